What follows belongs to an exercise in optimizing a design on an open flow for small area, a short achievable clock period and few clock cycles; a production flow would make more cautious choices. Where RTL was checked, it was by simulation tests only, not by an equivalence proof against the original. Order is by start time. A run may have started before the one above it ended, and the first run may already hold edits. The series may have gaps, and a smaller design here may also do less where the tests do not look. Function not checked in runs 2 to 4: the RTL went through the layout flow alone.

===== flow/run.sh =====
#!/bin/bash
# synth_recipe.tcl (not shown) runs the flow's synth.tcl, then flattens the netlist and writes it again
# the make line also repeats each setting of config.mk as NAME=value (left out here)
make -C /OpenROAD-flow-scripts/flow DESIGN_CONFIG=/design/flow/config.mk WORK_HOME=/design/flow/orfs CLKGATE_MAP_FILE= SYNTH_SCRIPT=/design/flow/synth_recipe.tcl finish

===== flow/config.mk =====
export PLATFORM = sky130hd
export DESIGN_NAME = conv_mac
export DESIGN_NICKNAME = conv_mac
export VERILOG_FILES = /design/flow/design.v
export SDC_FILE = /design/flow/constraint.sdc
export NUM_CORES = 4
export LEC_CHECK = 0
export CAP_MARGIN = 20
export CORE_MARGIN = 2
export CORE_UTILIZATION = 40
export SLEW_MARGIN = 20

===== flow/constraint.sdc =====
create_clock -name core_clock -period 44.0 [get_ports {clk}]
set_input_delay 8.8000 -clock core_clock [delete_from_list [all_inputs] [get_ports {clk}]]
set_output_delay 8.8000 -clock core_clock [all_outputs]
set_load 0.01 [all_outputs]

===== flow/design.v =====
module floating_Mult(
    input               clk, 
    input               rst,
    input       [31:0]  OperandA,
    input       [31:0]  OperandB,
    input               in_valid,
    output              zero_exponent,  
    output              Exception,  
    output              NaN,  
    output reg          out_valid,
    output reg  [31:0]  out
);
    reg sign_out;
    reg normalize;  
    reg [7:0] Exponent_out;
    reg [22:0] Mantissa_out;
    reg [23:0] OperandA_reg, OperandB_reg;  
    reg [47:0] Mantissa_product;
    localparam BIAS = 127;
    always @(*) begin
        out = 32'b0;
        out_valid = 1'b0;
        sign_out = 1'b0;
        normalize = 1'b0;
        Exponent_out = 8'b0;
        Mantissa_out = 23'b0;
        OperandA_reg = 24'b0;
        OperandB_reg = 24'b0;
        Mantissa_product = 48'b0;
        if(~rst) begin
            out = 32'b0;
            out_valid = 1'b0;
        end
        else if(in_valid) begin 
            sign_out = OperandA[31] ^ OperandB[31];
       		OperandA_reg = (|OperandA[30:23]) ? {1'b1, OperandA[22:0]} : {1'b0, OperandA[22:0]};
            OperandB_reg = (|OperandB[30:23]) ? {1'b1, OperandB[22:0]} : {1'b0, OperandB[22:0]};
            Mantissa_product = OperandA_reg * OperandB_reg;
            normalize = Mantissa_product[47];  
            if(~normalize && ~zero_exponent) begin
      			Mantissa_product = Mantissa_product << 1 ;
      			Mantissa_out = Mantissa_product[46:24] + Mantissa_product[23] ;  
      			normalize = Mantissa_product[47];
      			Exponent_out = (OperandA[30:23] + OperandB[30:23] - BIAS);
    		end
  			else begin
  				Mantissa_out = Mantissa_product [46:24];  
  				Exponent_out = (OperandA[30:23] + OperandB[30:23] - BIAS) + normalize;
  			end
            if (zero_exponent) begin
                out = 32'b0;
                out_valid = 1'b1;
            end
            else if(NaN) begin
                out = {sign_out,8'b1111_1111, 23'b111_1111_1111_1111_1111_1111};
                out_valid = 1'b1;
            end
            else if(Exception) begin
                out = {sign_out,8'b1111_1111,23'b0};
                out_valid = 1'b1;
            end
            else if (normalize) begin
                out = {sign_out, Exponent_out, Mantissa_out};
                out_valid = 1'b1;
            end
        end
        else begin  
            out = 32'b0;
            out_valid = 1'b0;
        end
    end
    assign Exception = ( ( (&OperandA[30:23]) && (OperandA[22:0] == 0) )   || ( (&OperandB[30:23]) && (OperandB[22:0] == 0) ) ) ? 1'b1 : 1'b0;
    assign zero_exponent = ((OperandA[30:23] == 0) | (OperandB[30:23] == 0)) ? 1'b1 : 1'b0;
    assign NaN =( ( (OperandA[30:23] == 8'b1111_1111) && (OperandA [22:0] != 23'b0) ) || ( (OperandB[30:23] == 8'b1111_1111) && (OperandB [22:0] != 23'b0) ) ) ? 1 : 0; 
endmodule
module Adder(
    input               clk,
    input               rst,
    input       [31:0]  OperandA,
    input       [31:0]  OperandB,
    input               in_valid,
    output              Exception,  
    output              zero_exponent,
    output              NaN,
    output reg out_valid,
output reg [31:0] out
    );
reg signA;
reg [23:0] mantissaA;
reg [7:0] expA;
reg signB;
reg [23:0] mantissaB;
reg [7:0] expB, expB_new;
reg [24:0] mantissa_sum;
reg [23:0] mantissaB_shift;
reg sign_out;
reg [7:0] exp_out;
reg [22:0] mantissa_out;
reg [8:0] Diff_exponent;  
integer norm_i;
always @(*) begin
    out = 32'b0;
    out_valid = 1'b0;
    expB_new = 8'b0;
    mantissa_sum = 25'b0;
    mantissaB_shift = 24'b0;
    sign_out = 1'b0;
    exp_out = 8'b0;
    mantissa_out = 23'b0;
    Diff_exponent = 9'b0;
    signA = OperandA [31];
    expA = OperandA [30:23];
    mantissaA = (|OperandA[30:23]) ? {1'b1, OperandA[22:0]} : {1'b0, OperandA[22:0]};
    signB = OperandB [31];
    expB = OperandB [30:23];
    mantissaB = (|OperandB[30:23]) ? {1'b1, OperandB[22:0]} : {1'b0, OperandB[22:0]};
    if (~rst) begin
        out = 32'b0;
        out_valid = 1'b0;
    end
    else if(in_valid) begin
       if (expA < expB) begin
            {signA, expA, mantissaA, signB, expB, mantissaB} = {signB, expB, mantissaB, signA, expA, mantissaA};
        end
        Diff_exponent = expA - expB ;
        expB_new = expB + Diff_exponent ;
        mantissaB_shift = (Diff_exponent > 0) ? mantissaB >> Diff_exponent : mantissaB ;
        exp_out = expA;
        if(signA == signB) begin
            mantissa_sum = mantissaA + mantissaB_shift;
            sign_out = signA;
        end
        else begin
        if(mantissaA >= mantissaB_shift) begin
            mantissa_sum = mantissaA - mantissaB_shift;
            sign_out = signA;
        end
        else begin
            mantissa_sum = mantissaB_shift - mantissaA;
            sign_out = signB ;
        end
        end
        if(mantissa_sum[24]) begin
            mantissa_sum = mantissa_sum >> 1;  
            exp_out = exp_out + 1 ;
        end 
        for (norm_i = 0; norm_i < 24; norm_i = norm_i + 1)
            if (~ mantissa_sum[23] & (|mantissa_sum) )
            begin
            mantissa_sum = mantissa_sum << 1;
            exp_out = exp_out - 1;
            end
        mantissa_out = mantissa_sum[22:0];
         if(NaN) begin
            out = {sign_out,8'b1111_1111, 23'b111_1111_1111_1111_1111_1111};
            out_valid = 1'b1;
        end
        else if(Exception) begin
            out = {sign_out,8'b1111_1111,23'b0};
            out_valid = 1'b1;
        end
        else begin
            out = {sign_out, exp_out, mantissa_out};
            out_valid = 1'b1;
        end
    end
    else begin
        out_valid = 1'b0;
    end
end
assign NaN =( ( (OperandA[30:23] == 8'b1111_1111) && (OperandA [22:0] != 23'b0) ) || ( (OperandB[30:23] == 8'b1111_1111) && (OperandB [22:0] != 23'b0) ) ) ? 1 : 0;
assign Exception = ( ( (&OperandA[30:23]) && (OperandA[22:0] == 0) )   || ( (&OperandB[30:23]) && (OperandB[22:0] == 0) ) ) ? 1'b1 : 1'b0;
endmodule 
module Accumulator(
    input               clk, 
    input               rst,
    input    [31:0]     IN1,
    input               in_valid,
    input [7:0]         kernel_size,
    output reg [31:0]   Accumulator,
    output reg              output_valid
    );
wire [31:0] out;
wire [15:0] counter_tmp;
reg  [15:0] counter ;
assign counter_tmp = kernel_size*kernel_size;
always @(posedge clk or negedge rst) begin
    if(~rst) begin
        Accumulator <= 0;
        output_valid <= 0;
        counter <= 0;
    end
    else if (in_valid) begin
      counter <= counter + 1 ;
        if (counter == counter_tmp-1)
          begin
            counter <= 0;
            output_valid <= 1;
            Accumulator <= (counter == 0) ? IN1 : out;  
          end
        else if (counter == 0)begin
          Accumulator <= IN1;  
          output_valid <= 0;
        end
       else
         begin
        Accumulator <= out;
        output_valid <= 0;
         end
    end
    else begin
      Accumulator <= Accumulator;  
      output_valid <= 0;
      end
end
        Adder add_inst(
            .clk(clk),
            .rst(rst),
            .OperandA(IN1),
            .OperandB(Accumulator),
            .in_valid(in_valid),
            .Exception(),
            .zero_exponent(),
            .NaN(),
            .out_valid(),
            .out(out)
        );
endmodule 
module conv_mac (
    input         clk,
    input         rst,           
    input         in_valid,
    input  [31:0] OperandA,      
    input  [31:0] OperandB,      
    input  [7:0]  kernel_size,
    output        out_valid,
    output [31:0] result
);
wire        acc_en;
wire [31:0] mult_result;
floating_Mult multiplier(
    .clk(clk),
    .rst(rst),
    .OperandA(OperandA),
    .OperandB(OperandB),
    .in_valid(in_valid),
    .zero_exponent(),
    .Exception(),
    .NaN(),
    .out_valid(acc_en),
    .out(mult_result)
);
Accumulator accumulator(
    .clk(clk),
    .rst(rst),
    .IN1(mult_result),
    .in_valid(acc_en),
    .Accumulator(result),
    .output_valid(out_valid),
    .kernel_size(kernel_size)
);
endmodule

==> impl_metrics.csv, run 1 <==
group,metric,value,unit
synth,synth_edf_count,0,
clocking,post_cts_clock_slew_at_the_launch_and_capture_registers_of_the_worst_setup_and_hold_paths,0.09,ns
global_routing,number_of_antenna_violations_at_the_first_check_in_global_routing,1,
final_layout,instances_no_fill,7131,
clocking,tritoncts.num_buffers,5,
worst_hold_path,worstHoldPathCells,1,
final_layout,filler_cell_count,10900,
final_layout,layout-drive-gt1-share,0.0557,
placed_design,placed_cells_incl_taps,7123,
worst_hold_path,hp-class,"reg2reg",
clocking,h-tree-depth,2,
placed_design,io_buffer_count,107,
clocking,clock_path_buffers,2,
synth,synth_cells,5809,
timing,fin_crit_sh,0.958,
clocking,insertion_delay,0.33,ns
routing,drt-initial-drc-count,4191,
global_routing,grt_start_max_net_pins,46,
timing,fin_worst_skew,0.0121,ns
synth,synthesis.area,0.0426,mm²
synth,synth.most_common_cell,"nand2_1",
critical_path,cp.arrival,42.36,ns
global_routing,grtUsageTotal,0.284,
synth,synth_commonest_cells,"nand2_1, inv_1, fa_1",
die,die_x,331,µm
global_routing,grt_overflow_total,0,
synth,ys_top_cells_by_area,"fa_1, ha_1, nand2_1",
final_layout,sequential_cell_area,0.00123,mm²
die,dieHeight,331,µm
die,top_level_port_count,108,
critical_path,reg2regPathDepth,95,
synth,synth-seq-cells,49,
timing,final.hold.worst_slack,0.566,ns
timing,max_slew.worst_pin.slew,1.24,ns
synth,yosysSeqAreaShare,0.0287,
clocking,cts-root-buf,"clkbuf_16",
placed_design,place.gp.congestion,1.03,
clocking,cts_setup_buffers,0,
critical_path,path_class,"in2reg",
synth,syn-mean-instance-area,7.34,µm²
critical_path,worstPathRequired,44.22,ns
clocking,ctsHoldBuffers,0,
final_layout,post-route-util,0.430,
timing,timing.setup.tns,0,ns
routing,viasPerCell,5.98,
timing,setup_viol_count_final,0,
die,core_box_area,0.106,mm²
global_routing,grt_first_pass_wirelength,244,mm
timing,final_hold_viol_count,0,
synth,async_flop_share,1.00,
routing,residual_drc,0,
global_routing,grt_pass1_vias,42100,
synth,ys_dominant_reg_cell,"dfrtp_1",
critical_path,critPathMostFrequentCell,"ha_1",
placed_design,dp_hpwl,127,mm
critical_path,critPathCaptureType,"flop",
synth,netlist.top_cell.by_area,"fa_1",
run,max_cap_viol_count,0,
clocking,tritoncts_num_sinks,49,
timing,max-slew-margin-rel,0.172,
final_layout,area_occupied_by_multi_input_gates,0.0374,mm²
die,floorplan.initialDensity,0.404,
timing,setup_repair_after_global_routing_missed_its_margin,"false",
die,row_count,119,
synth,portion_of_synthesized_cell_area_occupied_by_the_leading_cell_type,0.242,
final_layout,syn_to_final_growth,6.46,%
timing,finalCriticalPeriod,42.14,ns
final_layout,nets,6659,
die,floorplan.die_area,0.109,mm²
critical_path,worstPathMaxFanout,22,
critical_path,max_stage_delay,0.85,ns
timing,timing_max_transition_violations_final,0,
routing,total_wirelength_of_the_detailed_routed_design,156,mm
timing,max_freq,0.0237,GHz
synth,synth_fp_nets,6729,
routing,vias,42600,
final_layout,count_of_antenna_diodes_in_the_layout,0,
critical_path,worstSetupStartpointType,"primary input",
routing,drt_pass1_iterations,8,
critical_path,crit_slowest_cell,"clkdlybuf4s50_1",
routing,detail_route.wl_per_cell,21.9,µm
routing,drtAntennaViolNets,0,
synth,synth-warning-count,3,
outcome,outcome,"no timing/DRC/antenna violations",
clocking,tritoncts,"done",
synth,synth_cell_types,119,
-- layer usage --
| metal | share of wire | global-route usage |
|---|---|---|
| met1 | 0.41 | 0.370 |
| met2 | 0.47 | 0.479 |
| met3 | 0.076 | 0.0367 |
| met4 | 0.045 | 0.107 |
| met5 | 0 | 0 |
-- worst max-delay path, delay by kind of cell --
family	cells	cell delay (ns)
buffers and inverters	11	1.87
xor gates and xnor gates	3	0.84
muxes	15	4.02
and+or+nand+nor	38	8.64
AOI/OAI and AO/OA	38	10.25
adders and majority gates	21	7.86
-- what timing repair did --
item	in CTS	in global routing
endpoints found under the setup margin	0	7
endpoints found under the hold margin	0	0
resized for setup	0	15
-- stage by stage --
step	cell area, µm²	setup slack, ns
2_1_floorplan	42600	7.56
3_3_place_gp	45200	1.85
3_5_place_dp	45200	1.48
4_1_cts	45400	1.72
5_1_grt	45400	0.00261
6_report	45400	1.86
-- layout make-up --
class,instances,area share
clock inverters,3,0.000744
inverters,737,0.0609
repair buffers,241,0.0455
well taps,1391,0.0383
clock buffers,5,0.00276
flip-flops and latches,49,0.0270
multi-input cells,4705,0.825
-- cells by family after synthesis --
| family | share of synthesized area |
|---|---|
| adders and majority gates | 0.339 |
| and+or+nand+nor | 0.248 |
| buffers and inverters | 0.0954 |
| DFF | 0.0288 |
| muxes | 0.0430 |
| xor gates and xnor gates | 0.0562 |
| AOI/OAI and AO/OA | 0.190 |
-- layout by cell type (no fill, tap or decap), types with 118 or more instances in the layout --
cell type  count
ha_1         330
nand3_1      127
a21oi_1      318
nor2_1       410
xnor2_1      174
mux2i_1      118
inv_1        731
nor3_1       120
and2_1       264
o21ai_0      244
nand2_1      824
fa_1         515
buf_4        134
-- path summary, 6_finish.rpt --
path / slack (ns) / start / endpoint
min reg2reg: 0.57 / accumulator.counter[0]$_DFFE_PN0P_ / accumulator.counter[0]$_DFFE_PN0P_
max in group asynchronous: 34.67 / rst / accumulator.output_valid$_DFF_PN0_
max reg2reg: 18.57 / accumulator.Accumulator[24]$_DFFE_PN0P_ / accumulator.Accumulator[29]$_DFFE_PN0P_
min: 0.57 / accumulator.counter[0]$_DFFE_PN0P_ / accumulator.counter[0]$_DFFE_PN0P_
min in group asynchronous: 8.56 / rst / accumulator.Accumulator[12]$_DFFE_PN0P_
max: 1.86 / OperandA[12] / accumulator.Accumulator[29]$_DFFE_PN0P_
-- state kept, by name, indices dropped and copies added, names as in the netlist --
register,count
accumulator.Accumulator,32
accumulator.counter,16
accumulator.output_valid,1
Testbench counts, summed over its fixed seeds: cycles 56,404.
Power of run 1 is not shown: default switching activity piles up to over one toggle a cycle in this logic, so the estimate is an artifact.
==> inputs of run 2 (changes only) <==
==> flow/design.v (replaced) <==
module floating_Mult(
    input  [31:0] OperandA,
    input  [31:0] OperandB,
    input         sign_in,       
    output [31:0] out
);
    wire [7:0]  eA = OperandA[30:23];
    wire [7:0]  eB = OperandB[30:23];
    wire        zero_exponent = ~|eA | ~|eB;
    wire        NaN = (&eA & |OperandA[22:0]) | (&eB & |OperandB[22:0]);
    wire        Exception = (&eA & ~|OperandA[22:0]) | (&eB & ~|OperandB[22:0]);
    wire [47:0] P = {1'b1, OperandA[22:0]} * {1'b1, OperandB[22:0]};
    wire [7:0]  e_base = eA + eB + 8'd129;           
    wire [22:0] frac_rnd = P[45:23] + {22'b0, P[22]};
    wire [7:0]  e_out = P[47] ? e_base + 8'd1 : e_base;
    wire [22:0] f_out = P[47] ? P[46:24] : frac_rnd;
    assign out = zero_exponent ? 32'b0 :
                 NaN           ? {sign_in, 8'hFF, 23'h7FFFFF} :
                 Exception     ? {sign_in, 8'hFF, 23'h0} :
                                 {sign_in, e_out, f_out};
endmodule
module Adder(
    input  [31:0] OperandA,
    input  [31:0] OperandB,
    output [31:0] out
);
    wire [7:0]  eX = OperandA[30:23];
    wire [7:0]  eY = OperandB[30:23];
    wire [23:0] mX = {|eX, OperandA[22:0]};
    wire [23:0] mY = {|eY, OperandB[22:0]};
    wire        swap = eX < eY;
    wire        sA = swap ? OperandB[31] : OperandA[31];
    wire        sB = swap ? OperandA[31] : OperandB[31];
    wire [7:0]  eA = swap ? eY : eX;
    wire [7:0]  eB = swap ? eX : eY;
    wire [23:0] mA = swap ? mY : mX;
    wire [23:0] mB = swap ? mX : mY;
    wire [7:0]  diff = eA - eB;
    wire [23:0] mBs = mB >> diff;
    wire        same = sA == sB;
    wire        ge = mA >= mBs;
    wire [24:0] sum = same ? {1'b0, mA} + {1'b0, mBs} :
                      ge   ? {1'b0, mA} - {1'b0, mBs} :
                             {1'b0, mBs} - {1'b0, mA};
    wire        sign_out = (same | ge) ? sA : sB;
    wire [23:0] n0 = sum[23:0];
    wire        z16 = ~|n0[23:8];
    wire [23:0] n1 = z16 ? {n0[7:0], 16'b0} : n0;
    wire        z8 = ~|n1[23:16];
    wire [23:0] n2 = z8 ? {n1[15:0], 8'b0} : n1;
    wire        z4 = ~|n2[23:20];
    wire [23:0] n3 = z4 ? {n2[19:0], 4'b0} : n2;
    wire        z2 = ~|n3[23:22];
    wire [23:0] n4 = z2 ? {n3[21:0], 2'b0} : n3;
    wire        z1 = ~n4[23];
    wire [23:0] n5 = z1 ? {n4[22:0], 1'b0} : n4;
    wire [4:0]  lz = {z16, z8, z4, z2, z1};
    wire        is_zero = ~|sum;
    wire [7:0]  exp_out = sum[24] ? eA + 8'd1 :
                          is_zero ? eA : eA - {3'b0, lz};
    wire [22:0] mant_out = sum[24] ? sum[23:1] : n5[22:0];
    wire NaN = (&eX & |OperandA[22:0]) | (&eY & |OperandB[22:0]);
    wire Exception = (&eX & ~|OperandA[22:0]) | (&eY & ~|OperandB[22:0]);
    assign out = NaN       ? {sign_out, 8'hFF, 23'h7FFFFF} :
                 Exception ? {sign_out, 8'hFF, 23'h0} :
                             {sign_out, exp_out, mant_out};
endmodule
module Accumulator(
    input             clk,
    input             rst,
    input      [31:0] IN1,
    input             in_valid,
    input      [7:0]  kernel_size,
    output reg [31:0] Accumulator,
    output reg        output_valid
);
    reg  [7:0] cnt_j, cnt_i;
    wire [7:0] j1 = cnt_j + 8'd1;
    wire [7:0] i1 = cnt_i + 8'd1;
    wire       j_wrap = j1 == kernel_size;
    wire       i_wrap = i1 == kernel_size;
    wire       first = ~|cnt_j & ~|cnt_i;
    wire       last = j_wrap & i_wrap & |kernel_size;
    wire [31:0] out;
    always @(posedge clk or negedge rst) begin
        if (~rst) begin
            cnt_j <= 8'd0;
            cnt_i <= 8'd0;
            output_valid <= 1'b0;
        end else begin
            output_valid <= in_valid & last;
            if (in_valid) begin
                cnt_j <= j_wrap ? 8'd0 : j1;
                if (j_wrap) cnt_i <= i_wrap ? 8'd0 : i1;
            end
        end
    end
    always @(posedge clk)
        if (in_valid) Accumulator <= first ? IN1 : out;
    Adder add_inst(
        .OperandA(IN1),
        .OperandB(Accumulator),
        .out(out)
    );
endmodule
module conv_mac (
    input         clk,
    input         rst,           
    input         in_valid,
    input  [31:0] OperandA,      
    input  [31:0] OperandB,      
    input  [7:0]  kernel_size,
    output        out_valid,
    output [31:0] result
);
reg         v_in;
reg  [30:0] a_in, b_in;
reg         s_in;
reg         v_prod;
reg  [31:0] prod;
wire [31:0] mult_result;
always @(posedge clk or negedge rst) begin
    if (~rst) begin
        v_in <= 1'b0;
        v_prod <= 1'b0;
    end else begin
        v_in <= in_valid;
        v_prod <= v_in;
    end
end
always @(posedge clk) begin
    a_in <= OperandA[30:0];
    b_in <= OperandB[30:0];
    s_in <= OperandA[31] ^ OperandB[31];
    prod <= mult_result;
end
floating_Mult multiplier(
    .OperandA({1'b0, a_in}),
    .OperandB({1'b0, b_in}),
    .sign_in(s_in),
    .out(mult_result)
);
Accumulator accumulator(
    .clk(clk),
    .rst(rst),
    .IN1(prod),
    .in_valid(v_prod),
    .kernel_size(kernel_size),
    .Accumulator(result),
    .output_valid(out_valid)
);
endmodule
==> run 2 against run 1 <==
  * Still clean
  * Critical path depth fell by 81
  * Utilization rose by 0.58 points
  * First-iteration DRC count fell by 45%
  * Worst setup slack improved by 28 ns
  * Via count fell by 33%
  * Cell area fell by 21%
  * Clock-buffer cell count rose by 12
==> impl_metrics.csv, run 2 <==
group,metric,value,unit
placed_design,placed_cells_incl_taps,4967,
placed_design,dp_hpwl,84.4,mm
clocking,post_cts_resized,0,
routing,vias,28400,
routing,total_wirelength_of_the_detailed_routed_design,112,mm
synth,yosysSeqAreaShare,0.101,
synth,synth-seq-cells,146,
die,floorplan.die_area,0.0847,mm²
synth,synth_cell_types,103,
synth,synth_commonest_cells,"inv_1, nand2_1, fa_1",
clocking,ctsHoldBuffers,0,
die,core_box_area,0.0818,mm²
synth,synthesis.area,0.0329,mm²
routing,detail_route.wl_per_cell,22.4,µm
critical_path,critPathCaptureType,"flop",
timing,setup_repair_after_global_routing_missed_its_margin,"false",
die,die_x,291,µm
synth,ys_dominant_reg_cell,"dfxtp_1",
synth,syn-mean-instance-area,8.39,µm²
clocking,tritoncts_num_sinks,146,
clocking,h-tree-depth,4,
final_layout,registers.top_by_ff_count,"prod",
synth,ys_top_cells_by_area,"fa_1, ha_1, inv_1",
timing,fin_worst_skew,0.0202,ns
synth,portion_of_synthesized_cell_area_occupied_by_the_leading_cell_type,0.295,
global_routing,grt_first_pass_wirelength,173,mm
synth,synth-warning-count,2,
clocking,cts_setup_buffers,0,
timing,timing.setup.tns,0,ns
clocking,tritoncts,"done",
routing,drt-initial-drc-count,2300,
critical_path,worstSetupStartpointType,"flop",
synth,async_flop_share,0.130,
timing,max_freq,0.0700,GHz
final_layout,count_of_antenna_diodes_in_the_layout,0,
placed_design,io_buffer_count,107,
die,row_count,105,
routing,drt_pass1_iterations,6,
timing,timing_max_transition_violations_final,0,
critical_path,crit_slowest_cell,"nor2_1",
die,dieHeight,291,µm
synth,synth_cells,3927,
placed_design,place.gp.congestion,0.962,
global_routing,number_of_antenna_violations_at_the_first_check_in_global_routing,0,
synth,synth.most_common_cell,"inv_1",
timing,final_hold_viol_count,0,
timing,fin_crit_sh,0.325,
final_layout,instances_no_fill,4999,
worst_hold_path,hp-class,"reg2reg",
clocking,tritoncts.num_buffers,17,
final_layout,layout-drive-gt1-share,0.0532,
die,top_level_port_count,108,
global_routing,grt_start_max_net_pins,53,
final_layout,filler_cell_count,8152,
global_routing,grt_pass1_vias,28900,
synth,netlist.top_cell.by_area,"fa_1",
critical_path,critical_path.n_buffers_inverters,4,
final_layout,sequential_cell_area,0.00334,mm²
clocking,post_cts_clock_slew_at_the_launch_and_capture_registers_of_the_worst_setup_and_hold_paths,0.07,ns
critical_path,critical-path-top-delay-family,"simple AND/OR/NAND/NOR gates",
routing,residual_drc,0,
synth,synth_fp_nets,4764,
global_routing,grt_overflow_total,0,
critical_path,cp.arrival,14.47,ns
timing,max-slew-margin-rel,0.261,
final_layout,mostFrequentLayoutCells,"inv_1, nand2_1, fa_1, ha_1, and2_1",
global_routing,grtUsageTotal,0.266,
die,floorplan.initialDensity,0.403,
critical_path,worstPathRequired,44.19,ns
clocking,insertion_delay,0.50,ns
final_layout,nets,4753,
timing,finalCriticalPeriod,14.28,ns
timing,setup_viol_count_final,0,
critical_path,max_stage_delay,0.87,ns
final_layout,number_of_flip_flops_in_the_largest_register,32,
outcome,outcome,"no timing/DRC/antenna violations",
final_layout,area_occupied_by_multi_input_gates,0.0265,mm²
critical_path,worstPathMaxFanout,26,
final_layout,mostFrequentLayoutCell,"inv_1",
run,max_cap_viol_count,0,
critical_path,critPathMostFrequentCell,"o21a_1",
routing,viasPerCell,5.68,
clocking,cts-root-buf,"clkbuf_16",
timing,max_slew.worst_pin.slew,1.10,ns
critical_path,path_class,"reg2reg",
final_layout,syn_to_final_growth,8.29,%
routing,drtAntennaViolNets,0,
synth,synth_edf_count,32,
clocking,clock_path_buffers,2,
-- run 2: changes by cell type after synthesis, moves of 67 or more --
cell / change
nand2_1: -289
nor3_1: -67
clkbuf_1: -93
o21ai_0: -110
xnor2_1: -86
nand3_1: -71
nor2_1: -255
inv_1: -101
a21oi_1: -127
dfxtp_1: +95
-- run 2: final timing paths --
| path | start | endpoint | slack, ns | depth (start not counted) |
|---|---|---|---|---|
| max in group asynchronous | rst | accumulator.output_valid$_DFF_PN0_ | 34.57 | 1 |
| worst max register to register | accumulator.Accumulator[24]$_DFFE_PP_ | accumulator.Accumulator[29]$_DFFE_PP_ | 29.72 | 45 |
| min in group asynchronous | rst | accumulator.cnt_i[7]$_DFFE_PN0P_ | 8.84 | 1 |
| worst min register to register | v_in$_DFF_PN0_ | v_prod$_DFF_PN0_ | 0.35 | 0 |
| worst min-delay path | v_in$_DFF_PN0_ | v_prod$_DFF_PN0_ | 0.35 | 0 |
| worst max-delay path | accumulator.Accumulator[24]$_DFFE_PP_ | accumulator.Accumulator[29]$_DFFE_PP_ | 29.72 | 45 |
-- run 2: logic make-up after synthesis --
| kind of cell | after synthesis | share of synthesized area |
|---|---|---|
| compound gates | 684 | 0.139 |
| xor+xnor | 121 | 0.0324 |
| fa+ha+maj | 762 | 0.400 |
| buf+inv | 837 | 0.0971 |
| flops | 146 | 0.101 |
| mux | 100 | 0.0403 |
| simple gates | 1277 | 0.190 |
-- run 2: metrics by stage --
step	hold slack, ns	area [µm²]	util	setup slack [ns]
5_1_grt	0.358	35700	0.436	28.77
6_report	0.349	35700	0.436	29.72
2_1_floorplan	0.331	32900	-	33.53
4_1_cts	0.349	35700	0.436	29.93
3_5_place_dp	0.336	35100	0.429	30.00
3_3_place_gp	0.332	35100	0.429	30.03
-- run 2: cell type report --
type	count	share of cell area
repair buffers	172	0.0437
well taps	1070	0.0375
clock inverters	15	0.00473
clock buffers	17	0.0119
flip-flops and latches	146	0.0937
multi-input cells	2944	0.741
inverters	635	0.0670
-- run 2: routing by layer --
layer | up-vias | global-route usage | share of wire
met5 | - | 0 | 0
met3 | 204 | 0.0446 | 0.071
met2 | 1139 | 0.434 | 0.46
li1 | 12900 | - | -
met1 | 14200 | 0.357 | 0.43
met4 | 0 | 0.0904 | 0.033
Power of run 2 is left out for the same reason.
==> inputs of run 3 (changes only) <==
--- a/flow/config.mk
+++ b/flow/config.mk
@@ -5,7 +5,7 @@
 export SDC_FILE = /design/flow/constraint.sdc
 export NUM_CORES = 4
 export LEC_CHECK = 0
-export CAP_MARGIN = 20
+export CAP_MARGIN = 70
 export CORE_MARGIN = 2
 export CORE_UTILIZATION = 40
-export SLEW_MARGIN = 20
+export SLEW_MARGIN = 70
==> run 3 against run 2 <==
  * Sequential share of layout area shrank 0.29 points
  * Clock skew down 0.0074 ns
  * Clock-buffer cell count is the same
  * Via count grew 1.6%
  * Hold slack is essentially flat
  * Critical endpoint is now accumulator.Accumulator[30]$_DFFE_PP_
  * Largest cell class unchanged
==> impl_metrics.csv, run 3 <==
group,metric,value,unit
outcome,outcome,"no timing/DRC/antenna violations",
timing,max_freq,0.0823,GHz
critical_path,critPathMostFrequentCell,"ha_1",
die,die_x,291,µm
synth,syn-mean-instance-area,8.39,µm²
routing,drt-initial-drc-count,2512,
placed_design,place_ws,31.86,ns
clocking,ctsHoldBuffers,0,
critical_path,max_stage_delay,0.64,ns
clocking,cts_setup_buffers,0,
synth,synth-seq-cells,146,
clocking,tritoncts_num_sinks,146,
synth,synthesis.area,0.0329,mm²
final_layout,registers.top_by_ff_count,"prod",
timing,finalCriticalPeriod,12.16,ns
timing,timing_max_transition_violations_final,0,
clocking,clock_path_buffers,2,
placed_design,io_buffer_count,107,
timing,final_hold_viol_count,0,
critical_path,worstPathRequired,44.23,ns
critical_path,worstPathMaxFanout,26,
critical_path,cp.arrival,12.39,ns
synth,ys_dominant_reg_cell,"dfxtp_1",
critical_path,reg2reg_setup_slack,31.84,ns
global_routing,grtUsageTotal,0.268,
global_routing,grt_pass1_vias,29400,
timing,max-slew-margin-rel,0.681,
synth,async_flop_share,0.130,
routing,vias,28900,
timing,fin_crit_sh,0.276,
routing,detail_route.wl_per_cell,22.3,µm
final_layout,filler_cell_count,8024,
die,dieHeight,291,µm
synth,portion_of_synthesized_cell_area_occupied_by_the_leading_cell_type,0.295,
placed_design,dp_hpwl,85.7,mm
synth,synth_fp_nets,4764,
synth,synth_edf_count,32,
global_routing,grt_overflow_total,0,
die,floorplan.die_area,0.0847,mm²
clocking,tritoncts,"done",
synth,synth_cell_types,103,
synth,synth_cells,3927,
critical_path,crit_slowest_cell,"or4_1",
critical_path,critPathCaptureType,"flop",
die,floorplan.initialDensity,0.403,
final_layout,nets,4792,
timing,final.hold.worst_slack,0.349,ns
timing,fin_worst_skew,0.0129,ns
clocking,post_cts_clock_slew_at_the_launch_and_capture_registers_of_the_worst_setup_and_hold_paths,0.07,ns
final_layout,count_of_antenna_diodes_in_the_layout,0,
global_routing,number_of_antenna_violations_at_the_first_check_in_global_routing,2,
timing,setup_ws,31.84,ns
placed_design,place.gp.congestion,0.962,
final_layout,mostFrequentLayoutCell,"inv_1",
synth,synth_commonest_cells,"inv_1, nand2_1, fa_1",
die,core_box_area,0.0818,mm²
critical_path,path_class,"reg2reg",
synth,yosysSeqAreaShare,0.101,
timing,setup_repair_after_global_routing_missed_its_margin,"false",
final_layout,layout-drive-gt1-share,0.0935,
final_layout,syn_to_final_growth,12.2,%
clocking,h-tree-depth,4,
synth,ys_top_cells_by_area,"fa_1, ha_1, inv_1",
global_routing,grt_start_max_net_pins,50,
worst_hold_path,hp-class,"reg2reg",
routing,total_wirelength_of_the_detailed_routed_design,112,mm
clocking,tritoncts.num_buffers,17,
synth,netlist.top_cell.by_area,"fa_1",
final_layout,mostFrequentLayoutCells,"inv_1, nand2_1, fa_1, ha_1, and2_1",
clocking,post_cts_resized,0,
timing,timing.setup.tns,0,ns
synth,synth.most_common_cell,"inv_1",
die,row_count,105,
final_layout,number_of_flip_flops_in_the_largest_register,32,
critical_path,worstSetupStartpointType,"flop",
global_routing,grt_first_pass_wirelength,175,mm
die,top_level_port_count,108,
timing,setup_viol_count_final,0,
routing,residual_drc,0,
routing,drtAntennaViolNets,0,
synth,synth-warning-count,2,
clocking,insertion_delay,0.50,ns
clocking,cts-root-buf,"clkbuf_16",
run,max_cap_viol_count,0,
routing,viasPerCell,5.73,
timing,max_slew.worst_pin.slew,0.479,ns
routing,drt_pass1_iterations,6,
## run 3: cell counts after synthesis
No cell type changed its count.
## run 3: layer usage
layer	wire, µm	GRT usage
met1	48100	0.364
met2	51700	0.434
met3	8350	0.0386
met4	4110	0.0990
met5	25	0
## run 3: worst paths after layout
kind                                                       startpoint                                     to  cells past startpoint
worst max register to register  accumulator.Accumulator[24]$_DFFE_PP_  accumulator.Accumulator[30]$_DFFE_PP_                     48
worst min-delay path                                   v_in$_DFF_PN0_                       v_prod$_DFF_PN0_                      0
worst min register to register                         v_in$_DFF_PN0_                       v_prod$_DFF_PN0_                      0
max in group asynchronous                                         rst     accumulator.output_valid$_DFF_PN0_                      1
worst max-delay path            accumulator.Accumulator[24]$_DFFE_PP_  accumulator.Accumulator[30]$_DFFE_PP_                     48
min in group asynchronous                                         rst       accumulator.cnt_i[7]$_DFFE_PN0P_                      1
## run 3: stage by stage
stage                     instance area (µm²)   util  std cells
after floorplan                         32900      -       3927
after detailed placement                36000  0.440       4998
after CTS                               36600  0.447       5030
after global placement                  35100  0.429       4967
final                                   37000  0.452       5038
after global routing                    37000  0.452       5038
## run 3: critical path, delay by kind of cell, from the launching register on
kind,cells,cell delay (ns)
AO/OA/AOI/OAI,22,5.05
XOR/XNOR,2,0.29
adder cells (fa/ha/maj),4,1.25
buffers and inverters,7,1.28
flip-flops,1,0.44
multiplexers,1,0.18
AND/OR/NAND/NOR,12,3.37
## run 3: area by class of cell
| type | count | area [µm²] | area share |
|---|---|---|---|
| tap | 1070 | 1340 | 0.0362 |
| clock buffer | 17 | 425 | 0.0115 |
| inverter | 635 | 2390 | 0.0647 |
| clock inverter | 15 | 186 | 0.00504 |
| sequential | 146 | 3350 | 0.0907 |
| multi-input combinational | 2944 | 27200 | 0.737 |
| timing repair buffer | 211 | 2040 | 0.0552 |
## run 3: cells by family after synthesis
family	after synthesis	synth area share
fa+ha+maj	762	0.400
mux	100	0.0403
flops	146	0.101
simple gates	1277	0.190
buf+inv	837	0.0971
compound gates	684	0.139
xor+xnor	121	0.0324
Power of run 3 is left out for the same reason.
==> inputs of run 4 (changes only) <==
--- a/flow/config.mk
+++ b/flow/config.mk
@@ -5,7 +5,7 @@
 export SDC_FILE = /design/flow/constraint.sdc
 export NUM_CORES = 4
 export LEC_CHECK = 0
-export CAP_MARGIN = 70
+export CAP_MARGIN = 90
 export CORE_MARGIN = 2
 export CORE_UTILIZATION = 40
-export SLEW_MARGIN = 70
+export SLEW_MARGIN = 90
==> run 4 against run 3 <==
  * The run now fails in 5_1_grt
  * Synthesized area stayed put
  * Synthesized cell count stayed put
==> impl_metrics.csv, run 4 <==
group,metric,value,unit
outcome,outcome,"stopped before the end",
outcome,failing_step,"5_1_grt",
outcome,error_line,"[ERROR GRT-0116] Global routing finished with congestion. Check the congestion regions in the DRC Viewer.",
synth,synth_edf_count,32,
global_routing,grtUsageTotal,0.793,
die,row_count,105,
global_routing,grt_pass1_vias,58000,
synth,netlist.top_cell.by_area,"fa_1",
placed_design,dp_hpwl,174,mm
global_routing,grt_start_max_net_pins,18,
synth,synth-seq-cells,146,
placed_design,placed_cells_incl_taps,6767,
synth,synth-warning-count,2,
die,top_level_port_count,108,
placed_design,io_buffer_count,107,
synth,ys_dominant_reg_cell,"dfxtp_1",
synth,synth_cell_types,103,
synth,yosys.area_share.adder,0.400,
synth,synth.area.mux_share,0.0403,
synth,synth_cells,3927,
synth,syn-mean-instance-area,8.39,µm²
synth,synth_fp_nets,4764,
synth,synthesis.area,0.0329,mm²
clocking,clock_path_buffers,2,
global_routing,grt_first_pass_wirelength,485,mm
global_routing,grt_overflow_total,1202,
synth,async_flop_share,0.130,
clocking,tritoncts.num_buffers,17,
synth,synth_top_family_by_area,"adder cells",
clocking,ctsHoldBuffers,0,
die,floorplan.initialDensity,0.403,
die,die_x,291,µm
synth,synth.most_common_cell,"inv_1",
clocking,tritoncts_num_sinks,146,
synth,synth_simple_gate_area_share,0.190,
synth,ys_top_cells_by_area,"fa_1, ha_1, inv_1",
clocking,cts-root-buf,"clkbuf_16",
placed_design,place.gp.congestion,0.962,
clocking,h-tree-depth,4,
synth,post_synth_xor_area_fraction,0.0324,
synth,synth_commonest_cells,"inv_1, nand2_1, fa_1",
synth,yosysSeqAreaShare,0.101,
die,dieHeight,291,µm
synth,portion_of_synthesized_cell_area_occupied_by_the_leading_cell_type,0.295,
synth,synth-compound-area-share,0.139,
## run 4: how the worst min path moves through the flow
stage | from | to | slack (ns)
after detailed placement | v_in$_DFF_PN0_ | v_prod$_DFF_PN0_ | 0.35
after global placement | v_in$_DFF_PN0_ | v_prod$_DFF_PN0_ | 0.33
after CTS | v_in$_DFF_PN0_ | v_prod$_DFF_PN0_ | 0.37
after floorplan | v_in$_DFF_PN0_ | v_prod$_DFF_PN0_ | 0.33
## run 4: cell families after synthesis
logic type | after synthesis
mux | 100
xor+xnor | 121
buf+inv | 837
simple gates | 1277
compound gates | 684
fa+ha+maj | 762
flops | 146
## run 4: repair_timing
action                                  in CTS
pin swaps                                    3
buffers inserted                             1
endpoints found under the setup margin       4
resized for setup                            8
## run 4: metrics by stage
stage,setup TNS [ns],cell area (µm²),setup WS (ns)
2_1_floorplan,0,32900,33.53
3_3_place_gp,0,35100,30.03
3_5_place_dp,-4.92,60300,-4.92
4_1_cts,0,60700,0.0324
## run 4: layer usage
layer | track usage | GRT overflow
met1 | 0.792 | 126
met2 | 0.924 | 711
met3 | 0.695 | 72
met4 | 0.736 | 288
met5 | 0.530 | 5
==> inputs of run 5 (changes only) <==
==> flow/design.v (replaced) <==
module floating_Mult(
    input  [31:0] OperandA,
    input  [31:0] OperandB,
    input         sign_in,       
    output [31:0] out
);
    wire [7:0]  eA = OperandA[30:23];
    wire [7:0]  eB = OperandB[30:23];
    wire        zero_exponent = ~|eA | ~|eB;
    wire        NaN = (&eA & |OperandA[22:0]) | (&eB & |OperandB[22:0]);
    wire        Exception = (&eA & ~|OperandA[22:0]) | (&eB & ~|OperandB[22:0]);
    wire [25:0] P;               
    mant_mul mm(.a({1'b1, OperandA[22:0]}), .b({1'b1, OperandB[22:0]}), .p(P));
    wire [7:0]  e_base = eA + eB + 8'd129;           
    wire [22:0] x = P[23:1];
    wire [22:0] c [0:5];         
    genvar k, l;
    generate
        for (k = 0; k < 23; k = k + 1) begin : pre
            assign c[0][k] = (k == 0) ? P[0] : x[k-1];
        end
        for (l = 0; l < 5; l = l + 1) begin : lvl
            for (k = 0; k < 23; k = k + 1) begin : node
                if (k >= (1 << l))
                    assign c[l+1][k] = c[l][k] & c[l][k - (1 << l)];
                else
                    assign c[l+1][k] = c[l][k];
            end
        end
    endgenerate
    wire [22:0] frac_rnd = x ^ c[5];
    wire [7:0]  e_out = P[25] ? e_base + 8'd1 : e_base;
    wire [22:0] f_out = P[25] ? P[24:2] : frac_rnd;
    assign out = zero_exponent ? 32'b0 :
                 NaN           ? {sign_in, 8'hFF, 23'h7FFFFF} :
                 Exception     ? {sign_in, 8'hFF, 23'h0} :
                                 {sign_in, e_out, f_out};
endmodule
module mant_mul(
    input  [23:0] a,
    input  [23:0] b,
    output [25:0] p
);
wire one0;
wire two0;
wire neg0;
wire pp1;
wire pp2;
wire pp3;
wire pp4;
wire pp5;
wire pp6;
wire pp7;
wire pp8;
wire pp9;
wire pp10;
wire pp11;
wire pp12;
wire pp13;
wire pp14;
wire pp15;
wire pp16;
wire pp17;
wire pp18;
wire pp19;
wire pp20;
wire pp21;
wire pp22;
wire pp23;
wire pp24;
wire pp25;
wire nn26;
wire one1;
wire two1;
wire neg1;
wire pp27;
wire pp28;
wire pp29;
wire pp30;
wire pp31;
wire pp32;
wire pp33;
wire pp34;
wire pp35;
wire pp36;
wire pp37;
wire pp38;
wire pp39;
wire pp40;
wire pp41;
wire pp42;
wire pp43;
wire pp44;
wire pp45;
wire pp46;
wire pp47;
wire pp48;
wire pp49;
wire pp50;
wire pp51;
wire nn52;
wire one2;
wire two2;
wire neg2;
wire pp53;
wire pp54;
wire pp55;
wire pp56;
wire pp57;
wire pp58;
wire pp59;
wire pp60;
wire pp61;
wire pp62;
wire pp63;
wire pp64;
wire pp65;
wire pp66;
wire pp67;
wire pp68;
wire pp69;
wire pp70;
wire pp71;
wire pp72;
wire pp73;
wire pp74;
wire pp75;
wire pp76;
wire pp77;
wire nn78;
wire one3;
wire two3;
wire neg3;
wire pp79;
wire pp80;
wire pp81;
wire pp82;
wire pp83;
wire pp84;
wire pp85;
wire pp86;
wire pp87;
wire pp88;
wire pp89;
wire pp90;
wire pp91;
wire pp92;
wire pp93;
wire pp94;
wire pp95;
wire pp96;
wire pp97;
wire pp98;
wire pp99;
wire pp100;
wire pp101;
wire pp102;
wire pp103;
wire nn104;
wire one4;
wire two4;
wire neg4;
wire pp105;
wire pp106;
wire pp107;
wire pp108;
wire pp109;
wire pp110;
wire pp111;
wire pp112;
wire pp113;
wire pp114;
wire pp115;
wire pp116;
wire pp117;
wire pp118;
wire pp119;
wire pp120;
wire pp121;
wire pp122;
wire pp123;
wire pp124;
wire pp125;
wire pp126;
wire pp127;
wire pp128;
wire pp129;
wire nn130;
wire one5;
wire two5;
wire neg5;
wire pp131;
wire pp132;
wire pp133;
wire pp134;
wire pp135;
wire pp136;
wire pp137;
wire pp138;
wire pp139;
wire pp140;
wire pp141;
wire pp142;
wire pp143;
wire pp144;
wire pp145;
wire pp146;
wire pp147;
wire pp148;
wire pp149;
wire pp150;
wire pp151;
wire pp152;
wire pp153;
wire pp154;
wire pp155;
wire nn156;
wire one6;
wire two6;
wire neg6;
wire pp157;
wire pp158;
wire pp159;
wire pp160;
wire pp161;
wire pp162;
wire pp163;
wire pp164;
wire pp165;
wire pp166;
wire pp167;
wire pp168;
wire pp169;
wire pp170;
wire pp171;
wire pp172;
wire pp173;
wire pp174;
wire pp175;
wire pp176;
wire pp177;
wire pp178;
wire pp179;
wire pp180;
wire pp181;
wire nn182;
wire one7;
wire two7;
wire neg7;
wire pp183;
wire pp184;
wire pp185;
wire pp186;
wire pp187;
wire pp188;
wire pp189;
wire pp190;
wire pp191;
wire pp192;
wire pp193;
wire pp194;
wire pp195;
wire pp196;
wire pp197;
wire pp198;
wire pp199;
wire pp200;
wire pp201;
wire pp202;
wire pp203;
wire pp204;
wire pp205;
wire pp206;
wire pp207;
wire nn208;
wire one8;
wire two8;
wire neg8;
wire pp209;
wire pp210;
wire pp211;
wire pp212;
wire pp213;
wire pp214;
wire pp215;
wire pp216;
wire pp217;
wire pp218;
wire pp219;
wire pp220;
wire pp221;
wire pp222;
wire pp223;
wire pp224;
wire pp225;
wire pp226;
wire pp227;
wire pp228;
wire pp229;
wire pp230;
wire pp231;
wire pp232;
wire pp233;
wire nn234;
wire one9;
wire two9;
wire neg9;
wire pp235;
wire pp236;
wire pp237;
wire pp238;
wire pp239;
wire pp240;
wire pp241;
wire pp242;
wire pp243;
wire pp244;
wire pp245;
wire pp246;
wire pp247;
wire pp248;
wire pp249;
wire pp250;
wire pp251;
wire pp252;
wire pp253;
wire pp254;
wire pp255;
wire pp256;
wire pp257;
wire pp258;
wire pp259;
wire nn260;
wire one10;
wire two10;
wire neg10;
wire pp261;
wire pp262;
wire pp263;
wire pp264;
wire pp265;
wire pp266;
wire pp267;
wire pp268;
wire pp269;
wire pp270;
wire pp271;
wire pp272;
wire pp273;
wire pp274;
wire pp275;
wire pp276;
wire pp277;
wire pp278;
wire pp279;
wire pp280;
wire pp281;
wire pp282;
wire pp283;
wire pp284;
wire pp285;
wire nn286;
wire one11;
wire two11;
wire neg11;
wire pp287;
wire pp288;
wire pp289;
wire pp290;
wire pp291;
wire pp292;
wire pp293;
wire pp294;
wire pp295;
wire pp296;
wire pp297;
wire pp298;
wire pp299;
wire pp300;
wire pp301;
wire pp302;
wire pp303;
wire pp304;
wire pp305;
wire pp306;
wire pp307;
wire pp308;
wire pp309;
wire pp310;
wire pp311;
wire s312;
wire c313;
wire s314;
wire c315;
wire s316;
wire c317;
wire s318;
wire c319;
wire s320;
wire c321;
wire s322;
wire c323;
wire s324;
wire c325;
wire s326;
wire c327;
wire s328;
wire c329;
wire s330;
wire c331;
wire s332;
wire c333;
wire s334;
wire c335;
wire s336;
wire c337;
wire s338;
wire c339;
wire s340;
wire c341;
wire s342;
wire c343;
wire s344;
wire c345;
wire s346;
wire c347;
wire s348;
wire c349;
wire s350;
wire c351;
wire s352;
wire c353;
wire s354;
wire c355;
wire s356;
wire c357;
wire s358;
wire c359;
wire s360;
wire c361;
wire s362;
wire c363;
wire s364;
wire c365;
wire s366;
wire c367;
wire s368;
wire c369;
wire s370;
wire c371;
wire s372;
wire c373;
wire s374;
wire c375;
wire s376;
wire c377;
wire s378;
wire c379;
wire s380;
wire c381;
wire s382;
wire c383;
wire s384;
wire c385;
wire s386;
wire c387;
wire s388;
wire c389;
wire s390;
wire c391;
wire s392;
wire c393;
wire s394;
wire c395;
wire s396;
wire c397;
wire s398;
wire c399;
wire s400;
wire c401;
wire s402;
wire c403;
wire s404;
wire c405;
wire s406;
wire c407;
wire s408;
wire c409;
wire s410;
wire c411;
wire s412;
wire c413;
wire s414;
wire c415;
wire s416;
wire c417;
wire s418;
wire c419;
wire s420;
wire c421;
wire s422;
wire c423;
wire s424;
wire c425;
wire s426;
wire c427;
wire s428;
wire c429;
wire s430;
wire c431;
wire s432;
wire c433;
wire s434;
wire c435;
wire s436;
wire c437;
wire s438;
wire c439;
wire s440;
wire c441;
wire s442;
wire c443;
wire s444;
wire c445;
wire s446;
wire c447;
wire s448;
wire c449;
wire s450;
wire c451;
wire s452;
wire c453;
wire s454;
wire c455;
wire s456;
wire c457;
wire s458;
wire c459;
wire s460;
wire c461;
wire s462;
wire c463;
wire s464;
wire c465;
wire s466;
wire c467;
wire s468;
wire c469;
wire s470;
wire c471;
wire s472;
wire c473;
wire s474;
wire c475;
wire s476;
wire c477;
wire s478;
wire c479;
wire s480;
wire c481;
wire s482;
wire c483;
wire s484;
wire c485;
wire s486;
wire c487;
wire s488;
wire c489;
wire s490;
wire c491;
wire s492;
wire c493;
wire s494;
wire c495;
wire s496;
wire c497;
wire s498;
wire c499;
wire s500;
wire c501;
wire s502;
wire c503;
wire s504;
wire c505;
wire s506;
wire c507;
wire s508;
wire c509;
wire s510;
wire c511;
wire s512;
wire c513;
wire s514;
wire c515;
wire s516;
wire c517;
wire s518;
wire c519;
wire s520;
wire c521;
wire s522;
wire c523;
wire s524;
wire c525;
wire s526;
wire c527;
wire s528;
wire c529;
wire s530;
wire c531;
wire s532;
wire c533;
wire s534;
wire c535;
wire s536;
wire c537;
wire s538;
wire c539;
wire s540;
wire c541;
wire s542;
wire c543;
wire s544;
wire c545;
wire s546;
wire c547;
wire s548;
wire c549;
wire s550;
wire c551;
wire s552;
wire c553;
wire s554;
wire c555;
wire s556;
wire c557;
wire s558;
wire c559;
wire s560;
wire c561;
wire s562;
wire c563;
wire s564;
wire c565;
wire s566;
wire c567;
wire s568;
wire c569;
wire s570;
wire c571;
wire s572;
wire c573;
wire s574;
wire c575;
wire s576;
wire c577;
wire s578;
wire c579;
wire s580;
wire c581;
wire s582;
wire c583;
wire s584;
wire c585;
wire s586;
wire c587;
wire s588;
wire c589;
wire s590;
wire c591;
wire s592;
wire c593;
wire s594;
wire c595;
wire s596;
wire c597;
wire s598;
wire c599;
wire s600;
wire c601;
wire s602;
wire c603;
wire s604;
wire c605;
wire s606;
wire c607;
wire s608;
wire c609;
wire s610;
wire c611;
wire s612;
wire c613;
wire s614;
wire c615;
wire s616;
wire c617;
wire s618;
wire c619;
wire s620;
wire c621;
wire s622;
wire c623;
wire s624;
wire c625;
wire s626;
wire c627;
wire s628;
wire c629;
wire s630;
wire c631;
wire s632;
wire c633;
wire s634;
wire c635;
wire s636;
wire c637;
wire s638;
wire c639;
wire s640;
wire c641;
wire s642;
wire c643;
wire s644;
wire c645;
wire s646;
wire c647;
wire s648;
wire c649;
wire s650;
wire c651;
wire s652;
wire c653;
wire s654;
wire c655;
wire s656;
wire c657;
wire s658;
wire c659;
wire s660;
wire c661;
wire s662;
wire c663;
wire s664;
wire c665;
wire s666;
wire c667;
wire s668;
wire c669;
wire s670;
wire c671;
wire s672;
wire c673;
wire s674;
wire c675;
wire s676;
wire c677;
wire s678;
wire c679;
wire s680;
wire c681;
wire s682;
wire c683;
wire s684;
wire c685;
wire s686;
wire c687;
wire s688;
wire c689;
wire s690;
wire c691;
wire s692;
wire c693;
wire s694;
wire c695;
wire s696;
wire c697;
wire s698;
wire c699;
wire s700;
wire c701;
wire s702;
wire c703;
wire s704;
wire c705;
wire s706;
wire c707;
wire s708;
wire c709;
wire s710;
wire c711;
wire s712;
wire c713;
wire s714;
wire c715;
wire s716;
wire c717;
wire s718;
wire c719;
wire s720;
wire c721;
wire s722;
wire c723;
wire s724;
wire c725;
wire s726;
wire c727;
wire s728;
wire c729;
wire s730;
wire c731;
wire s732;
wire c733;
wire s734;
wire c735;
wire s736;
wire c737;
wire s738;
wire c739;
wire s740;
wire c741;
wire s742;
wire c743;
wire s744;
wire c745;
wire s746;
wire c747;
wire s748;
wire c749;
wire s750;
wire c751;
wire s752;
wire c753;
wire s754;
wire c755;
wire s756;
wire c757;
wire s758;
wire c759;
wire s760;
wire c761;
wire s762;
wire c763;
wire s764;
wire c765;
wire s766;
wire c767;
wire s768;
wire c769;
wire s770;
wire c771;
wire s772;
wire c773;
wire s774;
wire c775;
wire s776;
wire c777;
wire s778;
wire c779;
wire s780;
wire c781;
wire s782;
wire c783;
wire s784;
wire c785;
wire s786;
wire c787;
wire s788;
wire c789;
wire s790;
wire c791;
wire s792;
wire c793;
wire s794;
wire c795;
wire s796;
wire c797;
wire s798;
wire c799;
wire s800;
wire c801;
wire s802;
wire c803;
wire s804;
wire c805;
wire s806;
wire c807;
wire s808;
wire c809;
wire s810;
wire c811;
wire s812;
wire c813;
wire s814;
wire c815;
wire s816;
wire c817;
wire s818;
wire c819;
wire s820;
wire c821;
wire s822;
wire c823;
wire s824;
wire c825;
wire s826;
wire c827;
wire s828;
wire c829;
wire s830;
wire c831;
wire s832;
wire c833;
wire s834;
wire c835;
wire s836;
wire c837;
wire s838;
wire c839;
wire s840;
wire c841;
wire s842;
wire c843;
wire s844;
wire c845;
wire s846;
wire c847;
wire s848;
wire c849;
wire s850;
wire c851;
wire s852;
wire c853;
wire s854;
wire c855;
wire s856;
wire c857;
wire s858;
wire c859;
wire s860;
wire c861;
wire s862;
wire c863;
wire s864;
wire c865;
wire s866;
wire c867;
wire s868;
wire c869;
wire s870;
wire c871;
wire s872;
wire c873;
wire s874;
wire c875;
wire s876;
wire c877;
wire s878;
wire c879;
wire s880;
wire c881;
wire s882;
wire c883;
wire s884;
wire c885;
wire s886;
wire c887;
wire s888;
wire c889;
wire s890;
wire c891;
wire s892;
wire c893;
wire s894;
wire c895;
wire s896;
wire c897;
wire s898;
wire c899;
wire s900;
wire c901;
wire s902;
wire c903;
wire s904;
wire c905;
wire s906;
wire c907;
wire g908;
wire p909;
wire g910;
wire p911;
wire g912;
wire p913;
wire g914;
wire p915;
wire g916;
wire p917;
wire g918;
wire p919;
wire g920;
wire p921;
wire g922;
wire p923;
wire g924;
wire p925;
wire g926;
wire p927;
wire g928;
wire p929;
wire g930;
wire p931;
wire g932;
wire p933;
wire g934;
wire p935;
wire g936;
wire p937;
wire g938;
wire p939;
wire g940;
wire p941;
wire g942;
wire p943;
wire g944;
wire p945;
wire g946;
wire p947;
wire g948;
wire p949;
wire g950;
wire p951;
wire g952;
wire p953;
wire g954;
wire p955;
wire g956;
wire p957;
wire g958;
wire p959;
wire g960;
wire p961;
wire g962;
wire p963;
wire g964;
wire p965;
wire g966;
wire p967;
wire g968;
wire p969;
wire g970;
wire p971;
wire g972;
wire p973;
wire g974;
wire p975;
wire g976;
wire p977;
wire g978;
wire p979;
wire g980;
wire p981;
wire g982;
wire p983;
wire g984;
wire p985;
wire g986;
wire p987;
wire g988;
wire p989;
wire g990;
wire p991;
wire g992;
wire p993;
wire g994;
wire p995;
wire g996;
wire p997;
wire g998;
wire p999;
wire g1000;
wire p1001;
wire g1002;
wire p1003;
wire G1004;
wire P1005;
wire G1006;
wire P1007;
wire G1008;
wire P1009;
wire G1010;
wire P1011;
wire G1012;
wire P1013;
wire G1014;
wire P1015;
wire G1016;
wire P1017;
wire G1018;
wire P1019;
wire G1020;
wire P1021;
wire G1022;
wire P1023;
wire G1024;
wire P1025;
wire G1026;
wire P1027;
wire G1028;
wire P1029;
wire G1030;
wire P1031;
wire G1032;
wire P1033;
wire G1034;
wire P1035;
wire G1036;
wire P1037;
wire G1038;
wire P1039;
wire G1040;
wire P1041;
wire G1042;
wire P1043;
wire G1044;
wire P1045;
wire G1046;
wire P1047;
wire G1048;
wire P1049;
wire G1050;
wire P1051;
wire G1052;
wire P1053;
wire G1054;
wire P1055;
wire G1056;
wire P1057;
wire G1058;
wire P1059;
wire G1060;
wire P1061;
wire G1062;
wire P1063;
wire G1064;
wire P1065;
wire G1066;
wire P1067;
wire G1068;
wire P1069;
wire G1070;
wire P1071;
wire G1072;
wire P1073;
wire G1074;
wire P1075;
wire G1076;
wire P1077;
wire G1078;
wire P1079;
wire G1080;
wire P1081;
wire G1082;
wire P1083;
wire G1084;
wire P1085;
wire G1086;
wire P1087;
wire G1088;
wire P1089;
wire G1090;
wire P1091;
wire G1092;
wire P1093;
wire G1094;
wire P1095;
wire G1096;
wire P1097;
wire G1098;
wire P1099;
wire G1100;
wire P1101;
wire G1102;
wire P1103;
wire G1104;
wire P1105;
wire G1106;
wire P1107;
wire G1108;
wire P1109;
wire G1110;
wire P1111;
wire G1112;
wire P1113;
wire G1114;
wire P1115;
wire G1116;
wire P1117;
wire G1118;
wire P1119;
wire G1120;
wire P1121;
wire G1122;
wire P1123;
wire G1124;
wire P1125;
wire G1126;
wire P1127;
wire G1128;
wire P1129;
wire G1130;
wire P1131;
wire G1132;
wire P1133;
wire G1134;
wire P1135;
wire G1136;
wire P1137;
wire G1138;
wire P1139;
wire G1140;
wire P1141;
wire G1142;
wire P1143;
wire G1144;
wire P1145;
wire G1146;
wire P1147;
wire G1148;
wire P1149;
wire G1150;
wire P1151;
wire G1152;
wire P1153;
wire G1154;
wire P1155;
wire G1156;
wire P1157;
wire G1158;
wire P1159;
wire G1160;
wire P1161;
wire G1162;
wire P1163;
wire G1164;
wire P1165;
wire G1166;
wire P1167;
wire G1168;
wire P1169;
wire G1170;
wire P1171;
wire G1172;
wire P1173;
wire G1174;
wire P1175;
wire G1176;
wire P1177;
wire G1178;
wire P1179;
wire o1180;
wire o1181;
wire o1182;
wire o1183;
wire o1184;
wire o1185;
wire o1186;
wire o1187;
wire o1188;
wire o1189;
wire o1190;
wire o1191;
wire o1192;
wire o1193;
wire o1194;
wire o1195;
wire o1196;
wire o1197;
wire o1198;
wire o1199;
wire o1200;
wire o1201;
wire o1202;
wire o1203;
wire o1204;
wire o1205;
assign one0 = b[0] ^ 1'b0;
assign two0 = (b[1] & ~b[0] & ~1'b0) | (~b[1] & b[0] & 1'b0);
assign neg0 = b[1];
assign pp1 = (((one0 & a[0]) | (two0 & 1'b0))) ^ neg0;
assign pp2 = (((one0 & a[1]) | (two0 & a[0]))) ^ neg0;
assign pp3 = (((one0 & a[2]) | (two0 & a[1]))) ^ neg0;
assign pp4 = (((one0 & a[3]) | (two0 & a[2]))) ^ neg0;
assign pp5 = (((one0 & a[4]) | (two0 & a[3]))) ^ neg0;
assign pp6 = (((one0 & a[5]) | (two0 & a[4]))) ^ neg0;
assign pp7 = (((one0 & a[6]) | (two0 & a[5]))) ^ neg0;
assign pp8 = (((one0 & a[7]) | (two0 & a[6]))) ^ neg0;
assign pp9 = (((one0 & a[8]) | (two0 & a[7]))) ^ neg0;
assign pp10 = (((one0 & a[9]) | (two0 & a[8]))) ^ neg0;
assign pp11 = (((one0 & a[10]) | (two0 & a[9]))) ^ neg0;
assign pp12 = (((one0 & a[11]) | (two0 & a[10]))) ^ neg0;
assign pp13 = (((one0 & a[12]) | (two0 & a[11]))) ^ neg0;
assign pp14 = (((one0 & a[13]) | (two0 & a[12]))) ^ neg0;
assign pp15 = (((one0 & a[14]) | (two0 & a[13]))) ^ neg0;
assign pp16 = (((one0 & a[15]) | (two0 & a[14]))) ^ neg0;
assign pp17 = (((one0 & a[16]) | (two0 & a[15]))) ^ neg0;
assign pp18 = (((one0 & a[17]) | (two0 & a[16]))) ^ neg0;
assign pp19 = (((one0 & a[18]) | (two0 & a[17]))) ^ neg0;
assign pp20 = (((one0 & a[19]) | (two0 & a[18]))) ^ neg0;
assign pp21 = (((one0 & a[20]) | (two0 & a[19]))) ^ neg0;
assign pp22 = (((one0 & a[21]) | (two0 & a[20]))) ^ neg0;
assign pp23 = (((one0 & a[22]) | (two0 & a[21]))) ^ neg0;
assign pp24 = (((one0 & 1'b1) | (two0 & a[22]))) ^ neg0;
assign pp25 = (((one0 & 1'b0) | (two0 & 1'b1))) ^ neg0;
assign nn26 = ~neg0;
assign one1 = b[2] ^ b[1];
assign two1 = (b[3] & ~b[2] & ~b[1]) | (~b[3] & b[2] & b[1]);
assign neg1 = b[3];
assign pp27 = (((one1 & a[0]) | (two1 & 1'b0))) ^ neg1;
assign pp28 = (((one1 & a[1]) | (two1 & a[0]))) ^ neg1;
assign pp29 = (((one1 & a[2]) | (two1 & a[1]))) ^ neg1;
assign pp30 = (((one1 & a[3]) | (two1 & a[2]))) ^ neg1;
assign pp31 = (((one1 & a[4]) | (two1 & a[3]))) ^ neg1;
assign pp32 = (((one1 & a[5]) | (two1 & a[4]))) ^ neg1;
assign pp33 = (((one1 & a[6]) | (two1 & a[5]))) ^ neg1;
assign pp34 = (((one1 & a[7]) | (two1 & a[6]))) ^ neg1;
assign pp35 = (((one1 & a[8]) | (two1 & a[7]))) ^ neg1;
assign pp36 = (((one1 & a[9]) | (two1 & a[8]))) ^ neg1;
assign pp37 = (((one1 & a[10]) | (two1 & a[9]))) ^ neg1;
assign pp38 = (((one1 & a[11]) | (two1 & a[10]))) ^ neg1;
assign pp39 = (((one1 & a[12]) | (two1 & a[11]))) ^ neg1;
assign pp40 = (((one1 & a[13]) | (two1 & a[12]))) ^ neg1;
assign pp41 = (((one1 & a[14]) | (two1 & a[13]))) ^ neg1;
assign pp42 = (((one1 & a[15]) | (two1 & a[14]))) ^ neg1;
assign pp43 = (((one1 & a[16]) | (two1 & a[15]))) ^ neg1;
assign pp44 = (((one1 & a[17]) | (two1 & a[16]))) ^ neg1;
assign pp45 = (((one1 & a[18]) | (two1 & a[17]))) ^ neg1;
assign pp46 = (((one1 & a[19]) | (two1 & a[18]))) ^ neg1;
assign pp47 = (((one1 & a[20]) | (two1 & a[19]))) ^ neg1;
assign pp48 = (((one1 & a[21]) | (two1 & a[20]))) ^ neg1;
assign pp49 = (((one1 & a[22]) | (two1 & a[21]))) ^ neg1;
assign pp50 = (((one1 & 1'b1) | (two1 & a[22]))) ^ neg1;
assign pp51 = (((one1 & 1'b0) | (two1 & 1'b1))) ^ neg1;
assign nn52 = ~neg1;
assign one2 = b[4] ^ b[3];
assign two2 = (b[5] & ~b[4] & ~b[3]) | (~b[5] & b[4] & b[3]);
assign neg2 = b[5];
assign pp53 = (((one2 & a[0]) | (two2 & 1'b0))) ^ neg2;
assign pp54 = (((one2 & a[1]) | (two2 & a[0]))) ^ neg2;
assign pp55 = (((one2 & a[2]) | (two2 & a[1]))) ^ neg2;
assign pp56 = (((one2 & a[3]) | (two2 & a[2]))) ^ neg2;
assign pp57 = (((one2 & a[4]) | (two2 & a[3]))) ^ neg2;
assign pp58 = (((one2 & a[5]) | (two2 & a[4]))) ^ neg2;
assign pp59 = (((one2 & a[6]) | (two2 & a[5]))) ^ neg2;
assign pp60 = (((one2 & a[7]) | (two2 & a[6]))) ^ neg2;
assign pp61 = (((one2 & a[8]) | (two2 & a[7]))) ^ neg2;
assign pp62 = (((one2 & a[9]) | (two2 & a[8]))) ^ neg2;
assign pp63 = (((one2 & a[10]) | (two2 & a[9]))) ^ neg2;
assign pp64 = (((one2 & a[11]) | (two2 & a[10]))) ^ neg2;
assign pp65 = (((one2 & a[12]) | (two2 & a[11]))) ^ neg2;
assign pp66 = (((one2 & a[13]) | (two2 & a[12]))) ^ neg2;
assign pp67 = (((one2 & a[14]) | (two2 & a[13]))) ^ neg2;
assign pp68 = (((one2 & a[15]) | (two2 & a[14]))) ^ neg2;
assign pp69 = (((one2 & a[16]) | (two2 & a[15]))) ^ neg2;
assign pp70 = (((one2 & a[17]) | (two2 & a[16]))) ^ neg2;
assign pp71 = (((one2 & a[18]) | (two2 & a[17]))) ^ neg2;
assign pp72 = (((one2 & a[19]) | (two2 & a[18]))) ^ neg2;
assign pp73 = (((one2 & a[20]) | (two2 & a[19]))) ^ neg2;
assign pp74 = (((one2 & a[21]) | (two2 & a[20]))) ^ neg2;
assign pp75 = (((one2 & a[22]) | (two2 & a[21]))) ^ neg2;
assign pp76 = (((one2 & 1'b1) | (two2 & a[22]))) ^ neg2;
assign pp77 = (((one2 & 1'b0) | (two2 & 1'b1))) ^ neg2;
assign nn78 = ~neg2;
assign one3 = b[6] ^ b[5];
assign two3 = (b[7] & ~b[6] & ~b[5]) | (~b[7] & b[6] & b[5]);
assign neg3 = b[7];
assign pp79 = (((one3 & a[0]) | (two3 & 1'b0))) ^ neg3;
assign pp80 = (((one3 & a[1]) | (two3 & a[0]))) ^ neg3;
assign pp81 = (((one3 & a[2]) | (two3 & a[1]))) ^ neg3;
assign pp82 = (((one3 & a[3]) | (two3 & a[2]))) ^ neg3;
assign pp83 = (((one3 & a[4]) | (two3 & a[3]))) ^ neg3;
assign pp84 = (((one3 & a[5]) | (two3 & a[4]))) ^ neg3;
assign pp85 = (((one3 & a[6]) | (two3 & a[5]))) ^ neg3;
assign pp86 = (((one3 & a[7]) | (two3 & a[6]))) ^ neg3;
assign pp87 = (((one3 & a[8]) | (two3 & a[7]))) ^ neg3;
assign pp88 = (((one3 & a[9]) | (two3 & a[8]))) ^ neg3;
assign pp89 = (((one3 & a[10]) | (two3 & a[9]))) ^ neg3;
assign pp90 = (((one3 & a[11]) | (two3 & a[10]))) ^ neg3;
assign pp91 = (((one3 & a[12]) | (two3 & a[11]))) ^ neg3;
assign pp92 = (((one3 & a[13]) | (two3 & a[12]))) ^ neg3;
assign pp93 = (((one3 & a[14]) | (two3 & a[13]))) ^ neg3;
assign pp94 = (((one3 & a[15]) | (two3 & a[14]))) ^ neg3;
assign pp95 = (((one3 & a[16]) | (two3 & a[15]))) ^ neg3;
assign pp96 = (((one3 & a[17]) | (two3 & a[16]))) ^ neg3;
assign pp97 = (((one3 & a[18]) | (two3 & a[17]))) ^ neg3;
assign pp98 = (((one3 & a[19]) | (two3 & a[18]))) ^ neg3;
assign pp99 = (((one3 & a[20]) | (two3 & a[19]))) ^ neg3;
assign pp100 = (((one3 & a[21]) | (two3 & a[20]))) ^ neg3;
assign pp101 = (((one3 & a[22]) | (two3 & a[21]))) ^ neg3;
assign pp102 = (((one3 & 1'b1) | (two3 & a[22]))) ^ neg3;
assign pp103 = (((one3 & 1'b0) | (two3 & 1'b1))) ^ neg3;
assign nn104 = ~neg3;
assign one4 = b[8] ^ b[7];
assign two4 = (b[9] & ~b[8] & ~b[7]) | (~b[9] & b[8] & b[7]);
assign neg4 = b[9];
assign pp105 = (((one4 & a[0]) | (two4 & 1'b0))) ^ neg4;
assign pp106 = (((one4 & a[1]) | (two4 & a[0]))) ^ neg4;
assign pp107 = (((one4 & a[2]) | (two4 & a[1]))) ^ neg4;
assign pp108 = (((one4 & a[3]) | (two4 & a[2]))) ^ neg4;
assign pp109 = (((one4 & a[4]) | (two4 & a[3]))) ^ neg4;
assign pp110 = (((one4 & a[5]) | (two4 & a[4]))) ^ neg4;
assign pp111 = (((one4 & a[6]) | (two4 & a[5]))) ^ neg4;
assign pp112 = (((one4 & a[7]) | (two4 & a[6]))) ^ neg4;
assign pp113 = (((one4 & a[8]) | (two4 & a[7]))) ^ neg4;
assign pp114 = (((one4 & a[9]) | (two4 & a[8]))) ^ neg4;
assign pp115 = (((one4 & a[10]) | (two4 & a[9]))) ^ neg4;
assign pp116 = (((one4 & a[11]) | (two4 & a[10]))) ^ neg4;
assign pp117 = (((one4 & a[12]) | (two4 & a[11]))) ^ neg4;
assign pp118 = (((one4 & a[13]) | (two4 & a[12]))) ^ neg4;
assign pp119 = (((one4 & a[14]) | (two4 & a[13]))) ^ neg4;
assign pp120 = (((one4 & a[15]) | (two4 & a[14]))) ^ neg4;
assign pp121 = (((one4 & a[16]) | (two4 & a[15]))) ^ neg4;
assign pp122 = (((one4 & a[17]) | (two4 & a[16]))) ^ neg4;
assign pp123 = (((one4 & a[18]) | (two4 & a[17]))) ^ neg4;
assign pp124 = (((one4 & a[19]) | (two4 & a[18]))) ^ neg4;
assign pp125 = (((one4 & a[20]) | (two4 & a[19]))) ^ neg4;
assign pp126 = (((one4 & a[21]) | (two4 & a[20]))) ^ neg4;
assign pp127 = (((one4 & a[22]) | (two4 & a[21]))) ^ neg4;
assign pp128 = (((one4 & 1'b1) | (two4 & a[22]))) ^ neg4;
assign pp129 = (((one4 & 1'b0) | (two4 & 1'b1))) ^ neg4;
assign nn130 = ~neg4;
assign one5 = b[10] ^ b[9];
assign two5 = (b[11] & ~b[10] & ~b[9]) | (~b[11] & b[10] & b[9]);
assign neg5 = b[11];
assign pp131 = (((one5 & a[0]) | (two5 & 1'b0))) ^ neg5;
assign pp132 = (((one5 & a[1]) | (two5 & a[0]))) ^ neg5;
assign pp133 = (((one5 & a[2]) | (two5 & a[1]))) ^ neg5;
assign pp134 = (((one5 & a[3]) | (two5 & a[2]))) ^ neg5;
assign pp135 = (((one5 & a[4]) | (two5 & a[3]))) ^ neg5;
assign pp136 = (((one5 & a[5]) | (two5 & a[4]))) ^ neg5;
assign pp137 = (((one5 & a[6]) | (two5 & a[5]))) ^ neg5;
assign pp138 = (((one5 & a[7]) | (two5 & a[6]))) ^ neg5;
assign pp139 = (((one5 & a[8]) | (two5 & a[7]))) ^ neg5;
assign pp140 = (((one5 & a[9]) | (two5 & a[8]))) ^ neg5;
assign pp141 = (((one5 & a[10]) | (two5 & a[9]))) ^ neg5;
assign pp142 = (((one5 & a[11]) | (two5 & a[10]))) ^ neg5;
assign pp143 = (((one5 & a[12]) | (two5 & a[11]))) ^ neg5;
assign pp144 = (((one5 & a[13]) | (two5 & a[12]))) ^ neg5;
assign pp145 = (((one5 & a[14]) | (two5 & a[13]))) ^ neg5;
assign pp146 = (((one5 & a[15]) | (two5 & a[14]))) ^ neg5;
assign pp147 = (((one5 & a[16]) | (two5 & a[15]))) ^ neg5;
assign pp148 = (((one5 & a[17]) | (two5 & a[16]))) ^ neg5;
assign pp149 = (((one5 & a[18]) | (two5 & a[17]))) ^ neg5;
assign pp150 = (((one5 & a[19]) | (two5 & a[18]))) ^ neg5;
assign pp151 = (((one5 & a[20]) | (two5 & a[19]))) ^ neg5;
assign pp152 = (((one5 & a[21]) | (two5 & a[20]))) ^ neg5;
assign pp153 = (((one5 & a[22]) | (two5 & a[21]))) ^ neg5;
assign pp154 = (((one5 & 1'b1) | (two5 & a[22]))) ^ neg5;
assign pp155 = (((one5 & 1'b0) | (two5 & 1'b1))) ^ neg5;
assign nn156 = ~neg5;
assign one6 = b[12] ^ b[11];
assign two6 = (b[13] & ~b[12] & ~b[11]) | (~b[13] & b[12] & b[11]);
assign neg6 = b[13];
assign pp157 = (((one6 & a[0]) | (two6 & 1'b0))) ^ neg6;
assign pp158 = (((one6 & a[1]) | (two6 & a[0]))) ^ neg6;
assign pp159 = (((one6 & a[2]) | (two6 & a[1]))) ^ neg6;
assign pp160 = (((one6 & a[3]) | (two6 & a[2]))) ^ neg6;
assign pp161 = (((one6 & a[4]) | (two6 & a[3]))) ^ neg6;
assign pp162 = (((one6 & a[5]) | (two6 & a[4]))) ^ neg6;
assign pp163 = (((one6 & a[6]) | (two6 & a[5]))) ^ neg6;
assign pp164 = (((one6 & a[7]) | (two6 & a[6]))) ^ neg6;
assign pp165 = (((one6 & a[8]) | (two6 & a[7]))) ^ neg6;
assign pp166 = (((one6 & a[9]) | (two6 & a[8]))) ^ neg6;
assign pp167 = (((one6 & a[10]) | (two6 & a[9]))) ^ neg6;
assign pp168 = (((one6 & a[11]) | (two6 & a[10]))) ^ neg6;
assign pp169 = (((one6 & a[12]) | (two6 & a[11]))) ^ neg6;
assign pp170 = (((one6 & a[13]) | (two6 & a[12]))) ^ neg6;
assign pp171 = (((one6 & a[14]) | (two6 & a[13]))) ^ neg6;
assign pp172 = (((one6 & a[15]) | (two6 & a[14]))) ^ neg6;
assign pp173 = (((one6 & a[16]) | (two6 & a[15]))) ^ neg6;
assign pp174 = (((one6 & a[17]) | (two6 & a[16]))) ^ neg6;
assign pp175 = (((one6 & a[18]) | (two6 & a[17]))) ^ neg6;
assign pp176 = (((one6 & a[19]) | (two6 & a[18]))) ^ neg6;
assign pp177 = (((one6 & a[20]) | (two6 & a[19]))) ^ neg6;
assign pp178 = (((one6 & a[21]) | (two6 & a[20]))) ^ neg6;
assign pp179 = (((one6 & a[22]) | (two6 & a[21]))) ^ neg6;
assign pp180 = (((one6 & 1'b1) | (two6 & a[22]))) ^ neg6;
assign pp181 = (((one6 & 1'b0) | (two6 & 1'b1))) ^ neg6;
assign nn182 = ~neg6;
assign one7 = b[14] ^ b[13];
assign two7 = (b[15] & ~b[14] & ~b[13]) | (~b[15] & b[14] & b[13]);
assign neg7 = b[15];
assign pp183 = (((one7 & a[0]) | (two7 & 1'b0))) ^ neg7;
assign pp184 = (((one7 & a[1]) | (two7 & a[0]))) ^ neg7;
assign pp185 = (((one7 & a[2]) | (two7 & a[1]))) ^ neg7;
assign pp186 = (((one7 & a[3]) | (two7 & a[2]))) ^ neg7;
assign pp187 = (((one7 & a[4]) | (two7 & a[3]))) ^ neg7;
assign pp188 = (((one7 & a[5]) | (two7 & a[4]))) ^ neg7;
assign pp189 = (((one7 & a[6]) | (two7 & a[5]))) ^ neg7;
assign pp190 = (((one7 & a[7]) | (two7 & a[6]))) ^ neg7;
assign pp191 = (((one7 & a[8]) | (two7 & a[7]))) ^ neg7;
assign pp192 = (((one7 & a[9]) | (two7 & a[8]))) ^ neg7;
assign pp193 = (((one7 & a[10]) | (two7 & a[9]))) ^ neg7;
assign pp194 = (((one7 & a[11]) | (two7 & a[10]))) ^ neg7;
assign pp195 = (((one7 & a[12]) | (two7 & a[11]))) ^ neg7;
assign pp196 = (((one7 & a[13]) | (two7 & a[12]))) ^ neg7;
assign pp197 = (((one7 & a[14]) | (two7 & a[13]))) ^ neg7;
assign pp198 = (((one7 & a[15]) | (two7 & a[14]))) ^ neg7;
assign pp199 = (((one7 & a[16]) | (two7 & a[15]))) ^ neg7;
assign pp200 = (((one7 & a[17]) | (two7 & a[16]))) ^ neg7;
assign pp201 = (((one7 & a[18]) | (two7 & a[17]))) ^ neg7;
assign pp202 = (((one7 & a[19]) | (two7 & a[18]))) ^ neg7;
assign pp203 = (((one7 & a[20]) | (two7 & a[19]))) ^ neg7;
assign pp204 = (((one7 & a[21]) | (two7 & a[20]))) ^ neg7;
assign pp205 = (((one7 & a[22]) | (two7 & a[21]))) ^ neg7;
assign pp206 = (((one7 & 1'b1) | (two7 & a[22]))) ^ neg7;
assign pp207 = (((one7 & 1'b0) | (two7 & 1'b1))) ^ neg7;
assign nn208 = ~neg7;
assign one8 = b[16] ^ b[15];
assign two8 = (b[17] & ~b[16] & ~b[15]) | (~b[17] & b[16] & b[15]);
assign neg8 = b[17];
assign pp209 = (((one8 & a[0]) | (two8 & 1'b0))) ^ neg8;
assign pp210 = (((one8 & a[1]) | (two8 & a[0]))) ^ neg8;
assign pp211 = (((one8 & a[2]) | (two8 & a[1]))) ^ neg8;
assign pp212 = (((one8 & a[3]) | (two8 & a[2]))) ^ neg8;
assign pp213 = (((one8 & a[4]) | (two8 & a[3]))) ^ neg8;
assign pp214 = (((one8 & a[5]) | (two8 & a[4]))) ^ neg8;
assign pp215 = (((one8 & a[6]) | (two8 & a[5]))) ^ neg8;
assign pp216 = (((one8 & a[7]) | (two8 & a[6]))) ^ neg8;
assign pp217 = (((one8 & a[8]) | (two8 & a[7]))) ^ neg8;
assign pp218 = (((one8 & a[9]) | (two8 & a[8]))) ^ neg8;
assign pp219 = (((one8 & a[10]) | (two8 & a[9]))) ^ neg8;
assign pp220 = (((one8 & a[11]) | (two8 & a[10]))) ^ neg8;
assign pp221 = (((one8 & a[12]) | (two8 & a[11]))) ^ neg8;
assign pp222 = (((one8 & a[13]) | (two8 & a[12]))) ^ neg8;
assign pp223 = (((one8 & a[14]) | (two8 & a[13]))) ^ neg8;
assign pp224 = (((one8 & a[15]) | (two8 & a[14]))) ^ neg8;
assign pp225 = (((one8 & a[16]) | (two8 & a[15]))) ^ neg8;
assign pp226 = (((one8 & a[17]) | (two8 & a[16]))) ^ neg8;
assign pp227 = (((one8 & a[18]) | (two8 & a[17]))) ^ neg8;
assign pp228 = (((one8 & a[19]) | (two8 & a[18]))) ^ neg8;
assign pp229 = (((one8 & a[20]) | (two8 & a[19]))) ^ neg8;
assign pp230 = (((one8 & a[21]) | (two8 & a[20]))) ^ neg8;
assign pp231 = (((one8 & a[22]) | (two8 & a[21]))) ^ neg8;
assign pp232 = (((one8 & 1'b1) | (two8 & a[22]))) ^ neg8;
assign pp233 = (((one8 & 1'b0) | (two8 & 1'b1))) ^ neg8;
assign nn234 = ~neg8;
assign one9 = b[18] ^ b[17];
assign two9 = (b[19] & ~b[18] & ~b[17]) | (~b[19] & b[18] & b[17]);
assign neg9 = b[19];
assign pp235 = (((one9 & a[0]) | (two9 & 1'b0))) ^ neg9;
assign pp236 = (((one9 & a[1]) | (two9 & a[0]))) ^ neg9;
assign pp237 = (((one9 & a[2]) | (two9 & a[1]))) ^ neg9;
assign pp238 = (((one9 & a[3]) | (two9 & a[2]))) ^ neg9;
assign pp239 = (((one9 & a[4]) | (two9 & a[3]))) ^ neg9;
assign pp240 = (((one9 & a[5]) | (two9 & a[4]))) ^ neg9;
assign pp241 = (((one9 & a[6]) | (two9 & a[5]))) ^ neg9;
assign pp242 = (((one9 & a[7]) | (two9 & a[6]))) ^ neg9;
assign pp243 = (((one9 & a[8]) | (two9 & a[7]))) ^ neg9;
assign pp244 = (((one9 & a[9]) | (two9 & a[8]))) ^ neg9;
assign pp245 = (((one9 & a[10]) | (two9 & a[9]))) ^ neg9;
assign pp246 = (((one9 & a[11]) | (two9 & a[10]))) ^ neg9;
assign pp247 = (((one9 & a[12]) | (two9 & a[11]))) ^ neg9;
assign pp248 = (((one9 & a[13]) | (two9 & a[12]))) ^ neg9;
assign pp249 = (((one9 & a[14]) | (two9 & a[13]))) ^ neg9;
assign pp250 = (((one9 & a[15]) | (two9 & a[14]))) ^ neg9;
assign pp251 = (((one9 & a[16]) | (two9 & a[15]))) ^ neg9;
assign pp252 = (((one9 & a[17]) | (two9 & a[16]))) ^ neg9;
assign pp253 = (((one9 & a[18]) | (two9 & a[17]))) ^ neg9;
assign pp254 = (((one9 & a[19]) | (two9 & a[18]))) ^ neg9;
assign pp255 = (((one9 & a[20]) | (two9 & a[19]))) ^ neg9;
assign pp256 = (((one9 & a[21]) | (two9 & a[20]))) ^ neg9;
assign pp257 = (((one9 & a[22]) | (two9 & a[21]))) ^ neg9;
assign pp258 = (((one9 & 1'b1) | (two9 & a[22]))) ^ neg9;
assign pp259 = (((one9 & 1'b0) | (two9 & 1'b1))) ^ neg9;
assign nn260 = ~neg9;
assign one10 = b[20] ^ b[19];
assign two10 = (b[21] & ~b[20] & ~b[19]) | (~b[21] & b[20] & b[19]);
assign neg10 = b[21];
assign pp261 = (((one10 & a[0]) | (two10 & 1'b0))) ^ neg10;
assign pp262 = (((one10 & a[1]) | (two10 & a[0]))) ^ neg10;
assign pp263 = (((one10 & a[2]) | (two10 & a[1]))) ^ neg10;
assign pp264 = (((one10 & a[3]) | (two10 & a[2]))) ^ neg10;
assign pp265 = (((one10 & a[4]) | (two10 & a[3]))) ^ neg10;
assign pp266 = (((one10 & a[5]) | (two10 & a[4]))) ^ neg10;
assign pp267 = (((one10 & a[6]) | (two10 & a[5]))) ^ neg10;
assign pp268 = (((one10 & a[7]) | (two10 & a[6]))) ^ neg10;
assign pp269 = (((one10 & a[8]) | (two10 & a[7]))) ^ neg10;
assign pp270 = (((one10 & a[9]) | (two10 & a[8]))) ^ neg10;
assign pp271 = (((one10 & a[10]) | (two10 & a[9]))) ^ neg10;
assign pp272 = (((one10 & a[11]) | (two10 & a[10]))) ^ neg10;
assign pp273 = (((one10 & a[12]) | (two10 & a[11]))) ^ neg10;
assign pp274 = (((one10 & a[13]) | (two10 & a[12]))) ^ neg10;
assign pp275 = (((one10 & a[14]) | (two10 & a[13]))) ^ neg10;
assign pp276 = (((one10 & a[15]) | (two10 & a[14]))) ^ neg10;
assign pp277 = (((one10 & a[16]) | (two10 & a[15]))) ^ neg10;
assign pp278 = (((one10 & a[17]) | (two10 & a[16]))) ^ neg10;
assign pp279 = (((one10 & a[18]) | (two10 & a[17]))) ^ neg10;
assign pp280 = (((one10 & a[19]) | (two10 & a[18]))) ^ neg10;
assign pp281 = (((one10 & a[20]) | (two10 & a[19]))) ^ neg10;
assign pp282 = (((one10 & a[21]) | (two10 & a[20]))) ^ neg10;
assign pp283 = (((one10 & a[22]) | (two10 & a[21]))) ^ neg10;
assign pp284 = (((one10 & 1'b1) | (two10 & a[22]))) ^ neg10;
assign pp285 = (((one10 & 1'b0) | (two10 & 1'b1))) ^ neg10;
assign nn286 = ~neg10;
assign one11 = b[22] ^ b[21];
assign two11 = (1'b1 & ~b[22] & ~b[21]) | (~1'b1 & b[22] & b[21]);
assign neg11 = 1'b1;
assign pp287 = (((one11 & a[0]) | (two11 & 1'b0))) ^ neg11;
assign pp288 = (((one11 & a[1]) | (two11 & a[0]))) ^ neg11;
assign pp289 = (((one11 & a[2]) | (two11 & a[1]))) ^ neg11;
assign pp290 = (((one11 & a[3]) | (two11 & a[2]))) ^ neg11;
assign pp291 = (((one11 & a[4]) | (two11 & a[3]))) ^ neg11;
assign pp292 = (((one11 & a[5]) | (two11 & a[4]))) ^ neg11;
assign pp293 = (((one11 & a[6]) | (two11 & a[5]))) ^ neg11;
assign pp294 = (((one11 & a[7]) | (two11 & a[6]))) ^ neg11;
assign pp295 = (((one11 & a[8]) | (two11 & a[7]))) ^ neg11;
assign pp296 = (((one11 & a[9]) | (two11 & a[8]))) ^ neg11;
assign pp297 = (((one11 & a[10]) | (two11 & a[9]))) ^ neg11;
assign pp298 = (((one11 & a[11]) | (two11 & a[10]))) ^ neg11;
assign pp299 = (((one11 & a[12]) | (two11 & a[11]))) ^ neg11;
assign pp300 = (((one11 & a[13]) | (two11 & a[12]))) ^ neg11;
assign pp301 = (((one11 & a[14]) | (two11 & a[13]))) ^ neg11;
assign pp302 = (((one11 & a[15]) | (two11 & a[14]))) ^ neg11;
assign pp303 = (((one11 & a[16]) | (two11 & a[15]))) ^ neg11;
assign pp304 = (((one11 & a[17]) | (two11 & a[16]))) ^ neg11;
assign pp305 = (((one11 & a[18]) | (two11 & a[17]))) ^ neg11;
assign pp306 = (((one11 & a[19]) | (two11 & a[18]))) ^ neg11;
assign pp307 = (((one11 & a[20]) | (two11 & a[19]))) ^ neg11;
assign pp308 = (((one11 & a[21]) | (two11 & a[20]))) ^ neg11;
assign pp309 = (((one11 & a[22]) | (two11 & a[21]))) ^ neg11;
assign pp310 = (((one11 & 1'b1) | (two11 & a[22]))) ^ neg11;
assign pp311 = (((one11 & 1'b0) | (two11 & 1'b1))) ^ neg11;
assign s312 = nn26 ^ pp50;
assign c313 = nn26 & pp50;
assign s314 = pp51 ^ pp75;
assign c315 = pp51 & pp75;
assign s316 = pp17 ^ pp41;
assign c317 = pp17 & pp41;
assign s318 = pp18 ^ pp42;
assign c319 = pp18 & pp42;
assign s320 = pp19 ^ pp43 ^ pp67;
assign c321 = (pp19 & pp43) | (pp19 & pp67) | (pp43 & pp67);
assign s322 = pp91 ^ pp115;
assign c323 = pp91 & pp115;
assign s324 = pp20 ^ pp44 ^ pp68;
assign c325 = (pp20 & pp44) | (pp20 & pp68) | (pp44 & pp68);
assign s326 = pp92 ^ pp116;
assign c327 = pp92 & pp116;
assign s328 = pp21 ^ pp45 ^ pp69;
assign c329 = (pp21 & pp45) | (pp21 & pp69) | (pp45 & pp69);
assign s330 = pp93 ^ pp117 ^ pp141;
assign c331 = (pp93 & pp117) | (pp93 & pp141) | (pp117 & pp141);
assign s332 = pp165 ^ pp189;
assign c333 = pp165 & pp189;
assign s334 = pp22 ^ pp46 ^ pp70;
assign c335 = (pp22 & pp46) | (pp22 & pp70) | (pp46 & pp70);
assign s336 = pp94 ^ pp118 ^ pp142;
assign c337 = (pp94 & pp118) | (pp94 & pp142) | (pp118 & pp142);
assign s338 = pp166 ^ pp190;
assign c339 = pp166 & pp190;
assign s340 = pp23 ^ pp47 ^ pp71;
assign c341 = (pp23 & pp47) | (pp23 & pp71) | (pp47 & pp71);
assign s342 = pp95 ^ pp119 ^ pp143;
assign c343 = (pp95 & pp119) | (pp95 & pp143) | (pp119 & pp143);
assign s344 = pp167 ^ pp191 ^ pp215;
assign c345 = (pp167 & pp191) | (pp167 & pp215) | (pp191 & pp215);
assign s346 = pp239 ^ pp263;
assign c347 = pp239 & pp263;
assign s348 = pp24 ^ pp48 ^ pp72;
assign c349 = (pp24 & pp48) | (pp24 & pp72) | (pp48 & pp72);
assign s350 = pp96 ^ pp120 ^ pp144;
assign c351 = (pp96 & pp120) | (pp96 & pp144) | (pp120 & pp144);
assign s352 = pp168 ^ pp192 ^ pp216;
assign c353 = (pp168 & pp192) | (pp168 & pp216) | (pp192 & pp216);
assign s354 = pp240 ^ pp264;
assign c355 = pp240 & pp264;
assign s356 = pp25 ^ pp49 ^ pp73;
assign c357 = (pp25 & pp49) | (pp25 & pp73) | (pp49 & pp73);
assign s358 = pp97 ^ pp121 ^ pp145;
assign c359 = (pp97 & pp121) | (pp97 & pp145) | (pp121 & pp145);
assign s360 = pp169 ^ pp193 ^ pp217;
assign c361 = (pp169 & pp193) | (pp169 & pp217) | (pp193 & pp217);
assign s362 = pp241 ^ pp265 ^ pp289;
assign c363 = (pp241 & pp265) | (pp241 & pp289) | (pp265 & pp289);
assign s364 = s312 ^ pp74 ^ pp98;
assign c365 = (s312 & pp74) | (s312 & pp98) | (pp74 & pp98);
assign s366 = pp122 ^ pp146 ^ pp170;
assign c367 = (pp122 & pp146) | (pp122 & pp170) | (pp146 & pp170);
assign s368 = pp194 ^ pp218 ^ pp242;
assign c369 = (pp194 & pp218) | (pp194 & pp242) | (pp218 & pp242);
assign s370 = pp266 ^ pp290 ^ a[1];
assign c371 = (pp266 & pp290) | (pp266 & a[1]) | (pp290 & a[1]);
assign s372 = c313 ^ s314 ^ pp99;
assign c373 = (c313 & s314) | (c313 & pp99) | (s314 & pp99);
assign s374 = pp123 ^ pp147 ^ pp171;
assign c375 = (pp123 & pp147) | (pp123 & pp171) | (pp147 & pp171);
assign s376 = pp195 ^ pp219 ^ pp243;
assign c377 = (pp195 & pp219) | (pp195 & pp243) | (pp219 & pp243);
assign s378 = pp267 ^ pp291 ^ a[2];
assign c379 = (pp267 & pp291) | (pp267 & a[2]) | (pp291 & a[2]);
assign s380 = c315 ^ nn52 ^ pp76;
assign c381 = (c315 & nn52) | (c315 & pp76) | (nn52 & pp76);
assign s382 = pp100 ^ pp124 ^ pp148;
assign c383 = (pp100 & pp124) | (pp100 & pp148) | (pp124 & pp148);
assign s384 = pp172 ^ pp196 ^ pp220;
assign c385 = (pp172 & pp196) | (pp172 & pp220) | (pp196 & pp220);
assign s386 = pp244 ^ pp268 ^ pp292;
assign c387 = (pp244 & pp268) | (pp244 & pp292) | (pp268 & pp292);
assign s388 = pp77 ^ pp101 ^ pp125;
assign c389 = (pp77 & pp101) | (pp77 & pp125) | (pp101 & pp125);
assign s390 = pp149 ^ pp173 ^ pp197;
assign c391 = (pp149 & pp173) | (pp149 & pp197) | (pp173 & pp197);
assign s392 = pp221 ^ pp245 ^ pp269;
assign c393 = (pp221 & pp245) | (pp221 & pp269) | (pp245 & pp269);
assign s394 = pp293 ^ a[4];
assign c395 = pp293 & a[4];
assign s396 = nn78 ^ pp102 ^ pp126;
assign c397 = (nn78 & pp102) | (nn78 & pp126) | (pp102 & pp126);
assign s398 = pp150 ^ pp174 ^ pp198;
assign c399 = (pp150 & pp174) | (pp150 & pp198) | (pp174 & pp198);
assign s400 = pp222 ^ pp246 ^ pp270;
assign c401 = (pp222 & pp246) | (pp222 & pp270) | (pp246 & pp270);
assign s402 = pp103 ^ pp127 ^ pp151;
assign c403 = (pp103 & pp127) | (pp103 & pp151) | (pp127 & pp151);
assign s404 = pp175 ^ pp199 ^ pp223;
assign c405 = (pp175 & pp199) | (pp175 & pp223) | (pp199 & pp223);
assign s406 = pp247 ^ pp271;
assign c407 = pp247 & pp271;
assign s408 = nn104 ^ pp128 ^ pp152;
assign c409 = (nn104 & pp128) | (nn104 & pp152) | (pp128 & pp152);
assign s410 = pp176 ^ pp200 ^ pp224;
assign c411 = (pp176 & pp200) | (pp176 & pp224) | (pp200 & pp224);
assign s412 = pp129 ^ pp153 ^ pp177;
assign c413 = (pp129 & pp153) | (pp129 & pp177) | (pp153 & pp177);
assign s414 = pp201 ^ pp225;
assign c415 = pp201 & pp225;
assign s416 = nn130 ^ pp154 ^ pp178;
assign c417 = (nn130 & pp154) | (nn130 & pp178) | (pp154 & pp178);
assign s418 = pp155 ^ pp179;
assign c419 = pp155 & pp179;
assign s420 = pp11 ^ pp35;
assign c421 = pp11 & pp35;
assign s422 = pp12 ^ pp36;
assign c423 = pp12 & pp36;
assign s424 = pp13 ^ pp37 ^ pp61;
assign c425 = (pp13 & pp37) | (pp13 & pp61) | (pp37 & pp61);
assign s426 = pp85 ^ pp109;
assign c427 = pp85 & pp109;
assign s428 = pp14 ^ pp38 ^ pp62;
assign c429 = (pp14 & pp38) | (pp14 & pp62) | (pp38 & pp62);
assign s430 = pp86 ^ pp110;
assign c431 = pp86 & pp110;
assign s432 = pp15 ^ pp39 ^ pp63;
assign c433 = (pp15 & pp39) | (pp15 & pp63) | (pp39 & pp63);
assign s434 = pp87 ^ pp111 ^ pp135;
assign c435 = (pp87 & pp111) | (pp87 & pp135) | (pp111 & pp135);
assign s436 = pp159 ^ pp183;
assign c437 = pp159 & pp183;
assign s438 = pp16 ^ pp40 ^ pp64;
assign c439 = (pp16 & pp40) | (pp16 & pp64) | (pp40 & pp64);
assign s440 = pp88 ^ pp112 ^ pp136;
assign c441 = (pp88 & pp112) | (pp88 & pp136) | (pp112 & pp136);
assign s442 = pp160 ^ pp184;
assign c443 = pp160 & pp184;
assign s444 = s316 ^ pp65 ^ pp89;
assign c445 = (s316 & pp65) | (s316 & pp89) | (pp65 & pp89);
assign s446 = pp113 ^ pp137 ^ pp161;
assign c447 = (pp113 & pp137) | (pp113 & pp161) | (pp137 & pp161);
assign s448 = pp185 ^ pp209 ^ neg8;
assign c449 = (pp185 & pp209) | (pp185 & neg8) | (pp209 & neg8);
assign s450 = c317 ^ s318 ^ pp66;
assign c451 = (c317 & s318) | (c317 & pp66) | (s318 & pp66);
assign s452 = pp90 ^ pp114 ^ pp138;
assign c453 = (pp90 & pp114) | (pp90 & pp138) | (pp114 & pp138);
assign s454 = pp162 ^ pp186 ^ pp210;
assign c455 = (pp162 & pp186) | (pp162 & pp210) | (pp186 & pp210);
assign s456 = c319 ^ s320 ^ s322;
assign c457 = (c319 & s320) | (c319 & s322) | (s320 & s322);
assign s458 = pp139 ^ pp163 ^ pp187;
assign c459 = (pp139 & pp163) | (pp139 & pp187) | (pp163 & pp187);
assign s460 = pp211 ^ pp235 ^ neg9;
assign c461 = (pp211 & pp235) | (pp211 & neg9) | (pp235 & neg9);
assign s462 = c321 ^ c323 ^ s324;
assign c463 = (c321 & c323) | (c321 & s324) | (c323 & s324);
assign s464 = s326 ^ pp140 ^ pp164;
assign c465 = (s326 & pp140) | (s326 & pp164) | (pp140 & pp164);
assign s466 = pp188 ^ pp212 ^ pp236;
assign c467 = (pp188 & pp212) | (pp188 & pp236) | (pp212 & pp236);
assign s468 = c325 ^ c327 ^ s328;
assign c469 = (c325 & c327) | (c325 & s328) | (c327 & s328);
assign s470 = s330 ^ s332 ^ pp213;
assign c471 = (s330 & s332) | (s330 & pp213) | (s332 & pp213);
assign s472 = pp237 ^ pp261 ^ neg10;
assign c473 = (pp237 & pp261) | (pp237 & neg10) | (pp261 & neg10);
assign s474 = c329 ^ c331 ^ c333;
assign c475 = (c329 & c331) | (c329 & c333) | (c331 & c333);
assign s476 = s334 ^ s336 ^ s338;
assign c477 = (s334 & s336) | (s334 & s338) | (s336 & s338);
assign s478 = pp214 ^ pp238 ^ pp262;
assign c479 = (pp214 & pp238) | (pp214 & pp262) | (pp238 & pp262);
assign s480 = c335 ^ c337 ^ c339;
assign c481 = (c335 & c337) | (c335 & c339) | (c337 & c339);
assign s482 = s340 ^ s342 ^ s344;
assign c483 = (s340 & s342) | (s340 & s344) | (s342 & s344);
assign s484 = s346 ^ pp287 ^ 1'b1;
assign c485 = (s346 & pp287) | (s346 & 1'b1) | (pp287 & 1'b1);
assign s486 = c341 ^ c343 ^ c345;
assign c487 = (c341 & c343) | (c341 & c345) | (c343 & c345);
assign s488 = c347 ^ s348 ^ s350;
assign c489 = (c347 & s348) | (c347 & s350) | (s348 & s350);
assign s490 = s352 ^ s354 ^ pp288;
assign c491 = (s352 & s354) | (s352 & pp288) | (s354 & pp288);
assign s492 = c349 ^ c351 ^ c353;
assign c493 = (c349 & c351) | (c349 & c353) | (c351 & c353);
assign s494 = c355 ^ s356 ^ s358;
assign c495 = (c355 & s356) | (c355 & s358) | (s356 & s358);
assign s496 = s360 ^ s362 ^ a[0];
assign c497 = (s360 & s362) | (s360 & a[0]) | (s362 & a[0]);
assign s498 = c357 ^ c359 ^ c361;
assign c499 = (c357 & c359) | (c357 & c361) | (c359 & c361);
assign s500 = c363 ^ s364 ^ s366;
assign c501 = (c363 & s364) | (c363 & s366) | (s364 & s366);
assign s502 = s368 ^ s370 ^ 1'b1;
assign c503 = (s368 & s370) | (s368 & 1'b1) | (s370 & 1'b1);
assign s504 = c365 ^ c367 ^ c369;
assign c505 = (c365 & c367) | (c365 & c369) | (c367 & c369);
assign s506 = c371 ^ s372 ^ s374;
assign c507 = (c371 & s372) | (c371 & s374) | (s372 & s374);
assign s508 = s376 ^ s378 ^ 1'b1;
assign c509 = (s376 & s378) | (s376 & 1'b1) | (s378 & 1'b1);
assign s510 = c373 ^ c375 ^ c377;
assign c511 = (c373 & c375) | (c373 & c377) | (c375 & c377);
assign s512 = c379 ^ s380 ^ s382;
assign c513 = (c379 & s380) | (c379 & s382) | (s380 & s382);
assign s514 = s384 ^ s386 ^ a[3];
assign c515 = (s384 & s386) | (s384 & a[3]) | (s386 & a[3]);
assign s516 = c381 ^ c383 ^ c385;
assign c517 = (c381 & c383) | (c381 & c385) | (c383 & c385);
assign s518 = c387 ^ s388 ^ s390;
assign c519 = (c387 & s388) | (c387 & s390) | (s388 & s390);
assign s520 = s392 ^ s394 ^ 1'b1;
assign c521 = (s392 & s394) | (s392 & 1'b1) | (s394 & 1'b1);
assign s522 = c389 ^ c391 ^ c393;
assign c523 = (c389 & c391) | (c389 & c393) | (c391 & c393);
assign s524 = c395 ^ s396 ^ s398;
assign c525 = (c395 & s396) | (c395 & s398) | (s396 & s398);
assign s526 = s400 ^ pp294 ^ a[5];
assign c527 = (s400 & pp294) | (s400 & a[5]) | (pp294 & a[5]);
assign s528 = c397 ^ c399 ^ c401;
assign c529 = (c397 & c399) | (c397 & c401) | (c399 & c401);
assign s530 = s402 ^ s404 ^ s406;
assign c531 = (s402 & s404) | (s402 & s406) | (s404 & s406);
assign s532 = pp295 ^ a[6] ^ 1'b1;
assign c533 = (pp295 & a[6]) | (pp295 & 1'b1) | (a[6] & 1'b1);
assign s534 = c403 ^ c405 ^ c407;
assign c535 = (c403 & c405) | (c403 & c407) | (c405 & c407);
assign s536 = s408 ^ s410 ^ pp248;
assign c537 = (s408 & s410) | (s408 & pp248) | (s410 & pp248);
assign s538 = pp272 ^ pp296 ^ a[7];
assign c539 = (pp272 & pp296) | (pp272 & a[7]) | (pp296 & a[7]);
assign s540 = c409 ^ c411 ^ s412;
assign c541 = (c409 & c411) | (c409 & s412) | (c411 & s412);
assign s542 = s414 ^ pp249 ^ pp273;
assign c543 = (s414 & pp249) | (s414 & pp273) | (pp249 & pp273);
assign s544 = pp297 ^ a[8] ^ 1'b1;
assign c545 = (pp297 & a[8]) | (pp297 & 1'b1) | (a[8] & 1'b1);
assign s546 = c413 ^ c415 ^ s416;
assign c547 = (c413 & c415) | (c413 & s416) | (c415 & s416);
assign s548 = pp202 ^ pp226 ^ pp250;
assign c549 = (pp202 & pp226) | (pp202 & pp250) | (pp226 & pp250);
assign s550 = pp274 ^ pp298 ^ a[9];
assign c551 = (pp274 & pp298) | (pp274 & a[9]) | (pp298 & a[9]);
assign s552 = c417 ^ s418 ^ pp203;
assign c553 = (c417 & s418) | (c417 & pp203) | (s418 & pp203);
assign s554 = pp227 ^ pp251 ^ pp275;
assign c555 = (pp227 & pp251) | (pp227 & pp275) | (pp251 & pp275);
assign s556 = pp299 ^ a[10] ^ 1'b1;
assign c557 = (pp299 & a[10]) | (pp299 & 1'b1) | (a[10] & 1'b1);
assign s558 = c419 ^ nn156 ^ pp180;
assign c559 = (c419 & nn156) | (c419 & pp180) | (nn156 & pp180);
assign s560 = pp204 ^ pp228 ^ pp252;
assign c561 = (pp204 & pp228) | (pp204 & pp252) | (pp228 & pp252);
assign s562 = pp276 ^ pp300 ^ a[11];
assign c563 = (pp276 & pp300) | (pp276 & a[11]) | (pp300 & a[11]);
assign s564 = pp181 ^ pp205 ^ pp229;
assign c565 = (pp181 & pp205) | (pp181 & pp229) | (pp205 & pp229);
assign s566 = pp253 ^ pp277 ^ pp301;
assign c567 = (pp253 & pp277) | (pp253 & pp301) | (pp277 & pp301);
assign s568 = a[12] ^ 1'b1;
assign c569 = a[12] & 1'b1;
assign s570 = nn182 ^ pp206 ^ pp230;
assign c571 = (nn182 & pp206) | (nn182 & pp230) | (pp206 & pp230);
assign s572 = pp254 ^ pp278 ^ pp302;
assign c573 = (pp254 & pp278) | (pp254 & pp302) | (pp278 & pp302);
assign s574 = pp207 ^ pp231 ^ pp255;
assign c575 = (pp207 & pp231) | (pp207 & pp255) | (pp231 & pp255);
assign s576 = pp279 ^ pp303;
assign c577 = pp279 & pp303;
assign s578 = nn208 ^ pp232 ^ pp256;
assign c579 = (nn208 & pp232) | (nn208 & pp256) | (pp232 & pp256);
assign s580 = pp233 ^ pp257;
assign c581 = pp233 & pp257;
assign s582 = pp7 ^ pp31;
assign c583 = pp7 & pp31;
assign s584 = pp8 ^ pp32;
assign c585 = pp8 & pp32;
assign s586 = pp9 ^ pp33 ^ pp57;
assign c587 = (pp9 & pp33) | (pp9 & pp57) | (pp33 & pp57);
assign s588 = pp81 ^ pp105;
assign c589 = pp81 & pp105;
assign s590 = pp10 ^ pp34 ^ pp58;
assign c591 = (pp10 & pp34) | (pp10 & pp58) | (pp34 & pp58);
assign s592 = pp82 ^ pp106;
assign c593 = pp82 & pp106;
assign s594 = s420 ^ pp59 ^ pp83;
assign c595 = (s420 & pp59) | (s420 & pp83) | (pp59 & pp83);
assign s596 = pp107 ^ pp131 ^ neg5;
assign c597 = (pp107 & pp131) | (pp107 & neg5) | (pp131 & neg5);
assign s598 = c421 ^ s422 ^ pp60;
assign c599 = (c421 & s422) | (c421 & pp60) | (s422 & pp60);
assign s600 = pp84 ^ pp108 ^ pp132;
assign c601 = (pp84 & pp108) | (pp84 & pp132) | (pp108 & pp132);
assign s602 = c423 ^ s424 ^ s426;
assign c603 = (c423 & s424) | (c423 & s426) | (s424 & s426);
assign s604 = pp133 ^ pp157 ^ neg6;
assign c605 = (pp133 & pp157) | (pp133 & neg6) | (pp157 & neg6);
assign s606 = c425 ^ c427 ^ s428;
assign c607 = (c425 & c427) | (c425 & s428) | (c427 & s428);
assign s608 = s430 ^ pp134 ^ pp158;
assign c609 = (s430 & pp134) | (s430 & pp158) | (pp134 & pp158);
assign s610 = c429 ^ c431 ^ s432;
assign c611 = (c429 & c431) | (c429 & s432) | (c431 & s432);
assign s612 = s434 ^ s436 ^ neg7;
assign c613 = (s434 & s436) | (s434 & neg7) | (s436 & neg7);
assign s614 = c433 ^ c435 ^ c437;
assign c615 = (c433 & c435) | (c433 & c437) | (c435 & c437);
assign s616 = s438 ^ s440 ^ s442;
assign c617 = (s438 & s440) | (s438 & s442) | (s440 & s442);
assign s618 = c439 ^ c441 ^ c443;
assign c619 = (c439 & c441) | (c439 & c443) | (c441 & c443);
assign s620 = s444 ^ s446 ^ s448;
assign c621 = (s444 & s446) | (s444 & s448) | (s446 & s448);
assign s622 = c445 ^ c447 ^ c449;
assign c623 = (c445 & c447) | (c445 & c449) | (c447 & c449);
assign s624 = s450 ^ s452 ^ s454;
assign c625 = (s450 & s452) | (s450 & s454) | (s452 & s454);
assign s626 = c451 ^ c453 ^ c455;
assign c627 = (c451 & c453) | (c451 & c455) | (c453 & c455);
assign s628 = s456 ^ s458 ^ s460;
assign c629 = (s456 & s458) | (s456 & s460) | (s458 & s460);
assign s630 = c457 ^ c459 ^ c461;
assign c631 = (c457 & c459) | (c457 & c461) | (c459 & c461);
assign s632 = s462 ^ s464 ^ s466;
assign c633 = (s462 & s464) | (s462 & s466) | (s464 & s466);
assign s634 = c463 ^ c465 ^ c467;
assign c635 = (c463 & c465) | (c463 & c467) | (c465 & c467);
assign s636 = s468 ^ s470 ^ s472;
assign c637 = (s468 & s470) | (s468 & s472) | (s470 & s472);
assign s638 = c469 ^ c471 ^ c473;
assign c639 = (c469 & c471) | (c469 & c473) | (c471 & c473);
assign s640 = s474 ^ s476 ^ s478;
assign c641 = (s474 & s476) | (s474 & s478) | (s476 & s478);
assign s642 = c475 ^ c477 ^ c479;
assign c643 = (c475 & c477) | (c475 & c479) | (c477 & c479);
assign s644 = s480 ^ s482 ^ s484;
assign c645 = (s480 & s482) | (s480 & s484) | (s482 & s484);
assign s646 = c481 ^ c483 ^ c485;
assign c647 = (c481 & c483) | (c481 & c485) | (c483 & c485);
assign s648 = s486 ^ s488 ^ s490;
assign c649 = (s486 & s488) | (s486 & s490) | (s488 & s490);
assign s650 = c487 ^ c489 ^ c491;
assign c651 = (c487 & c489) | (c487 & c491) | (c489 & c491);
assign s652 = s492 ^ s494 ^ s496;
assign c653 = (s492 & s494) | (s492 & s496) | (s494 & s496);
assign s654 = c493 ^ c495 ^ c497;
assign c655 = (c493 & c495) | (c493 & c497) | (c495 & c497);
assign s656 = s498 ^ s500 ^ s502;
assign c657 = (s498 & s500) | (s498 & s502) | (s500 & s502);
assign s658 = c499 ^ c501 ^ c503;
assign c659 = (c499 & c501) | (c499 & c503) | (c501 & c503);
assign s660 = s504 ^ s506 ^ s508;
assign c661 = (s504 & s506) | (s504 & s508) | (s506 & s508);
assign s662 = c505 ^ c507 ^ c509;
assign c663 = (c505 & c507) | (c505 & c509) | (c507 & c509);
assign s664 = s510 ^ s512 ^ s514;
assign c665 = (s510 & s512) | (s510 & s514) | (s512 & s514);
assign s666 = c511 ^ c513 ^ c515;
assign c667 = (c511 & c513) | (c511 & c515) | (c513 & c515);
assign s668 = s516 ^ s518 ^ s520;
assign c669 = (s516 & s518) | (s516 & s520) | (s518 & s520);
assign s670 = c517 ^ c519 ^ c521;
assign c671 = (c517 & c519) | (c517 & c521) | (c519 & c521);
assign s672 = s522 ^ s524 ^ s526;
assign c673 = (s522 & s524) | (s522 & s526) | (s524 & s526);
assign s674 = c523 ^ c525 ^ c527;
assign c675 = (c523 & c525) | (c523 & c527) | (c525 & c527);
assign s676 = s528 ^ s530 ^ s532;
assign c677 = (s528 & s530) | (s528 & s532) | (s530 & s532);
assign s678 = c529 ^ c531 ^ c533;
assign c679 = (c529 & c531) | (c529 & c533) | (c531 & c533);
assign s680 = s534 ^ s536 ^ s538;
assign c681 = (s534 & s536) | (s534 & s538) | (s536 & s538);
assign s682 = c535 ^ c537 ^ c539;
assign c683 = (c535 & c537) | (c535 & c539) | (c537 & c539);
assign s684 = s540 ^ s542 ^ s544;
assign c685 = (s540 & s542) | (s540 & s544) | (s542 & s544);
assign s686 = c541 ^ c543 ^ c545;
assign c687 = (c541 & c543) | (c541 & c545) | (c543 & c545);
assign s688 = s546 ^ s548 ^ s550;
assign c689 = (s546 & s548) | (s546 & s550) | (s548 & s550);
assign s690 = c547 ^ c549 ^ c551;
assign c691 = (c547 & c549) | (c547 & c551) | (c549 & c551);
assign s692 = s552 ^ s554 ^ s556;
assign c693 = (s552 & s554) | (s552 & s556) | (s554 & s556);
assign s694 = c553 ^ c555 ^ c557;
assign c695 = (c553 & c555) | (c553 & c557) | (c555 & c557);
assign s696 = s558 ^ s560 ^ s562;
assign c697 = (s558 & s560) | (s558 & s562) | (s560 & s562);
assign s698 = c559 ^ c561 ^ c563;
assign c699 = (c559 & c561) | (c559 & c563) | (c561 & c563);
assign s700 = s564 ^ s566 ^ s568;
assign c701 = (s564 & s566) | (s564 & s568) | (s566 & s568);
assign s702 = c565 ^ c567 ^ c569;
assign c703 = (c565 & c567) | (c565 & c569) | (c567 & c569);
assign s704 = s570 ^ s572 ^ a[13];
assign c705 = (s570 & s572) | (s570 & a[13]) | (s572 & a[13]);
assign s706 = c571 ^ c573 ^ s574;
assign c707 = (c571 & c573) | (c571 & s574) | (c573 & s574);
assign s708 = s576 ^ a[14] ^ 1'b1;
assign c709 = (s576 & a[14]) | (s576 & 1'b1) | (a[14] & 1'b1);
assign s710 = c575 ^ c577 ^ s578;
assign c711 = (c575 & c577) | (c575 & s578) | (c577 & s578);
assign s712 = pp280 ^ pp304 ^ a[15];
assign c713 = (pp280 & pp304) | (pp280 & a[15]) | (pp304 & a[15]);
assign s714 = c579 ^ s580 ^ pp281;
assign c715 = (c579 & s580) | (c579 & pp281) | (s580 & pp281);
assign s716 = pp305 ^ a[16] ^ 1'b1;
assign c717 = (pp305 & a[16]) | (pp305 & 1'b1) | (a[16] & 1'b1);
assign s718 = c581 ^ nn234 ^ pp258;
assign c719 = (c581 & nn234) | (c581 & pp258) | (nn234 & pp258);
assign s720 = pp282 ^ pp306 ^ a[17];
assign c721 = (pp282 & pp306) | (pp282 & a[17]) | (pp306 & a[17]);
assign s722 = pp259 ^ pp283 ^ pp307;
assign c723 = (pp259 & pp283) | (pp259 & pp307) | (pp283 & pp307);
assign s724 = a[18] ^ 1'b1;
assign c725 = a[18] & 1'b1;
assign s726 = nn260 ^ pp284 ^ pp308;
assign c727 = (nn260 & pp284) | (nn260 & pp308) | (pp284 & pp308);
assign s728 = pp285 ^ pp309;
assign c729 = pp285 & pp309;
assign s730 = pp5 ^ pp29;
assign c731 = pp5 & pp29;
assign s732 = pp6 ^ pp30;
assign c733 = pp6 & pp30;
assign s734 = s582 ^ pp55 ^ pp79;
assign c735 = (s582 & pp55) | (s582 & pp79) | (pp55 & pp79);
assign s736 = c583 ^ s584 ^ pp56;
assign c737 = (c583 & s584) | (c583 & pp56) | (s584 & pp56);
assign s738 = c585 ^ s586 ^ s588;
assign c739 = (c585 & s586) | (c585 & s588) | (s586 & s588);
assign s740 = c587 ^ c589 ^ s590;
assign c741 = (c587 & c589) | (c587 & s590) | (c589 & s590);
assign s742 = c591 ^ c593 ^ s594;
assign c743 = (c591 & c593) | (c591 & s594) | (c593 & s594);
assign s744 = c595 ^ c597 ^ s598;
assign c745 = (c595 & c597) | (c595 & s598) | (c597 & s598);
assign s746 = c599 ^ c601 ^ s602;
assign c747 = (c599 & c601) | (c599 & s602) | (c601 & s602);
assign s748 = c603 ^ c605 ^ s606;
assign c749 = (c603 & c605) | (c603 & s606) | (c605 & s606);
assign s750 = c607 ^ c609 ^ s610;
assign c751 = (c607 & c609) | (c607 & s610) | (c609 & s610);
assign s752 = c611 ^ c613 ^ s614;
assign c753 = (c611 & c613) | (c611 & s614) | (c613 & s614);
assign s754 = c615 ^ c617 ^ s618;
assign c755 = (c615 & c617) | (c615 & s618) | (c617 & s618);
assign s756 = c619 ^ c621 ^ s622;
assign c757 = (c619 & c621) | (c619 & s622) | (c621 & s622);
assign s758 = c623 ^ c625 ^ s626;
assign c759 = (c623 & c625) | (c623 & s626) | (c625 & s626);
assign s760 = c627 ^ c629 ^ s630;
assign c761 = (c627 & c629) | (c627 & s630) | (c629 & s630);
assign s762 = c631 ^ c633 ^ s634;
assign c763 = (c631 & c633) | (c631 & s634) | (c633 & s634);
assign s764 = c635 ^ c637 ^ s638;
assign c765 = (c635 & c637) | (c635 & s638) | (c637 & s638);
assign s766 = c639 ^ c641 ^ s642;
assign c767 = (c639 & c641) | (c639 & s642) | (c641 & s642);
assign s768 = c643 ^ c645 ^ s646;
assign c769 = (c643 & c645) | (c643 & s646) | (c645 & s646);
assign s770 = c647 ^ c649 ^ s650;
assign c771 = (c647 & c649) | (c647 & s650) | (c649 & s650);
assign s772 = c651 ^ c653 ^ s654;
assign c773 = (c651 & c653) | (c651 & s654) | (c653 & s654);
assign s774 = c655 ^ c657 ^ s658;
assign c775 = (c655 & c657) | (c655 & s658) | (c657 & s658);
assign s776 = c659 ^ c661 ^ s662;
assign c777 = (c659 & c661) | (c659 & s662) | (c661 & s662);
assign s778 = c663 ^ c665 ^ s666;
assign c779 = (c663 & c665) | (c663 & s666) | (c665 & s666);
assign s780 = c667 ^ c669 ^ s670;
assign c781 = (c667 & c669) | (c667 & s670) | (c669 & s670);
assign s782 = c671 ^ c673 ^ s674;
assign c783 = (c671 & c673) | (c671 & s674) | (c673 & s674);
assign s784 = c675 ^ c677 ^ s678;
assign c785 = (c675 & c677) | (c675 & s678) | (c677 & s678);
assign s786 = c679 ^ c681 ^ s682;
assign c787 = (c679 & c681) | (c679 & s682) | (c681 & s682);
assign s788 = c683 ^ c685 ^ s686;
assign c789 = (c683 & c685) | (c683 & s686) | (c685 & s686);
assign s790 = c687 ^ c689 ^ s690;
assign c791 = (c687 & c689) | (c687 & s690) | (c689 & s690);
assign s792 = c691 ^ c693 ^ s694;
assign c793 = (c691 & c693) | (c691 & s694) | (c693 & s694);
assign s794 = c695 ^ c697 ^ s698;
assign c795 = (c695 & c697) | (c695 & s698) | (c697 & s698);
assign s796 = c699 ^ c701 ^ s702;
assign c797 = (c699 & c701) | (c699 & s702) | (c701 & s702);
assign s798 = c703 ^ c705 ^ s706;
assign c799 = (c703 & c705) | (c703 & s706) | (c705 & s706);
assign s800 = c707 ^ c709 ^ s710;
assign c801 = (c707 & c709) | (c707 & s710) | (c709 & s710);
assign s802 = c711 ^ c713 ^ s714;
assign c803 = (c711 & c713) | (c711 & s714) | (c713 & s714);
assign s804 = c715 ^ c717 ^ s718;
assign c805 = (c715 & c717) | (c715 & s718) | (c717 & s718);
assign s806 = c719 ^ c721 ^ s722;
assign c807 = (c719 & c721) | (c719 & s722) | (c721 & s722);
assign s808 = c723 ^ c725 ^ s726;
assign c809 = (c723 & c725) | (c723 & s726) | (c725 & s726);
assign s810 = c727 ^ s728 ^ a[20];
assign c811 = (c727 & s728) | (c727 & a[20]) | (s728 & a[20]);
assign s812 = c729 ^ nn286 ^ pp310;
assign c813 = (c729 & nn286) | (c729 & pp310) | (nn286 & pp310);
assign s814 = pp311 ^ a[22];
assign c815 = pp311 & a[22];
assign s816 = pp3 ^ pp27;
assign c817 = pp3 & pp27;
assign s818 = pp4 ^ pp28;
assign c819 = pp4 & pp28;
assign s820 = s730 ^ pp53 ^ neg2;
assign c821 = (s730 & pp53) | (s730 & neg2) | (pp53 & neg2);
assign s822 = c731 ^ s732 ^ pp54;
assign c823 = (c731 & s732) | (c731 & pp54) | (s732 & pp54);
assign s824 = c733 ^ s734 ^ neg3;
assign c825 = (c733 & s734) | (c733 & neg3) | (s734 & neg3);
assign s826 = c735 ^ s736 ^ pp80;
assign c827 = (c735 & s736) | (c735 & pp80) | (s736 & pp80);
assign s828 = c737 ^ s738 ^ neg4;
assign c829 = (c737 & s738) | (c737 & neg4) | (s738 & neg4);
assign s830 = c739 ^ s740 ^ s592;
assign c831 = (c739 & s740) | (c739 & s592) | (s740 & s592);
assign s832 = c741 ^ s742 ^ s596;
assign c833 = (c741 & s742) | (c741 & s596) | (s742 & s596);
assign s834 = c743 ^ s744 ^ s600;
assign c835 = (c743 & s744) | (c743 & s600) | (s744 & s600);
assign s836 = c745 ^ s746 ^ s604;
assign c837 = (c745 & s746) | (c745 & s604) | (s746 & s604);
assign s838 = c747 ^ s748 ^ s608;
assign c839 = (c747 & s748) | (c747 & s608) | (s748 & s608);
assign s840 = c749 ^ s750 ^ s612;
assign c841 = (c749 & s750) | (c749 & s612) | (s750 & s612);
assign s842 = c751 ^ s752 ^ s616;
assign c843 = (c751 & s752) | (c751 & s616) | (s752 & s616);
assign s844 = c753 ^ s754 ^ s620;
assign c845 = (c753 & s754) | (c753 & s620) | (s754 & s620);
assign s846 = c755 ^ s756 ^ s624;
assign c847 = (c755 & s756) | (c755 & s624) | (s756 & s624);
assign s848 = c757 ^ s758 ^ s628;
assign c849 = (c757 & s758) | (c757 & s628) | (s758 & s628);
assign s850 = c759 ^ s760 ^ s632;
assign c851 = (c759 & s760) | (c759 & s632) | (s760 & s632);
assign s852 = c761 ^ s762 ^ s636;
assign c853 = (c761 & s762) | (c761 & s636) | (s762 & s636);
assign s854 = c763 ^ s764 ^ s640;
assign c855 = (c763 & s764) | (c763 & s640) | (s764 & s640);
assign s856 = c765 ^ s766 ^ s644;
assign c857 = (c765 & s766) | (c765 & s644) | (s766 & s644);
assign s858 = c767 ^ s768 ^ s648;
assign c859 = (c767 & s768) | (c767 & s648) | (s768 & s648);
assign s860 = c769 ^ s770 ^ s652;
assign c861 = (c769 & s770) | (c769 & s652) | (s770 & s652);
assign s862 = c771 ^ s772 ^ s656;
assign c863 = (c771 & s772) | (c771 & s656) | (s772 & s656);
assign s864 = c773 ^ s774 ^ s660;
assign c865 = (c773 & s774) | (c773 & s660) | (s774 & s660);
assign s866 = c775 ^ s776 ^ s664;
assign c867 = (c775 & s776) | (c775 & s664) | (s776 & s664);
assign s868 = c777 ^ s778 ^ s668;
assign c869 = (c777 & s778) | (c777 & s668) | (s778 & s668);
assign s870 = c779 ^ s780 ^ s672;
assign c871 = (c779 & s780) | (c779 & s672) | (s780 & s672);
assign s872 = c781 ^ s782 ^ s676;
assign c873 = (c781 & s782) | (c781 & s676) | (s782 & s676);
assign s874 = c783 ^ s784 ^ s680;
assign c875 = (c783 & s784) | (c783 & s680) | (s784 & s680);
assign s876 = c785 ^ s786 ^ s684;
assign c877 = (c785 & s786) | (c785 & s684) | (s786 & s684);
assign s878 = c787 ^ s788 ^ s688;
assign c879 = (c787 & s788) | (c787 & s688) | (s788 & s688);
assign s880 = c789 ^ s790 ^ s692;
assign c881 = (c789 & s790) | (c789 & s692) | (s790 & s692);
assign s882 = c791 ^ s792 ^ s696;
assign c883 = (c791 & s792) | (c791 & s696) | (s792 & s696);
assign s884 = c793 ^ s794 ^ s700;
assign c885 = (c793 & s794) | (c793 & s700) | (s794 & s700);
assign s886 = c795 ^ s796 ^ s704;
assign c887 = (c795 & s796) | (c795 & s704) | (s796 & s704);
assign s888 = c797 ^ s798 ^ s708;
assign c889 = (c797 & s798) | (c797 & s708) | (s798 & s708);
assign s890 = c799 ^ s800 ^ s712;
assign c891 = (c799 & s800) | (c799 & s712) | (s800 & s712);
assign s892 = c801 ^ s802 ^ s716;
assign c893 = (c801 & s802) | (c801 & s716) | (s802 & s716);
assign s894 = c803 ^ s804 ^ s720;
assign c895 = (c803 & s804) | (c803 & s720) | (s804 & s720);
assign s896 = c805 ^ s806 ^ s724;
assign c897 = (c805 & s806) | (c805 & s724) | (s806 & s724);
assign s898 = c807 ^ s808 ^ a[19];
assign c899 = (c807 & s808) | (c807 & a[19]) | (s808 & a[19]);
assign s900 = c809 ^ s810 ^ 1'b1;
assign c901 = (c809 & s810) | (c809 & 1'b1) | (s810 & 1'b1);
assign s902 = c811 ^ s812 ^ a[21];
assign c903 = (c811 & s812) | (c811 & a[21]) | (s812 & a[21]);
assign s904 = c813 ^ s814 ^ 1'b1;
assign c905 = (c813 & s814) | (c813 & 1'b1) | (s814 & 1'b1);
assign s906 = c815 ^ 1'b1;
assign c907 = c815 & 1'b1;
assign g908 = pp1 & neg0;
assign p909 = pp1 ^ neg0;
assign g910 = pp2 & 1'b0;
assign p911 = pp2 ^ 1'b0;
assign g912 = s816 & neg1;
assign p913 = s816 ^ neg1;
assign g914 = c817 & s818;
assign p915 = c817 ^ s818;
assign g916 = c819 & s820;
assign p917 = c819 ^ s820;
assign g918 = c821 & s822;
assign p919 = c821 ^ s822;
assign g920 = c823 & s824;
assign p921 = c823 ^ s824;
assign g922 = c825 & s826;
assign p923 = c825 ^ s826;
assign g924 = c827 & s828;
assign p925 = c827 ^ s828;
assign g926 = c829 & s830;
assign p927 = c829 ^ s830;
assign g928 = c831 & s832;
assign p929 = c831 ^ s832;
assign g930 = c833 & s834;
assign p931 = c833 ^ s834;
assign g932 = c835 & s836;
assign p933 = c835 ^ s836;
assign g934 = c837 & s838;
assign p935 = c837 ^ s838;
assign g936 = c839 & s840;
assign p937 = c839 ^ s840;
assign g938 = c841 & s842;
assign p939 = c841 ^ s842;
assign g940 = c843 & s844;
assign p941 = c843 ^ s844;
assign g942 = c845 & s846;
assign p943 = c845 ^ s846;
assign g944 = c847 & s848;
assign p945 = c847 ^ s848;
assign g946 = c849 & s850;
assign p947 = c849 ^ s850;
assign g948 = c851 & s852;
assign p949 = c851 ^ s852;
assign g950 = c853 & s854;
assign p951 = c853 ^ s854;
assign g952 = c855 & s856;
assign p953 = c855 ^ s856;
assign g954 = c857 & s858;
assign p955 = c857 ^ s858;
assign g956 = c859 & s860;
assign p957 = c859 ^ s860;
assign g958 = c861 & s862;
assign p959 = c861 ^ s862;
assign g960 = c863 & s864;
assign p961 = c863 ^ s864;
assign g962 = c865 & s866;
assign p963 = c865 ^ s866;
assign g964 = c867 & s868;
assign p965 = c867 ^ s868;
assign g966 = c869 & s870;
assign p967 = c869 ^ s870;
assign g968 = c871 & s872;
assign p969 = c871 ^ s872;
assign g970 = c873 & s874;
assign p971 = c873 ^ s874;
assign g972 = c875 & s876;
assign p973 = c875 ^ s876;
assign g974 = c877 & s878;
assign p975 = c877 ^ s878;
assign g976 = c879 & s880;
assign p977 = c879 ^ s880;
assign g978 = c881 & s882;
assign p979 = c881 ^ s882;
assign g980 = c883 & s884;
assign p981 = c883 ^ s884;
assign g982 = c885 & s886;
assign p983 = c885 ^ s886;
assign g984 = c887 & s888;
assign p985 = c887 ^ s888;
assign g986 = c889 & s890;
assign p987 = c889 ^ s890;
assign g988 = c891 & s892;
assign p989 = c891 ^ s892;
assign g990 = c893 & s894;
assign p991 = c893 ^ s894;
assign g992 = c895 & s896;
assign p993 = c895 ^ s896;
assign g994 = c897 & s898;
assign p995 = c897 ^ s898;
assign g996 = c899 & s900;
assign p997 = c899 ^ s900;
assign g998 = c901 & s902;
assign p999 = c901 ^ s902;
assign g1000 = c903 & s904;
assign p1001 = c903 ^ s904;
assign g1002 = c905 & s906;
assign p1003 = c905 ^ s906;
assign G1004 = g910 | (p911 & g908);
assign P1005 = p911 & p909;
assign G1006 = g914 | (p915 & g912);
assign P1007 = p915 & p913;
assign G1008 = g918 | (p919 & g916);
assign P1009 = p919 & p917;
assign G1010 = g922 | (p923 & g920);
assign P1011 = p923 & p921;
assign G1012 = g926 | (p927 & g924);
assign P1013 = p927 & p925;
assign G1014 = g930 | (p931 & g928);
assign P1015 = p931 & p929;
assign G1016 = g934 | (p935 & g932);
assign P1017 = p935 & p933;
assign G1018 = g938 | (p939 & g936);
assign P1019 = p939 & p937;
assign G1020 = g942 | (p943 & g940);
assign P1021 = p943 & p941;
assign G1022 = g946 | (p947 & g944);
assign P1023 = p947 & p945;
assign G1024 = g950 | (p951 & g948);
assign P1025 = p951 & p949;
assign G1026 = g954 | (p955 & g952);
assign P1027 = p955 & p953;
assign G1028 = g958 | (p959 & g956);
assign P1029 = p959 & p957;
assign G1030 = g962 | (p963 & g960);
assign P1031 = p963 & p961;
assign G1032 = g966 | (p967 & g964);
assign P1033 = p967 & p965;
assign G1034 = g970 | (p971 & g968);
assign P1035 = p971 & p969;
assign G1036 = g974 | (p975 & g972);
assign P1037 = p975 & p973;
assign G1038 = g978 | (p979 & g976);
assign P1039 = p979 & p977;
assign G1040 = g982 | (p983 & g980);
assign P1041 = p983 & p981;
assign G1042 = g986 | (p987 & g984);
assign P1043 = p987 & p985;
assign G1044 = g990 | (p991 & g988);
assign P1045 = p991 & p989;
assign G1046 = g994 | (p995 & g992);
assign P1047 = p995 & p993;
assign G1048 = g998 | (p999 & g996);
assign P1049 = p999 & p997;
assign G1050 = g1002 | (p1003 & g1000);
assign P1051 = p1003 & p1001;
assign G1052 = G1006 | (P1007 & G1004);
assign P1053 = P1007 & P1005;
assign G1054 = G1010 | (P1011 & G1008);
assign P1055 = P1011 & P1009;
assign G1056 = G1014 | (P1015 & G1012);
assign P1057 = P1015 & P1013;
assign G1058 = G1018 | (P1019 & G1016);
assign P1059 = P1019 & P1017;
assign G1060 = G1022 | (P1023 & G1020);
assign P1061 = P1023 & P1021;
assign G1062 = G1026 | (P1027 & G1024);
assign P1063 = P1027 & P1025;
assign G1064 = G1030 | (P1031 & G1028);
assign P1065 = P1031 & P1029;
assign G1066 = G1034 | (P1035 & G1032);
assign P1067 = P1035 & P1033;
assign G1068 = G1038 | (P1039 & G1036);
assign P1069 = P1039 & P1037;
assign G1070 = G1042 | (P1043 & G1040);
assign P1071 = P1043 & P1041;
assign G1072 = G1046 | (P1047 & G1044);
assign P1073 = P1047 & P1045;
assign G1074 = G1050 | (P1051 & G1048);
assign P1075 = P1051 & P1049;
assign G1076 = G1054 | (P1055 & G1052);
assign P1077 = P1055 & P1053;
assign G1078 = G1058 | (P1059 & G1056);
assign P1079 = P1059 & P1057;
assign G1080 = G1062 | (P1063 & G1060);
assign P1081 = P1063 & P1061;
assign G1082 = G1066 | (P1067 & G1064);
assign P1083 = P1067 & P1065;
assign G1084 = G1070 | (P1071 & G1068);
assign P1085 = P1071 & P1069;
assign G1086 = G1074 | (P1075 & G1072);
assign P1087 = P1075 & P1073;
assign G1088 = G1078 | (P1079 & G1076);
assign P1089 = P1079 & P1077;
assign G1090 = G1082 | (P1083 & G1080);
assign P1091 = P1083 & P1081;
assign G1092 = G1086 | (P1087 & G1084);
assign P1093 = P1087 & P1085;
assign G1094 = G1090 | (P1091 & G1088);
assign P1095 = P1091 & P1089;
assign G1096 = G1092 | (P1093 & G1094);
assign P1097 = P1093 & P1095;
assign G1098 = G1080 | (P1081 & G1088);
assign P1099 = P1081 & P1089;
assign G1100 = G1084 | (P1085 & G1094);
assign P1101 = P1085 & P1095;
assign G1102 = G1056 | (P1057 & G1076);
assign P1103 = P1057 & P1077;
assign G1104 = G1060 | (P1061 & G1088);
assign P1105 = P1061 & P1089;
assign G1106 = G1064 | (P1065 & G1098);
assign P1107 = P1065 & P1099;
assign G1108 = G1068 | (P1069 & G1094);
assign P1109 = P1069 & P1095;
assign G1110 = G1072 | (P1073 & G1100);
assign P1111 = P1073 & P1101;
assign G1112 = G1008 | (P1009 & G1052);
assign P1113 = P1009 & P1053;
assign G1114 = G1012 | (P1013 & G1076);
assign P1115 = P1013 & P1077;
assign G1116 = G1016 | (P1017 & G1102);
assign P1117 = P1017 & P1103;
assign G1118 = G1020 | (P1021 & G1088);
assign P1119 = P1021 & P1089;
assign G1120 = G1024 | (P1025 & G1104);
assign P1121 = P1025 & P1105;
assign G1122 = G1028 | (P1029 & G1098);
assign P1123 = P1029 & P1099;
assign G1124 = G1032 | (P1033 & G1106);
assign P1125 = P1033 & P1107;
assign G1126 = G1036 | (P1037 & G1094);
assign P1127 = P1037 & P1095;
assign G1128 = G1040 | (P1041 & G1108);
assign P1129 = P1041 & P1109;
assign G1130 = G1044 | (P1045 & G1100);
assign P1131 = P1045 & P1101;
assign G1132 = G1048 | (P1049 & G1110);
assign P1133 = P1049 & P1111;
assign G1134 = g912 | (p913 & G1004);
assign P1135 = p913 & P1005;
assign G1136 = g916 | (p917 & G1052);
assign P1137 = p917 & P1053;
assign G1138 = g920 | (p921 & G1112);
assign P1139 = p921 & P1113;
assign G1140 = g924 | (p925 & G1076);
assign P1141 = p925 & P1077;
assign G1142 = g928 | (p929 & G1114);
assign P1143 = p929 & P1115;
assign G1144 = g932 | (p933 & G1102);
assign P1145 = p933 & P1103;
assign G1146 = g936 | (p937 & G1116);
assign P1147 = p937 & P1117;
assign G1148 = g940 | (p941 & G1088);
assign P1149 = p941 & P1089;
assign G1150 = g944 | (p945 & G1118);
assign P1151 = p945 & P1119;
assign G1152 = g948 | (p949 & G1104);
assign P1153 = p949 & P1105;
assign G1154 = g952 | (p953 & G1120);
assign P1155 = p953 & P1121;
assign G1156 = g956 | (p957 & G1098);
assign P1157 = p957 & P1099;
assign G1158 = g960 | (p961 & G1122);
assign P1159 = p961 & P1123;
assign G1160 = g964 | (p965 & G1106);
assign P1161 = p965 & P1107;
assign G1162 = g968 | (p969 & G1124);
assign P1163 = p969 & P1125;
assign G1164 = g972 | (p973 & G1094);
assign P1165 = p973 & P1095;
assign G1166 = g976 | (p977 & G1126);
assign P1167 = p977 & P1127;
assign G1168 = g980 | (p981 & G1108);
assign P1169 = p981 & P1109;
assign G1170 = g984 | (p985 & G1128);
assign P1171 = p985 & P1129;
assign G1172 = g988 | (p989 & G1100);
assign P1173 = p989 & P1101;
assign G1174 = g992 | (p993 & G1130);
assign P1175 = p993 & P1131;
assign G1176 = g996 | (p997 & G1110);
assign P1177 = p997 & P1111;
assign G1178 = g1000 | (p1001 & G1132);
assign P1179 = p1001 & P1133;
assign o1180 = p953 ^ G1120;
assign o1181 = p955 ^ G1154;
assign o1182 = p957 ^ G1098;
assign o1183 = p959 ^ G1156;
assign o1184 = p961 ^ G1122;
assign o1185 = p963 ^ G1158;
assign o1186 = p965 ^ G1106;
assign o1187 = p967 ^ G1160;
assign o1188 = p969 ^ G1124;
assign o1189 = p971 ^ G1162;
assign o1190 = p973 ^ G1094;
assign o1191 = p975 ^ G1164;
assign o1192 = p977 ^ G1126;
assign o1193 = p979 ^ G1166;
assign o1194 = p981 ^ G1108;
assign o1195 = p983 ^ G1168;
assign o1196 = p985 ^ G1128;
assign o1197 = p987 ^ G1170;
assign o1198 = p989 ^ G1100;
assign o1199 = p991 ^ G1172;
assign o1200 = p993 ^ G1130;
assign o1201 = p995 ^ G1174;
assign o1202 = p997 ^ G1110;
assign o1203 = p999 ^ G1176;
assign o1204 = p1001 ^ G1132;
assign o1205 = p1003 ^ G1178;
assign p = {o1205, o1204, o1203, o1202, o1201, o1200, o1199, o1198, o1197, o1196, o1195, o1194, o1193, o1192, o1191, o1190, o1189, o1188, o1187, o1186, o1185, o1184, o1183, o1182, o1181, o1180};
endmodule
module Adder(
    input  [31:0] OperandA,
    input  [31:0] OperandB,
    output [31:0] out
);
    wire [7:0]  eX = OperandA[30:23];
    wire [7:0]  eY = OperandB[30:23];
    wire [23:0] mX = {|eX, OperandA[22:0]};
    wire [23:0] mY = {|eY, OperandB[22:0]};
    wire        swap = OperandA[30:0] < OperandB[30:0];
    wire [8:0]  dxy = {1'b0, eX} - {1'b0, eY};
    wire [7:0]  dyx = eY - eX;
    wire [7:0]  diff = dxy[8] ? dyx : dxy[7:0];    
    wire        sA = swap ? OperandB[31] : OperandA[31];
    wire [7:0]  eA = swap ? eY : eX;
    wire [23:0] mA = swap ? mY : mX;
    wire [23:0] mB = swap ? mX : mY;
    wire        sub = OperandA[31] ^ OperandB[31];
    wire [23:0] mBs = (|diff[7:5] | (diff[4] & diff[3])) ? 24'b0 : mB >> diff[4:0];
    wire [24:0] sum_raw = {1'b0, mA} + {1'b0, mBs ^ {24{sub}}} + {24'b0, sub};
    wire [24:0] sum = {sum_raw[24] & ~sub, sum_raw[23:0]};
    wire [23:0] n0 = sum[23:0];
    wire        z16 = ~|n0[23:8];
    wire [23:0] n1 = z16 ? {n0[7:0], 16'b0} : n0;
    wire        z8 = ~|n1[23:16];
    wire [23:0] n2 = z8 ? {n1[15:0], 8'b0} : n1;
    wire        z4 = ~|n2[23:20];
    wire [23:0] n3 = z4 ? {n2[19:0], 4'b0} : n2;
    wire        z2 = ~|n3[23:22];
    wire [23:0] n4 = z2 ? {n3[21:0], 2'b0} : n3;
    wire        z1 = ~n4[23];
    wire [23:0] n5 = z1 ? {n4[22:0], 1'b0} : n4;
    wire [4:0]  lz = {z16, z8, z4, z2, z1};
    wire        is_zero = ~|sum;
    wire [7:0]  exp_out = sum[24] ? eA + 8'd1 :
                          is_zero ? eA : eA - {3'b0, lz};
    wire [22:0] mant_out = sum[24] ? sum[23:1] : n5[22:0];
    wire NaN = (&eX & |OperandA[22:0]) | (&eY & |OperandB[22:0]);
    wire Exception = (&eX & ~|OperandA[22:0]) | (&eY & ~|OperandB[22:0]);
    assign out = NaN       ? {sA, 8'hFF, 23'h7FFFFF} :
                 Exception ? {sA, 8'hFF, 23'h0} :
                             {sA, exp_out, mant_out};
endmodule
module Accumulator(
    input             clk,
    input             rst,
    input      [31:0] IN1,
    input             in_valid,
    input      [7:0]  kernel_size,    
    output reg [31:0] Accumulator,
    output reg        output_valid
);
    reg  [7:0] cnt_j, cnt_i;
    wire [7:0] j1 = cnt_j + 8'd1;
    wire [7:0] i1 = cnt_i + 8'd1;
    wire       j_wrap = j1 == kernel_size;
    wire       i_wrap = i1 == kernel_size;
    wire       first = ~|cnt_j & ~|cnt_i;
    wire       last = j_wrap & i_wrap & |kernel_size;
    wire [31:0] out;
    always @(posedge clk or negedge rst) begin
        if (~rst) begin
            cnt_j <= 8'd0;
            cnt_i <= 8'd0;
            output_valid <= 1'b0;
        end else begin
            output_valid <= in_valid & last;
            if (in_valid) begin
                cnt_j <= j_wrap ? 8'd0 : j1;
                if (j_wrap) cnt_i <= i_wrap ? 8'd0 : i1;
            end
        end
    end
    always @(posedge clk)
        if (in_valid) Accumulator <= first ? IN1 : out;
    Adder add_inst(
        .OperandA(IN1),
        .OperandB(Accumulator),
        .out(out)
    );
endmodule
module conv_mac (
    input         clk,
    input         rst,           
    input         in_valid,
    input  [31:0] OperandA,      
    input  [31:0] OperandB,      
    input  [7:0]  kernel_size,
    output        out_valid,
    output [31:0] result
);
reg         v_in;
reg  [30:0] a_in, b_in;
reg         s_in;
reg         v_prod;
reg  [31:0] prod;
reg  [7:0]  ksz;    
wire [31:0] mult_result;
always @(posedge clk or negedge rst) begin
    if (~rst) begin
        v_in <= 1'b0;
        v_prod <= 1'b0;
    end else begin
        v_in <= in_valid;
        v_prod <= v_in;
    end
end
always @(posedge clk) begin
    a_in <= OperandA[30:0];
    b_in <= OperandB[30:0];
    s_in <= OperandA[31] ^ OperandB[31];
    prod <= mult_result;
    ksz <= kernel_size;
end
floating_Mult multiplier(
    .OperandA({1'b0, a_in}),
    .OperandB({1'b0, b_in}),
    .sign_in(s_in),
    .out(mult_result)
);
Accumulator accumulator(
    .clk(clk),
    .rst(rst),
    .IN1(prod),
    .in_valid(v_prod),
    .kernel_size(ksz),
    .Accumulator(result),
    .output_valid(out_valid)
);
endmodule
--- a/flow/config.mk
+++ b/flow/config.mk
@@ -5,7 +5,8 @@
 export SDC_FILE = /design/flow/constraint.sdc
 export NUM_CORES = 4
 export LEC_CHECK = 0
-export CAP_MARGIN = 90
+export ABC_AREA = 1
+export CAP_MARGIN = 80
 export CORE_MARGIN = 2
 export CORE_UTILIZATION = 40
-export SLEW_MARGIN = 90
+export SLEW_MARGIN = 80
==> run 5 against run 4 <==
  * Now clean on timing, DRC and antenna
  * Synthesized area fell by 20%
  * Synthesized cell count fell by 10%
==> impl_metrics.csv, run 5 <==
group,metric,value,unit
synth,synth_cell_types,63,
clocking,insertion_delay,0.49,ns
placed_design,dp_hpwl,65.8,mm
final_layout,layout-drive-gt1-share,0.106,
clocking,post_cts_resized,0,
synth,post_synth_xor_area_fraction,0.120,
timing,max_freq,0.0945,GHz
global_routing,grt_pass1_vias,23800,
final_layout,mostFrequentLayoutCells,"nand2_1, inv_1, xor2_1, o22ai_1, fa_1",
die,top_level_port_count,108,
die,dieHeight,260,µm
critical_path,reg2regPathDepth,60,
placed_design,placed_cells_incl_taps,4390,
final_layout,mostFrequentLayoutCell,"nand2_1",
critical_path,critPathLaunch,"accumulator.Accumulator[7]$_DFFE_PP_",
worst_hold_path,hp-class,"reg2reg",
synth,ys_dominant_reg_cell,"dfxtp_1",
synth,synth_commonest_cells,"nand2_1, inv_1, xor2_1",
final_layout,nets,4069,
placed_design,place_ws,33.97,ns
synth,synth.area.mux_share,0.00234,
global_routing,grtUsageTotal,0.252,
clocking,tritoncts,"done",
routing,vias,24300,
final_layout,instances_no_fill,4428,
routing,drt_pass1_iterations,5,
critical_path,crit-reg2reg-capture,"accumulator.Accumulator[29]$_DFFE_PP_",
critical_path,reg2reg_setup_slack,33.99,ns
global_routing,number_of_antenna_violations_at_the_first_check_in_global_routing,0,
routing,drt-initial-drc-count,1762,
clocking,cts_setup_buffers,0,
clocking,cts-root-buf,"clkbuf_16",
critical_path,worstPathMaxFanout,3,
timing,fin_crit_sh,0.240,
synth,synth-warning-count,3,
routing,detail_route.wl_per_cell,19.1,µm
synth,yosys.area_share.adder,0.281,
final_layout,filler_cell_count,6582,
synth,yosysSeqAreaShare,0.133,
final_layout,reg_top3,"accumulator.Accumulator (32), prod (32)",
synth,synth_top_family_by_area,"adder cells",
synth,synth_edf_count,32,
critical_path,critPathCaptureType,"primary output",
critical_path,cp.arrival,1.78,ns
final_layout,count_of_antenna_diodes_in_the_layout,0,
routing,drtAntennaViolNets,0,
synth,portion_of_synthesized_cell_area_occupied_by_the_leading_cell_type,0.198,
synth,synth-seq-cells,154,
global_routing,grt_overflow_total,0,
clocking,ctsHoldBuffers,0,
critical_path,cp_capture_point,"result[7]",
final_layout,final_cell_area,0.0301,mm²
routing,viasPerCell,5.49,
synth,synth.most_common_cell,"nand2_1",
synth,ys_top_cells_by_area,"fa_1, xor2_1, ha_1",
final_layout,syn_to_final_growth,14.7,%
synth,synth_simple_gate_area_share,0.188,
clocking,tritoncts_num_sinks,154,
clocking,h-tree-depth,4,
synth,synth-compound-area-share,0.161,
synth,async_flop_share,0.123,
global_routing,grt_first_pass_wirelength,133,mm
synth,synthesis.area,0.0262,mm²
run,max_cap_viol_count,0,
die,core_box_area,0.0647,mm²
timing,setup_repair_after_global_routing_missed_its_margin,"false",
routing,residual_drc,0,
outcome,outcome,"no timing/DRC/antenna violations",
timing,finalCriticalPeriod,10.58,ns
critical_path,worstSetupStartpointType,"flop",
synth,netlist.top_cell.by_area,"fa_1",
synth,synth_fp_nets,4035,
placed_design,place.gp.congestion,0.962,
die,die_x,260,µm
final_layout,sequential_cell_area,0.00353,mm²
timing,setup_ws,33.42,ns
timing,timing_max_transition_violations_final,0,
routing,total_wirelength_of_the_detailed_routed_design,84.4,mm
timing,max_slew.worst_pin.slew,0.332,ns
synth,synth_cells,3526,
placed_design,detailed_place.area,0.0292,mm²
synth,syn-mean-instance-area,7.44,µm²
timing,timing.setup.tns,0,ns
die,floorplan.initialDensity,0.406,
timing,fin_worst_skew,0.0160,ns
critical_path,rr_startpoint,"accumulator.Accumulator[24]$_DFFE_PP_",
timing,max-slew-margin-rel,0.779,
timing,final_hold_viol_count,0,
final_layout,area_occupied_by_multi_input_gates,0.0206,mm²
die,floorplan.die_area,0.0677,mm²
die,row_count,93,
critical_path,worstPathRequired,35.20,ns
placed_design,io_buffer_count,107,
timing,setup_viol_count_final,0,
critical_path,path_class,"reg2out",
clocking,tritoncts.num_buffers,17,
global_routing,grt_start_max_net_pins,44,
clocking,clock_path_buffers,2,
clocking,post_cts_clock_slew_at_the_launch_and_capture_registers_of_the_worst_setup_and_hold_paths,0.07,ns
==> run 5: cell count changes after synthesis, sizes merged, moves of 29 or more <==
cell | before | now
xor2 | 31 | 323
nand3 | 56 | 214
a21oi | 192 | 161
clkbuf | 159 | 129
o21ai | 136 | 193
fa | 486 | 259
mux2i | 56 | 5
o22ai | 21 | 270
xnor2 | 90 | 35
a21o | 34 | 5
ha | 276 | 175
inv | 633 | 554
and2 | 224 | 7
==> run 5: metrics by stage <==
stage	util	hold slack (ns)
2_1_floorplan	-	0.331
3_3_place_gp	0.431	0.339
3_5_place_dp	0.452	0.342
4_1_cts	0.461	0.357
5_1_grt	0.465	0.374
6_report	0.465	0.355
==> run 5: cell type report <==
type                            instances  area share
Tap cell                              855      0.0355
Sequential cell                       154       0.117
Clock inverter                         14     0.00544
Clock buffer                           18      0.0143
Inverter                              568      0.0753
Timing Repair Buffer                  215      0.0692
Multi-Input combinational cell       2604       0.683
==> run 5: worst max-delay path, stage by stage, from the launching register on <==
cell             delay [ns]
edfxtp_1               0.42
clkdlybuf4s18_2        0.29
clkdlybuf4s50_1        0.58
==> run 5: how the worst min path moves through the flow <==
stage              startpoint          endpoint  slack [ns]  cells past startpoint
3_5_place_dp   v_in$_DFF_PN0_  v_prod$_DFF_PN0_        0.34                      0
2_1_floorplan  v_in$_DFF_PN0_  v_prod$_DFF_PN0_        0.33                      0
5_1_grt        v_in$_DFF_PN0_  v_prod$_DFF_PN0_        0.37                      0
4_1_cts        v_in$_DFF_PN0_  v_prod$_DFF_PN0_        0.36                      0
6_report       v_in$_DFF_PN0_  v_prod$_DFF_PN0_        0.35                      0
3_3_place_gp   v_in$_DFF_PN0_  v_prod$_DFF_PN0_        0.34                      0
==> run 5: layer usage <==
metal  up-vias  routed length, µm  GRT usage
met5         -                  0          0
met4         0               3450      0.107
met3       178               6060     0.0468
met2       929              39000      0.413
met1     11600              35900      0.326
li1      11700                  -          -
==> run 5: logic make-up after synthesis <==
| group | Yosys count |
|---|---|
| AOI/OAI and AO/OA | 718 |
| xor gates and xnor gates | 358 |
| adders and majority gates | 434 |
| buffers and inverters | 768 |
| DFF | 154 |
| muxes | 6 |
| and+or+nand+nor | 1088 |
Testbench counts for the RTL of run 5, summed over its fixed seeds: cycles 56,460.
Power of run 5 is left out for the same reason.
==> inputs of run 6 (changes only) <==
--- a/flow/config.mk
+++ b/flow/config.mk
@@ -6,7 +6,7 @@
 export NUM_CORES = 4
 export LEC_CHECK = 0
 export ABC_AREA = 1
-export CAP_MARGIN = 80
+export CAP_MARGIN = 60
 export CORE_MARGIN = 2
 export CORE_UTILIZATION = 40
-export SLEW_MARGIN = 80
+export SLEW_MARGIN = 60
==> run 6 against run 5 <==
  * Die area is the same
  * Hold slack lost 0.0025 ns
  * Synthesized cell count is the same
  * Synthesized area is the same
  * Sequential share of layout area grew 0.49 points
  * Via count shrank 1.4%
  * Clock-buffer cell count is the same
==> impl_metrics.csv, run 6 <==
group,metric,value,unit
timing,max-slew-margin-rel,0.609,
critical_path,critical_path.n_buffers_inverters,1,
final_layout,mostFrequentLayoutCells,"nand2_1, inv_1, xor2_1, o22ai_1, fa_1",
die,floorplan.initialDensity,0.406,
clocking,cts-root-buf,"clkbuf_16",
clocking,post_cts_resized,0,
clocking,cts_setup_buffers,0,
synth,synth.most_common_cell,"nand2_1",
critical_path,max_stage_delay,0.62,ns
global_routing,grt_start_max_net_pins,90,
synth,ys_top_cells_by_area,"fa_1, xor2_1, ha_1",
synth,synth_commonest_cells,"nand2_1, inv_1, xor2_1",
timing,max_slew.worst_pin.slew,0.582,ns
run,max_cap_viol_count,0,
routing,viasPerCell,5.49,
routing,residual_drc,0,
critical_path,cp.arrival,1.76,ns
final_layout,area_occupied_by_multi_input_gates,0.0199,mm²
placed_design,io_buffer_count,107,
placed_design,detailed_place.area,0.0280,mm²
synth,synthesis.area,0.0262,mm²
final_layout,syn_to_final_growth,9.23,%
routing,total_wirelength_of_the_detailed_routed_design,84.2,mm
clocking,tritoncts.num_buffers,17,
synth,yosysSeqAreaShare,0.133,
routing,drtAntennaViolNets,0,
global_routing,number_of_antenna_violations_at_the_first_check_in_global_routing,0,
placed_design,dp_hpwl,64.7,mm
final_layout,final_cell_area,0.0287,mm²
critical_path,worstPathMaxFanout,5,
timing,timing.setup.tns,0,ns
synth,ys_dominant_reg_cell,"dfxtp_1",
timing,fin_worst_skew,0.0195,ns
synth,synth-warning-count,3,
clocking,ctsHoldBuffers,0,
clocking,h-tree-depth,4,
critical_path,worstPathRequired,35.20,ns
critical_path,critical-path-top-delay-family,"flip-flops",
die,dieHeight,260,µm
final_layout,layout-drive-gt1-share,0.0642,
timing,setup_repair_after_global_routing_missed_its_margin,"false",
routing,drt-initial-drc-count,1948,
synth,synth_cell_types,63,
final_layout,filler_cell_count,6670,
timing,finalCriticalPeriod,10.56,ns
timing,setup_viol_count_final,0,
global_routing,grt_pass1_vias,23500,
final_layout,sequential_cell_area,0.00351,mm²
critical_path,critPathCaptureType,"primary output",
clocking,clock_path_buffers,2,
final_layout,count_of_antenna_diodes_in_the_layout,0,
timing,max_freq,0.0947,GHz
synth,portion_of_synthesized_cell_area_occupied_by_the_leading_cell_type,0.198,
global_routing,grtUsageTotal,0.253,
die,row_count,93,
die,die_x,260,µm
timing,fin_crit_sh,0.240,
timing,timing_max_transition_violations_final,0,
synth,async_flop_share,0.123,
global_routing,grt_overflow_total,0,
final_layout,reg_top3,"accumulator.Accumulator (32), prod (32)",
clocking,post_cts_clock_slew_at_the_launch_and_capture_registers_of_the_worst_setup_and_hold_paths,0.08,ns
worst_hold_path,hp-class,"reg2reg",
critical_path,crit_slowest_cell,"edfxtp_1",
die,top_level_port_count,108,
critical_path,path_class,"reg2out",
routing,detail_route.wl_per_cell,19.3,µm
synth,synth_cells,3526,
clocking,tritoncts,"done",
routing,drt_pass1_iterations,7,
timing,final_hold_viol_count,0,
synth,syn-mean-instance-area,7.44,µm²
die,floorplan.die_area,0.0677,mm²
final_layout,mostFrequentLayoutCell,"nand2_1",
synth,netlist.top_cell.by_area,"fa_1",
timing,final.hold.worst_slack,0.352,ns
die,core_box_area,0.0647,mm²
final_layout,nets,4014,
critical_path,worstSetupStartpointType,"flop",
placed_design,place.gp.congestion,0.962,
outcome,outcome,"no timing/DRC/antenna violations",
clocking,insertion_delay,0.52,ns
global_routing,grt_first_pass_wirelength,133,mm
critical_path,crit_chain,"clkdlybuf4s50_1",
clocking,tritoncts_num_sinks,154,
synth,synth-seq-cells,154,
routing,vias,24000,
synth,synth_fp_nets,4035,
synth,synth_edf_count,32,
==> run 6: area by class of cell <==
class,count,share of cell area
flip-flops and latches,154,0.122
repair buffers,160,0.0514
inverters,568,0.0755
multi-input cells,2604,0.694
clock inverters,14,0.00484
well taps,855,0.0373
clock buffers,18,0.0150
==> run 6: cells by family (layout without fill, tap and decap cells) <==
group	Yosys count	in the layout	synth area share
xor gates and xnor gates	358	358	0.120
muxes	6	6	0.00234
DFF	154	154	0.133
buffers and inverters	768	760	0.115
AOI/OAI and AO/OA	718	718	0.161
adders and majority gates	434	434	0.281
and+or+nand+nor	1088	1088	0.188
==> run 6: through the flow <==
| stage | setup slack (ns) | instances | utilization |
|---|---|---|---|
| CTS | 33.40 | 4372 | 0.442 |
| floorplan | 34.70 | 3526 | - |
| global route | 32.64 | 4373 | 0.443 |
| global placement | 33.36 | 4337 | 0.431 |
| finish | 33.44 | 4373 | 0.443 |
| detailed placement | 33.78 | 4340 | 0.433 |
==> run 6: metal layers <==
metal | GRT usage | routed length (µm) | vias up | share of wire
li1 | - | - | 11500 | -
met5 | 0 | 0 | - | 0
met3 | 0.0507 | 6320 | 172 | 0.075
met4 | 0.114 | 3510 | 0 | 0.042
met1 | 0.325 | 36200 | 11400 | 0.43
met2 | 0.409 | 38200 | 924 | 0.45
==> run 6: path summary, 6_finish.rpt <==
path,cells after the start,from,slack (ns),to
min,0,v_in$_DFF_PN0_,0.35,v_prod$_DFF_PN0_
min reg2reg,0,v_in$_DFF_PN0_,0.35,v_prod$_DFF_PN0_
max reg2reg,56,accumulator.Accumulator[23]$_DFFE_PP_,33.82,accumulator.Accumulator[29]$_DFFE_PP_
max in group asynchronous,1,rst,35.43,v_prod$_DFF_PN0_
max,1,accumulator.Accumulator[0]$_DFFE_PP_,33.44,result[0]
min in group asynchronous,1,rst,8.23,accumulator.cnt_i[2]$_DFFE_PN0P_
Power of run 6 is left out for the same reason.
==> inputs of run 7 (changes only) <==
==> flow/flow/run.sh (new file) <==
#!/bin/bash
# Standard layout, with faster port buffers and timing repair aimed at a
# tighter setup target than the clock period requires.
export BUFFER_PORTS_ARGS="-buffer_cell sky130_fd_sc_hd__buf_2"
export SETUP_SLACK_MARGIN=34
bash standard.sh > standard.log 2>&1
==> flow/standard.sh (new file) <==
#!/bin/bash
# synth_recipe.tcl (not shown) runs the flow's synth.tcl, then flattens the netlist and writes it again
# the make line also repeats each setting of config.mk as NAME=value (left out here)
make -C /OpenROAD-flow-scripts/flow DESIGN_CONFIG=/design/flow/config.mk WORK_HOME=/design/flow/orfs CLKGATE_MAP_FILE= SYNTH_SCRIPT=/design/flow/synth_recipe.tcl "${@:-finish}"
removed: flow/run.sh
==> run 7 against run 6 <==
  * Critical path depth did not move
  * Utilization barely moved
  * Still clean on timing, DRC and antenna
  * Non-clock buffer count rose by 44
  * Highest routed layer is now met5
  * Die area did not move
==> impl_metrics.csv, run 7 <==
group,metric,value,unit
outcome,outcome,"no timing/DRC/antenna violations",
critical_path,critical_path.n_buffers_inverters,1,
placed_design,dp_hpwl,64.4,mm
final_layout,mostFrequentLayoutCell,"nand2_1",
global_routing,grt_pass1_vias,24000,
timing,final_hold_viol_count,0,
clocking,insertion_delay,0.51,ns
die,die_x,260,µm
critical_path,crit_chain,"buf_2",
die,floorplan.die_area,0.0677,mm²
routing,drt-initial-drc-count,2164,
global_routing,grt_start_max_net_pins,50,
die,top_level_port_count,108,
clocking,tritoncts,"done",
timing,setup_viol_count_final,0,
synth,netlist.top_cell.by_area,"fa_1",
timing,fin_crit_sh,0.229,
synth,synth.most_common_cell,"nand2_1",
die,floorplan.initialDensity,0.406,
final_layout,nets,4063,
die,row_count,93,
critical_path,critPathCaptureType,"primary output",
timing,max_freq,0.0994,GHz
final_layout,syn_to_final_growth,9.11,%
critical_path,cp.arrival,1.26,ns
synth,synth-seq-cells,154,
global_routing,grt_overflow_total,0,
synth,portion_of_synthesized_cell_area_occupied_by_the_leading_cell_type,0.198,
synth,ys_top_cells_by_area,"fa_1, xor2_1, ha_1",
clocking,cts-root-buf,"clkbuf_16",
critical_path,critical-path-top-delay-family,"flip-flops",
timing,max-slew-margin-rel,0.585,
run,max_cap_viol_count,0,
timing,timing.setup.tns,0,ns
final_layout,layout-drive-gt1-share,0.109,
final_layout,mostFrequentLayoutCells,"nand2_1, inv_1, xor2_1, o22ai_1, fa_1",
routing,vias,24300,
global_routing,number_of_antenna_violations_at_the_first_check_in_global_routing,1,
timing,setup_repair_after_global_routing_missed_its_margin,"true",
critical_path,reg2reg_setup_slack,34.75,ns
routing,drtAntennaViolNets,0,
clocking,post_cts_clock_slew_at_the_launch_and_capture_registers_of_the_worst_setup_and_hold_paths,0.08,ns
critical_path,max_stage_delay,0.55,ns
worst_hold_path,hp-class,"reg2reg",
synth,synth_edf_count,32,
synth,synth_cells,3526,
routing,drt_pass1_iterations,6,
die,dieHeight,260,µm
timing,finalCriticalPeriod,10.06,ns
global_routing,grtUsageTotal,0.255,
global_routing,grt_first_pass_wirelength,134,mm
final_layout,reg_top3,"accumulator.Accumulator (32), prod (32)",
clocking,tritoncts.num_buffers,17,
placed_design,place.gp.congestion,0.938,
critical_path,worstSetupStartpointType,"flop",
clocking,h-tree-depth,4,
synth,ys_dominant_reg_cell,"dfxtp_1",
synth,synthesis.area,0.0262,mm²
routing,total_wirelength_of_the_detailed_routed_design,85.5,mm
synth,syn-mean-instance-area,7.44,µm²
timing,final.hold.worst_slack,0.366,ns
clocking,tritoncts_num_sinks,154,
synth,async_flop_share,0.123,
final_layout,count_of_antenna_diodes_in_the_layout,0,
placed_design,io_buffer_count,107,
final_layout,final_cell_area,0.0286,mm²
routing,detail_route.wl_per_cell,19.3,µm
placed_design,detailed_place.area,0.0275,mm²
synth,synth-warning-count,3,
clocking,clock_path_buffers,2,
synth,synth_cell_types,63,
die,core_box_area,0.0647,mm²
routing,viasPerCell,5.50,
timing,max_slew.worst_pin.slew,0.618,ns
synth,yosysSeqAreaShare,0.133,
timing,fin_worst_skew,0.0210,ns
synth,synth_fp_nets,4035,
synth,synth_commonest_cells,"nand2_1, inv_1, xor2_1",
timing,timing_max_transition_violations_final,0,
routing,residual_drc,0,
critical_path,worstPathMaxFanout,3,
critical_path,crit_slowest_cell,"edfxtp_1",
critical_path,path_class,"reg2out",
critical_path,worstPathRequired,35.20,ns
run 7: cell types whose count changed in the layout (fill, tap and decap cells not counted), sizes merged, moves of 2 or more:
cell,previous run,this run
buf,53,204
clkdlybuf4s50,106,0
inv,556,554
nand2,565,568
run 7: final cells by class:
| type | count | area (µm²) |
|---|---|---|
| Clock buffer | 18 | 429 |
| Clock inverter | 14 | 164 |
| Fill cell | 6709 | 36100 |
| Inverter | 568 | 2170 |
| Multi-Input combinational cell | 2609 | 20000 |
| Sequential cell | 154 | 3510 |
| Tap cell | 855 | 1070 |
| Timing Repair Buffer | 204 | 1320 |
run 7: kinds of logic after synthesis:
kind of cell             count (synthesis)  synth area share
buffers and inverters                  768             0.115
AO/OA/AOI/OAI                          718             0.161
adder cells (fa/ha/maj)                434             0.281
XOR/XNOR                               358             0.120
multiplexers                             6           0.00234
AND/OR/NAND/NOR                       1088             0.188
flip-flops                             154             0.133
run 7: worst paths after layout:
kind                                                  startpoint                                     to  cells past startpoint
setup / recovery            accumulator.Accumulator[7]$_DFFE_PP_                              result[7]                      1
hold / removal                                    v_in$_DFF_PN0_                       v_prod$_DFF_PN0_                      0
setup reg to reg           accumulator.Accumulator[29]$_DFFE_PP_  accumulator.Accumulator[29]$_DFFE_PP_                     58
hold reg to reg                                   v_in$_DFF_PN0_                       v_prod$_DFF_PN0_                      0
max in group asynchronous                                    rst                       v_prod$_DFF_PN0_                      1
min in group asynchronous                                    rst       accumulator.cnt_j[2]$_DFFE_PN0P_                      1
run 7: metrics by stage:
step,setup WS (ns),util,cells
detailed placement,33.87,0.425,4341
global placement,33.47,0.423,4338
CTS,33.89,0.438,4399
finish,33.94,0.443,4422
global route,33.91,0.443,4422
floorplan,34.70,-,3526
run 7: layer usage:
layer | vias to the layer above | routed length (µm) | track usage
met1 | 11400 | 36900 | 0.335
met5 | - | 13 | 0
met4 | 2 | 3180 | 0.110
met3 | 182 | 6680 | 0.0452
met2 | 1064 | 38700 | 0.410
li1 | 11600 | - | -
run 7: what timing repair did:
| item | CTS | global route |
|---|---|---|
| pin swaps | 2 | 7 |
| resized for setup | 7 | 18 |
| gates cloned | 2 | 3 |
| hold buffers | 0 | 0 |
| buffers inserted | 24 | 19 |
| endpoints found under the setup margin | 24 | 57 |
| endpoints found under the hold margin | 0 | 0 |
Power of run 7 is left out for the same reason.
==> inputs of run 8 (changes only) <==
==> flow/flow/run.sh (replaced) <==
#!/bin/bash
# Standard layout, with faster port buffers and timing repair aimed at a
# tighter setup target than the clock period requires.
export BUFFER_PORTS_ARGS="-buffer_cell sky130_fd_sc_hd__buf_2"
export SETUP_SLACK_MARGIN=34.5
bash standard.sh > standard.log 2>&1
==> run 8 against run 7 <==
  * Worst setup slack improved by 0.0060 ns
  * Critical endpoint unchanged
  * Clock-buffer cell count unchanged
  * Cell area up 1.7%
  * Die area did not move
  * Synthesized area unchanged
  * Fmax is essentially flat
  * Utilization rose by 0.75 points
==> impl_metrics.csv, run 8 <==
group,metric,value,unit
routing,drt-initial-drc-count,2249,
critical_path,reg2regPathDepth,60,
clocking,insertion_delay,0.51,ns
synth,async_flop_share,0.123,
global_routing,number_of_antenna_violations_at_the_first_check_in_global_routing,1,
routing,total_wirelength_of_the_detailed_routed_design,86.4,mm
global_routing,grtUsageTotal,0.256,
global_routing,grt_first_pass_wirelength,135,mm
synth,synth_fp_nets,4035,
placed_design,place_ws,33.87,ns
timing,setup_ws,33.94,ns
worst_hold_path,worstHoldPathCells,0,
critical_path,worstPathRequired,35.20,ns
critical_path,worst-path-stages,1,
synth,synth_edf_count,32,
timing,setup_viol_count_final,0,
final_layout,reg_top3,"accumulator.Accumulator (32), prod (32)",
final_layout,layout-drive-gt1-share,0.125,
synth,portion_of_synthesized_cell_area_occupied_by_the_leading_cell_type,0.198,
critical_path,critical_path.n_buffers_inverters,1,
routing,residual_drc,0,
timing,setup_repair_after_global_routing_missed_its_margin,"true",
die,die_x,260,µm
routing,viasPerCell,5.51,
synth,synthesis.area,0.0262,mm²
placed_design,io_buffer_count,107,
routing,detail_route.wl_per_cell,19.4,µm
die,row_count,93,
critical_path,cp.arrival,1.26,ns
timing,fin_worst_skew,0.0212,ns
final_layout,mostFrequentLayoutCells,"nand2_1, inv_1, xor2_1, o22ai_1, fa_1",
timing,timing_max_transition_violations_final,0,
timing,finalCriticalPeriod,10.06,ns
die,floorplan.initialDensity,0.406,
placed_design,place.gp.congestion,0.938,
critical_path,crit-reg2reg-capture,"accumulator.Accumulator[29]$_DFFE_PP_",
critical_path,worstPathMaxFanout,3,
synth,syn-mean-instance-area,7.44,µm²
synth,synth-seq-cells,154,
timing,final_hold_viol_count,0,
clocking,h-tree-depth,4,
critical_path,critPathLaunch,"accumulator.Accumulator[7]$_DFFE_PP_",
critical_path,worstSetupStartpointType,"flop",
routing,drt_pass1_iterations,6,
global_routing,grt_overflow_total,0,
timing,timing.setup.tns,0,ns
clocking,post_cts_clock_slew_at_the_launch_and_capture_registers_of_the_worst_setup_and_hold_paths,0.07,ns
synth,synth_cells,3526,
timing,final.hold.worst_slack,0.365,ns
synth,synth.most_common_cell,"nand2_1",
timing,max_freq,0.0994,GHz
synth,synth_commonest_cells,"nand2_1, inv_1, xor2_1",
critical_path,critical-path-top-delay-family,"flip-flops",
critical_path,reg2reg_setup_slack,34.92,ns
synth,synth_cell_types,63,
critical_path,cp_capture_point,"result[7]",
die,top_level_port_count,108,
clocking,ctsHoldBuffers,0,
timing,max_slew.worst_pin.slew,0.631,ns
critical_path,crit_chain,"buf_2",
clocking,cts-root-buf,"clkbuf_16",
die,core_box_area,0.0647,mm²
final_layout,mostFrequentLayoutCell,"nand2_1",
clocking,tritoncts_num_sinks,154,
global_routing,grt_pass1_vias,24100,
critical_path,crit_slowest_cell,"edfxtp_1",
routing,drtAntennaViolNets,0,
synth,ys_dominant_reg_cell,"dfxtp_1",
critical_path,path_class,"reg2out",
critical_path,rr_startpoint,"accumulator.Accumulator[26]$_DFFE_PP_",
die,dieHeight,260,µm
global_routing,grt_start_max_net_pins,50,
run,max_cap_viol_count,0,
synth,yosysSeqAreaShare,0.133,
clocking,tritoncts,"done",
synth,synth-warning-count,3,
final_layout,count_of_antenna_diodes_in_the_layout,0,
critical_path,max_stage_delay,0.55,ns
final_layout,syn_to_final_growth,11.0,%
routing,vias,24600,
synth,netlist.top_cell.by_area,"fa_1",
final_layout,nets,4097,
critical_path,critPathCaptureType,"primary output",
clocking,tritoncts.num_buffers,17,
worst_hold_path,hp-class,"reg2reg",
placed_design,dp_hpwl,64.4,mm
timing,max-slew-margin-rel,0.576,
clocking,clock_path_buffers,2,
die,floorplan.die_area,0.0677,mm²
outcome,outcome,"no timing/DRC/antenna violations",
timing,fin_crit_sh,0.229,
synth,ys_top_cells_by_area,"fa_1, xor2_1, ha_1",
==> run 8: per-stage QoR <==
| stage | utilization | area (µm²) | cells |
|---|---|---|---|
| 6_report | 0.450 | 29100 | 4456 |
| 3_3_place_gp | 0.423 | 27400 | 4338 |
| 2_1_floorplan | - | 26200 | 3526 |
| 4_1_cts | 0.441 | 28500 | 4415 |
| 3_5_place_dp | 0.425 | 27500 | 4341 |
| 5_1_grt | 0.450 | 29100 | 4456 |
==> run 8: cell type report <==
type	count	area, µm²
fillers	6661	35600
multi-input cells	2612	20200
flip-flops and latches	154	3520
inverters	568	2170
repair buffers	235	1600
well taps	855	1070
clock buffers	18	429
clock inverters	14	164
==> run 8: how the worst min path moves through the flow <==
stage,start,endpoint
after floorplan,v_in$_DFF_PN0_,v_prod$_DFF_PN0_
after global placement,v_in$_DFF_PN0_,v_prod$_DFF_PN0_
after detailed placement,v_in$_DFF_PN0_,v_prod$_DFF_PN0_
after CTS,v_in$_DFF_PN0_,v_prod$_DFF_PN0_
after global routing,v_in$_DFF_PN0_,v_prod$_DFF_PN0_
final,v_in$_DFF_PN0_,v_prod$_DFF_PN0_
==> run 8: repair_timing <==
item | CTS | global route
cloned | 3 | 5
setup endpoints to repair | 79 | 95
pin swaps | 3 | 17
gates resized for setup | 19 | 64
setup buffers | 39 | 35
==> run 8: cells by family (layout without fill, tap and decap cells) <==
family          count (synthesis)  in the layout  synth area share
simple gates                 1088           1095             0.188
buf+inv                       768            835             0.115
compound gates                718            719             0.161
fa+ha+maj                     434            434             0.281
xor+xnor                      358            358             0.120
flops                         154            154             0.133
mux                             6              6           0.00234
==> run 8: layer usage <==
layer / part of all wire / wire [µm] / track usage / up-vias
met1: 0.42 / 36700 / 0.336 / 11600
met4: 0.040 / 3420 / 0.112 / 2
met5: 0.00015 / 13 / 0 / -
met2: 0.46 / 39400 / 0.411 / 1092
li1: - / - / - / 11700
met3: 0.080 / 6940 / 0.0462 / 199
Power of run 8 is left out for the same reason.
==> inputs of run 9 (changes only) <==
==> flow/flow/run.sh (replaced) <==
#!/bin/bash
# Standard layout, with faster port buffers and timing repair aimed at a
# tighter setup target than the clock period requires.
export BUFFER_PORTS_ARGS="-buffer_cell sky130_fd_sc_hd__buf_2"
export SETUP_SLACK_MARGIN=34
bash standard.sh > standard.log 2>&1
--- a/flow/config.mk
+++ b/flow/config.mk
@@ -8,5 +8,5 @@
 export ABC_AREA = 1
 export CAP_MARGIN = 60
 export CORE_MARGIN = 2
-export CORE_UTILIZATION = 40
+export CORE_UTILIZATION = 55
 export SLEW_MARGIN = 60
==> run 9 against run 8 <==
  * Still clean
  * Fmax increased by 0.24%
  * Synthesized area unchanged
  * Global-route usage rose by 12 points
  * Hold slack better by 0.0018 ns
  * Non-clock buffer count is 54 lower
  * Via count is 3.7% higher
  * First-iteration DRC count up 14%
  * Critical path type unchanged
  * Critical endpoint is now result[9]
  * Highest routed layer is now met4
==> impl_metrics.csv, run 9 <==
group,metric,value,unit
routing,vias,25500,
timing,setup_viol_count_final,0,
placed_design,place.gp.congestion,1.03,
routing,detail_route.wl_per_cell,22.3,µm
outcome,outcome,"no timing/DRC/antenna violations",
global_routing,grtUsageTotal,0.374,
synth,synthesis.area,0.0262,mm²
routing,residual_drc,0,
timing,finalCriticalPeriod,10.03,ns
timing,max-slew-margin-rel,0.603,
clocking,h-tree-depth,4,
synth,synth_cells,3526,
routing,drt-initial-drc-count,2574,
final_layout,mostFrequentLayoutCells,"nand2_1, inv_1, xor2_1, o22ai_1, fa_1",
die,top_level_port_count,108,
placed_design,dp_hpwl,69.0,mm
synth,synth_top_family_by_area,"adder cells",
synth,synth_cell_types,63,
critical_path,max_stage_delay,0.53,ns
clocking,post_cts_clock_slew_at_the_launch_and_capture_registers_of_the_worst_setup_and_hold_paths,0.08,ns
synth,synth-seq-cells,154,
critical_path,critical_path.n_buffers_inverters,1,
timing,timing_max_transition_violations_final,0,
placed_design,io_buffer_count,107,
clocking,insertion_delay,0.51,ns
die,floorplan.die_area,0.0495,mm²
synth,netlist.top_cell.by_area,"fa_1",
critical_path,critPathCaptureType,"primary output",
timing,fin_worst_skew,0.0183,ns
synth,yosysSeqAreaShare,0.133,
clocking,tritoncts.num_buffers,17,
critical_path,path_class,"reg2out",
critical_path,crit_chain,"buf_2",
die,row_count,80,
global_routing,grt_pass1_vias,25600,
final_layout,mostFrequentLayoutCell,"nand2_1",
synth,synth_commonest_cells,"nand2_1, inv_1, xor2_1",
synth,synth-warning-count,3,
synth,synth.most_common_cell,"nand2_1",
synth,synth_edf_count,32,
final_layout,count_of_antenna_diodes_in_the_layout,0,
final_layout,syn_to_final_growth,7.53,%
synth,post_synth_xor_area_fraction,0.120,
synth,synth-compound-area-share,0.161,
critical_path,worstPathMaxFanout,3,
critical_path,cp.arrival,1.23,ns
global_routing,grt_overflow_total,0,
synth,portion_of_synthesized_cell_area_occupied_by_the_leading_cell_type,0.198,
routing,drt_pass1_iterations,8,
final_layout,layout-drive-gt1-share,0.108,
synth,synth.area.mux_share,0.00234,
clocking,tritoncts_num_sinks,154,
synth,synth_fp_nets,4035,
synth,syn-mean-instance-area,7.44,µm²
synth,synth_simple_gate_area_share,0.188,
worst_hold_path,hp-class,"reg2reg",
placed_design,place_ws,33.54,ns
global_routing,grt_first_pass_wirelength,143,mm
placed_design,placed_cells_incl_taps,4094,
critical_path,worstPathRequired,35.20,ns
clocking,tritoncts,"done",
timing,timing.setup.tns,0,ns
synth,async_flop_share,0.123,
routing,total_wirelength_of_the_detailed_routed_design,92.9,mm
clocking,cts-root-buf,"clkbuf_16",
timing,final_hold_viol_count,0,
critical_path,reg2reg_setup_slack,34.56,ns
global_routing,grt_start_max_net_pins,50,
global_routing,number_of_antenna_violations_at_the_first_check_in_global_routing,0,
die,dieHeight,222,µm
die,die_x,222,µm
die,core_box_area,0.0474,mm²
timing,setup_ws,33.97,ns
clocking,clock_path_buffers,2,
run,max_cap_viol_count,0,
critical_path,worstSetupStartpointType,"flop",
synth,ys_dominant_reg_cell,"dfxtp_1",
synth,ys_top_cells_by_area,"fa_1, xor2_1, ha_1",
routing,viasPerCell,6.13,
routing,drtAntennaViolNets,0,
final_layout,nets,4040,
critical_path,critical-path-top-delay-family,"flip-flops",
timing,fin_crit_sh,0.228,
clocking,ctsHoldBuffers,0,
final_layout,reg_top3,"accumulator.Accumulator (32), prod (32)",
timing,max_freq,0.0997,GHz
timing,final.hold.worst_slack,0.367,ns
timing,setup_repair_after_global_routing_missed_its_margin,"true",
final_layout,instances_no_fill,4159,
critical_path,crit_slowest_cell,"edfxtp_1",
die,floorplan.initialDensity,0.553,
timing,max_slew.worst_pin.slew,0.590,ns
synth,yosys.area_share.adder,0.281,
run 9: worst paths after layout:
path / startpoint / end / cells past startpoint
worst min register to register: v_in$_DFF_PN0_ / v_prod$_DFF_PN0_ / 0
worst max-delay path: accumulator.Accumulator[9]$_DFFE_PP_ / result[9] / 1
max in group asynchronous: rst / v_prod$_DFF_PN0_ / 1
min in group asynchronous: rst / accumulator.cnt_i[7]$_DFFE_PN0P_ / 1
worst max register to register: accumulator.Accumulator[23]$_DFFE_PP_ / accumulator.Accumulator[29]$_DFFE_PP_ / 56
worst min-delay path: v_in$_DFF_PN0_ / v_prod$_DFF_PN0_ / 0
run 9: final cells by class:
cell class	count	area, µm²
clock buffer	17	425
tap	615	769
multi-input combinational	2609	20000
timing repair buffer	181	1150
fill	4402	19200
sequential	154	3510
inverter	568	2190
clock inverter	15	176
run 9: cells by family (layout without fill, tap and decap cells):
family          Yosys count  after routing
flops                   154            154
mux                       6              6
xor+xnor                358            358
buf+inv                 768            781
compound gates          718            719
simple gates           1088           1092
fa+ha+maj               434            434
run 9: stage by stage:
stage / cell area (µm²) / utilization
after floorplan: 26200 / -
after global placement: 27000 / 0.569
after detailed placement: 27200 / 0.573
after CTS: 28000 / 0.590
after global routing: 28200 / 0.595
final: 28200 / 0.595
run 9: what timing repair did:
action,4_1_cts,5_1_grt
setup buffers,19,8
gates resized for setup,9,31
gates cloned,1,4
endpoints found under the setup margin,49,60
pin swaps,2,4
run 9: metal layers:
metal	global-route usage	wire [µm]	part of all wire
met4	0.239	6150	0.066
met2	0.614	42800	0.46
met5	0	0	0
met3	0.0747	8340	0.090
met1	0.449	35600	0.38
Power of run 9 is left out for the same reason.
==> inputs of run 10 (changes only) <==
--- a/flow/config.mk
+++ b/flow/config.mk
@@ -8,5 +8,5 @@
 export ABC_AREA = 1
 export CAP_MARGIN = 60
 export CORE_MARGIN = 2
-export CORE_UTILIZATION = 55
+export CORE_UTILIZATION = 65
 export SLEW_MARGIN = 60
==> run 10 against run 9 <==
  * Register-to-register slack improved by 0.02 ns
  * Worst setup slack improved by 0.018 ns
  * Synthesized area unchanged
  * Critical endpoint is now result[11]
  * Fmax increased by 0.18%
  * Largest cell class unchanged
  * Synthesized cell count unchanged
  * Flip-flop and latch count unchanged
  * Critical path depth unchanged
  * Global-route usage increased by 6.0 points
  * Cell area decreased by 0.61%
  * Via count increased by 2.4%
  * Critical path type unchanged
  * Clock-buffer cell count unchanged
==> impl_metrics.csv, run 10 <==
group,metric,value,unit
outcome,outcome,"no timing/DRC/antenna violations",
critical_path,worstPathRequired,35.20,ns
routing,drt_pass1_iterations,7,
synth,synth.most_common_cell,"nand2_1",
critical_path,critical_path.n_buffers_inverters,1,
die,floorplan.die_area,0.0420,mm²
placed_design,dp_hpwl,65.9,mm
worst_hold_path,hp-class,"reg2reg",
routing,drt-initial-drc-count,3136,
clocking,tritoncts.num_buffers,17,
placed_design,io_buffer_count,107,
final_layout,mostFrequentLayoutCells,"nand2_1, inv_1, xor2_1, o22ai_1, fa_1",
die,floorplan.initialDensity,0.659,
die,dieHeight,205,µm
critical_path,critical-path-top-delay-family,"flip-flops",
routing,dr_wl_met2,41.2,mm
critical_path,worstSetupStartpointType,"flop",
critical_path,crit_chain,"buf_2",
synth,ys_dominant_reg_cell,"dfxtp_1",
die,row_count,73,
routing,viasPerCell,6.42,
clocking,post_cts_clock_slew_at_the_launch_and_capture_registers_of_the_worst_setup_and_hold_paths,0.08,ns
routing,wl_met1,32.1,mm
synth,ys_top_cells_by_area,"fa_1, xor2_1, ha_1",
timing,setup_repair_after_global_routing_missed_its_margin,"true",
critical_path,max_stage_delay,0.52,ns
timing,max_slew.worst_pin.slew,0.605,ns
die,top_level_port_count,108,
synth,synth_cells,3526,
clocking,tritoncts_num_sinks,154,
die,core_box_area,0.0398,mm²
final_layout,count_of_antenna_diodes_in_the_layout,0,
synth,synth_edf_count,32,
synth,synth_fp_nets,4035,
critical_path,cp.arrival,1.22,ns
routing,total_wirelength_of_the_detailed_routed_design,90.4,mm
timing,timing.setup.tns,0,ns
final_layout,nets,4034,
timing,max_freq,0.0998,GHz
clocking,cts-root-buf,"clkbuf_16",
synth,synth_commonest_cells,"nand2_1, inv_1, xor2_1",
global_routing,grtUsageTotal,0.434,
synth,async_flop_share,0.123,
synth,netlist.top_cell.by_area,"fa_1",
critical_path,critPathCaptureType,"primary output",
global_routing,number_of_antenna_violations_at_the_first_check_in_global_routing,0,
placed_design,place.gp.congestion,1.04,
critical_path,crit_slowest_cell,"edfxtp_1",
clocking,clock_path_buffers,2,
routing,detail_route.wl_per_cell,22.3,µm
timing,final.hold.worst_slack,0.353,ns
timing,max-slew-margin-rel,0.595,
routing,vias,26100,
final_layout,layout-drive-gt1-share,0.108,
run,max_cap_viol_count,0,
critical_path,worstPathMaxFanout,2,
timing,timing_max_transition_violations_final,0,
synth,synthesis.area,0.0262,mm²
die,die_x,205,µm
final_layout,mostFrequentLayoutCell,"nand2_1",
synth,portion_of_synthesized_cell_area_occupied_by_the_leading_cell_type,0.198,
global_routing,grt_pass1_vias,26100,
routing,wl_met3,10.2,mm
synth,syn-mean-instance-area,7.44,µm²
global_routing,grt_first_pass_wirelength,140,mm
synth,synth_cell_types,63,
synth,synth-seq-cells,154,
routing,residual_drc,0,
timing,fin_crit_sh,0.228,
final_layout,reg_top3,"accumulator.Accumulator (32), prod (32)",
critical_path,path_class,"reg2out",
timing,fin_worst_skew,0.0150,ns
final_layout,syn_to_final_growth,6.87,%
placed_design,place_ws,33.60,ns
routing,drtAntennaViolNets,0,
routing,routed.top_layer,"met4",
synth,synth-warning-count,3,
global_routing,grt_start_max_net_pins,50,
timing,setup_viol_count_final,0,
timing,setup_ws,33.98,ns
clocking,h-tree-depth,4,
timing,finalCriticalPeriod,10.02,ns
clocking,insertion_delay,0.50,ns
global_routing,grt_overflow_total,0,
timing,final_hold_viol_count,0,
clocking,ctsHoldBuffers,0,
clocking,tritoncts,"done",
synth,yosysSeqAreaShare,0.133,
run 10: logic make-up (layout without fill, tap and decap cells):
logic type | Yosys count | count (layout) | share of synthesized area
adder cells (fa/ha/maj) | 434 | 434 | 0.281
buffers and inverters | 768 | 774 | 0.115
AO/OA/AOI/OAI | 718 | 719 | 0.161
flip-flops | 154 | 154 | 0.133
AND/OR/NAND/NOR | 1088 | 1093 | 0.188
XOR/XNOR | 358 | 358 | 0.120
multiplexers | 6 | 6 | 0.00234
run 10: layout make-up:
cell class	instances	area, µm²
multi-input cells	2610	20000
inverters	568	2180
fillers	3258	11800
clock buffers	17	425
flip-flops and latches	154	3520
well taps	525	657
repair buffers	174	1070
clock inverters	15	174
run 10: metal layers:
layer / up-vias / GRT usage
li1: 11600 / -
met1: 12100 / 0.502
met2: 1825 / 0.711
met3: 556 / 0.116
met4: 0 / 0.279
met5: - / 0
run 10: worst paths after layout:
kind | from | to | slack [ns] | depth (start not counted)
setup reg to reg | b_in[3]$_DFF_P_ | prod[29]$_SDFF_PP0_ | 34.58 | 44
hold / removal | v_in$_DFF_PN0_ | v_prod$_DFF_PN0_ | 0.35 | 0
setup / recovery | accumulator.Accumulator[11]$_DFFE_PP_ | result[11] | 33.98 | 1
min in group asynchronous | rst | accumulator.cnt_j[2]$_DFFE_PN0P_ | 8.24 | 1
hold reg to reg | v_in$_DFF_PN0_ | v_prod$_DFF_PN0_ | 0.35 | 0
max in group asynchronous | rst | v_prod$_DFF_PN0_ | 35.40 | 1
run 10: timing repair:
action,in CTS,in global routing
pin swaps,2,10
setup buffers,12,14
endpoints found under the setup margin,44,52
cloned,2,4
gates resized for setup,6,29
run 10: through the flow:
step                utilization  cell area [µm²]  std cells
detailed placement        0.678            27000       3999
CTS                       0.697            27700       4045
finish                    0.704            28100       4063
floorplan                     -            26200       3526
global placement          0.675            26900       3996
global route              0.704            28100       4063
Power of run 10 is left out for the same reason.
==> inputs of run 11 (changes only) <==
--- a/flow/design.v
+++ b/flow/design.v
@@ -2621,7 +2621,6 @@
 reg         s_in;
 reg         v_prod;
 reg  [31:0] prod;
-reg  [7:0]  ksz;    
 wire [31:0] mult_result;
 always @(posedge clk or negedge rst) begin
     if (~rst) begin
@@ -2637,7 +2636,6 @@
     b_in <= OperandB[30:0];
     s_in <= OperandA[31] ^ OperandB[31];
     prod <= mult_result;
-    ksz <= kernel_size;
 end
 floating_Mult multiplier(
     .OperandA({1'b0, a_in}),
@@ -2650,7 +2648,7 @@
     .rst(rst),
     .IN1(prod),
     .in_valid(v_prod),
-    .kernel_size(ksz),
+    .kernel_size(kernel_size),
     .Accumulator(result),
     .output_valid(out_valid)
 );
==> run 11 against run 10 <==
  * Via count fell by 0.31%
  * First-iteration DRC count grew 9.4%
  * Die area is 1.3% lower
  * Still clean on timing, DRC and antenna
  * Utilization about the same
  * Sequential share of layout area down 0.49 points
  * Synthesized cell count is 0.79% lower
  * Fmax rose by 0.28%
  * Register-to-register slack better by 0.03 ns
==> impl_metrics.csv, run 11 <==
group,metric,value,unit
critical_path,worstSetupStartpointType,"flop",
critical_path,critPathCaptureType,"primary output",
synth,synth.area.mux_share,0.00116,
final_layout,layout-drive-gt1-share,0.0991,
synth,synth-warning-count,3,
timing,final_hold_viol_count,0,
critical_path,worst-path-stages,1,
synth,synth_edf_count,32,
timing,fin_crit_sh,0.227,
die,top_level_port_count,108,
critical_path,max_stage_delay,0.51,ns
critical_path,worstPathMaxFanout,3,
clocking,ctsHoldBuffers,0,
synth,synth_cell_types,63,
synth,yosys.area_share.adder,0.285,
critical_path,critical_path.n_buffers_inverters,1,
worst_hold_path,worstHoldPathCells,0,
critical_path,worstPathRequired,35.20,ns
critical_path,path_class,"reg2out",
critical_path,crit-reg2reg-capture,"accumulator.Accumulator[29]$_DFFE_PP_",
critical_path,critical-path-top-delay-family,"flip-flops",
global_routing,number_of_antenna_violations_at_the_first_check_in_global_routing,0,
synth,synth-compound-area-share,0.165,
synth,portion_of_synthesized_cell_area_occupied_by_the_leading_cell_type,0.200,
clocking,tritoncts.num_buffers,17,
clocking,tritoncts,"done",
routing,viasPerCell,6.43,
placed_design,io_buffer_count,107,
routing,drt_pass1_iterations,8,
critical_path,cp.arrival,1.19,ns
clocking,h-tree-depth,4,
die,floorplan.die_area,0.0415,mm²
synth,netlist.top_cell.by_area,"fa_1",
global_routing,grt_first_pass_wirelength,137,mm
synth,synthesis.area,0.0259,mm²
synth,yosysSeqAreaShare,0.129,
global_routing,grtUsageTotal,0.423,
routing,drt-initial-drc-count,3432,
timing,setup_repair_after_global_routing_missed_its_margin,"true",
timing,max_freq,0.100,GHz
critical_path,crit_slowest_cell,"edfxtp_1",
synth,post_synth_xor_area_fraction,0.125,
timing,finalCriticalPeriod,9.99,ns
timing,max-slew-margin-rel,0.549,
global_routing,grt_start_max_net_pins,50,
synth,synth_top_family_by_area,"adder cells",
final_layout,mostFrequentLayoutCell,"nand2_1",
clocking,tritoncts_num_sinks,146,
synth,synth_fp_nets,4007,
timing,setup_viol_count_final,0,
die,core_box_area,0.0395,mm²
final_layout,filler_cell_count,3263,
clocking,insertion_delay,0.49,ns
die,floorplan.initialDensity,0.655,
synth,synth-seq-cells,146,
synth,synth_simple_gate_area_share,0.183,
timing,final.hold.worst_slack,0.373,ns
final_layout,count_of_antenna_diodes_in_the_layout,0,
critical_path,reg2reg_setup_slack,34.61,ns
synth,synth_commonest_cells,"nand2_1, inv_1, xor2_1",
synth,syn-mean-instance-area,7.41,µm²
timing,fin_worst_skew,0.0212,ns
routing,vias,26000,
critical_path,rr_startpoint,"prod[23]$_SDFF_PP0_",
clocking,cts-root-buf,"clkbuf_16",
critical_path,crit_chain,"buf_2",
routing,detail_route.wl_per_cell,21.9,µm
outcome,outcome,"no timing/DRC/antenna violations",
die,row_count,73,
final_layout,nets,4016,
final_layout,final_cell_area,0.0279,mm²
final_layout,mostFrequentLayoutCells,"nand2_1, inv_1, xor2_1, o22ai_1, fa_1",
clocking,post_cts_clock_slew_at_the_launch_and_capture_registers_of_the_worst_setup_and_hold_paths,0.07,ns
run,max_cap_viol_count,0,
worst_hold_path,hp-class,"reg2reg",
worst_hold_path,hold_start,"v_in$_DFF_PN0_",
synth,ys_top_cells_by_area,"fa_1, xor2_1, ha_1",
critical_path,reg2regPathDepth,53,
synth,synth.most_common_cell,"nand2_1",
placed_design,place.gp.congestion,0.987,
routing,drtAntennaViolNets,0,
global_routing,grt_overflow_total,0,
global_routing,grt_pass1_vias,25900,
timing,max_slew.worst_pin.slew,0.675,ns
final_layout,reg_top3,"accumulator.Accumulator (32), prod (32)",
final_layout,syn_to_final_growth,7.51,%
routing,total_wirelength_of_the_detailed_routed_design,88.6,mm
die,die_x,204,µm
die,dieHeight,204,µm
synth,async_flop_share,0.130,
routing,residual_drc,0,
clocking,clock_path_buffers,2,
synth,ys_dominant_reg_cell,"dfxtp_1",
timing,timing.setup.tns,0,ns
placed_design,detailed_place.area,0.0268,mm²
timing,timing_max_transition_violations_final,0,
worst_hold_path,hold_end,"v_prod$_DFF_PN0_",
synth,synth_cells,3498,
placed_design,dp_hpwl,65.0,mm
==> run 11: cell types whose count changed after synthesis, sizes merged, moves of 6 or more <==
| cell | change |
|---|---|
| nand2 | -12 |
| xor2 | +7 |
| o21ai | -13 |
| or2 | -8 |
| xnor2 | +6 |
| buf | -12 |
| dfxtp | -8 |
| nor3 | +7 |
| inv | -16 |
| clkbuf | +12 |
==> run 11: cell families (layout without fill, tap and decap cells) <==
group                      after synthesis  count (layout)
AOI/OAI and AO/OA                      719             720
DFF                                    146             146
adders and majority gates              434             434
buffers and inverters                  756             774
xor gates and xnor gates               371             371
and+or+nand+nor                       1069            1072
muxes                                    3               3
==> run 11: how the worst max path moves through the flow <==
stage / to / slack, ns / from
floorplan: accumulator.cnt_i[0]$_DFFE_PN0P_ / 33.97 / kernel_size[0]
global placement: accumulator.cnt_i[7]$_DFFE_PN0P_ / 33.53 / kernel_size[0]
detailed placement: accumulator.cnt_i[0]$_DFFE_PN0P_ / 33.52 / kernel_size[0]
CTS: result[17] / 34.00 / accumulator.Accumulator[17]$_DFFE_PP_
global route: accumulator.Accumulator[29]$_DFFE_PP_ / 33.95 / prod[23]$_SDFF_PP0_
finish: result[20] / 34.01 / accumulator.Accumulator[20]$_DFFE_PP_
==> run 11: layer usage <==
| metal | GRT usage | part of all wire | routed length, µm | vias to the layer above |
|---|---|---|---|---|
| met5 | 0 | 0 | 0 | - |
| met4 | 0.259 | 0.068 | 5980 | 0 |
| met3 | 0.100 | 0.11 | 9380 | 514 |
| met2 | 0.703 | 0.47 | 41300 | 1769 |
| met1 | 0.495 | 0.36 | 31900 | 12200 |
| li1 | - | - | - | 11600 |
==> run 11: area by class of cell <==
class                           instances  area [µm²]  area share
Sequential cell                       146        3360       0.121
Timing Repair Buffer                  185        1160      0.0417
Multi-Input combinational cell       2600       19900       0.716
Clock inverter                         14         159     0.00570
Clock buffer                           18         450      0.0162
Inverter                              557        2130      0.0764
Tap cell                              525         657      0.0236
==> run 11: repair_timing <==
item,CTS,global route
gates resized for setup,0,37
hold endpoints to repair,0,0
buffers inserted,7,18
pin swaps,2,6
setup endpoints to repair,14,57
cloned,2,3
==> run 11: per-stage QoR <==
stage	setup WS [ns]	std cells	util
after detailed placement	33.52	3980	0.677
after CTS	34.00	4021	0.695
after floorplan	33.97	3498	-
final	34.01	4045	0.704
after global placement	33.53	3979	0.675
after global routing	33.95	4045	0.704
Testbench counts for the RTL of run 11, summed over its fixed seeds: cycles 56,460.
Power of run 11 is left out for the same reason.
==> inputs of run 12 (changes only) <==
--- a/flow/config.mk
+++ b/flow/config.mk
@@ -9,4 +9,6 @@
 export CAP_MARGIN = 60
 export CORE_MARGIN = 2
 export CORE_UTILIZATION = 65
+export CTS_CLUSTER_DIAMETER = 100
+export CTS_CLUSTER_SIZE = 40
 export SLEW_MARGIN = 60
==> run 12 against run 11 <==
  * Flip-flop and latch count stayed put
  * First-iteration DRC count did not move
  * Utilization unchanged
  * Cell area unchanged
  * Routed wire length unchanged
  * Via count is the same
  * Still clean
  * Critical endpoint unchanged
  * Fmax unchanged
  * Largest cell class unchanged
  * Die area unchanged
  * Sequential share of layout area is the same
  * Critical path depth did not move
==> impl_metrics.csv, run 12 <==
group,metric,value,unit
outcome,outcome,"no timing/DRC/antenna violations",
critical_path,worst-path-stages,1,
die,row_count,73,
synth,synth_cell_types,63,
timing,fin_worst_skew,0.0212,ns
die,floorplan.initialDensity,0.655,
critical_path,worstPathMaxFanout,3,
synth,ys_dominant_reg_cell,"dfxtp_1",
critical_path,critPathCaptureType,"primary output",
critical_path,path_class,"reg2out",
routing,wl_met3,9.38,mm
timing,fin_crit_sh,0.227,
synth,synth_commonest_cells,"nand2_1, inv_1, xor2_1",
critical_path,cp.arrival,1.19,ns
worst_hold_path,hp-class,"reg2reg",
critical_path,max_stage_delay,0.51,ns
final_layout,final_cell_area,0.0279,mm²
critical_path,worstPathRequired,35.20,ns
synth,synth_top_family_by_area,"adder cells",
critical_path,rr_startpoint,"prod[23]$_SDFF_PP0_",
routing,total_wirelength_of_the_detailed_routed_design,88.6,mm
critical_path,crit_slowest_cell,"edfxtp_1",
die,top_level_port_count,108,
routing,detail_route.wl_per_cell,21.9,µm
synth,ys_top_cells_by_area,"fa_1, xor2_1, ha_1",
global_routing,grt_pass1_vias,25900,
synth,synth-seq-cells,146,
routing,dr_wl_met2,41.3,mm
timing,setup_repair_after_global_routing_missed_its_margin,"true",
critical_path,reg2regPathDepth,53,
worst_hold_path,hold_start,"v_in$_DFF_PN0_",
timing,max-slew-margin-rel,0.549,
synth,synth.most_common_cell,"nand2_1",
placed_design,detailed_place.area,0.0268,mm²
final_layout,instances_no_fill,4045,
routing,vias,26000,
routing,routed.top_layer,"met4",
placed_design,place.gp.congestion,0.987,
critical_path,crit_chain,"buf_2",
synth,synthesis.area,0.0259,mm²
synth,synth-warning-count,3,
global_routing,grt_overflow_total,0,
timing,final_hold_viol_count,0,
synth,synth_simple_gate_area_share,0.183,
synth,portion_of_synthesized_cell_area_occupied_by_the_leading_cell_type,0.200,
critical_path,reg2reg_setup_slack,34.61,ns
run,max_cap_viol_count,0,
clocking,tritoncts,"done",
critical_path,worstSetupStartpointType,"flop",
routing,wl_met1,31.9,mm
final_layout,mostFrequentLayoutCell,"nand2_1",
clocking,post_cts_clock_slew_at_the_launch_and_capture_registers_of_the_worst_setup_and_hold_paths,0.07,ns
timing,timing.setup.tns,0,ns
routing,drt_pass1_iterations,8,
synth,post_synth_xor_area_fraction,0.125,
synth,syn-mean-instance-area,7.41,µm²
critical_path,critical-path-top-delay-family,"flip-flops",
synth,yosysSeqAreaShare,0.129,
timing,setup_viol_count_final,0,
timing,max_freq,0.100,GHz
routing,viasPerCell,6.43,
routing,residual_drc,0,
critical_path,critical_path.n_buffers_inverters,1,
timing,finalCriticalPeriod,9.99,ns
clocking,h-tree-depth,4,
clocking,tritoncts.num_buffers,17,
placed_design,io_buffer_count,107,
synth,synth_cells,3498,
critical_path,cp_capture_point,"result[20]",
global_routing,grtUsageTotal,0.423,
critical_path,crit-reg2reg-capture,"accumulator.Accumulator[29]$_DFFE_PP_",
global_routing,grt_first_pass_wirelength,137,mm
die,dieHeight,204,µm
die,core_box_area,0.0395,mm²
final_layout,count_of_antenna_diodes_in_the_layout,0,
placed_design,placed_cells_incl_taps,3980,
final_layout,reg_top3,"accumulator.Accumulator (32), prod (32)",
placed_design,dp_hpwl,65.0,mm
synth,synth-compound-area-share,0.165,
synth,netlist.top_cell.by_area,"fa_1",
critical_path,critPathLaunch,"accumulator.Accumulator[20]$_DFFE_PP_",
timing,timing_max_transition_violations_final,0,
clocking,tritoncts_num_sinks,146,
global_routing,grt_start_max_net_pins,50,
die,die_x,204,µm
clocking,insertion_delay,0.49,ns
die,floorplan.die_area,0.0415,mm²
synth,synth_edf_count,32,
synth,synth_fp_nets,4007,
routing,drtAntennaViolNets,0,
synth,synth.area.mux_share,0.00116,
global_routing,number_of_antenna_violations_at_the_first_check_in_global_routing,0,
final_layout,nets,4016,
final_layout,layout-drive-gt1-share,0.0991,
routing,drt-initial-drc-count,3432,
clocking,cts-root-buf,"clkbuf_16",
clocking,clock_path_buffers,2,
final_layout,syn_to_final_growth,7.51,%
timing,max_slew.worst_pin.slew,0.675,ns
synth,yosys.area_share.adder,0.285,
final_layout,mostFrequentLayoutCells,"nand2_1, inv_1, xor2_1, o22ai_1, fa_1",
synth,async_flop_share,0.130,
==> run 12: layout make-up <==
cell class / count / area [µm²]
Sequential cell: 146 / 3360
Clock inverter: 14 / 159
Fill cell: 3263 / 11700
Timing Repair Buffer: 185 / 1160
Multi-Input combinational cell: 2600 / 19900
Tap cell: 525 / 657
Inverter: 557 / 2130
Clock buffer: 18 / 450
==> run 12: layer usage <==
layer | GRT usage | vias to the layer above
li1 | - | 11600
met1 | 0.495 | 12200
met2 | 0.703 | 1769
met3 | 0.100 | 514
met4 | 0.259 | 0
met5 | 0 | -
==> run 12: repair_timing <==
action	CTS	global route
gates resized for setup	0	37
hold endpoints to repair	0	0
gates cloned	2	3
buffers inserted	7	18
pin swaps	2	6
hold buffers	0	0
setup endpoints to repair	14	57
==> run 12: kinds of logic (layout without fill, tap and decap cells) <==
group                    count (synthesis)  count (layout)
XOR/XNOR                               371             371
buffers and inverters                  756             774
multiplexers                             3               3
AO/OA/AOI/OAI                          719             720
flip-flops                             146             146
adder cells (fa/ha/maj)                434             434
AND/OR/NAND/NOR                       1069            1072
==> run 12: stage by stage <==
stage               hold slack (ns)   util  setup WS [ns]
CTS                           0.373  0.695          34.00
finish                        0.373  0.704          34.01
global route                  0.383  0.704          33.95
detailed placement            0.361  0.677          33.52
global placement              0.341  0.675          33.53
floorplan                     0.331      -          33.97
==> run 12: worst min path at each step <==
stage / to / slack (ns) / cells after the start
final: v_prod$_DFF_PN0_ / 0.37 / 0
after global routing: v_prod$_DFF_PN0_ / 0.38 / 0
after CTS: v_prod$_DFF_PN0_ / 0.37 / 0
after detailed placement: v_prod$_DFF_PN0_ / 0.36 / 0
after global placement: v_prod$_DFF_PN0_ / 0.34 / 0
after floorplan: v_prod$_DFF_PN0_ / 0.33 / 0
Power of run 12 is left out for the same reason.
==> inputs of run 13 (changes only) <==
==> flow/flow/run.sh (replaced) <==
#!/bin/bash
# The standard layout (standard.sh) with three changes:
#  - after the standard synthesis, flow/fa_polarity.py re-chooses the
#    polarity of each full-adder cell to drop inverters between adders
#    (combinational only; registers and their names are untouched);
#  - the port buffers are sky130_fd_sc_hd__buf_2 cells;
#  - timing repair aims at 34 ns of setup slack at the design's period.
set -euo pipefail
export BUFFER_PORTS_ARGS="-buffer_cell sky130_fd_sc_hd__buf_2"
export SETUP_SLACK_MARGIN=34
bash standard.sh synth > synth.log 2>&1
R=orfs/results/sky130hd/conv_mac/base
cp $R/1_2_yosys.v 1_2_yosys_standard.v
python3 flow/fa_polarity.py 1_2_yosys_standard.v $R/1_2_yosys.v > fa_polarity.log 2>&1
rm -f $R/1_synth.odb
bash standard.sh > standard.log 2>&1
==> flow/flow/fa_polarity.py (new file) <==
#!/usr/bin/env python3
"""Remove inverters around the full-adder cells of a flat gate-level netlist.

A full adder is self-dual: FA(~a, ~b, ~c) = (~cout, ~sum).  Yosys' adder
extraction picks each full adder's polarity on its own, which leaves
inverters between adders.  This pass chooses a polarity for every full adder
(by local search) so that as few signals as possible are needed in both
polarities, then rebuilds the inverters: every signal that some load needs
complemented gets one inverter.  The logic function is unchanged.

Usage: fa_polarity.py IN.v OUT.v"""
import re, sys, random, collections

FA = 'sky130_fd_sc_hd__fa_'
INVS = ('sky130_fd_sc_hd__inv_', 'sky130_fd_sc_hd__clkinv_')
OUTPINS = {'X', 'Y', 'Q', 'Q_N', 'SUM', 'COUT', 'HI', 'LO'}

src = open(sys.argv[1]).read()
m = re.search(r'(module\s+\w+\s*\(.*?\);)(.*)(endmodule)', src, re.S)
head, body, tail = src[:m.start(2)], m.group(2), src[m.end(2):]
pin_re = re.compile(r'\.(\w+)\(\s*(.*?)\s*\)\s*(?:,|$)', re.S)

items, cells, pos = [], [], 0
for mm in re.finditer(r'(?ms)^\s*(sky130_fd_sc_hd__\w+)\s+(\S+)\s*\((.*?)\);\s*$', body):
    items.append(('text', body[pos:mm.start()]))
    pins = collections.OrderedDict(pin_re.findall(mm.group(3).strip()))
    c = {'type': mm.group(1), 'name': mm.group(2), 'pins': pins, 'alive': True}
    cells.append(c)
    items.append(('cell', c))
    pos = mm.end()
items.append(('text', body[pos:]))

ident_re = re.compile(r'\\\S+|[A-Za-z_][\w$]*(?:\s*\[\d+\])?')
protected = set()
for t in re.findall(r'assign\s+(.*?);', body, re.S):
    protected.update(i.replace(' ', '') for i in ident_re.findall(t))
for t in re.findall(r'(?m)^\s*(?:input|output|inout)\s+(?:\[[^\]]*\]\s*)?(.*?);', src):
    protected.update(n.strip() for n in t.split(','))

def is_inv(c):
    return c['type'].startswith(INVS)

driver = {}
for c in cells:
    for p, n in c['pins'].items():
        if p in OUTPINS:
            driver[n] = (c, p)

# an inverter is "free" when its output is an internal net: it can be rebuilt
def free_inv(c):
    return is_inv(c) and c['pins']['Y'] not in protected

def root(n):
    """(root net, parity) following free inverters back"""
    par = 0
    seen = 0
    while n in driver and free_inv(driver[n][0]) and seen < 50:
        n = driver[n][0]['pins']['A']
        par ^= 1
        seen += 1
    return n, par

fas = [c for c in cells if c['type'].startswith(FA)]
fa_index = {id(c): i for i, c in enumerate(fas)}
# loads: every input pin of a cell that is not a free inverter
loads = []      # (cell, pin, root, parity)
for c in cells:
    if free_inv(c):
        continue
    for p, n in c['pins'].items():
        if p in OUTPINS:
            continue
        r, par = root(n)
        loads.append((c, p, r, par))
# a root net's polarity follows its driver's flip when the driver is a full adder
def root_flipper(r):
    d = driver.get(r)
    if d and d[0]['type'].startswith(FA) and r not in protected:
        return fa_index[id(d[0])]
    return None
by_root = collections.defaultdict(list)
for i, (c, p, r, par) in enumerate(loads):
    by_root[r].append(i)
roots = list(by_root)
rflip = {r: root_flipper(r) for r in roots}
load_fa = [fa_index.get(id(c)) if c['type'].startswith(FA) else None for c, _, _, _ in loads]
fa_roots = collections.defaultdict(set)    # roots touched by a full adder
for r in roots:
    if rflip[r] is not None:
        fa_roots[rflip[r]].add(r)
for i, (c, p, r, par) in enumerate(loads):
    if load_fa[i] is not None:
        fa_roots[load_fa[i]].add(r)

x = [0] * len(fas)
pinned = [any(c['pins'][p] in protected for p in ('SUM', 'COUT')) for c in fas]
def need_inv(r):
    xd = x[rflip[r]] if rflip[r] is not None else 0
    for i in by_root[r]:
        xl = x[load_fa[i]] if load_fa[i] is not None else 0
        if loads[i][3] ^ xl ^ xd:
            return 1
    return 0
def cost_of(rs):
    return sum(need_inv(r) for r in rs)

before = sum(1 for c in cells if is_inv(c))
start_cost = cost_of(roots)
random.seed(1)
best = start_cost
cur = start_cost
best_x = x[:]
order = list(range(len(fas)))
T = 0.6
for it in range(60):
    random.shuffle(order)
    for f in order:
        rs = fa_roots[f]
        if pinned[f]:
            continue
        c0 = cost_of(rs)
        x[f] ^= 1
        c1 = cost_of(rs)
        d = c1 - c0
        if d <= 0 or random.random() < pow(2.718, -d / T):
            cur += d
            if cur < best:
                best, best_x = cur, x[:]
        else:
            x[f] ^= 1
    T *= 0.9
x = best_x

# rebuild: drop the free inverters, then one inverter per root needing it
for c in cells:
    if free_inv(c):
        c['alive'] = False
newid = [0]
extra = []
inv_net = {}
def complement(r):
    if r not in inv_net:
        newid[0] += 1
        y = f'_fapol_n{newid[0]}_'
        extra.append(y)
        c = {'type': 'sky130_fd_sc_hd__inv_1', 'name': f'_fapol_i{newid[0]}_',
             'pins': collections.OrderedDict([('A', r), ('Y', y)]), 'alive': True}
        cells.append(c)
        items.append(('cell', c))
        inv_net[r] = y
    return inv_net[r]
# full adder outputs carry the complement after a flip: rename them so the
# old net names never hold a changed value
renamed = {}
for f, c in enumerate(fas):
    if x[f]:
        for p in ('SUM', 'COUT'):
            n = c['pins'][p]
            newid[0] += 1
            nn = f'_fapol_f{newid[0]}_'
            extra.append(nn)
            renamed[n] = nn
            c['pins'][p] = nn
for i, (c, p, r, par) in enumerate(loads):
    xl = x[load_fa[i]] if load_fa[i] is not None else 0
    xd = x[rflip[r]] if rflip[r] is not None else 0
    net = renamed.get(r, r)
    if par ^ xl ^ xd:
        net = complement(net)
    c['pins'][p] = net
after = sum(1 for c in cells if c['alive'] and is_inv(c))

out = [head]
for w in extra:
    out.append(f'\n  wire {w};')
for kind, it in items:
    if kind == 'text':
        out.append(it)
    elif it['alive']:
        pins = ',\n'.join(f'    .{p}({n}{" " if n.startswith(chr(92)) else ""})' for p, n in it['pins'].items())
        out.append(f"\n  {it['type']} {it['name']} (\n{pins}\n  );")
out.append(tail)
open(sys.argv[2], 'w').write(''.join(out))
print(f'fa_polarity: {len(fas)} full adders, {sum(x)} flipped; inverters {before} -> {after}'
      f' (cost {start_cost} -> {best})', file=sys.stderr)
--- a/flow/config.mk
+++ b/flow/config.mk
@@ -9,6 +9,4 @@
 export CAP_MARGIN = 60
 export CORE_MARGIN = 2
 export CORE_UTILIZATION = 65
-export CTS_CLUSTER_DIAMETER = 100
-export CTS_CLUSTER_SIZE = 40
 export SLEW_MARGIN = 60
==> run 13 against run 12 <==
  * First-iteration DRC count fell by 11%
  * Synthesized area fell by 1.5%
  * Synthesized cell count down 3.0%
  * Fmax fell by 0.19%
  * Cell count is 3.0% lower
  * Non-clock buffer count fell by 10
  * Critical endpoint is now result[16]
  * Still clean on timing, DRC and antenna
==> impl_metrics.csv, run 13 <==
group,metric,value,unit
timing,timing.setup.tns,0,ns
final_layout,nets,3900,
critical_path,reg2regPathDepth,44,
timing,finalCriticalPeriod,10.01,ns
synth,synth-warning-count,3,
critical_path,rr_startpoint,"b_in[9]$_DFF_P_",
clocking,tritoncts.num_buffers,17,
timing,setup_repair_after_global_routing_missed_its_margin,"true",
clocking,ctsHoldBuffers,0,
clocking,tritoncts_num_sinks,146,
timing,timing_max_transition_violations_final,0,
die,row_count,72,
final_layout,mostFrequentLayoutCells,"nand2_1, inv_1, xor2_1, o22ai_1, fa_1",
routing,drt-initial-drc-count,3058,
run,max_cap_viol_count,0,
routing,viasPerCell,6.50,
routing,drt_pass1_iterations,8,
critical_path,worstSetupStartpointType,"flop",
critical_path,critical_path.n_buffers_inverters,1,
placed_design,place.gp.congestion,1.05,
clocking,cts-root-buf,"clkbuf_16",
global_routing,grt_first_pass_wirelength,134,mm
worst_hold_path,hold_start,"v_in$_DFF_PN0_",
critical_path,crit-reg2reg-capture,"prod[30]$_SDFF_PP0_",
routing,vias,25500,
routing,detail_route.wl_per_cell,21.8,µm
worst_hold_path,worstHoldPathCells,0,
final_layout,layout-drive-gt1-share,0.0987,
critical_path,crit_slowest_cell,"edfxtp_1",
final_layout,reg_top3,"accumulator.Accumulator (32), prod (32)",
global_routing,grt_pass1_vias,25300,
final_layout,mostFrequentLayoutCell,"nand2_1",
synth,synth_cells,3392,
placed_design,io_buffer_count,107,
critical_path,reg2reg_setup_slack,34.52,ns
synth,synth_fp_nets,3901,
clocking,insertion_delay,0.48,ns
synth,synthesis.area,0.0255,mm²
timing,setup_viol_count_final,0,
die,core_box_area,0.0387,mm²
die,floorplan.initialDensity,0.659,
timing,max_slew.worst_pin.slew,0.616,ns
critical_path,critPathCaptureType,"primary output",
global_routing,grtUsageTotal,0.418,
timing,max_freq,0.0999,GHz
final_layout,syn_to_final_growth,6.88,%
final_layout,count_of_antenna_diodes_in_the_layout,0,
die,top_level_port_count,108,
critical_path,worstPathRequired,35.20,ns
timing,max-slew-margin-rel,0.586,
critical_path,cp.arrival,1.21,ns
die,dieHeight,202,µm
outcome,outcome,"no timing/DRC/antenna violations",
worst_hold_path,hold_end,"v_prod$_DFF_PN0_",
critical_path,max_stage_delay,0.52,ns
routing,dr_wl_met2,39.8,mm
synth,syn-mean-instance-area,7.52,µm²
routing,routed.top_layer,"met4",
die,die_x,202,µm
clocking,clock_path_buffers,2,
timing,fin_worst_skew,0.0197,ns
global_routing,grt_overflow_total,0,
worst_hold_path,hp-class,"reg2reg",
timing,fin_crit_sh,0.227,
clocking,post_cts_clock_slew_at_the_launch_and_capture_registers_of_the_worst_setup_and_hold_paths,0.08,ns
die,floorplan.die_area,0.0409,mm²
placed_design,dp_hpwl,64.2,mm
routing,total_wirelength_of_the_detailed_routed_design,85.6,mm
clocking,h-tree-depth,4,
clocking,tritoncts,"done",
critical_path,critical-path-top-delay-family,"flip-flops",
routing,wl_met1,30.1,mm
routing,drtAntennaViolNets,0,
critical_path,crit_chain,"buf_2",
global_routing,grt_start_max_net_pins,89,
routing,wl_met3,9.77,mm
timing,final_hold_viol_count,0,
critical_path,path_class,"reg2out",
critical_path,worstPathMaxFanout,4,
global_routing,number_of_antenna_violations_at_the_first_check_in_global_routing,0,
routing,residual_drc,0,
## run 13: metal layers
layer,track usage,up-vias
met4,0.255,0
li1,-,11300
met2,0.696,1812
met1,0.494,11900
met3,0.0929,473
met5,0,-
## run 13: final cells by class
cell class	count	area, µm²
Sequential cell	146	3350
Multi-Input combinational cell	2599	19900
Timing Repair Buffer	175	1080
Timing Repair inverter	1	5.00
Clock inverter	14	138
Clock buffer	18	429
Fill cell	3233	11500
Inverter	451	1720
Tap cell	518	648
## run 13: worst max-delay path by stage
stage | from | to | slack, ns | cells after the start
6_report | accumulator.Accumulator[16]$_DFFE_PP_ | result[16] | 33.99 | 1
5_1_grt | accumulator.Accumulator[7]$_DFFE_PP_ | result[7] | 33.99 | 2
4_1_cts | accumulator.Accumulator[7]$_DFFE_PP_ | result[7] | 33.99 | 2
3_5_place_dp | kernel_size[0] | accumulator.cnt_i[0]$_DFFE_PN0P_ | 33.67 | 8
3_3_place_gp | b_in[9]$_DFF_P_ | prod[30]$_SDFF_PP0_ | 33.14 | 44
2_1_floorplan | kernel_size[0] | accumulator.cnt_i[0]$_DFFE_PN0P_ | 33.95 | 7
## run 13: what timing repair did
action / 4_1_cts / 5_1_grt
setup endpoints to repair: 6 / 50
gates resized for setup: 2 / 22
endpoints found under the hold margin: 0 / 0
cloned: 0 / 4
pin swaps: 0 / 4
buffers inserted: 7 / 14
## run 13: stage by stage
stage | setup slack, ns | cell area [µm²] | hold WS (ns) | std cells | utilization
5_1_grt | 33.99 | 27300 | 0.388 | 3922 | 0.704
6_report | 33.99 | 27300 | 0.362 | 3922 | 0.704
4_1_cts | 33.99 | 27000 | 0.367 | 3902 | 0.697
3_3_place_gp | 33.14 | 26200 | 0.337 | 3860 | 0.677
2_1_floorplan | 33.95 | 25500 | 0.331 | 3392 | -
3_5_place_dp | 33.67 | 26400 | 0.351 | 3863 | 0.681
Power of run 13 is left out for the same reason.
==> inputs of run 14 (changes only) <==
==> flow/flow/run.sh (replaced) <==
#!/bin/bash
# The standard layout (standard.sh) with four changes:
#  - after the standard synthesis, flow/fa_polarity.py re-chooses the
#    polarity of each full-adder cell to drop inverters between adders, and
#    flow/port_iso.py moves the internal loads of flip-flops that drive
#    output ports behind an inverter pair (combinational only; registers and
#    their names are untouched);
#  - the port buffers are sky130_fd_sc_hd__buf_2 cells;
#  - timing repair aims at 34.3 ns of setup slack at the design's period.
set -euo pipefail
export BUFFER_PORTS_ARGS="-buffer_cell sky130_fd_sc_hd__buf_2"
export SETUP_SLACK_MARGIN=34.3
bash standard.sh synth > synth.log 2>&1
R=orfs/results/sky130hd/conv_mac/base
cp $R/1_2_yosys.v 1_2_yosys_standard.v
python3 flow/fa_polarity.py 1_2_yosys_standard.v 1_2_yosys_fapol.v > fa_polarity.log 2>&1
python3 flow/port_iso.py 1_2_yosys_fapol.v $R/1_2_yosys.v > port_iso.log 2>&1
rm -f $R/1_synth.odb
bash standard.sh > standard.log 2>&1
==> flow/flow/port_iso.py (new file) <==
#!/usr/bin/env python3
"""Give output-port nets driven by a flip-flop a driver of their own.

Where a flip-flop's output is both an output port and an input of internal
logic, the internal loads move behind a pair of inverters, so the flip-flop
drives little more than the port's buffer.  The logic function is unchanged.
Usage: port_iso.py IN.v OUT.v"""
import re, sys, collections

src = open(sys.argv[1]).read()
outs = set()
for decl in re.findall(r'(?m)^\s*output\s+(\[\s*(\d+)\s*:\s*(\d+)\s*\])?\s*(\w+)\s*;', src):
    _, hi, lo, name = decl
    if hi:
        for i in range(min(int(hi), int(lo)), max(int(hi), int(lo)) + 1):
            outs.add(f'{name}[{i}]')
    else:
        outs.add(name)

cell_re = re.compile(r'(?ms)^(\s*)(sky130_fd_sc_hd__\w+)(\s+\S+\s*)\((.*?)\);\s*$')
pin_re = re.compile(r'\.(\w+)\(\s*(.*?)\s*\)')
cells = []
for m in cell_re.finditer(src):
    cells.append((m, m.group(2), pin_re.findall(m.group(4))))
flop_q = set()
for m, typ, pins in cells:
    if re.match(r'sky130_fd_sc_hd__(e?df|sdf)', typ):
        for p, n in pins:
            if p == 'Q' and n in outs:
                flop_q.add(n)
# internal loads of those nets
load_cnt = collections.Counter()
for m, typ, pins in cells:
    for p, n in pins:
        if n in flop_q and p not in ('Q',):
            load_cnt[n] += 1
targets = sorted(n for n in flop_q if load_cnt[n] > 0)
newname = {n: f'_portiso_{i}_' for i, n in enumerate(targets)}

def fix(m):
    typ = m.group(2)
    body = m.group(4)
    def rep(pm):
        p, n = pm.group(1), pm.group(2)
        if n in newname and p != 'Q':
            return f'.{p}({newname[n]})'
        return pm.group(0)
    return f'{m.group(1)}{typ}{m.group(3)}({pin_re.sub(rep, body)});'
body = cell_re.sub(fix, src)
add = []
for i, n in enumerate(targets):
    a = f'_portiso_{i}_n'
    add.append(f'  wire {a};\n  wire {newname[n]};\n'
               f'  sky130_fd_sc_hd__inv_1 _portiso_i{i}a_ (.A({n}), .Y({a}));\n'
               f'  sky130_fd_sc_hd__inv_2 _portiso_i{i}b_ (.A({a}), .Y({newname[n]}));\n')
k = body.rindex('endmodule')
body = body[:k] + ''.join(add) + body[k:]
open(sys.argv[2], 'w').write(body)
print(f'port_iso: {len(targets)} port nets isolated', file=sys.stderr)
==> run 14 against run 13 <==
  * Routed wire length increased by 8.7%
  * Non-clock buffer count rose by 49
  * Hold slack better by 0.015 ns
  * Clock skew about the same
  * Sequential share of layout area is 0.44 points lower
  * Register-to-register slack improved by 0.37 ns
  * Via count up 4.2%
  * Largest cell class unchanged
==> impl_metrics.csv, run 14 <==
group,metric,value,unit
outcome,outcome,"no timing/DRC/antenna violations",
critical_path,critical_path.n_buffers_inverters,1,
synth,synth_fp_nets,3965,
timing,timing_max_transition_violations_final,0,
critical_path,reg2regPathDepth,43,
timing,timing.setup.tns,0,ns
timing,max_freq,0.101,GHz
global_routing,grt_first_pass_wirelength,142,mm
routing,drtAntennaViolNets,0,
timing,max_slew.worst_pin.slew,0.650,ns
die,core_box_area,0.0389,mm²
final_layout,filler_cell_count,3065,
placed_design,io_buffer_count,107,
global_routing,grt_overflow_total,0,
critical_path,worstPathRequired,35.20,ns
routing,residual_drc,0,
critical_path,max_stage_delay,0.44,ns
timing,fin_crit_sh,0.225,
clocking,h-tree-depth,4,
global_routing,grt_start_max_net_pins,50,
critical_path,crit-reg2reg-capture,"prod[30]$_SDFF_PP0_",
timing,setup_repair_after_global_routing_missed_its_margin,"true",
placed_design,detailed_place.area,0.0267,mm²
final_layout,mostFrequentLayoutCell,"nand2_1",
final_layout,layout-drive-gt1-share,0.125,
global_routing,grtUsageTotal,0.447,
clocking,post_cts_clock_slew_at_the_launch_and_capture_registers_of_the_worst_setup_and_hold_paths,0.08,ns
routing,vias,26500,
clocking,tritoncts.num_buffers,17,
critical_path,cp.arrival,1.12,ns
placed_design,placed_cells_incl_taps,3937,
clocking,tritoncts,"done",
final_layout,syn_to_final_growth,9.87,%
critical_path,worst-path-stages,1,
routing,viasPerCell,6.58,
global_routing,grt_pass1_vias,26300,
timing,final_hold_viol_count,0,
clocking,clock_path_buffers,2,
routing,drt_pass1_iterations,7,
timing,finalCriticalPeriod,9.92,ns
placed_design,dp_hpwl,67.4,mm
worst_hold_path,worstHoldPathCells,0,
final_layout,mostFrequentLayoutCells,"nand2_1, inv_1, xor2_1, o22ai_1, fa_1",
placed_design,place.gp.congestion,0.995,
synth,synth-warning-count,3,
timing,fin_worst_skew,0.0201,ns
die,die_x,203,µm
final_layout,count_of_antenna_diodes_in_the_layout,0,
synth,syn-mean-instance-area,7.45,µm²
die,floorplan.initialDensity,0.662,
clocking,insertion_delay,0.51,ns
worst_hold_path,hp-class,"reg2reg",
critical_path,critical-path-top-delay-family,"flip-flops",
timing,setup_viol_count_final,0,
run,max_cap_viol_count,0,
final_layout,reg_top3,"accumulator.Accumulator (32), prod (32)",
synth,synthesis.area,0.0258,mm²
die,top_level_port_count,108,
timing,final.hold.worst_slack,0.377,ns
critical_path,crit_slowest_cell,"edfxtp_1",
routing,total_wirelength_of_the_detailed_routed_design,93.1,mm
critical_path,path_class,"reg2out",
critical_path,rr_startpoint,"b_in[7]$_DFF_P_",
routing,drt-initial-drc-count,3683,
critical_path,cp_capture_point,"result[8]",
routing,detail_route.wl_per_cell,23.1,µm
die,dieHeight,203,µm
critical_path,critPathLaunch,"accumulator.Accumulator[8]$_DFFE_PP_",
clocking,cts-root-buf,"clkbuf_16",
die,row_count,72,
critical_path,critPathCaptureType,"primary output",
clocking,tritoncts_num_sinks,146,
timing,max-slew-margin-rel,0.563,
synth,synth_cells,3456,
critical_path,worstSetupStartpointType,"flop",
critical_path,reg2reg_setup_slack,34.89,ns
die,floorplan.die_area,0.0412,mm²
final_layout,instances_no_fill,4037,
global_routing,number_of_antenna_violations_at_the_first_check_in_global_routing,0,
final_layout,final_cell_area,0.0283,mm²
critical_path,crit_chain,"buf_2",
critical_path,worstPathMaxFanout,2,
final_layout,nets,4015,
[run 14: repair_timing]
action / CTS / global route
gates cloned: 3 / 4
hold buffers: 0 / 0
buffers inserted: 36 / 24
pin swaps: 9 / 12
endpoints found under the setup margin: 81 / 95
gates resized for setup: 39 / 91
[run 14: worst min-delay path by stage]
stage	start	to
2_1_floorplan	v_in$_DFF_PN0_	v_prod$_DFF_PN0_
3_3_place_gp	v_in$_DFF_PN0_	v_prod$_DFF_PN0_
3_5_place_dp	v_in$_DFF_PN0_	v_prod$_DFF_PN0_
4_1_cts	v_in$_DFF_PN0_	v_prod$_DFF_PN0_
5_1_grt	v_in$_DFF_PN0_	v_prod$_DFF_PN0_
6_report	v_in$_DFF_PN0_	v_prod$_DFF_PN0_
[run 14: final cells by class]
class                           count  area [µm²]  share of cell area
Multi-Input combinational cell   2601       20100               0.711
Sequential cell                   146        3360               0.119
Inverter                          515        1970              0.0695
Timing Repair Buffer              224        1560              0.0550
Tap cell                          518         648              0.0229
Clock buffer                       18         429              0.0152
Clock inverter                     14         205             0.00725
Timing Repair inverter              1        5.00            0.000177
[run 14: worst register-to-register path: cells and delay by family (launching register included)]
kind,cells,cell delay (ns)
AOI/OAI and AO/OA,11,2.16
buffers and inverters,9,1.56
DFF,1,0.43
xor gates and xnor gates,1,0.21
adders and majority gates,7,3.02
and+or+nand+nor,15,1.67
[run 14: routing by layer]
metal | wire length [µm] | part of all wire | up-vias | track usage
met1 | 32600 | 0.35 | 12400 | 0.514
met4 | 7350 | 0.079 | 0 | 0.289
met2 | 42500 | 0.46 | 1985 | 0.742
met3 | 10700 | 0.11 | 631 | 0.112
li1 | - | - | 11600 | -
met5 | 0 | 0 | - | 0
[run 14: per-stage QoR]
| stage | worst slack (ns) | util |
|---|---|---|
| 2_1_floorplan | 33.95 | - |
| 3_3_place_gp | 33.39 | 0.683 |
| 3_5_place_dp | 33.53 | 0.685 |
| 4_1_cts | 34.08 | 0.712 |
| 5_1_grt | 34.07 | 0.727 |
| 6_report | 34.08 | 0.727 |
Power of run 14 is left out for the same reason.
==> inputs of run 15 (changes only) <==
==> flow/flow/run.sh (replaced) <==
#!/bin/bash
# The standard layout (standard.sh) with three changes:
#  - after the standard synthesis, flow/fa_polarity.py re-chooses the
#    polarity of adder and xor cells to drop inverters between them
#    (combinational only; registers and their names are untouched);
#  - the port buffers are sky130_fd_sc_hd__buf_2 cells;
#  - timing repair aims at 34 ns of setup slack at the design's period.
set -euo pipefail
export BUFFER_PORTS_ARGS="-buffer_cell sky130_fd_sc_hd__buf_2"
export SETUP_SLACK_MARGIN=34
bash standard.sh synth > synth.log 2>&1
R=orfs/results/sky130hd/conv_mac/base
cp $R/1_2_yosys.v 1_2_yosys_standard.v
python3 flow/fa_polarity.py 1_2_yosys_standard.v $R/1_2_yosys.v > fa_polarity.log 2>&1
rm -f $R/1_synth.odb
bash standard.sh > standard.log 2>&1
==> flow/flow/fa_polarity.py (replaced) <==
#!/usr/bin/env python3
"""Remove inverters around adder and XOR cells of a flat gate-level netlist.

Yosys' adder extraction picks each adder's polarity on its own, which leaves
many inverters between adder cells.  This pass re-chooses polarities where
that costs no area:
  - a full adder is self-dual: FA(~a, ~b, ~c) = (~cout, ~sum);
  - a half adder can take both inputs complemented (xor2 + nor2) or give
    both outputs complemented (xnor2 + nand2), at the area of the cell;
  - an xor2/xnor2/xor3/xnor3 absorbs any complement on an input or output
    by trading xor for xnor.
A local search picks the polarities that leave the fewest signals needed in
both polarities; every such signal then gets one inverter.  Registers are
not touched and the logic function is unchanged.

Usage: fa_polarity.py IN.v OUT.v"""
import re, sys, random, collections

LIBP = 'sky130_fd_sc_hd__'
INVS = (LIBP + 'inv_', LIBP + 'clkinv_')
OUTPINS = {'X', 'Y', 'Q', 'Q_N', 'SUM', 'COUT', 'HI', 'LO'}

src = open(sys.argv[1]).read()
m = re.search(r'(module\s+\w+\s*\(.*?\);)(.*)(endmodule)', src, re.S)
head, body, tail = src[:m.start(2)], m.group(2), src[m.end(2):]
pin_re = re.compile(r'\.(\w+)\(\s*(.*?)\s*\)\s*(?:,|$)', re.S)

items, cells, pos = [], [], 0
for mm in re.finditer(r'(?ms)^\s*(sky130_fd_sc_hd__\w+)\s+(\S+)\s*\((.*?)\);\s*$', body):
    items.append(('text', body[pos:mm.start()]))
    pins = collections.OrderedDict(pin_re.findall(mm.group(3).strip()))
    c = {'type': mm.group(1), 'name': mm.group(2), 'pins': pins, 'alive': True}
    cells.append(c)
    items.append(('cell', c))
    pos = mm.end()
items.append(('text', body[pos:]))

ident_re = re.compile(r'\\\S+|[A-Za-z_][\w$]*(?:\s*\[\d+\])?')
protected = set()
for t in re.findall(r'assign\s+(.*?);', body, re.S):
    protected.update(i.replace(' ', '') for i in ident_re.findall(t))
for t in re.findall(r'(?m)^\s*(?:input|output|inout)\s+(?:\[[^\]]*\]\s*)?(.*?);', src):
    protected.update(n.strip() for n in t.split(','))

def kind(c):
    t = c['type'][len(LIBP):]
    if t.startswith('fa_'):
        return 'fa'
    if t == 'ha_1':
        return 'ha'
    if re.match(r'x(n)?or[23]_\d$', t):
        return 'x'
    return None

def xinfo(t):
    """(is_xnor, arity, size) of an xor-family cell type"""
    mm = re.match(LIBP + r'x(n?)or([23])_(\d)$', t)
    return mm.group(1) == 'n', int(mm.group(2)), mm.group(3)

def xtype(is_xnor, ar, size):
    return f"{LIBP}{'xnor' if is_xnor else 'xor'}{ar}_{size}"

def xout(t):
    return 'Y' if re.match(LIBP + r'xnor2_', t) else 'X'

driver = {}
for c in cells:
    for p, n in c['pins'].items():
        if p in OUTPINS:
            driver[n] = (c, p)

def free_inv(c):
    return c['type'].startswith(INVS) and c['pins']['Y'] not in protected

def root(n):
    par, k = 0, 0
    while n in driver and free_inv(driver[n][0]) and k < 64:
        n = driver[n][0]['pins']['A']
        par ^= 1
        k += 1
    return n, par

# variables: 'fa' one (x), 'ha' two (i, o), 'x' one (o)
var = {}          # (id(cell), name) -> index
cellof = []
def addvar(c, nm):
    var[(id(c), nm)] = len(cellof)
    cellof.append((c, nm))
for c in cells:
    k = kind(c)
    if k == 'fa':
        addvar(c, 'x')
    elif k == 'ha':
        addvar(c, 'i'); addvar(c, 'o')
    elif k == 'x':
        addvar(c, 'o')
nv = len(cellof)
val = [0] * nv

def outflip_var(c):
    k = kind(c)
    if k == 'fa':
        return var[(id(c), 'x')]
    if k in ('ha', 'x'):
        return var[(id(c), 'o')]
    return None

def inexp_var(c):
    """variable giving the polarity a cell expects on its inputs"""
    k = kind(c)
    if k == 'fa':
        return var[(id(c), 'x')]
    if k == 'ha':
        return var[(id(c), 'i')]
    return None

loads = []   # (cell, pin, root, parity)
for c in cells:
    if free_inv(c):
        continue
    for p, n in c['pins'].items():
        if p in OUTPINS:
            continue
        r, par = root(n)
        loads.append((c, p, r, par))

by_root = collections.defaultdict(list)
for i, ld in enumerate(loads):
    if kind(ld[0]) != 'x':            # xor inputs absorb any polarity
        by_root[ld[2]].append(i)
def rdriver_var(r):
    d = driver.get(r)
    if d and r not in protected:
        return outflip_var(d[0])
    return None
rvar = {r: rdriver_var(r) for r in by_root}
lvar = [inexp_var(ld[0]) for ld in loads]
# pinned: a cell whose output net is protected keeps its output polarity
pinned = [False] * nv
for c in cells:
    v = outflip_var(c)
    if v is not None:
        if any(n in protected for p, n in c['pins'].items() if p in OUTPINS):
            pinned[v] = True
touch = collections.defaultdict(set)
for r in by_root:
    if rvar[r] is not None:
        touch[rvar[r]].add(r)
for i, ld in enumerate(loads):
    if lvar[i] is not None and kind(ld[0]) != 'x':
        touch[lvar[i]].add(ld[2])
HA_BOTH = 0.67    # extra area of an or2 (ha with both flips), in inverters

def g(v):
    return val[v] if v is not None else 0

def need_inv(r):
    fr = g(rvar.get(r))
    for i in by_root[r]:
        if loads[i][3] ^ fr ^ g(lvar[i]):
            return 1
    return 0

def cost_cell(v):
    c, nm = cellof[v]
    if kind(c) == 'ha':
        return HA_BOTH if (val[var[(id(c), 'i')]] and val[var[(id(c), 'o')]]) else 0
    return 0

def local_cost(v):
    return sum(need_inv(r) for r in touch[v]) + cost_cell(v)

start = sum(need_inv(r) for r in by_root)
random.seed(1)
cur = start
best, best_val = cur, val[:]
order = [v for v in range(nv) if not pinned[v]]
T = 0.8
for it in range(80):
    random.shuffle(order)
    for v in order:
        c0 = local_cost(v)
        val[v] ^= 1
        d = local_cost(v) - c0
        if d <= 0 or random.random() < 2.718 ** (-d / T):
            cur += d
            if cur < best - 1e-9:
                best, best_val = cur, val[:]
        else:
            val[v] ^= 1
    T *= 0.9
val = best_val

# ---- rebuild ----
before = sum(1 for c in cells if c['type'].startswith(INVS))
for c in cells:
    if free_inv(c):
        c['alive'] = False
newid = [0]
extra = []
def newnet(tag):
    newid[0] += 1
    n = f'_fapol_{tag}{newid[0]}_'
    extra.append(n)
    return n
def addcell(typ, pins):
    newid[0] += 1
    c = {'type': typ, 'name': f'_fapol_c{newid[0]}_',
         'pins': collections.OrderedDict(pins), 'alive': True}
    cells.append(c)
    items.append(('cell', c))
    return c
inv_net = {}
def complement(n):
    if n not in inv_net:
        y = newnet('n')
        addcell(LIBP + 'inv_1', [('A', n), ('Y', y)])
        inv_net[n] = y
    return inv_net[n]

# output renaming for cells whose outputs are complemented
renamed = {}
for c in list(cells):
    v = outflip_var(c)
    if v is not None and val[v]:
        for p in list(c['pins']):
            if p in OUTPINS:
                n = c['pins'][p]
                nn = newnet('f')
                renamed[n] = nn
                c['pins'][p] = nn
def avail(r):
    """net holding root r's original value or its complement, and parity"""
    fr = g(rvar.get(r)) if r in rvar else (g(rdriver_var(r)) if r in driver else 0)
    return renamed.get(r, r), fr

xpar = collections.Counter()
for i, (c, p, r, par) in enumerate(loads):
    net, fr = avail(r)
    want = par ^ g(lvar[i]) if kind(c) != 'x' else par
    if kind(c) == 'x':
        if want ^ fr:
            xpar[id(c)] ^= 1          # absorbed by the xor's type
        c['pins'][p] = net
    else:
        c['pins'][p] = complement(net) if (want ^ fr) else net

nha = 0
for c in list(cells):
    if not c['alive']:
        continue
    k = kind(c)
    if k == 'x':
        flip = xpar[id(c)] ^ g(outflip_var(c))
        if flip:
            is_xnor, ar, size = xinfo(c['type'])
            old = xout(c['type'])
            c['type'] = xtype(not is_xnor, ar, size)
            new = xout(c['type'])
            c['pins'] = collections.OrderedDict((new if q == old else q, n) for q, n in c['pins'].items())
    elif k == 'ha':
        i_, o_ = val[var[(id(c), 'i')]], val[var[(id(c), 'o')]]
        if i_ or o_:
            a, b = c['pins']['A'], c['pins']['B']
            s, co = c['pins']['SUM'], c['pins']['COUT']
            c['alive'] = False
            nha += 1
            if not i_ and o_:       # ~sum = xnor(a, b), ~cout = nand(a, b)
                addcell(LIBP + 'xnor2_1', [('A', a), ('B', b), ('Y', s)])
                addcell(LIBP + 'nand2_1', [('A', a), ('B', b), ('Y', co)])
            elif i_ and not o_:     # inputs complemented: sum = xor, cout = nor
                addcell(LIBP + 'xor2_1', [('A', a), ('B', b), ('X', s)])
                addcell(LIBP + 'nor2_1', [('A', a), ('B', b), ('Y', co)])
            else:                   # both: ~sum = xnor, ~cout = or
                addcell(LIBP + 'xnor2_1', [('A', a), ('B', b), ('Y', s)])
                addcell(LIBP + 'or2_1', [('A', a), ('B', b), ('X', co)])
after = sum(1 for c in cells if c['alive'] and c['type'].startswith(INVS))

out = [head]
for w in extra:
    out.append(f'\n  wire {w};')
for kd, it in items:
    if kd == 'text':
        out.append(it)
    elif it['alive']:
        pins = ',\n'.join(f'    .{p}({n}{" " if n.startswith(chr(92)) else ""})' for p, n in it['pins'].items())
        out.append(f"\n  {it['type']} {it['name']} (\n{pins}\n  );")
out.append(tail)
open(sys.argv[2], 'w').write(''.join(out))
print(f'fa_polarity: {nv} polarity choices, {sum(val)} set, {nha} half adders split;'
      f' inverters {before} -> {after} (cost {start} -> {best:.2f})', file=sys.stderr)
removed: flow/flow/port_iso.py
==> run 15 against run 14 <==
  * Still clean
  * Worst setup slack worse by 0.086 ns
  * Cell count down 3.5%
  * Die area down 2.8%
  * Register-to-register slack worse by 0.19 ns
  * Synthesized cell count is 2.6% lower
  * Cell area fell by 5.0%
  * Global-route usage fell by 1.7 points
  * Critical path type unchanged
  * Highest routed layer unchanged
==> impl_metrics.csv, run 15 <==
group,metric,value,unit
die,top_level_port_count,108,
clocking,post_cts_clock_slew_at_the_launch_and_capture_registers_of_the_worst_setup_and_hold_paths,0.07,ns
final_layout,reg_top3,"accumulator.Accumulator (32), prod (32)",
clocking,tritoncts_num_sinks,146,
timing,setup_viol_count_final,0,
die,floorplan.die_area,0.0401,mm²
synth,synthesis.area,0.0250,mm²
timing,fin_crit_sh,0.227,
timing,max_freq,0.0999,GHz
critical_path,critPathCaptureType,"primary output",
global_routing,grtUsageTotal,0.430,
critical_path,path_class,"reg2out",
timing,max_slew.worst_pin.slew,0.606,ns
synth,syn-mean-instance-area,7.43,µm²
timing,timing.setup.tns,0,ns
clocking,h-tree-depth,4,
timing,finalCriticalPeriod,10.01,ns
timing,timing_max_transition_violations_final,0,
critical_path,worstPathMaxFanout,2,
worst_hold_path,hp-class,"reg2reg",
clocking,insertion_delay,0.50,ns
global_routing,grt_pass1_vias,25200,
critical_path,crit_chain,"buf_2",
final_layout,sequential_cell_area,0.00335,mm²
final_layout,nets,3777,
outcome,outcome,"no timing/DRC/antenna violations",
die,core_box_area,0.0378,mm²
final_layout,layout-drive-gt1-share,0.104,
die,dieHeight,200,µm
routing,detail_route.wl_per_cell,22.4,µm
timing,setup_repair_after_global_routing_missed_its_margin,"true",
timing,fin_worst_skew,0.0182,ns
routing,vias,25600,
synth,synth_cells,3365,
synth,synth_fp_nets,3771,
global_routing,number_of_antenna_violations_at_the_first_check_in_global_routing,0,
critical_path,worstPathRequired,35.20,ns
die,die_x,200,µm
run,max_cap_viol_count,0,
final_layout,syn_to_final_growth,7.47,%
routing,viasPerCell,6.58,
timing,max-slew-margin-rel,0.594,
placed_design,dp_hpwl,64.0,mm
placed_design,place.gp.congestion,1.06,
clocking,tritoncts.num_buffers,17,
final_layout,count_of_antenna_diodes_in_the_layout,0,
placed_design,place_ws,33.56,ns
routing,drt-initial-drc-count,3505,
critical_path,critical-path-top-delay-family,"flip-flops",
placed_design,io_buffer_count,107,
critical_path,worstSetupStartpointType,"flop",
final_layout,mostFrequentLayoutCells,"nand2_1, xor2_1, inv_1, o22ai_1, fa_1",
global_routing,grt_first_pass_wirelength,136,mm
critical_path,critical_path.n_buffers_inverters,1,
timing,final_hold_viol_count,0,
final_layout,mostFrequentLayoutCell,"nand2_1",
timing,setup_ws,33.99,ns
final_layout,area_occupied_by_multi_input_gates,0.0199,mm²
routing,residual_drc,0,
clocking,tritoncts,"done",
critical_path,cp.arrival,1.21,ns
critical_path,max_stage_delay,0.52,ns
routing,drtAntennaViolNets,0,
clocking,ctsHoldBuffers,0,
routing,total_wirelength_of_the_detailed_routed_design,87.4,mm
global_routing,grt_start_max_net_pins,50,
synth,synth-warning-count,3,
die,row_count,71,
routing,drt_pass1_iterations,10,
critical_path,crit_slowest_cell,"edfxtp_1",
clocking,clock_path_buffers,2,
final_layout,filler_cell_count,3036,
global_routing,grt_overflow_total,0,
die,floorplan.initialDensity,0.662,
clocking,cts-root-buf,"clkbuf_16",
==> run 15: timing repair <==
item	in CTS	in global routing
pin swaps	2	4
endpoints found under the setup margin	34	55
cloned	2	2
gates resized for setup	2	33
buffers inserted	15	15
endpoints found under the hold margin	0	0
==> run 15: worst paths after layout <==
kind	startpoint	slack (ns)	end	depth (start not counted)
worst max-delay path	accumulator.Accumulator[9]$_DFFE_PP_	33.99	result[9]	1
max in group asynchronous	rst	35.41	v_prod$_DFF_PN0_	1
worst min register to register	v_in$_DFF_PN0_	0.36	v_prod$_DFF_PN0_	0
worst min-delay path	v_in$_DFF_PN0_	0.36	v_prod$_DFF_PN0_	0
worst max register to register	b_in[3]$_DFF_P_	34.70	prod[30]$_SDFF_PP0_	43
min in group asynchronous	rst	8.24	accumulator.output_valid$_DFF_PN0_	1
==> run 15: area by class of cell <==
class	count	share of cell area
clock buffer	19	0.0173
clock inverter	13	0.00484
inverter	326	0.0469
multi-input combinational	2698	0.741
sequential	146	0.124
tap	511	0.0238
timing repair buffer	182	0.0420
==> run 15: stage by stage <==
step                      instance area [µm²]  std cells  hold slack [ns]  utilization
after global routing                    26900       3895            0.375        0.712
after CTS                               26500       3875            0.364        0.703
after detailed placement                25800       3826            0.348        0.684
after global placement                  25700       3824            0.341        0.681
after floorplan                         25000       3365            0.331            -
final                                   26900       3895            0.359        0.712
==> run 15: layer usage <==
layer / up-vias / share of wire / global-route usage / wire [µm]
met1: 11900 / 0.36 / 0.523 / 31600
met2: 1908 / 0.44 / 0.674 / 38500
met3: 578 / 0.11 / 0.113 / 9920
met5: - / 0 / 0 / 0
met4: 0 / 0.083 / 0.289 / 7280
li1: 11300 / - / - / -
==> run 15: worst register-to-register path: cells and delay by family, from the launching register on <==
kind	cells	cell delay (ns)
AOI/OAI and AO/OA	13	2.73
xor gates and xnor gates	2	0.37
adders and majority gates	6	2.91
buffers and inverters	7	1.38
DFF	1	0.31
and+or+nand+nor	15	1.59
Power of run 15 is left out for the same reason.
==> inputs of run 16 (changes only) <==
--- a/flow/config.mk
+++ b/flow/config.mk
@@ -6,7 +6,7 @@
 export NUM_CORES = 4
 export LEC_CHECK = 0
 export ABC_AREA = 1
-export CAP_MARGIN = 60
+export CAP_MARGIN = 30
 export CORE_MARGIN = 2
 export CORE_UTILIZATION = 65
-export SLEW_MARGIN = 60
+export SLEW_MARGIN = 30
==> run 16 against run 15 <==
  * Still clean on timing, DRC and antenna
  * Routed wire length up 2.0%
  * Clock skew down 0.0014 ns
  * Utilization up 0.75 points
  * Critical path depth unchanged
  * Worst setup slack worse by 0.018 ns
  * Non-clock buffer count up 26
  * Critical endpoint is now result[25]
==> impl_metrics.csv, run 16 <==
group,metric,value,unit
outcome,outcome,"no timing/DRC/antenna violations",
clocking,clock_path_buffers,2,
synth,synthesis.area,0.0250,mm²
die,die_x,200,µm
die,floorplan.initialDensity,0.662,
synth,syn-mean-instance-area,7.43,µm²
timing,final_hold_viol_count,0,
timing,timing_max_transition_violations_final,0,
critical_path,path_class,"reg2out",
worst_hold_path,hold_start,"v_in$_DFF_PN0_",
timing,max-slew-margin-rel,0.266,
run,max_cap_viol_count,0,
timing,timing.setup.tns,0,ns
clocking,cts-root-buf,"clkbuf_16",
routing,drtAntennaViolNets,0,
global_routing,number_of_antenna_violations_at_the_first_check_in_global_routing,0,
final_layout,count_of_antenna_diodes_in_the_layout,0,
routing,viasPerCell,6.61,
timing,max_slew.worst_pin.slew,1.09,ns
timing,finalCriticalPeriod,10.02,ns
die,floorplan.die_area,0.0401,mm²
critical_path,critPathCaptureType,"primary output",
critical_path,rr_startpoint,"b_in[9]$_DFF_P_",
critical_path,worstPathMaxFanout,4,
critical_path,worstSetupStartpointType,"flop",
placed_design,place_ws,33.10,ns
routing,drt-initial-drc-count,3328,
timing,setup_ws,33.98,ns
final_layout,nets,3812,
critical_path,crit_chain,"buf_2",
global_routing,grt_first_pass_wirelength,136,mm
global_routing,grt_start_max_net_pins,50,
clocking,insertion_delay,0.51,ns
final_layout,mostFrequentLayoutCell,"nand2_1",
global_routing,grtUsageTotal,0.430,
worst_hold_path,hp-class,"reg2reg",
final_layout,reg_top3,"accumulator.Accumulator (32), prod (32)",
die,dieHeight,200,µm
global_routing,grt_pass1_vias,25300,
routing,detail_route.wl_per_cell,22.7,µm
critical_path,crit_slowest_cell,"edfxtp_1",
critical_path,critical_path.n_buffers_inverters,1,
clocking,h-tree-depth,4,
die,top_level_port_count,108,
critical_path,worstPathRequired,35.20,ns
timing,fin_worst_skew,0.0168,ns
final_layout,post-route-util,0.719,
die,row_count,71,
clocking,tritoncts.num_buffers,17,
critical_path,cp.arrival,1.22,ns
clocking,post_cts_clock_slew_at_the_launch_and_capture_registers_of_the_worst_setup_and_hold_paths,0.07,ns
timing,setup_viol_count_final,0,
critical_path,critical-path-top-delay-family,"flip-flops",
final_layout,layout-drive-gt1-share,0.104,
routing,drt_pass1_iterations,9,
critical_path,max_stage_delay,0.53,ns
global_routing,grt_overflow_total,0,
timing,fin_crit_sh,0.228,
placed_design,dp_hpwl,64.4,mm
synth,synth_fp_nets,3771,
final_layout,mostFrequentLayoutCells,"nand2_1, xor2_1, inv_1, o22ai_1, fa_1",
placed_design,io_buffer_count,107,
routing,residual_drc,0,
final_layout,syn_to_final_growth,8.60,%
placed_design,place.gp.congestion,1.06,
routing,vias,26000,
die,core_box_area,0.0378,mm²
clocking,tritoncts_num_sinks,146,
routing,total_wirelength_of_the_detailed_routed_design,89.1,mm
critical_path,critPathLaunch,"accumulator.Accumulator[25]$_DFFE_PP_",
synth,synth-warning-count,3,
timing,max_freq,0.0998,GHz
synth,synth_cells,3365,
timing,setup_repair_after_global_routing_missed_its_margin,"true",
clocking,tritoncts,"done",
run 16: cell count changes in the layout (fill, tap and decap cells not counted), sizes merged:
cell / before / now
a21oi: 162 / 164
buf: 182 / 208
clkbuf: 19 / 18
clkinv: 11 / 7
clkinvlp: 1 / 19
inv: 327 / 321
run 16: worst register-to-register path, delay by kind of cell (launching register included):
kind                     cells  cell delay, ns
adder cells (fa/ha/maj)      6            2.72
AO/OA/AOI/OAI               10            2.41
AND/OR/NAND/NOR             16            1.79
buffers and inverters        7            1.45
flip-flops                   1            0.64
XOR/XNOR                     2            0.43
run 16: layout make-up:
class / instances / area, µm²
Tap cell: 511 / 639
Multi-Input combinational cell: 2700 / 19900
Fill cell: 3063 / 10600
Inverter: 326 / 1260
Clock buffer: 18 / 439
Sequential cell: 146 / 3340
Timing Repair Buffer: 208 / 1370
Timing Repair inverter: 7 / 47.5
Clock inverter: 14 / 139
run 16: worst paths after layout:
kind,to,slack (ns),cells past startpoint
worst min register to register,v_prod$_DFF_PN0_,0.36,0
worst min-delay path,v_prod$_DFF_PN0_,0.36,0
max in group asynchronous,v_prod$_DFF_PN0_,35.43,1
worst max-delay path,result[25],33.98,1
worst max register to register,prod[30]$_SDFF_PP0_,34.52,41
min in group asynchronous,accumulator.output_valid$_DFF_PN0_,8.23,1
run 16: metrics by stage:
stage,hold slack (ns),cells,area [µm²]
4_1_cts,0.364,3876,26500
2_1_floorplan,0.331,3365,25000
3_5_place_dp,0.348,3826,25700
6_report,0.358,3930,27200
3_3_place_gp,0.341,3824,25700
5_1_grt,0.374,3930,27200
run 16: timing repair:
| item | 4_1_cts | 5_1_grt |
|---|---|---|
| gates cloned | 3 | 10 |
| setup endpoints to repair | 60 | 56 |
| pin swaps | 2 | 7 |
| gates resized for setup | 11 | 44 |
| buffers inserted | 15 | 41 |
| hold buffers | 0 | 0 |
run 16: routing by layer:
| metal | wire length, µm | global-route usage | vias up |
|---|---|---|---|
| met5 | 0 | 0 | - |
| met2 | 39300 | 0.679 | 2082 |
| met1 | 31600 | 0.526 | 11900 |
| met3 | 10500 | 0.0923 | 618 |
| li1 | - | - | 11400 |
| met4 | 7680 | 0.299 | 0 |
Power of run 16 is left out for the same reason.
==> inputs of run 17 (changes only) <==
--- a/flow/flow/fa_polarity.py
+++ b/flow/flow/fa_polarity.py
@@ -171,24 +171,27 @@
     return sum(need_inv(r) for r in touch[v]) + cost_cell(v)
 
 start = sum(need_inv(r) for r in by_root)
-random.seed(1)
-cur = start
-best, best_val = cur, val[:]
-order = [v for v in range(nv) if not pinned[v]]
-T = 0.8
-for it in range(80):
-    random.shuffle(order)
-    for v in order:
-        c0 = local_cost(v)
-        val[v] ^= 1
-        d = local_cost(v) - c0
-        if d <= 0 or random.random() < 2.718 ** (-d / T):
-            cur += d
-            if cur < best - 1e-9:
-                best, best_val = cur, val[:]
-        else:
+order0 = [v for v in range(nv) if not pinned[v]]
+best, best_val = start, val[:]
+for seed in range(1, 5):            # a few annealing runs; keep the best
+    random.seed(seed)
+    val = [0] * nv
+    cur = start
+    order = order0[:]
+    T = 0.8
+    for it in range(400):
+        random.shuffle(order)
+        for v in order:
+            c0 = local_cost(v)
             val[v] ^= 1
-    T *= 0.9
+            d = local_cost(v) - c0
+            if d <= 0 or random.random() < 2.718 ** (-d / T):
+                cur += d
+                if cur < best - 1e-9:
+                    best, best_val = cur, val[:]
+            else:
+                val[v] ^= 1
+        T *= 0.98
 val = best_val
 
 # ---- rebuild ----
--- a/flow/config.mk
+++ b/flow/config.mk
@@ -6,7 +6,7 @@
 export NUM_CORES = 4
 export LEC_CHECK = 0
 export ABC_AREA = 1
-export CAP_MARGIN = 30
+export CAP_MARGIN = 60
 export CORE_MARGIN = 2
 export CORE_UTILIZATION = 65
-export SLEW_MARGIN = 30
+export SLEW_MARGIN = 60
==> run 17 against run 16 <==
  * First-iteration DRC count decreased by 2.8%
  * Still clean on timing, DRC and antenna
  * Fmax about the same
  * Hold slack got worse by 0.0046 ns
  * Utilization decreased by 1.0 points
  * Largest cell class unchanged
  * Cell count decreased by 1.3%
  * Die area decreased by 0.19%
  * Synthesized cell count decreased by 0.36%
==> impl_metrics.csv, run 17 <==
group,metric,value,unit
global_routing,grt_use_met3,0.118,
placed_design,dp_hpwl,63.4,mm
routing,drt_pass1_iterations,8,
die,core_box_area,0.0378,mm²
placed_design,io_buffer_count,107,
critical_path,reg2regPathDepth,43,
global_routing,number_of_antenna_violations_at_the_first_check_in_global_routing,1,
worst_hold_path,hp-class,"reg2reg",
final_layout,syn_to_final_growth,7.23,%
clocking,cts-root-buf,"clkbuf_16",
critical_path,max_stage_delay,0.52,ns
global_routing,grt_start_max_net_pins,50,
timing,fin_worst_skew,0.0195,ns
global_routing,grtUsageTotal,0.440,
synth,synth-warning-count,3,
die,floorplan.initialDensity,0.661,
synth,synthesis.area,0.0250,mm²
clocking,clock_path_buffers,2,
timing,timing_max_transition_violations_final,0,
timing,final_hold_viol_count,0,
routing,detail_route.wl_per_cell,22.4,µm
timing,max_freq,0.0998,GHz
die,row_count,71,
final_layout,final_cell_area,0.0268,mm²
critical_path,worst-path-stages,1,
synth,synth_fp_nets,3756,
critical_path,path_class,"reg2out",
critical_path,worstPathMaxFanout,2,
timing,fin_crit_sh,0.228,
placed_design,place.gp.congestion,1.05,
die,die_x,200,µm
final_layout,mostFrequentLayoutCells,"nand2_1, xor2_1, inv_1, o22ai_1, fa_1",
timing,setup_viol_count_final,0,
placed_design,detailed_place.area,0.0258,mm²
clocking,tritoncts_num_sinks,146,
final_layout,layout-drive-gt1-share,0.102,
global_routing,grt.met2_usage,0.697,
timing,finalCriticalPeriod,10.02,ns
routing,total_wirelength_of_the_detailed_routed_design,87.0,mm
run,max_cap_viol_count,0,
placed_design,place_ws,33.54,ns
die,floorplan.die_area,0.0400,mm²
critical_path,critical_path.n_buffers_inverters,1,
global_routing,grt_first_pass_wirelength,134,mm
final_layout,instances_no_fill,3877,
synth,syn-mean-instance-area,7.44,µm²
global_routing,gr-max-usage-layer,"met2",
synth,synth_cells,3353,
die,top_level_port_count,108,
clocking,insertion_delay,0.51,ns
clocking,post_cts_clock_slew_at_the_launch_and_capture_registers_of_the_worst_setup_and_hold_paths,0.08,ns
critical_path,reg2reg_setup_slack,34.60,ns
final_layout,reg_top3,"accumulator.Accumulator (32), prod (32)",
timing,setup_repair_after_global_routing_missed_its_margin,"true",
timing,setup_ws,33.98,ns
critical_path,crit_chain,"buf_2",
critical_path,cp.arrival,1.22,ns
global_routing,grt_overflow_total,0,
critical_path,crit_slowest_cell,"edfxtp_1",
final_layout,count_of_antenna_diodes_in_the_layout,0,
critical_path,critical-path-top-delay-family,"flip-flops",
critical_path,critPathCaptureType,"primary output",
critical_path,worstSetupStartpointType,"flop",
timing,timing.setup.tns,0,ns
routing,drtAntennaViolNets,0,
routing,vias,25500,
outcome,outcome,"no timing/DRC/antenna violations",
clocking,h-tree-depth,4,
critical_path,critPathLaunch,"accumulator.Accumulator[10]$_DFFE_PP_",
timing,max-slew-margin-rel,0.568,
routing,drt-initial-drc-count,3234,
critical_path,rr_startpoint,"b_in[1]$_DFF_P_",
clocking,tritoncts.num_buffers,17,
final_layout,mostFrequentLayoutCell,"nand2_1",
routing,residual_drc,0,
die,dieHeight,200,µm
placed_design,placed_cells_incl_taps,3817,
global_routing,grt_pass1_vias,25200,
final_layout,nets,3756,
critical_path,cp_capture_point,"result[10]",
clocking,ctsHoldBuffers,0,
clocking,tritoncts,"done",
critical_path,crit-reg2reg-capture,"prod[30]$_SDFF_PP0_",
timing,max_slew.worst_pin.slew,0.647,ns
global_routing,globalRouteMet1Util,0.525,
critical_path,worstPathRequired,35.20,ns
routing,viasPerCell,6.57,
[run 17: worst min path at each step]
stage	depth (start not counted)	endpoint	slack [ns]	from
final	0	v_prod$_DFF_PN0_	0.35	v_in$_DFF_PN0_
after global placement	0	v_prod$_DFF_PN0_	0.34	v_in$_DFF_PN0_
after global routing	0	v_prod$_DFF_PN0_	0.37	v_in$_DFF_PN0_
after CTS	0	v_prod$_DFF_PN0_	0.36	v_in$_DFF_PN0_
after floorplan	0	v_prod$_DFF_PN0_	0.33	v_in$_DFF_PN0_
after detailed placement	0	v_prod$_DFF_PN0_	0.34	v_in$_DFF_PN0_
[run 17: layer usage]
metal  vias to the layer above  part of all wire  routed length, µm
met1                     11800              0.35              30600
li1                      11200                 -                  -
met3                       550              0.12              10700
met2                      1935              0.45              38900
met5                         -                 0                  0
met4                         0             0.079               6910
[run 17: metrics by stage]
stage / hold slack (ns) / util
finish: 0.354 / 0.709
global route: 0.375 / 0.709
CTS: 0.356 / 0.702
detailed placement: 0.340 / 0.683
global placement: 0.340 / 0.680
floorplan: 0.331 / -
[run 17: repair_timing]
item	4_1_cts	5_1_grt
pin swaps	2	4
setup buffers	14	8
endpoints found under the setup margin	41	57
resized for setup	1	29
gates cloned	2	4
[run 17: area by class of cell]
type / count / area, µm²
clock buffer: 19 / 443
clock inverter: 13 / 121
fill: 3061 / 11000
inverter: 310 / 1200
multi-input combinational: 2703 / 20000
sequential: 146 / 3350
tap: 511 / 639
timing repair buffer: 174 / 1040
timing repair inverter: 1 / 5.00
Power of run 17 is left out for the same reason.
==> inputs of run 18 (changes only) <==
--- a/flow/config.mk
+++ b/flow/config.mk
@@ -8,5 +8,5 @@
 export ABC_AREA = 1
 export CAP_MARGIN = 60
 export CORE_MARGIN = 2
-export CORE_UTILIZATION = 65
+export CORE_UTILIZATION = 70
 export SLEW_MARGIN = 60
==> run 18 against run 17 <==
  * Global-route usage up 3.3 points
  * Utilization is 4.7 points higher
  * Clock skew is 0.0042 ns higher
==> impl_metrics.csv, run 18 <==
group,metric,value,unit
timing,max_freq,0.0999,GHz
clocking,tritoncts_num_sinks,146,
global_routing,grt_first_pass_wirelength,135,mm
run,max_cap_viol_count,0,
clocking,insertion_delay,0.47,ns
routing,drtAntennaViolNets,0,
clocking,tritoncts,"done",
synth,synthesis.area,0.0250,mm²
timing,setup_ws,33.99,ns
critical_path,crit_slowest_cell,"edfxtp_1",
final_layout,reg_top3,"accumulator.Accumulator (32), prod (32)",
placed_design,place.gp.congestion,1.06,
final_layout,syn_to_final_growth,6.90,%
critical_path,path_class,"reg2out",
routing,detail_route.wl_per_cell,22.9,µm
critical_path,worstPathRequired,35.20,ns
synth,synth_cells,3353,
clocking,tritoncts.num_buffers,17,
die,core_box_area,0.0353,mm²
routing,vias,26000,
clocking,cts-root-buf,"clkbuf_16",
final_layout,layout-drive-gt1-share,0.103,
synth,synth_fp_nets,3756,
global_routing,number_of_antenna_violations_at_the_first_check_in_global_routing,0,
timing,final_hold_viol_count,0,
die,dieHeight,193,µm
clocking,ctsHoldBuffers,0,
critical_path,cp.arrival,1.21,ns
timing,timing.setup.tns,0,ns
timing,max-slew-margin-rel,0.581,
global_routing,grt_pass1_vias,25400,
placed_design,dp_hpwl,64.4,mm
global_routing,grtUsageTotal,0.473,
routing,viasPerCell,6.79,
final_layout,mostFrequentLayoutCell,"nand2_1",
final_layout,nets,3758,
placed_design,io_buffer_count,107,
global_routing,grt_overflow_total,0,
critical_path,crit_chain,"buf_2",
critical_path,critical_path.n_buffers_inverters,1,
timing,finalCriticalPeriod,10.01,ns
clocking,post_cts_clock_slew_at_the_launch_and_capture_registers_of_the_worst_setup_and_hold_paths,0.08,ns
die,top_level_port_count,108,
critical_path,worstSetupStartpointType,"flop",
routing,total_wirelength_of_the_detailed_routed_design,87.8,mm
placed_design,place_ws,33.54,ns
routing,drt-initial-drc-count,4214,
timing,fin_worst_skew,0.0237,ns
timing,timing_max_transition_violations_final,0,
die,floorplan.initialDensity,0.707,
final_layout,mostFrequentLayoutCells,"nand2_1, xor2_1, o22ai_1, inv_1, fa_1",
timing,setup_viol_count_final,0,
synth,syn-mean-instance-area,7.44,µm²
worst_hold_path,hp-class,"reg2reg",
timing,max_slew.worst_pin.slew,0.628,ns
critical_path,critical-path-top-delay-family,"flip-flops",
critical_path,max_stage_delay,0.53,ns
final_layout,count_of_antenna_diodes_in_the_layout,0,
clocking,clock_path_buffers,2,
routing,drt_pass1_iterations,10,
timing,fin_crit_sh,0.227,
die,row_count,69,
critical_path,critPathCaptureType,"primary output",
timing,setup_repair_after_global_routing_missed_its_margin,"true",
clocking,h-tree-depth,4,
die,floorplan.die_area,0.0372,mm²
global_routing,grt_start_max_net_pins,50,
critical_path,worstPathMaxFanout,5,
synth,synth-warning-count,3,
outcome,outcome,"no timing/DRC/antenna violations",
routing,residual_drc,0,
die,die_x,193,µm
run 18: what timing repair did:
action,CTS,global route
pin swaps,2,4
setup endpoints to repair,33,42
gates cloned,2,3
hold endpoints to repair,0,0
setup buffers,7,16
gates resized for setup,2,24
run 18: worst paths after layout:
check	slack [ns]	startpoint	end	cells after the start
max	33.99	accumulator.Accumulator[7]$_DFFE_PP_	result[7]	1
min	0.36	v_in$_DFF_PN0_	v_prod$_DFF_PN0_	0
max reg2reg	34.60	b_in[3]$_DFF_P_	prod[30]$_SDFF_PP0_	44
min reg2reg	0.36	v_in$_DFF_PN0_	v_prod$_DFF_PN0_	0
max in group asynchronous	35.36	rst	v_prod$_DFF_PN0_	1
min in group asynchronous	8.28	rst	accumulator.cnt_i[1]$_DFFE_PN0P_	1
run 18: per-layer routing:
layer	up-vias	GRT usage	wire (µm)
li1	11200	-	-
met1	11800	0.561	29700
met2	2248	0.742	38600
met3	683	0.120	11400
met4	0	0.347	8160
met5	-	0	0
run 18: area by class of cell:
type                       instances  area (µm²)
timing repair buffer             177        1100
clock buffer                      18         429
multi-input combinational       2702       19900
sequential                       146        3350
fill                            2570        8630
tap                              461         577
clock inverter                    14         105
timing repair inverter             1        5.00
inverter                         310        1190
run 18: metrics by stage:
stage	hold WS (ns)	cell area, µm²	instances	util
2_1_floorplan	0.331	25000	3353	-
3_3_place_gp	0.340	25600	3763	0.725
3_5_place_dp	0.339	25700	3766	0.729
4_1_cts	0.360	26400	3807	0.747
5_1_grt	0.377	26700	3829	0.756
6_report	0.358	26700	3829	0.756
Power of run 18 is left out for the same reason.

==> afterwards: timing with drivers on the ports <==
The flow's constraints put no driver on any port. The routed layouts listed below were extracted and timed again, unchanged, in two steps.
Step 1 sets driving cells, clkbuf_16 on the clock port and buf_2 on the other inputs (assumed; they add their load-dependent delay and slew).
Step 2 times the ports against the registers' clock, not the clock port: input delays grow and output delays shrink by t, the midpoint of the rising clock arrivals with the driver on.
Slacks: ideal ports / drivers / drivers and shift; pairs: ideal ports / drivers.
run | shift t [ns] | setup slack, ns | clock arrival spread, ns | pins driven straight from the clock port
run 1 | 0.382 | 1.855 / 1.888 / 1.506 | 0.012 / 0.012 | 1
run 2 | 0.545 | 29.720 / 29.720 / 29.720 | 0.022 / 0.022 | 1
run 3 | 0.547 | 31.842 / 31.842 / 31.842 | 0.014 / 0.014 | 1
run 5 | 0.546 | 33.423 / 33.360 / 33.906 | 0.018 / 0.018 | 1
run 6 | 0.573 | 33.438 / 33.375 / 33.825 | 0.020 / 0.021 | 1
run 7 | 0.559 | 33.936 / 33.876 / 34.435 | 0.022 / 0.022 | 1
run 8 | 0.560 | 33.942 / 33.881 / 34.441 | 0.023 / 0.022 | 1
run 9 | 0.567 | 33.966 / 33.903 / 34.471 | 0.018 / 0.018 | 1
run 10 | 0.552 | 33.984 / 33.925 / 34.476 | 0.015 / 0.015 | 1
run 11 | 0.540 | 34.012 / 33.952 / 33.632 | 0.021 / 0.021 | 1
run 12 | 0.540 | 34.012 / 33.952 / 33.632 | 0.021 / 0.021 | 1
run 13 | 0.527 | 33.992 / 33.936 / 33.625 | 0.020 / 0.020 | 1
run 14 | 0.554 | 34.079 / 34.022 / 33.669 | 0.021 / 0.020 | 1
run 15 | 0.555 | 33.993 / 33.933 / 33.600 | 0.029 / 0.029 | 1
run 16 | 0.557 | 33.975 / 33.915 / 33.559 | 0.017 / 0.018 | 1
run 17 | 0.555 | 33.977 / 33.918 / 33.650 | 0.019 / 0.019 | 1
run 18 | 0.522 | 33.991 / 33.930 / 33.663 | 0.024 / 0.024 | 1
After both steps setup and hold are still met in every run listed. The setup slack of run 16, which loses most, moves by -0.060 ns with the drivers and by -0.416 ns with both steps.
